This design comes from an exercise in tuning for small area, a short achievable clock period and few clock cycles per item on the open sky130 flow, not from production work. Where RTL was checked, it was by simulation tests only, not by an equivalence proof against the original. The runs stand in the order in which they began. Some may have run side by side, so a run need not build on the results above it, and the first need not be the original design. Some runs may be left out. An edit can pass the tests and still lose a function that they never use. Only the layout flow was run in runs 2 to 4; the RTL was not checked for function there.

==> design.v <==
module converter (clk, rst, number_in, valid_in,conv_type, select, reverse, number_out, valid_out);
input clk, rst;   
input reverse;    
input valid_in;   
input [31:0] number_in;  
input [1:0]  conv_type;  
input [2:0]  select;  
output [31:0] number_out;   
output valid_out;   
reg [31:0] conv_factor;   
reg [31:0] conv_add;    
wire m_valid_in,m_valid_out;  
wire a_valid_in,a_valid_out;  
wire [31:0] m_number_in,m_number_out;  
wire [31:0] a_number_in,a_number_out;  
fp_mul fp_mult(clk,rst,m_number_in,conv_factor,m_valid_in,m_number_out,m_valid_out);  
fp_add_sub fp_add(clk,rst,a_number_in,conv_add,a_valid_in,a_number_out,a_valid_out);  
assign m_number_in = (conv_type != 2'b11)? number_in   : (!reverse) ? a_number_out : number_in;
assign m_valid_in  = (conv_type != 2'b11)? valid_in    : (!reverse) ? a_valid_out  : valid_in ;
assign a_number_in = (conv_type != 2'b11)? 32'h0       : (!reverse) ? number_in    : m_number_out;
assign a_valid_in  = (conv_type != 2'b11)? 1'b0        : (!reverse) ? valid_in     : m_valid_out;
assign number_out  = (conv_type != 2'b11)? m_number_out: (!reverse) ? m_number_out : a_number_out;
assign valid_out   = (conv_type != 2'b11)? m_valid_out : (!reverse) ? m_valid_out  : a_valid_out ;
always @(posedge clk)
  begin
      if (rst) begin   
         conv_factor <= 0;
         conv_add    <= 0;
      end else 
      begin
  if(conv_type == 2'b00)   
      begin
      case (select)   
         0: conv_factor <= (!reverse) ? 32'h41cb3333 : 32'h3d214270;  
         1: conv_factor <= (!reverse) ? 32'h40228f5c : 32'h3ec9930c;  
         2: conv_factor <= (!reverse) ? 32'h3cd013a9 : 32'h421d7afb;  
         3: conv_factor <= (!reverse) ? 32'h3e9c0ebf : 32'h4051f944;  
         4: conv_factor <= (!reverse) ? 32'h399fcd90 : 32'h454d0d70;  
         5: conv_factor <= (!reverse) ? 32'h3f6a161e : 32'h3f8bfb83;  
         6: conv_factor <= (!reverse) ? 32'h3a6fb458 : 32'h4488b3a0;  
         7: conv_factor <= (!reverse) ? 32'h3fcdfd8b : 32'h3f1f1349;  
      endcase
      end
   else if(conv_type == 2'b01)  
         begin
            case (select)   
               0: conv_factor <= (!reverse) ? 32'h46dd7c00 : 32'h3813f27b;  
               1: conv_factor <= (!reverse) ? 32'h41e2cccd : 32'h3d107acc;  
               2: conv_factor <= (!reverse) ? 32'h43e2cccd : 32'h3b107ab7;  
               3: conv_factor <= (!reverse) ? 32'h3ee83e42 : 32'h400d17ee;  
               4: conv_factor <= (!reverse) ? 32'h40cb35a8 : 32'h3e214091;  
               5: conv_factor <= (!reverse) ? 32'h424b353f : 32'h3ca140c2;  
               6: conv_factor <= (!reverse) ? 32'h4462cccd : 32'h3a907ab7;  
               7: conv_factor <= (!reverse) ? 32'h3f683e42 : 32'h3f8d17ee;  
            endcase
         end
   else if(conv_type == 2'b10)  
         begin
            case (select)   
               0: conv_factor <= (!reverse) ? 32'h41831893 : 32'h3d79f341;  
               1: conv_factor <= (!reverse) ? 32'h3ce7ff58 : 32'h420d3e31;  
               2: conv_factor <= (!reverse) ? 32'h41ec978d : 32'h3d0a7f80;  
               3: conv_factor <= (!reverse) ? 32'h3cf2452c : 32'h42074102;  
               4: conv_factor <= (!reverse) ? 32'h43ec999a : 32'h3b0a7eca;  
               5: conv_factor <= (!reverse) ? 32'h3ef24745 : 32'h40073fd5;  
               6: conv_factor <= (!reverse) ? 32'h407243fe : 32'h3e8741a8;  
               7: conv_factor <= (!reverse) ? 32'h3b781479 : 32'h43841621;  
            endcase
         end
   else if(conv_type == 2'b11)  
         begin
            conv_add    <= (!reverse) ? 32'hc2000000 : 32'h42000000;  
            conv_factor <= (!reverse) ? 32'h3f0e38e4 : 32'h3fe66666;  
         end
   end
   end
endmodule   
module fp_mul(clk,rst,num1,num2,start,num_out,done);
input clk;  
input rst;  
input [31:0] num1;   
input [31:0] num2;   
input start;          
output [31:0] num_out;   
output done;             
reg done;   
reg [31:0] num_out;  
reg [23:0] num1_m, num2_m, out_m;   
reg [9:0] num1_exp, num2_exp, out_exp;  
reg num1_s,num2_s,out_s;   
reg [49:0] temp_product;   
reg [25:0] junk;  
reg [2:0] compute_state;   
parameter init_var        = 3'd0,
          check_number    = 3'd1,
          multiply_start  = 3'd2,
          multiply_finish = 3'd3,
          normalize       = 3'd4,
          output_result   = 3'd5;
always @(posedge clk)
begin
   if (rst) begin   
	 compute_state <= init_var;
    done <= 0;
    num_out <= 0;
   end
	else begin
		case(compute_state)
         init_var:
			begin
         done <= 0;  
				if (start)   
				begin
					num1_s <= num1[31];
					num2_s <= num2[31];
					num1_exp <= num1[30:23]-127;
					num2_exp <= num2[30:23]-127;
               num1_m <= num1[22:0];
					num2_m <= num2[22:0];
					compute_state <= check_number;  
				 end
			 end
         check_number:
         begin
				if ($signed(num1_exp) == -127) begin
				num1_exp <= -126;
				end
				else begin
				num1_m[23] <= 1;   
				end
				if ($signed(num2_exp) == -127) begin
				num2_exp <= -126;
				end 
				else begin
				num2_m[23] <= 1;   
				end
				compute_state <= multiply_start;  
			 end
         multiply_start:
         begin
            out_s <= num1_s ^ num2_s;  
            out_exp <= num1_exp + num2_exp + 1;  
            temp_product <= num1_m * num2_m * 4;  
            compute_state <= multiply_finish;  
         end
         multiply_finish:
         begin
            out_m <= temp_product[49:26];   
		      junk <= temp_product[25:0];   
            compute_state <= normalize;  
         end
         normalize:
         begin
            if (out_m[23] == 0) begin 
            out_exp <= out_exp - 1;
			   out_m <= out_m << 1;
            out_m[0] <= 0;
            end
		      else begin
            compute_state <= output_result;  
            end
         end
         output_result:
         begin
            done <= 1;  
            num_out[31] <= out_s;
            num_out[30:23] <= out_exp[7:0]+127;  
            num_out[22:0] <= out_m[22:0];
            compute_state <= init_var;  
         end
      endcase
	 end
end
endmodule
module fp_add_sub(clk,rst,num1,num2,start,num_out,done);
input clk;   
input rst;   
input [31:0] num1;   
input [31:0] num2;   
input start;          
output [31:0] num_out;   
output done;             
reg done;   
reg [31:0] num_out;  
reg [23:0] num1_m, num2_m;   
reg [23:0] out_m;  
reg [9:0] num1_exp, num2_exp, out_exp;  
reg num1_s, num2_s, out_s;   
reg [24:0] temp_sum_m;   
reg [2:0] compute_state;   
parameter init_var      = 3'd0,  
          balance       = 3'd1,
          start_adding  = 3'd2,
          check_overflow= 3'd3,
          normalize     = 3'd4,
          output_result = 3'd5;
always @(posedge clk)
begin
   if (rst) begin   
    compute_state <= init_var;
    done <= 0;
    num_out <= 0;
   end 
   else begin 
      case(compute_state)
         init_var:
         begin
         done <= 0;  
            if(start)   
            begin
               num1_s <= num1[31];
               num2_s <= num2[31];
               num1_exp <= num1[30:23]-127;
               num2_exp <= num2[30:23]-127;
               num1_m <= {1'b1,num1[22:0]};
               num2_m <= {1'b1,num2[22:0]};
               compute_state <= balance;  
            end
         end
         balance:
         begin
            if ($signed(num1_exp) > $signed(num2_exp)) begin   
               num2_exp <= num2_exp + 1;  
               num2_m <= num2_m >> 1;     
               end else if ($signed(num1_exp) < $signed(num2_exp)) begin  
               num1_exp <= num1_exp + 1;
               num1_m <= num1_m >> 1;
               end else begin  
               compute_state <= start_adding;
               end
         end
         start_adding:
         begin
              out_exp <= num1_exp;  
              if (num1_s == num2_s) begin  
              temp_sum_m <= num1_m + num2_m;  
              out_s <= num1_s;  
              end else begin
              if (num1_m >= num2_m) begin 
              temp_sum_m <= num1_m - num2_m;
              out_s <= num1_s;
              end else begin
              temp_sum_m <= num2_m - num1_m;
              out_s <= num2_s;
                       end
                  end
              compute_state <= check_overflow;   
         end
         check_overflow:
         begin
              if (temp_sum_m[24]) begin
              out_m <= temp_sum_m[24:1];
              out_exp <= out_exp + 1;
              end else begin  
              out_m <= temp_sum_m[23:0];
              end
              compute_state <= normalize;   
         end
         normalize:
         begin
               if (out_m[23] == 0 && $signed(out_exp) > -126) begin
               out_exp <= out_exp - 1;
               out_m <= out_m << 1;
               end else begin 
               compute_state <= output_result;  
               end
         end
         output_result:
         begin
               done <= 1;   
               num_out[31] <= out_s;
               num_out[30:23] <= out_exp[7:0]+127;  
               num_out[22:0] <= out_m[22:0];
               compute_state <= init_var;  
         end
      endcase
   end
end
endmodule
==> run.sh <==
#!/bin/bash
# synth_recipe.tcl (not shown) runs the flow's synth.tcl, then flattens the netlist and writes it again
# the make line also repeats each setting of config.mk as NAME=value (left out here)
make -C /OpenROAD-flow-scripts/flow DESIGN_CONFIG=/design/flow/config.mk WORK_HOME=/design/flow/orfs CLKGATE_MAP_FILE= SYNTH_SCRIPT=/design/flow/synth_recipe.tcl finish
==> config.mk <==
export PLATFORM = sky130hd
export DESIGN_NAME = converter
export DESIGN_NICKNAME = converter
export VERILOG_FILES = /design/flow/design.v
export SDC_FILE = /design/flow/constraint.sdc
export NUM_CORES = 4
export LEC_CHECK = 0
export CAP_MARGIN = 20
export CORE_MARGIN = 2
export CORE_UTILIZATION = 40
export PLACE_DENSITY = 0.6
export SLEW_MARGIN = 20
==> constraint.sdc <==
create_clock -name core_clock -period 10.0 [get_ports {clk}]
set_input_delay 2.0000 -clock core_clock [delete_from_list [all_inputs] [get_ports {clk}]]
set_output_delay 2.0000 -clock core_clock [all_outputs]
set_load 0.01 [all_outputs]
==> flow_summary.ini, run 1 <==
[min_path]
hold_start = conv_factor[10]$_SDFFE_PP0P_
hp-class = register to register
whs_endpoint = fp_mult.num2_m[10]$_DFFE_PP_
min_path_cells = 0

[worst_setup_path]
slowest_stage = edfxtp_1
cp.arrival_ns = 8.36
endpoint_kind = register
crit_required_ns = 10.33
worst-r2r-setup-slack_ns = 1.97
cpMostUsedCell = fa_1
slowest_delay_ns = 1.08
worstSetupStartpointType = register
cpLargestDelayFamily = adder cells
worst-path-buf-inv = 5
worstPathCellList = nand2_1, fa_1, inv_1, fa_1, inv_1, fa_1, inv_1, fa_1, fa_1, fa_1, inv_1, fa_1, inv_1, ha_1, nand4_2, nor2_2, nand3_2, o41ai_4, o2111ai_2, o21ai_4, a31oi_4, o31ai_4, a21oi_1, xnor2_1
worst_r2r_endpoint = fp_mult.temp_product[45]$_DFFE_PP_
critPathMaxFanout = 24
crit_type = register to register
r2r_start = fp_mult.num1_m[7]$_DFFE_PP_
r2r_cells = 24

[detailed_routing]
drt-total-wl_um = 114000
drc = 0
antenna_left = 0
first_iter_violations = 2365
avgRoutedWirePerCell_um = 20.6
dr_total_vias = 30000
firstDrtPassIters = 6
via_per_inst = 5.42

[timing]
fmax_mhz = 125
skew_ns = 0.0282
rsz0062_at_grt = false
tightest_slew_ns = 1.18
fin_setup_tns_ns = 0
setup_violations = 0
finalCriticalPeriod_ns = 8.03
hold_slack_ns = 0.388
hold_viol_final = 0
drv_slew = 0
period_share = 0.803
slew-limit-headroom = 0.212

[global_routing]
grt_max_degree = 79
grt_pass1_vias = 30700
overflow = 0
grt.total_usage = 0.230
antenna_found_initial = 6
grt_pass1_wl_um = 179000

[placement]
dp_hpwl_um = 85000
port_buffers = 73
gp_congestion = 0.939

[yosys]
synthTopCellsByArea = fa_1 25%, edfxtp_1 19%, ha_1 8.8%
synthArstFlopShare = 0
synth_top_area_frac = 0.248
yosysSeqAreaShare = 0.247
syn_area_mm2 = 0.0393
synth-edff-count = 254
ys_types = 90
yosysMostFrequentCell = inv_1
ys_top_cells_by_count = 656 x inv_1, 537 x nand2_1, 486 x fa_1, 292 x and2_1, 288 x a21oi_1
synth_warnings = 3
yosysTopAreaCell = fa_1
syn_inst = 4296
synth_flop_cell = edfxtp_1
avgSynthCellArea_um2 = 9.14
ys_ff_latch = 357

[die]
die-area_mm2 = 0.101
core_area_mm2 = 0.0970
die_h_um = 317
die_w_um = 317
rows = 114
start_util = 0.405
io_pins = 74

[cts]
root_buffer = clkbuf_16
clkLatencyLatePin_ns = 0.59
hold_buffers = 0
cts_setup_buffers = 0
cts_tree = built
clk_path_buf_depth = 3
clk_pin_slew_ns = 0.07
cts.repair.resized = 0
numClockSinks = 357
numCtsBuffers = 42
htree_levels = 2

[status]
outcome = finished clean

[final_layout]
layout-area-overhead-vs-synth_pct = 8.39
nets = 5028
drive_above_1_share = 0.0622

[flow_run]
cap_violations = 0
-- per-layer routing --
metal,track usage,part of all wire,up-vias
met5,0,0.00014,-
li1,-,-,13700
met2,0.386,0.48,1066
met4,0.0584,0.025,2
met1,0.314,0.43,15000
met3,0.0316,0.067,202
-- worst max path at each step --
stage                                     start                            endpoint  slack [ns]  cells past startpoint
floorplan                               reverse         fp_mult.num1_m[0]$_DFFE_PP_        3.08                      6
global placement    fp_mult.num1_m[7]$_DFFE_PP_  fp_mult.temp_product[49]$_DFFE_PP_        2.06                     24
detailed placement  fp_mult.num1_m[7]$_DFFE_PP_  fp_mult.temp_product[49]$_DFFE_PP_        1.99                     24
CTS                 fp_mult.num1_m[7]$_DFFE_PP_  fp_mult.temp_product[49]$_DFFE_PP_        1.96                     24
global route        fp_mult.num2_m[3]$_DFFE_PP_  fp_mult.temp_product[49]$_DFFE_PP_        1.53                     24
finish              fp_mult.num1_m[7]$_DFFE_PP_  fp_mult.temp_product[45]$_DFFE_PP_        1.97                     24
-- through the flow --
| stage | worst slack [ns] | area, µm² | instances | util |
|---|---|---|---|---|
| 2_1_floorplan | 3.08 | 39300 | 4296 | - |
| 3_3_place_gp | 2.06 | 41200 | 5457 | 0.424 |
| 3_5_place_dp | 1.99 | 41200 | 5457 | 0.424 |
| 4_1_cts | 1.96 | 42600 | 5535 | 0.439 |
| 5_1_grt | 1.53 | 42600 | 5537 | 0.439 |
| 6_report | 1.97 | 42600 | 5537 | 0.439 |
-- cell families after synthesis --
group | Yosys count | share of synthesized area
AOI/OAI and AO/OA | 692 | 0.108
DFF | 357 | 0.247
and+or+nand+nor | 1328 | 0.159
muxes | 142 | 0.0391
adders and majority gates | 761 | 0.335
xor gates and xnor gates | 108 | 0.0241
buffers and inverters | 908 | 0.0879
-- registers in the layout (all words and copies together), names as in the netlist, 25 cells and up --
register           cells
conv_factor           29
fp_add.num_out        32
fp_add.temp_sum_m     25
fp_mult.num_out       32
-- layout by cell type (no fill, tap or decap), types with 21 or more instances in the layout --
cell,count
a21o_1,36
o21bai_1,21
ha_1,275
xor2_1,28
nor2b_1,21
inv_1,656
a211oi_1,33
a21oi_1,286
nand3_1,63
dfxtp_1,103
mux2_2,87
and2_1,292
nor2_1,251
xnor2_1,78
o21ai_0,151
buf_4,61
clkbuf_16,45
nand2b_1,44
clkdlybuf4s50_1,69
nand2_1,535
mux2i_1,52
fa_1,486
nor3_1,34
edfxtp_1,254
-- final cells by class --
type / count / area [µm²]
clock inverter: 15 / 145
sequential: 357 / 9690
multi-input combinational: 3031 / 26200
tap: 1276 / 1600
antenna: 1 / 2.50
timing repair buffer: 133 / 1170
inverter: 661 / 2480
clock buffer: 63 / 1260
fill: 9550 / 54400
Testbench counts, summed over its fixed seeds: cycles 22,573, items 2,503.
Power of run 1 is not shown: the default activity estimate is doubtful for this run.
==> run 2: changes to the inputs <==
==> design.v (replaced) <==
module converter (clk, rst, number_in, valid_in, conv_type, select, reverse, number_out, valid_out);
input clk, rst;
input reverse;
input valid_in;
input [31:0] number_in;
input [1:0]  conv_type;
input [2:0]  select;
output [31:0] number_out;
output valid_out;
reg [5:0] set_r;
always @(posedge clk) set_r <= {conv_type, select, reverse};
reg [31:0] factor;
always @* begin
  case (set_r)
    6'b00_000_0: factor = 32'h41cb3333; 6'b00_000_1: factor = 32'h3d214270;
    6'b00_001_0: factor = 32'h40228f5c; 6'b00_001_1: factor = 32'h3ec9930c;
    6'b00_010_0: factor = 32'h3cd013a9; 6'b00_010_1: factor = 32'h421d7afb;
    6'b00_011_0: factor = 32'h3e9c0ebf; 6'b00_011_1: factor = 32'h4051f944;
    6'b00_100_0: factor = 32'h399fcd90; 6'b00_100_1: factor = 32'h454d0d70;
    6'b00_101_0: factor = 32'h3f6a161e; 6'b00_101_1: factor = 32'h3f8bfb83;
    6'b00_110_0: factor = 32'h3a6fb458; 6'b00_110_1: factor = 32'h4488b3a0;
    6'b00_111_0: factor = 32'h3fcdfd8b; 6'b00_111_1: factor = 32'h3f1f1349;
    6'b01_000_0: factor = 32'h46dd7c00; 6'b01_000_1: factor = 32'h3813f27b;
    6'b01_001_0: factor = 32'h41e2cccd; 6'b01_001_1: factor = 32'h3d107acc;
    6'b01_010_0: factor = 32'h43e2cccd; 6'b01_010_1: factor = 32'h3b107ab7;
    6'b01_011_0: factor = 32'h3ee83e42; 6'b01_011_1: factor = 32'h400d17ee;
    6'b01_100_0: factor = 32'h40cb35a8; 6'b01_100_1: factor = 32'h3e214091;
    6'b01_101_0: factor = 32'h424b353f; 6'b01_101_1: factor = 32'h3ca140c2;
    6'b01_110_0: factor = 32'h4462cccd; 6'b01_110_1: factor = 32'h3a907ab7;
    6'b01_111_0: factor = 32'h3f683e42; 6'b01_111_1: factor = 32'h3f8d17ee;
    6'b10_000_0: factor = 32'h41831893; 6'b10_000_1: factor = 32'h3d79f341;
    6'b10_001_0: factor = 32'h3ce7ff58; 6'b10_001_1: factor = 32'h420d3e31;
    6'b10_010_0: factor = 32'h41ec978d; 6'b10_010_1: factor = 32'h3d0a7f80;
    6'b10_011_0: factor = 32'h3cf2452c; 6'b10_011_1: factor = 32'h42074102;
    6'b10_100_0: factor = 32'h43ec999a; 6'b10_100_1: factor = 32'h3b0a7eca;
    6'b10_101_0: factor = 32'h3ef24745; 6'b10_101_1: factor = 32'h40073fd5;
    6'b10_110_0: factor = 32'h407243fe; 6'b10_110_1: factor = 32'h3e8741a8;
    6'b10_111_0: factor = 32'h3b781479; 6'b10_111_1: factor = 32'h43841621;
    default: factor = set_r[0] ? 32'h3fe66666 : 32'h3f0e38e4;  
  endcase
end
wire temp = set_r[5:4] == 2'b11;
wire fc2  = temp & ~set_r[0];    
wire c2f  = temp &  set_r[0];    
reg  [31:0] t_r;
wire [31:0] a = fc2 ? t_r : number_in;        
wire [47:0] ra, rb;
sigmul u_mul (.x({1'b1, a[22:0]}), .c({1'b1, factor[22:0]}), .ra(ra), .rb(rb));
wire [24:0] lo = {1'b0, ra[23:0]} + {1'b0, rb[23:0]};
reg [23:0] m_ra, m_rb;
reg        m_c, m_s;
reg [7:0]  m_e;
reg        v1, v2;
always @(posedge clk) begin
  v1   <= valid_in & ~rst;
  v2   <= v1 & ~rst;
  m_ra <= ra[47:24];
  m_rb <= rb[47:24];
  m_c  <= lo[24];
  m_s  <= a[31];
  m_e  <= a[30:23] + factor[30:23] - 8'd127;
end
wire [23:0] P = m_ra + m_rb + {23'd0, m_c};
wire [31:0] mul_y = {m_s, m_e + {7'd0, P[23]}, P[23] ? P[22:0] : {P[21:0], 1'b0}};
wire [31:0] add_y;
fp_add_sub u_add (.a(c2f ? mul_y : number_in), .sb(~c2f), .y(add_y));
always @(posedge clk) t_r <= add_y;
assign number_out = c2f ? t_r : mul_y;
assign valid_out  = temp ? v2 : v1;
endmodule   
module sigmul(x, c, ra, rb);
input  [23:0] x;
input  [23:0] c;
output [47:0] ra, rb;
wire [26:0] cc = {2'b00, c, 1'b0};
wire [11:0] neg, one, two;
assign neg[0] = cc[2] & ~(cc[1] & cc[0]);
assign one[0] = cc[1] ^ cc[0];
assign two[0] = (cc[2] & ~cc[1] & ~cc[0]) | (~cc[2] & cc[1] & cc[0]);
wire [24:0] pp0 = ({25{one[0]}} & {1'b0, x}) ^ ({25{two[0]}} & {x, 1'b0}) ^ {25{neg[0]}};
assign neg[1] = cc[4] & ~(cc[3] & cc[2]);
assign one[1] = cc[3] ^ cc[2];
assign two[1] = (cc[4] & ~cc[3] & ~cc[2]) | (~cc[4] & cc[3] & cc[2]);
wire [24:0] pp1 = ({25{one[1]}} & {1'b0, x}) ^ ({25{two[1]}} & {x, 1'b0}) ^ {25{neg[1]}};
assign neg[2] = cc[6] & ~(cc[5] & cc[4]);
assign one[2] = cc[5] ^ cc[4];
assign two[2] = (cc[6] & ~cc[5] & ~cc[4]) | (~cc[6] & cc[5] & cc[4]);
wire [24:0] pp2 = ({25{one[2]}} & {1'b0, x}) ^ ({25{two[2]}} & {x, 1'b0}) ^ {25{neg[2]}};
assign neg[3] = cc[8] & ~(cc[7] & cc[6]);
assign one[3] = cc[7] ^ cc[6];
assign two[3] = (cc[8] & ~cc[7] & ~cc[6]) | (~cc[8] & cc[7] & cc[6]);
wire [24:0] pp3 = ({25{one[3]}} & {1'b0, x}) ^ ({25{two[3]}} & {x, 1'b0}) ^ {25{neg[3]}};
assign neg[4] = cc[10] & ~(cc[9] & cc[8]);
assign one[4] = cc[9] ^ cc[8];
assign two[4] = (cc[10] & ~cc[9] & ~cc[8]) | (~cc[10] & cc[9] & cc[8]);
wire [24:0] pp4 = ({25{one[4]}} & {1'b0, x}) ^ ({25{two[4]}} & {x, 1'b0}) ^ {25{neg[4]}};
assign neg[5] = cc[12] & ~(cc[11] & cc[10]);
assign one[5] = cc[11] ^ cc[10];
assign two[5] = (cc[12] & ~cc[11] & ~cc[10]) | (~cc[12] & cc[11] & cc[10]);
wire [24:0] pp5 = ({25{one[5]}} & {1'b0, x}) ^ ({25{two[5]}} & {x, 1'b0}) ^ {25{neg[5]}};
assign neg[6] = cc[14] & ~(cc[13] & cc[12]);
assign one[6] = cc[13] ^ cc[12];
assign two[6] = (cc[14] & ~cc[13] & ~cc[12]) | (~cc[14] & cc[13] & cc[12]);
wire [24:0] pp6 = ({25{one[6]}} & {1'b0, x}) ^ ({25{two[6]}} & {x, 1'b0}) ^ {25{neg[6]}};
assign neg[7] = cc[16] & ~(cc[15] & cc[14]);
assign one[7] = cc[15] ^ cc[14];
assign two[7] = (cc[16] & ~cc[15] & ~cc[14]) | (~cc[16] & cc[15] & cc[14]);
wire [24:0] pp7 = ({25{one[7]}} & {1'b0, x}) ^ ({25{two[7]}} & {x, 1'b0}) ^ {25{neg[7]}};
assign neg[8] = cc[18] & ~(cc[17] & cc[16]);
assign one[8] = cc[17] ^ cc[16];
assign two[8] = (cc[18] & ~cc[17] & ~cc[16]) | (~cc[18] & cc[17] & cc[16]);
wire [24:0] pp8 = ({25{one[8]}} & {1'b0, x}) ^ ({25{two[8]}} & {x, 1'b0}) ^ {25{neg[8]}};
assign neg[9] = cc[20] & ~(cc[19] & cc[18]);
assign one[9] = cc[19] ^ cc[18];
assign two[9] = (cc[20] & ~cc[19] & ~cc[18]) | (~cc[20] & cc[19] & cc[18]);
wire [24:0] pp9 = ({25{one[9]}} & {1'b0, x}) ^ ({25{two[9]}} & {x, 1'b0}) ^ {25{neg[9]}};
assign neg[10] = cc[22] & ~(cc[21] & cc[20]);
assign one[10] = cc[21] ^ cc[20];
assign two[10] = (cc[22] & ~cc[21] & ~cc[20]) | (~cc[22] & cc[21] & cc[20]);
wire [24:0] pp10 = ({25{one[10]}} & {1'b0, x}) ^ ({25{two[10]}} & {x, 1'b0}) ^ {25{neg[10]}};
assign neg[11] = cc[24] & ~(cc[23] & cc[22]);
assign one[11] = cc[23] ^ cc[22];
assign two[11] = (cc[24] & ~cc[23] & ~cc[22]) | (~cc[24] & cc[23] & cc[22]);
wire [24:0] pp11 = ({25{one[11]}} & {1'b0, x}) ^ ({25{two[11]}} & {x, 1'b0}) ^ {25{neg[11]}};
wire s1 = ~neg[0] ^ pp1[23];
wire c2 = ~neg[0] & pp1[23];
wire s3 = pp1[24] ^ pp2[22];
wire c4 = pp1[24] & pp2[22];
wire s5 = pp0[16] ^ pp1[14];
wire c6 = pp0[16] & pp1[14];
wire s7 = pp0[17] ^ pp1[15];
wire c8 = pp0[17] & pp1[15];
wire s9 = pp0[18] ^ pp1[16] ^ pp2[14];
wire c10 = (pp0[18] & pp1[16]) | (pp0[18] & pp2[14]) | (pp1[16] & pp2[14]);
wire s11 = pp3[12] ^ pp4[10];
wire c12 = pp3[12] & pp4[10];
wire s13 = pp0[19] ^ pp1[17] ^ pp2[15];
wire c14 = (pp0[19] & pp1[17]) | (pp0[19] & pp2[15]) | (pp1[17] & pp2[15]);
wire s15 = pp3[13] ^ pp4[11];
wire c16 = pp3[13] & pp4[11];
wire s17 = pp0[20] ^ pp1[18] ^ pp2[16];
wire c18 = (pp0[20] & pp1[18]) | (pp0[20] & pp2[16]) | (pp1[18] & pp2[16]);
wire s19 = pp3[14] ^ pp4[12] ^ pp5[10];
wire c20 = (pp3[14] & pp4[12]) | (pp3[14] & pp5[10]) | (pp4[12] & pp5[10]);
wire s21 = pp6[8] ^ pp7[6];
wire c22 = pp6[8] & pp7[6];
wire s23 = pp0[21] ^ pp1[19] ^ pp2[17];
wire c24 = (pp0[21] & pp1[19]) | (pp0[21] & pp2[17]) | (pp1[19] & pp2[17]);
wire s25 = pp3[15] ^ pp4[13] ^ pp5[11];
wire c26 = (pp3[15] & pp4[13]) | (pp3[15] & pp5[11]) | (pp4[13] & pp5[11]);
wire s27 = pp6[9] ^ pp7[7];
wire c28 = pp6[9] & pp7[7];
wire s29 = pp0[22] ^ pp1[20] ^ pp2[18];
wire c30 = (pp0[22] & pp1[20]) | (pp0[22] & pp2[18]) | (pp1[20] & pp2[18]);
wire s31 = pp3[16] ^ pp4[14] ^ pp5[12];
wire c32 = (pp3[16] & pp4[14]) | (pp3[16] & pp5[12]) | (pp4[14] & pp5[12]);
wire s33 = pp6[10] ^ pp7[8] ^ pp8[6];
wire c34 = (pp6[10] & pp7[8]) | (pp6[10] & pp8[6]) | (pp7[8] & pp8[6]);
wire s35 = pp9[4] ^ pp10[2];
wire c36 = pp9[4] & pp10[2];
wire s37 = pp0[23] ^ pp1[21] ^ pp2[19];
wire c38 = (pp0[23] & pp1[21]) | (pp0[23] & pp2[19]) | (pp1[21] & pp2[19]);
wire s39 = pp3[17] ^ pp4[15] ^ pp5[13];
wire c40 = (pp3[17] & pp4[15]) | (pp3[17] & pp5[13]) | (pp4[15] & pp5[13]);
wire s41 = pp6[11] ^ pp7[9] ^ pp8[7];
wire c42 = (pp6[11] & pp7[9]) | (pp6[11] & pp8[7]) | (pp7[9] & pp8[7]);
wire s43 = pp9[5] ^ pp10[3];
wire c44 = pp9[5] & pp10[3];
wire s45 = pp0[24] ^ pp1[22] ^ pp2[20];
wire c46 = (pp0[24] & pp1[22]) | (pp0[24] & pp2[20]) | (pp1[22] & pp2[20]);
wire s47 = pp3[18] ^ pp4[16] ^ pp5[14];
wire c48 = (pp3[18] & pp4[16]) | (pp3[18] & pp5[14]) | (pp4[16] & pp5[14]);
wire s49 = pp6[12] ^ pp7[10] ^ pp8[8];
wire c50 = (pp6[12] & pp7[10]) | (pp6[12] & pp8[8]) | (pp7[10] & pp8[8]);
wire s51 = pp9[6] ^ pp10[4] ^ pp11[2];
wire c52 = (pp9[6] & pp10[4]) | (pp9[6] & pp11[2]) | (pp10[4] & pp11[2]);
wire s53 = pp2[21] ^ pp3[19] ^ pp4[17];
wire c54 = (pp2[21] & pp3[19]) | (pp2[21] & pp4[17]) | (pp3[19] & pp4[17]);
wire s55 = pp5[15] ^ pp6[13] ^ pp7[11];
wire c56 = (pp5[15] & pp6[13]) | (pp5[15] & pp7[11]) | (pp6[13] & pp7[11]);
wire s57 = pp8[9] ^ pp9[7] ^ pp10[5];
wire c58 = (pp8[9] & pp9[7]) | (pp8[9] & pp10[5]) | (pp9[7] & pp10[5]);
wire s59 = pp11[3] ^ x[1] ^ 1'b1;
wire c60 = (pp11[3] & x[1]) | (pp11[3] & 1'b1) | (x[1] & 1'b1);
wire s61 = pp3[20] ^ pp4[18] ^ pp5[16];
wire c62 = (pp3[20] & pp4[18]) | (pp3[20] & pp5[16]) | (pp4[18] & pp5[16]);
wire s63 = pp6[14] ^ pp7[12] ^ pp8[10];
wire c64 = (pp6[14] & pp7[12]) | (pp6[14] & pp8[10]) | (pp7[12] & pp8[10]);
wire s65 = pp9[8] ^ pp10[6] ^ pp11[4];
wire c66 = (pp9[8] & pp10[6]) | (pp9[8] & pp11[4]) | (pp10[6] & pp11[4]);
wire s67 = x[2] ^ 1'b1 ^ c2;
wire c68 = (x[2] & 1'b1) | (x[2] & c2) | (1'b1 & c2);
wire s69 = ~neg[1] ^ pp2[23] ^ pp3[21];
wire c70 = (~neg[1] & pp2[23]) | (~neg[1] & pp3[21]) | (pp2[23] & pp3[21]);
wire s71 = pp4[19] ^ pp5[17] ^ pp6[15];
wire c72 = (pp4[19] & pp5[17]) | (pp4[19] & pp6[15]) | (pp5[17] & pp6[15]);
wire s73 = pp7[13] ^ pp8[11] ^ pp9[9];
wire c74 = (pp7[13] & pp8[11]) | (pp7[13] & pp9[9]) | (pp8[11] & pp9[9]);
wire s75 = pp10[7] ^ pp11[5] ^ x[3];
wire c76 = (pp10[7] & pp11[5]) | (pp10[7] & x[3]) | (pp11[5] & x[3]);
wire s77 = pp2[24] ^ pp3[22] ^ pp4[20];
wire c78 = (pp2[24] & pp3[22]) | (pp2[24] & pp4[20]) | (pp3[22] & pp4[20]);
wire s79 = pp5[18] ^ pp6[16] ^ pp7[14];
wire c80 = (pp5[18] & pp6[16]) | (pp5[18] & pp7[14]) | (pp6[16] & pp7[14]);
wire s81 = pp8[12] ^ pp9[10] ^ pp10[8];
wire c82 = (pp8[12] & pp9[10]) | (pp8[12] & pp10[8]) | (pp9[10] & pp10[8]);
wire s83 = pp11[6] ^ x[4];
wire c84 = pp11[6] & x[4];
wire s85 = ~neg[2] ^ pp3[23] ^ pp4[21];
wire c86 = (~neg[2] & pp3[23]) | (~neg[2] & pp4[21]) | (pp3[23] & pp4[21]);
wire s87 = pp5[19] ^ pp6[17] ^ pp7[15];
wire c88 = (pp5[19] & pp6[17]) | (pp5[19] & pp7[15]) | (pp6[17] & pp7[15]);
wire s89 = pp8[13] ^ pp9[11] ^ pp10[9];
wire c90 = (pp8[13] & pp9[11]) | (pp8[13] & pp10[9]) | (pp9[11] & pp10[9]);
wire s91 = pp3[24] ^ pp4[22] ^ pp5[20];
wire c92 = (pp3[24] & pp4[22]) | (pp3[24] & pp5[20]) | (pp4[22] & pp5[20]);
wire s93 = pp6[18] ^ pp7[16] ^ pp8[14];
wire c94 = (pp6[18] & pp7[16]) | (pp6[18] & pp8[14]) | (pp7[16] & pp8[14]);
wire s95 = pp9[12] ^ pp10[10];
wire c96 = pp9[12] & pp10[10];
wire s97 = ~neg[3] ^ pp4[23] ^ pp5[21];
wire c98 = (~neg[3] & pp4[23]) | (~neg[3] & pp5[21]) | (pp4[23] & pp5[21]);
wire s99 = pp6[19] ^ pp7[17] ^ pp8[15];
wire c100 = (pp6[19] & pp7[17]) | (pp6[19] & pp8[15]) | (pp7[17] & pp8[15]);
wire s101 = pp4[24] ^ pp5[22] ^ pp6[20];
wire c102 = (pp4[24] & pp5[22]) | (pp4[24] & pp6[20]) | (pp5[22] & pp6[20]);
wire s103 = pp7[18] ^ pp8[16];
wire c104 = pp7[18] & pp8[16];
wire s105 = ~neg[4] ^ pp5[23] ^ pp6[21];
wire c106 = (~neg[4] & pp5[23]) | (~neg[4] & pp6[21]) | (pp5[23] & pp6[21]);
wire s107 = pp5[24] ^ pp6[22];
wire c108 = pp5[24] & pp6[22];
wire s109 = pp0[10] ^ pp1[8];
wire c110 = pp0[10] & pp1[8];
wire s111 = pp0[11] ^ pp1[9];
wire c112 = pp0[11] & pp1[9];
wire s113 = pp0[12] ^ pp1[10] ^ pp2[8];
wire c114 = (pp0[12] & pp1[10]) | (pp0[12] & pp2[8]) | (pp1[10] & pp2[8]);
wire s115 = pp3[6] ^ pp4[4];
wire c116 = pp3[6] & pp4[4];
wire s117 = pp0[13] ^ pp1[11] ^ pp2[9];
wire c118 = (pp0[13] & pp1[11]) | (pp0[13] & pp2[9]) | (pp1[11] & pp2[9]);
wire s119 = pp3[7] ^ pp4[5];
wire c120 = pp3[7] & pp4[5];
wire s121 = pp0[14] ^ pp1[12] ^ pp2[10];
wire c122 = (pp0[14] & pp1[12]) | (pp0[14] & pp2[10]) | (pp1[12] & pp2[10]);
wire s123 = pp3[8] ^ pp4[6] ^ pp5[4];
wire c124 = (pp3[8] & pp4[6]) | (pp3[8] & pp5[4]) | (pp4[6] & pp5[4]);
wire s125 = pp6[2] ^ pp7[0];
wire c126 = pp6[2] & pp7[0];
wire s127 = pp0[15] ^ pp1[13] ^ pp2[11];
wire c128 = (pp0[15] & pp1[13]) | (pp0[15] & pp2[11]) | (pp1[13] & pp2[11]);
wire s129 = pp3[9] ^ pp4[7] ^ pp5[5];
wire c130 = (pp3[9] & pp4[7]) | (pp3[9] & pp5[5]) | (pp4[7] & pp5[5]);
wire s131 = pp6[3] ^ pp7[1];
wire c132 = pp6[3] & pp7[1];
wire s133 = pp2[12] ^ pp3[10] ^ pp4[8];
wire c134 = (pp2[12] & pp3[10]) | (pp2[12] & pp4[8]) | (pp3[10] & pp4[8]);
wire s135 = pp5[6] ^ pp6[4] ^ pp7[2];
wire c136 = (pp5[6] & pp6[4]) | (pp5[6] & pp7[2]) | (pp6[4] & pp7[2]);
wire s137 = pp8[0] ^ neg[8] ^ s5;
wire c138 = (pp8[0] & neg[8]) | (pp8[0] & s5) | (neg[8] & s5);
wire s139 = pp2[13] ^ pp3[11] ^ pp4[9];
wire c140 = (pp2[13] & pp3[11]) | (pp2[13] & pp4[9]) | (pp3[11] & pp4[9]);
wire s141 = pp5[7] ^ pp6[5] ^ pp7[3];
wire c142 = (pp5[7] & pp6[5]) | (pp5[7] & pp7[3]) | (pp6[5] & pp7[3]);
wire s143 = pp8[1] ^ c6 ^ s7;
wire c144 = (pp8[1] & c6) | (pp8[1] & s7) | (c6 & s7);
wire s145 = pp5[8] ^ pp6[6] ^ pp7[4];
wire c146 = (pp5[8] & pp6[6]) | (pp5[8] & pp7[4]) | (pp6[6] & pp7[4]);
wire s147 = pp8[2] ^ pp9[0] ^ neg[9];
wire c148 = (pp8[2] & pp9[0]) | (pp8[2] & neg[9]) | (pp9[0] & neg[9]);
wire s149 = c8 ^ s9 ^ s11;
wire c150 = (c8 & s9) | (c8 & s11) | (s9 & s11);
wire s151 = pp5[9] ^ pp6[7] ^ pp7[5];
wire c152 = (pp5[9] & pp6[7]) | (pp5[9] & pp7[5]) | (pp6[7] & pp7[5]);
wire s153 = pp8[3] ^ pp9[1] ^ c10;
wire c154 = (pp8[3] & pp9[1]) | (pp8[3] & c10) | (pp9[1] & c10);
wire s155 = c12 ^ s13 ^ s15;
wire c156 = (c12 & s13) | (c12 & s15) | (s13 & s15);
wire s157 = pp8[4] ^ pp9[2] ^ pp10[0];
wire c158 = (pp8[4] & pp9[2]) | (pp8[4] & pp10[0]) | (pp9[2] & pp10[0]);
wire s159 = neg[10] ^ c14 ^ c16;
wire c160 = (neg[10] & c14) | (neg[10] & c16) | (c14 & c16);
wire s161 = s17 ^ s19 ^ s21;
wire c162 = (s17 & s19) | (s17 & s21) | (s19 & s21);
wire s163 = pp8[5] ^ pp9[3] ^ pp10[1];
wire c164 = (pp8[5] & pp9[3]) | (pp8[5] & pp10[1]) | (pp9[3] & pp10[1]);
wire s165 = c18 ^ c20 ^ c22;
wire c166 = (c18 & c20) | (c18 & c22) | (c20 & c22);
wire s167 = s23 ^ s25 ^ s27;
wire c168 = (s23 & s25) | (s23 & s27) | (s25 & s27);
wire s169 = pp11[0] ^ neg[11] ^ c24;
wire c170 = (pp11[0] & neg[11]) | (pp11[0] & c24) | (neg[11] & c24);
wire s171 = c26 ^ c28 ^ s29;
wire c172 = (c26 & c28) | (c26 & s29) | (c28 & s29);
wire s173 = s31 ^ s33 ^ s35;
wire c174 = (s31 & s33) | (s31 & s35) | (s33 & s35);
wire s175 = pp11[1] ^ c30 ^ c32;
wire c176 = (pp11[1] & c30) | (pp11[1] & c32) | (c30 & c32);
wire s177 = c34 ^ c36 ^ s37;
wire c178 = (c34 & c36) | (c34 & s37) | (c36 & s37);
wire s179 = s39 ^ s41 ^ s43;
wire c180 = (s39 & s41) | (s39 & s43) | (s41 & s43);
wire s181 = x[0] ^ c38 ^ c40;
wire c182 = (x[0] & c38) | (x[0] & c40) | (c38 & c40);
wire s183 = c42 ^ c44 ^ s45;
wire c184 = (c42 & c44) | (c42 & s45) | (c44 & s45);
wire s185 = s47 ^ s49 ^ s51;
wire c186 = (s47 & s49) | (s47 & s51) | (s49 & s51);
wire s187 = s1 ^ c46 ^ c48;
wire c188 = (s1 & c46) | (s1 & c48) | (c46 & c48);
wire s189 = c50 ^ c52 ^ s53;
wire c190 = (c50 & c52) | (c50 & s53) | (c52 & s53);
wire s191 = s55 ^ s57 ^ s59;
wire c192 = (s55 & s57) | (s55 & s59) | (s57 & s59);
wire s193 = s3 ^ c54 ^ c56;
wire c194 = (s3 & c54) | (s3 & c56) | (c54 & c56);
wire s195 = c58 ^ c60 ^ s61;
wire c196 = (c58 & c60) | (c58 & s61) | (c60 & s61);
wire s197 = s63 ^ s65 ^ s67;
wire c198 = (s63 & s65) | (s63 & s67) | (s65 & s67);
wire s199 = c4 ^ c62 ^ c64;
wire c200 = (c4 & c62) | (c4 & c64) | (c62 & c64);
wire s201 = c66 ^ c68 ^ s69;
wire c202 = (c66 & c68) | (c66 & s69) | (c68 & s69);
wire s203 = s71 ^ s73 ^ s75;
wire c204 = (s71 & s73) | (s71 & s75) | (s73 & s75);
wire s205 = 1'b1 ^ c70 ^ c72;
wire c206 = (1'b1 & c70) | (1'b1 & c72) | (c70 & c72);
wire s207 = c74 ^ c76 ^ s77;
wire c208 = (c74 & c76) | (c74 & s77) | (c76 & s77);
wire s209 = s79 ^ s81 ^ s83;
wire c210 = (s79 & s81) | (s79 & s83) | (s81 & s83);
wire s211 = pp11[7] ^ x[5] ^ c78;
wire c212 = (pp11[7] & x[5]) | (pp11[7] & c78) | (x[5] & c78);
wire s213 = c80 ^ c82 ^ c84;
wire c214 = (c80 & c82) | (c80 & c84) | (c82 & c84);
wire s215 = s85 ^ s87 ^ s89;
wire c216 = (s85 & s87) | (s85 & s89) | (s87 & s89);
wire s217 = pp11[8] ^ x[6] ^ 1'b1;
wire c218 = (pp11[8] & x[6]) | (pp11[8] & 1'b1) | (x[6] & 1'b1);
wire s219 = c86 ^ c88 ^ c90;
wire c220 = (c86 & c88) | (c86 & c90) | (c88 & c90);
wire s221 = s91 ^ s93 ^ s95;
wire c222 = (s91 & s93) | (s91 & s95) | (s93 & s95);
wire s223 = pp9[13] ^ pp10[11] ^ pp11[9];
wire c224 = (pp9[13] & pp10[11]) | (pp9[13] & pp11[9]) | (pp10[11] & pp11[9]);
wire s225 = x[7] ^ c92 ^ c94;
wire c226 = (x[7] & c92) | (x[7] & c94) | (c92 & c94);
wire s227 = c96 ^ s97 ^ s99;
wire c228 = (c96 & s97) | (c96 & s99) | (s97 & s99);
wire s229 = pp9[14] ^ pp10[12] ^ pp11[10];
wire c230 = (pp9[14] & pp10[12]) | (pp9[14] & pp11[10]) | (pp10[12] & pp11[10]);
wire s231 = x[8] ^ 1'b1 ^ c98;
wire c232 = (x[8] & 1'b1) | (x[8] & c98) | (1'b1 & c98);
wire s233 = c100 ^ s101 ^ s103;
wire c234 = (c100 & s101) | (c100 & s103) | (s101 & s103);
wire s235 = pp7[19] ^ pp8[17] ^ pp9[15];
wire c236 = (pp7[19] & pp8[17]) | (pp7[19] & pp9[15]) | (pp8[17] & pp9[15]);
wire s237 = pp10[13] ^ pp11[11] ^ x[9];
wire c238 = (pp10[13] & pp11[11]) | (pp10[13] & x[9]) | (pp11[11] & x[9]);
wire s239 = c102 ^ c104 ^ s105;
wire c240 = (c102 & c104) | (c102 & s105) | (c104 & s105);
wire s241 = pp7[20] ^ pp8[18] ^ pp9[16];
wire c242 = (pp7[20] & pp8[18]) | (pp7[20] & pp9[16]) | (pp8[18] & pp9[16]);
wire s243 = pp10[14] ^ pp11[12] ^ x[10];
wire c244 = (pp10[14] & pp11[12]) | (pp10[14] & x[10]) | (pp11[12] & x[10]);
wire s245 = 1'b1 ^ c106 ^ s107;
wire c246 = (1'b1 & c106) | (1'b1 & s107) | (c106 & s107);
wire s247 = ~neg[5] ^ pp6[23] ^ pp7[21];
wire c248 = (~neg[5] & pp6[23]) | (~neg[5] & pp7[21]) | (pp6[23] & pp7[21]);
wire s249 = pp8[19] ^ pp9[17] ^ pp10[15];
wire c250 = (pp8[19] & pp9[17]) | (pp8[19] & pp10[15]) | (pp9[17] & pp10[15]);
wire s251 = pp11[13] ^ x[11] ^ c108;
wire c252 = (pp11[13] & x[11]) | (pp11[13] & c108) | (x[11] & c108);
wire s253 = pp6[24] ^ pp7[22] ^ pp8[20];
wire c254 = (pp6[24] & pp7[22]) | (pp6[24] & pp8[20]) | (pp7[22] & pp8[20]);
wire s255 = pp9[18] ^ pp10[16] ^ pp11[14];
wire c256 = (pp9[18] & pp10[16]) | (pp9[18] & pp11[14]) | (pp10[16] & pp11[14]);
wire s257 = x[12] ^ 1'b1;
wire c258 = x[12] & 1'b1;
wire s259 = ~neg[6] ^ pp7[23] ^ pp8[21];
wire c260 = (~neg[6] & pp7[23]) | (~neg[6] & pp8[21]) | (pp7[23] & pp8[21]);
wire s261 = pp9[19] ^ pp10[17] ^ pp11[15];
wire c262 = (pp9[19] & pp10[17]) | (pp9[19] & pp11[15]) | (pp10[17] & pp11[15]);
wire s263 = pp7[24] ^ pp8[22] ^ pp9[20];
wire c264 = (pp7[24] & pp8[22]) | (pp7[24] & pp9[20]) | (pp8[22] & pp9[20]);
wire s265 = pp10[18] ^ pp11[16];
wire c266 = pp10[18] & pp11[16];
wire s267 = ~neg[7] ^ pp8[23] ^ pp9[21];
wire c268 = (~neg[7] & pp8[23]) | (~neg[7] & pp9[21]) | (pp8[23] & pp9[21]);
wire s269 = pp8[24] ^ pp9[22];
wire c270 = pp8[24] & pp9[22];
wire s271 = pp0[6] ^ pp1[4];
wire c272 = pp0[6] & pp1[4];
wire s273 = pp0[7] ^ pp1[5];
wire c274 = pp0[7] & pp1[5];
wire s275 = pp0[8] ^ pp1[6] ^ pp2[4];
wire c276 = (pp0[8] & pp1[6]) | (pp0[8] & pp2[4]) | (pp1[6] & pp2[4]);
wire s277 = pp3[2] ^ pp4[0];
wire c278 = pp3[2] & pp4[0];
wire s279 = pp0[9] ^ pp1[7] ^ pp2[5];
wire c280 = (pp0[9] & pp1[7]) | (pp0[9] & pp2[5]) | (pp1[7] & pp2[5]);
wire s281 = pp3[3] ^ pp4[1];
wire c282 = pp3[3] & pp4[1];
wire s283 = pp2[6] ^ pp3[4] ^ pp4[2];
wire c284 = (pp2[6] & pp3[4]) | (pp2[6] & pp4[2]) | (pp3[4] & pp4[2]);
wire s285 = pp5[0] ^ neg[5] ^ s109;
wire c286 = (pp5[0] & neg[5]) | (pp5[0] & s109) | (neg[5] & s109);
wire s287 = pp2[7] ^ pp3[5] ^ pp4[3];
wire c288 = (pp2[7] & pp3[5]) | (pp2[7] & pp4[3]) | (pp3[5] & pp4[3]);
wire s289 = pp5[1] ^ c110 ^ s111;
wire c290 = (pp5[1] & c110) | (pp5[1] & s111) | (c110 & s111);
wire s291 = pp5[2] ^ pp6[0] ^ neg[6];
wire c292 = (pp5[2] & pp6[0]) | (pp5[2] & neg[6]) | (pp6[0] & neg[6]);
wire s293 = c112 ^ s113 ^ s115;
wire c294 = (c112 & s113) | (c112 & s115) | (s113 & s115);
wire s295 = pp5[3] ^ pp6[1] ^ c114;
wire c296 = (pp5[3] & pp6[1]) | (pp5[3] & c114) | (pp6[1] & c114);
wire s297 = c116 ^ s117 ^ s119;
wire c298 = (c116 & s117) | (c116 & s119) | (s117 & s119);
wire s299 = neg[7] ^ c118 ^ c120;
wire c300 = (neg[7] & c118) | (neg[7] & c120) | (c118 & c120);
wire s301 = s121 ^ s123 ^ s125;
wire c302 = (s121 & s123) | (s121 & s125) | (s123 & s125);
wire s303 = c122 ^ c124 ^ c126;
wire c304 = (c122 & c124) | (c122 & c126) | (c124 & c126);
wire s305 = s127 ^ s129 ^ s131;
wire c306 = (s127 & s129) | (s127 & s131) | (s129 & s131);
wire s307 = c128 ^ c130 ^ c132;
wire c308 = (c128 & c130) | (c128 & c132) | (c130 & c132);
wire s309 = s133 ^ s135 ^ s137;
wire c310 = (s133 & s135) | (s133 & s137) | (s135 & s137);
wire s311 = c134 ^ c136 ^ c138;
wire c312 = (c134 & c136) | (c134 & c138) | (c136 & c138);
wire s313 = s139 ^ s141 ^ s143;
wire c314 = (s139 & s141) | (s139 & s143) | (s141 & s143);
wire s315 = c140 ^ c142 ^ c144;
wire c316 = (c140 & c142) | (c140 & c144) | (c142 & c144);
wire s317 = s145 ^ s147 ^ s149;
wire c318 = (s145 & s147) | (s145 & s149) | (s147 & s149);
wire s319 = c146 ^ c148 ^ c150;
wire c320 = (c146 & c148) | (c146 & c150) | (c148 & c150);
wire s321 = s151 ^ s153 ^ s155;
wire c322 = (s151 & s153) | (s151 & s155) | (s153 & s155);
wire s323 = c152 ^ c154 ^ c156;
wire c324 = (c152 & c154) | (c152 & c156) | (c154 & c156);
wire s325 = s157 ^ s159 ^ s161;
wire c326 = (s157 & s159) | (s157 & s161) | (s159 & s161);
wire s327 = c158 ^ c160 ^ c162;
wire c328 = (c158 & c160) | (c158 & c162) | (c160 & c162);
wire s329 = s163 ^ s165 ^ s167;
wire c330 = (s163 & s165) | (s163 & s167) | (s165 & s167);
wire s331 = c164 ^ c166 ^ c168;
wire c332 = (c164 & c166) | (c164 & c168) | (c166 & c168);
wire s333 = s169 ^ s171 ^ s173;
wire c334 = (s169 & s171) | (s169 & s173) | (s171 & s173);
wire s335 = c170 ^ c172 ^ c174;
wire c336 = (c170 & c172) | (c170 & c174) | (c172 & c174);
wire s337 = s175 ^ s177 ^ s179;
wire c338 = (s175 & s177) | (s175 & s179) | (s177 & s179);
wire s339 = c176 ^ c178 ^ c180;
wire c340 = (c176 & c178) | (c176 & c180) | (c178 & c180);
wire s341 = s181 ^ s183 ^ s185;
wire c342 = (s181 & s183) | (s181 & s185) | (s183 & s185);
wire s343 = c182 ^ c184 ^ c186;
wire c344 = (c182 & c184) | (c182 & c186) | (c184 & c186);
wire s345 = s187 ^ s189 ^ s191;
wire c346 = (s187 & s189) | (s187 & s191) | (s189 & s191);
wire s347 = c188 ^ c190 ^ c192;
wire c348 = (c188 & c190) | (c188 & c192) | (c190 & c192);
wire s349 = s193 ^ s195 ^ s197;
wire c350 = (s193 & s195) | (s193 & s197) | (s195 & s197);
wire s351 = c194 ^ c196 ^ c198;
wire c352 = (c194 & c196) | (c194 & c198) | (c196 & c198);
wire s353 = s199 ^ s201 ^ s203;
wire c354 = (s199 & s201) | (s199 & s203) | (s201 & s203);
wire s355 = c200 ^ c202 ^ c204;
wire c356 = (c200 & c202) | (c200 & c204) | (c202 & c204);
wire s357 = s205 ^ s207 ^ s209;
wire c358 = (s205 & s207) | (s205 & s209) | (s207 & s209);
wire s359 = c206 ^ c208 ^ c210;
wire c360 = (c206 & c208) | (c206 & c210) | (c208 & c210);
wire s361 = s211 ^ s213 ^ s215;
wire c362 = (s211 & s213) | (s211 & s215) | (s213 & s215);
wire s363 = c212 ^ c214 ^ c216;
wire c364 = (c212 & c214) | (c212 & c216) | (c214 & c216);
wire s365 = s217 ^ s219 ^ s221;
wire c366 = (s217 & s219) | (s217 & s221) | (s219 & s221);
wire s367 = c218 ^ c220 ^ c222;
wire c368 = (c218 & c220) | (c218 & c222) | (c220 & c222);
wire s369 = s223 ^ s225 ^ s227;
wire c370 = (s223 & s225) | (s223 & s227) | (s225 & s227);
wire s371 = c224 ^ c226 ^ c228;
wire c372 = (c224 & c226) | (c224 & c228) | (c226 & c228);
wire s373 = s229 ^ s231 ^ s233;
wire c374 = (s229 & s231) | (s229 & s233) | (s231 & s233);
wire s375 = c230 ^ c232 ^ c234;
wire c376 = (c230 & c232) | (c230 & c234) | (c232 & c234);
wire s377 = s235 ^ s237 ^ s239;
wire c378 = (s235 & s237) | (s235 & s239) | (s237 & s239);
wire s379 = c236 ^ c238 ^ c240;
wire c380 = (c236 & c238) | (c236 & c240) | (c238 & c240);
wire s381 = s241 ^ s243 ^ s245;
wire c382 = (s241 & s243) | (s241 & s245) | (s243 & s245);
wire s383 = c242 ^ c244 ^ c246;
wire c384 = (c242 & c244) | (c242 & c246) | (c244 & c246);
wire s385 = s247 ^ s249 ^ s251;
wire c386 = (s247 & s249) | (s247 & s251) | (s249 & s251);
wire s387 = c248 ^ c250 ^ c252;
wire c388 = (c248 & c250) | (c248 & c252) | (c250 & c252);
wire s389 = s253 ^ s255 ^ s257;
wire c390 = (s253 & s255) | (s253 & s257) | (s255 & s257);
wire s391 = x[13] ^ c254 ^ c256;
wire c392 = (x[13] & c254) | (x[13] & c256) | (c254 & c256);
wire s393 = c258 ^ s259 ^ s261;
wire c394 = (c258 & s259) | (c258 & s261) | (s259 & s261);
wire s395 = x[14] ^ 1'b1 ^ c260;
wire c396 = (x[14] & 1'b1) | (x[14] & c260) | (1'b1 & c260);
wire s397 = c262 ^ s263 ^ s265;
wire c398 = (c262 & s263) | (c262 & s265) | (s263 & s265);
wire s399 = pp10[19] ^ pp11[17] ^ x[15];
wire c400 = (pp10[19] & pp11[17]) | (pp10[19] & x[15]) | (pp11[17] & x[15]);
wire s401 = c264 ^ c266 ^ s267;
wire c402 = (c264 & c266) | (c264 & s267) | (c266 & s267);
wire s403 = pp10[20] ^ pp11[18] ^ x[16];
wire c404 = (pp10[20] & pp11[18]) | (pp10[20] & x[16]) | (pp11[18] & x[16]);
wire s405 = 1'b1 ^ c268 ^ s269;
wire c406 = (1'b1 & c268) | (1'b1 & s269) | (c268 & s269);
wire s407 = ~neg[8] ^ pp9[23] ^ pp10[21];
wire c408 = (~neg[8] & pp9[23]) | (~neg[8] & pp10[21]) | (pp9[23] & pp10[21]);
wire s409 = pp11[19] ^ x[17] ^ c270;
wire c410 = (pp11[19] & x[17]) | (pp11[19] & c270) | (x[17] & c270);
wire s411 = pp9[24] ^ pp10[22] ^ pp11[20];
wire c412 = (pp9[24] & pp10[22]) | (pp9[24] & pp11[20]) | (pp10[22] & pp11[20]);
wire s413 = x[18] ^ 1'b1;
wire c414 = x[18] & 1'b1;
wire s415 = ~neg[9] ^ pp10[23] ^ pp11[21];
wire c416 = (~neg[9] & pp10[23]) | (~neg[9] & pp11[21]) | (pp10[23] & pp11[21]);
wire s417 = pp10[24] ^ pp11[22];
wire c418 = pp10[24] & pp11[22];
wire s419 = pp0[4] ^ pp1[2];
wire c420 = pp0[4] & pp1[2];
wire s421 = pp0[5] ^ pp1[3];
wire c422 = pp0[5] & pp1[3];
wire s423 = pp2[2] ^ pp3[0] ^ neg[3];
wire c424 = (pp2[2] & pp3[0]) | (pp2[2] & neg[3]) | (pp3[0] & neg[3]);
wire s425 = pp2[3] ^ pp3[1] ^ c272;
wire c426 = (pp2[3] & pp3[1]) | (pp2[3] & c272) | (pp3[1] & c272);
wire s427 = neg[4] ^ c274 ^ s275;
wire c428 = (neg[4] & c274) | (neg[4] & s275) | (c274 & s275);
wire s429 = c276 ^ c278 ^ s279;
wire c430 = (c276 & c278) | (c276 & s279) | (c278 & s279);
wire s431 = c280 ^ c282 ^ s283;
wire c432 = (c280 & c282) | (c280 & s283) | (c282 & s283);
wire s433 = c284 ^ c286 ^ s287;
wire c434 = (c284 & c286) | (c284 & s287) | (c286 & s287);
wire s435 = c288 ^ c290 ^ s291;
wire c436 = (c288 & c290) | (c288 & s291) | (c290 & s291);
wire s437 = c292 ^ c294 ^ s295;
wire c438 = (c292 & c294) | (c292 & s295) | (c294 & s295);
wire s439 = c296 ^ c298 ^ s299;
wire c440 = (c296 & c298) | (c296 & s299) | (c298 & s299);
wire s441 = c300 ^ c302 ^ s303;
wire c442 = (c300 & c302) | (c300 & s303) | (c302 & s303);
wire s443 = c304 ^ c306 ^ s307;
wire c444 = (c304 & c306) | (c304 & s307) | (c306 & s307);
wire s445 = c308 ^ c310 ^ s311;
wire c446 = (c308 & c310) | (c308 & s311) | (c310 & s311);
wire s447 = c312 ^ c314 ^ s315;
wire c448 = (c312 & c314) | (c312 & s315) | (c314 & s315);
wire s449 = c316 ^ c318 ^ s319;
wire c450 = (c316 & c318) | (c316 & s319) | (c318 & s319);
wire s451 = c320 ^ c322 ^ s323;
wire c452 = (c320 & c322) | (c320 & s323) | (c322 & s323);
wire s453 = c324 ^ c326 ^ s327;
wire c454 = (c324 & c326) | (c324 & s327) | (c326 & s327);
wire s455 = c328 ^ c330 ^ s331;
wire c456 = (c328 & c330) | (c328 & s331) | (c330 & s331);
wire s457 = c332 ^ c334 ^ s335;
wire c458 = (c332 & c334) | (c332 & s335) | (c334 & s335);
wire s459 = c336 ^ c338 ^ s339;
wire c460 = (c336 & c338) | (c336 & s339) | (c338 & s339);
wire s461 = c340 ^ c342 ^ s343;
wire c462 = (c340 & c342) | (c340 & s343) | (c342 & s343);
wire s463 = c344 ^ c346 ^ s347;
wire c464 = (c344 & c346) | (c344 & s347) | (c346 & s347);
wire s465 = c348 ^ c350 ^ s351;
wire c466 = (c348 & c350) | (c348 & s351) | (c350 & s351);
wire s467 = c352 ^ c354 ^ s355;
wire c468 = (c352 & c354) | (c352 & s355) | (c354 & s355);
wire s469 = c356 ^ c358 ^ s359;
wire c470 = (c356 & c358) | (c356 & s359) | (c358 & s359);
wire s471 = c360 ^ c362 ^ s363;
wire c472 = (c360 & c362) | (c360 & s363) | (c362 & s363);
wire s473 = c364 ^ c366 ^ s367;
wire c474 = (c364 & c366) | (c364 & s367) | (c366 & s367);
wire s475 = c368 ^ c370 ^ s371;
wire c476 = (c368 & c370) | (c368 & s371) | (c370 & s371);
wire s477 = c372 ^ c374 ^ s375;
wire c478 = (c372 & c374) | (c372 & s375) | (c374 & s375);
wire s479 = c376 ^ c378 ^ s379;
wire c480 = (c376 & c378) | (c376 & s379) | (c378 & s379);
wire s481 = c380 ^ c382 ^ s383;
wire c482 = (c380 & c382) | (c380 & s383) | (c382 & s383);
wire s483 = c384 ^ c386 ^ s387;
wire c484 = (c384 & c386) | (c384 & s387) | (c386 & s387);
wire s485 = c388 ^ c390 ^ s391;
wire c486 = (c388 & c390) | (c388 & s391) | (c390 & s391);
wire s487 = c392 ^ c394 ^ s395;
wire c488 = (c392 & c394) | (c392 & s395) | (c394 & s395);
wire s489 = c396 ^ c398 ^ s399;
wire c490 = (c396 & c398) | (c396 & s399) | (c398 & s399);
wire s491 = c400 ^ c402 ^ s403;
wire c492 = (c400 & c402) | (c400 & s403) | (c402 & s403);
wire s493 = c404 ^ c406 ^ s407;
wire c494 = (c404 & c406) | (c404 & s407) | (c406 & s407);
wire s495 = c408 ^ c410 ^ s411;
wire c496 = (c408 & c410) | (c408 & s411) | (c410 & s411);
wire s497 = x[19] ^ c412 ^ c414;
wire c498 = (x[19] & c412) | (x[19] & c414) | (c412 & c414);
wire s499 = x[20] ^ 1'b1 ^ c416;
wire c500 = (x[20] & 1'b1) | (x[20] & c416) | (1'b1 & c416);
wire s501 = ~neg[10] ^ pp11[23] ^ x[21];
wire c502 = (~neg[10] & pp11[23]) | (~neg[10] & x[21]) | (pp11[23] & x[21]);
wire s503 = pp11[24] ^ x[22];
wire c504 = pp11[24] & x[22];
wire s505 = pp0[2] ^ pp1[0];
wire c506 = pp0[2] & pp1[0];
wire s507 = pp0[3] ^ pp1[1];
wire c508 = pp0[3] & pp1[1];
wire s509 = pp2[0] ^ neg[2] ^ s419;
wire c510 = (pp2[0] & neg[2]) | (pp2[0] & s419) | (neg[2] & s419);
wire s511 = pp2[1] ^ c420 ^ s421;
wire c512 = (pp2[1] & c420) | (pp2[1] & s421) | (c420 & s421);
wire s513 = s271 ^ c422 ^ s423;
wire c514 = (s271 & c422) | (s271 & s423) | (c422 & s423);
wire s515 = s273 ^ c424 ^ s425;
wire c516 = (s273 & c424) | (s273 & s425) | (c424 & s425);
wire s517 = s277 ^ c426 ^ s427;
wire c518 = (s277 & c426) | (s277 & s427) | (c426 & s427);
wire s519 = s281 ^ c428 ^ s429;
wire c520 = (s281 & c428) | (s281 & s429) | (c428 & s429);
wire s521 = s285 ^ c430 ^ s431;
wire c522 = (s285 & c430) | (s285 & s431) | (c430 & s431);
wire s523 = s289 ^ c432 ^ s433;
wire c524 = (s289 & c432) | (s289 & s433) | (c432 & s433);
wire s525 = s293 ^ c434 ^ s435;
wire c526 = (s293 & c434) | (s293 & s435) | (c434 & s435);
wire s527 = s297 ^ c436 ^ s437;
wire c528 = (s297 & c436) | (s297 & s437) | (c436 & s437);
wire s529 = s301 ^ c438 ^ s439;
wire c530 = (s301 & c438) | (s301 & s439) | (c438 & s439);
wire s531 = s305 ^ c440 ^ s441;
wire c532 = (s305 & c440) | (s305 & s441) | (c440 & s441);
wire s533 = s309 ^ c442 ^ s443;
wire c534 = (s309 & c442) | (s309 & s443) | (c442 & s443);
wire s535 = s313 ^ c444 ^ s445;
wire c536 = (s313 & c444) | (s313 & s445) | (c444 & s445);
wire s537 = s317 ^ c446 ^ s447;
wire c538 = (s317 & c446) | (s317 & s447) | (c446 & s447);
wire s539 = s321 ^ c448 ^ s449;
wire c540 = (s321 & c448) | (s321 & s449) | (c448 & s449);
wire s541 = s325 ^ c450 ^ s451;
wire c542 = (s325 & c450) | (s325 & s451) | (c450 & s451);
wire s543 = s329 ^ c452 ^ s453;
wire c544 = (s329 & c452) | (s329 & s453) | (c452 & s453);
wire s545 = s333 ^ c454 ^ s455;
wire c546 = (s333 & c454) | (s333 & s455) | (c454 & s455);
wire s547 = s337 ^ c456 ^ s457;
wire c548 = (s337 & c456) | (s337 & s457) | (c456 & s457);
wire s549 = s341 ^ c458 ^ s459;
wire c550 = (s341 & c458) | (s341 & s459) | (c458 & s459);
wire s551 = s345 ^ c460 ^ s461;
wire c552 = (s345 & c460) | (s345 & s461) | (c460 & s461);
wire s553 = s349 ^ c462 ^ s463;
wire c554 = (s349 & c462) | (s349 & s463) | (c462 & s463);
wire s555 = s353 ^ c464 ^ s465;
wire c556 = (s353 & c464) | (s353 & s465) | (c464 & s465);
wire s557 = s357 ^ c466 ^ s467;
wire c558 = (s357 & c466) | (s357 & s467) | (c466 & s467);
wire s559 = s361 ^ c468 ^ s469;
wire c560 = (s361 & c468) | (s361 & s469) | (c468 & s469);
wire s561 = s365 ^ c470 ^ s471;
wire c562 = (s365 & c470) | (s365 & s471) | (c470 & s471);
wire s563 = s369 ^ c472 ^ s473;
wire c564 = (s369 & c472) | (s369 & s473) | (c472 & s473);
wire s565 = s373 ^ c474 ^ s475;
wire c566 = (s373 & c474) | (s373 & s475) | (c474 & s475);
wire s567 = s377 ^ c476 ^ s477;
wire c568 = (s377 & c476) | (s377 & s477) | (c476 & s477);
wire s569 = s381 ^ c478 ^ s479;
wire c570 = (s381 & c478) | (s381 & s479) | (c478 & s479);
wire s571 = s385 ^ c480 ^ s481;
wire c572 = (s385 & c480) | (s385 & s481) | (c480 & s481);
wire s573 = s389 ^ c482 ^ s483;
wire c574 = (s389 & c482) | (s389 & s483) | (c482 & s483);
wire s575 = s393 ^ c484 ^ s485;
wire c576 = (s393 & c484) | (s393 & s485) | (c484 & s485);
wire s577 = s397 ^ c486 ^ s487;
wire c578 = (s397 & c486) | (s397 & s487) | (c486 & s487);
wire s579 = s401 ^ c488 ^ s489;
wire c580 = (s401 & c488) | (s401 & s489) | (c488 & s489);
wire s581 = s405 ^ c490 ^ s491;
wire c582 = (s405 & c490) | (s405 & s491) | (c490 & s491);
wire s583 = s409 ^ c492 ^ s493;
wire c584 = (s409 & c492) | (s409 & s493) | (c492 & s493);
wire s585 = s413 ^ c494 ^ s495;
wire c586 = (s413 & c494) | (s413 & s495) | (c494 & s495);
wire s587 = s415 ^ c496 ^ s497;
wire c588 = (s415 & c496) | (s415 & s497) | (c496 & s497);
wire s589 = s417 ^ c498 ^ s499;
wire c590 = (s417 & c498) | (s417 & s499) | (c498 & s499);
wire s591 = c418 ^ c500 ^ s501;
wire c592 = (c418 & c500) | (c418 & s501) | (c500 & s501);
wire s593 = 1'b1 ^ c502 ^ s503;
wire c594 = (1'b1 & c502) | (1'b1 & s503) | (c502 & s503);
wire s595 = ~neg[11] ^ x[23] ^ c504;
wire c596 = (~neg[11] & x[23]) | (~neg[11] & c504) | (x[23] & c504);
assign ra = {c594, c592, c590, c588, c586, c584, c582, c580, c578, c576, c574, c572, c570, c568, c566, c564, c562, c560, c558, c556, c554, c552, c550, c548, c546, c544, c542, c540, c538, c536, c534, c532, c530, c528, c526, c524, c522, c520, c518, c516, c514, c512, c510, c508, c506, neg[1], pp0[1], pp0[0]};
assign rb = {s595, s593, s591, s589, s587, s585, s583, s581, s579, s577, s575, s573, s571, s569, s567, s565, s563, s561, s559, s557, s555, s553, s551, s549, s547, s545, s543, s541, s539, s537, s535, s533, s531, s529, s527, s525, s523, s521, s519, s517, s515, s513, s511, s509, s507, s505, 1'b0, neg[0]};
endmodule
module fp_add_sub(a, sb, y);
input  [31:0] a;
input         sb;
output [31:0] y;
wire        sa = a[31];
wire [7:0]  fe = a[30:23];
wire [22:0] fr = a[22:0];
wire [23:0] ma = {1'b1, fr};
wire        sub = sa ^ sb;
wire        big   = fe >= 8'd132;                
wire [7:0]  db    = fe - 8'd132;                 
wire [7:0]  ds    = 8'd132 - fe;                 
wire        ds1   = ds == 8'd1;
wire        eq    = fe == 8'd132;
wire [23:0] oh = (db > 8'd23) ? 24'd0 : (24'h800000 >> db[4:0]);     
wire [23:0] t  = (ds > 8'd23) ? 24'd0 : (ma >> ds[4:0]);             
wire [24:0] X  = big ? {1'b0, ma} : 25'd0;
wire [24:0] Z  = big ? (sub ? {1'b1, ~oh} : {1'b0, oh}) : (sub ? {1'b1, ~t} : {1'b0, t});
wire [24:0] T  = X + Z + {24'd0, sub};
reg  [7:0]  f_far;
reg  [22:0] m_far;
always @* begin
  if (big) begin
    if (T[24] & ~sub)       begin f_far = fe + 8'd1; m_far = T[23:1];          end
    else if (~T[23])        begin f_far = fe - 8'd1; m_far = {T[21:0], 1'b0}; end
    else                    begin f_far = fe;        m_far = T[22:0];          end
  end else begin
    if (~sub)               begin f_far = 8'd132;    m_far = T[22:0];          end
    else if (t == 24'd0)    begin f_far = 8'd132;    m_far = 23'd0;            end
    else                    begin f_far = 8'd131;    m_far = {T[21:0], 1'b0}; end
  end
end
wire [22:0] N = eq ? fr : (23'h400000 - {1'b0, fr[22:1]});
reg  [4:0]  lz;
integer i;
always @* begin
  lz = 5'd23;
  for (i = 0; i < 23; i = i + 1)
    if (N[i]) lz = 5'd22 - i[4:0];
end
wire        nzero = (N == 23'd0);
wire [22:0] m_near = (N << lz) << 1;             
wire [7:0]  f_near = nzero ? 8'd1 : (8'd131 - {3'd0, lz});
wire        near = sub & (eq | ds1);
wire        s = (sub & ~big) ? sb : sa;
assign y = near ? {s, f_near, m_near} : {s, f_far, m_far};
endmodule
--- a/config.mk
+++ b/config.mk
@@ -9,4 +9,5 @@
 export CORE_MARGIN = 2
 export CORE_UTILIZATION = 40
 export PLACE_DENSITY = 0.6
+export SETUP_SLACK_MARGIN = 3.5
 export SLEW_MARGIN = 20
==> run 2 against run 1 <==
Net effect: still clean on timing, DRC and antenna; first-iteration DRC count increased by 80%; synthesized cell count decreased by 4.7%; fmax decreased by 1.4%; wire length increased by 13%; flip-flop and latch count decreased by 259; setup slack got worse by 0.12 ns; hold slack improved by 0.083 ns; via count increased by 7.8%; largest cell class unchanged; highest routed layer is now met4.
==> flow_summary.ini, run 2 <==
[yosys]
ys_types = 122
syn_inst = 4094
synthTopCellsByArea = fa_1 17%, xnor2_1 14%, dfxtp_1 6.5%
yosysTopAreaCell = fa_1
ys_top_cells_by_count = 516 x nand2_1, 490 x nor2_1, 468 x xnor2_1, 366 x inv_1, 251 x fa_1
yosysMostFrequentCell = nand2_1
synthArstFlopShare = 0
avgSynthCellArea_um2 = 7.35
synth_top_area_frac = 0.167
synth_flop_cell = dfxtp_1
ys_ff_latch = 98
synth-edff-count = 0
synth_warnings = 2
yosysSeqAreaShare = 0.0652
syn_area_mm2 = 0.0301

[worst_setup_path]
worstSetupStartpointType = register
crit_cells = 42
crit_required_ns = 10.31
worst-path-buf-inv = 6
worst-r2r-setup-slack_ns = 1.85
endpoint_kind = register
cp.arrival_ns = 8.46
r2r_cells = 42
cpLargestDelayFamily = compound AO/OA/AOI/OAI gates
r2r_start = m_ra[0]$_DFF_P_
critPathCapture = t_r[5]$_DFF_P_
slowest_delay_ns = 0.41
slowest_stage = fa_2
critPathMaxFanout = 7
crit_type = register to register
worst_r2r_endpoint = t_r[5]$_DFF_P_
crit_start = m_ra[0]$_DFF_P_

[timing]
fmax_mhz = 123
period_share = 0.815
drv_slew = 0
fin_setup_tns_ns = 0
rsz0062_at_grt = true
skew_ns = 0.0198
hold_slack_ns = 0.471
setup_violations = 0
hold_viol_final = 0
tightest_slew_ns = 1.10
slew-limit-headroom = 0.263
finalCriticalPeriod_ns = 8.15

[cts]
clkLatencyLatePin_ns = 0.39
clk_path_buf_depth = 2
clk_pin_slew_ns = 0.09
root_buffer = clkbuf_16
cts_tree = built
htree_levels = 3
numClockSinks = 98
numCtsBuffers = 9

[status]
outcome = finished clean

[final_layout]
mostFrequentLayoutCells = 496 x nand2_1, 453 x nor2_1, 447 x xnor2_1, 345 x buf_4, 331 x inv_1
final_util = 0.505
largest_reg_flops = 32
final_common_cell = nand2_1
layout-area-overhead-vs-synth_pct = 25.0
nets = 4793
drive_above_1_share = 0.223
top_regs = t_r: 32 flops, m_ra: 24 flops, m_rb: 24 flops
final_cells = 5322
top_register = t_r

[detailed_routing]
avgRoutedWirePerCell_um = 24.3
dr_total_vias = 32400
via_per_inst = 6.08
drt-total-wl_um = 129000
first_iter_violations = 4258
firstDrtPassIters = 6
antenna_left = 0
drc = 0

[global_routing]
grt_max_degree = 82
antenna_found_initial = 5
grt_pass1_wl_um = 185000
grt_pass1_vias = 29100
grt.total_usage = 0.310
overflow = 0

[placement]
port_buffers = 73
dp_hpwl_um = 88400
gp_congestion = 0.986
dp_cells = 4978

[die]
core_area_mm2 = 0.0744
die_h_um = 278
die-area_mm2 = 0.0775
rows = 100
die_w_um = 278
start_util = 0.404
io_pins = 74

[flow_run]
cap_violations = 0

[min_path]
hp-class = register to register
[run 2: cell types whose count changed after synthesis, moves of 50 or more]
| cell | delta |
|---|---|
| xnor2_1 | +389 |
| inv_1 | -290 |
| and2_1 | -270 |
| edfxtp_1 | -254 |
| nor2_1 | +236 |
| fa_1 | -235 |
| xor2_1 | +124 |
| ha_1 | -120 |
| a21oi_1 | -79 |
| o21ai_0 | +71 |
| mux2_2 | -50 |
[run 2: repair_timing]
action,4_1_cts,5_1_grt
hold buffers,0,0
resized for setup,148,459
pin swaps,50,156
buffers inserted,117,189
endpoints found under the setup margin,52,49
cloned,3,17
[run 2: layout make-up]
type / instances / area (µm²)
clock inverters: 6 / 55.1
flip-flops and latches: 98 / 1980
inverters: 374 / 1510
repair buffers: 525 / 5010
clock buffers: 10 / 229
multi-input cells: 3337 / 27600
repair inverters: 1 / 5.00
diodes: 2 / 5.00
well taps: 969 / 1210
fillers: 6976 / 36800
[run 2: per-layer routing]
layer  vias to the layer above  routed length, µm  global-route usage
li1                      14200                  -                   -
met4                         0               6810               0.118
met5                         -                  0                   0
met3                       416              14800              0.0524
met1                     15500              52900               0.435
met2                      2215              54700               0.476
[run 2: worst min path at each step]
| stage | start | end | slack, ns | depth (start not counted) |
|---|---|---|---|---|
| after floorplan | v1$_DFF_P_ | v2$_DFF_P_ | 0.43 | 1 |
| after global placement | v1$_DFF_P_ | v2$_DFF_P_ | 0.46 | 1 |
| after detailed placement | v1$_DFF_P_ | v2$_DFF_P_ | 0.46 | 1 |
| after CTS | v1$_DFF_P_ | v2$_DFF_P_ | 0.47 | 1 |
| after global routing | v1$_DFF_P_ | v2$_DFF_P_ | 0.49 | 1 |
| final | v1$_DFF_P_ | v2$_DFF_P_ | 0.47 | 1 |
[run 2: worst reg2reg max path, delay by kind of cell (launching register included)]
family / cells / cell delay, ns
buffers and inverters: 6 / 1.00
flip-flops: 1 / 0.33
multiplexers: 1 / 0.24
AO/OA/AOI/OAI: 19 / 3.56
XOR/XNOR: 3 / 0.73
AND/OR/NAND/NOR: 9 / 1.04
adder cells (fa/ha/maj): 4 / 1.16
[run 2: cells by family (layout without fill, tap and decap cells)]
group / Yosys count / count (layout) / synth area share
adder cells (fa/ha/maj): 406 / 406 / 0.231
multiplexers: 109 / 109 / 0.0464
AO/OA/AOI/OAI: 880 / 880 / 0.198
buffers and inverters: 661 / 916 / 0.0857
flip-flops: 98 / 98 / 0.0652
AND/OR/NAND/NOR: 1319 / 1320 / 0.193
XOR/XNOR: 621 / 622 / 0.181
other: 0 / 2 / 0
[run 2: stage by stage]
stage / area [µm²] / worst slack [ns]
after floorplan: 30500 / 1.40
after global placement: 32200 / 0.853
after detailed placement: 32200 / 0.728
after CTS: 34000 / 2.08
after global routing: 37600 / 1.46
final: 37600 / 1.85
Power of run 2 is not shown: default switching activity piles up to over one toggle a cycle in this logic, so the estimate is an artifact.
==> run 3: changes to the inputs <==
--- a/design.v
+++ b/design.v
@@ -48,7 +48,7 @@
 sigmul u_mul (.x({1'b1, a[22:0]}), .c({1'b1, factor[22:0]}), .ra(ra), .rb(rb));
 wire [24:0] lo = {1'b0, ra[23:0]} + {1'b0, rb[23:0]};
 reg [23:0] m_ra, m_rb;
-reg        m_c, m_s;
+reg        m_c, m_s, m_p;
 reg [7:0]  m_e;
 reg        v1, v2;
 always @(posedge clk) begin
@@ -59,11 +59,13 @@
   m_c  <= lo[24];
   m_s  <= a[31];
   m_e  <= a[30:23] + factor[30:23] - 8'd127;
+  m_p  <= {1'b1, a[22:0]} >= 24'h8e38e4;
 end
 wire [23:0] P = m_ra + m_rb + {23'd0, m_c};
 wire [31:0] mul_y = {m_s, m_e + {7'd0, P[23]}, P[23] ? P[22:0] : {P[21:0], 1'b0}};
+wire [31:0] cf_y  = {m_s, m_e + {7'd0, m_p}, m_p ? P[22:0] : {P[21:0], 1'b0}};   
 wire [31:0] add_y;
-fp_add_sub u_add (.a(c2f ? mul_y : number_in), .sb(~c2f), .y(add_y));
+fp_add_sub u_add (.a(c2f ? cf_y : number_in), .sb(~c2f), .y(add_y));
 always @(posedge clk) t_r <= add_y;
 assign number_out = c2f ? t_r : mul_y;
 assign valid_out  = temp ? v2 : v1;
@@ -725,46 +727,91 @@
 input  [31:0] a;
 input         sb;
 output [31:0] y;
-wire        sa = a[31];
-wire [7:0]  fe = a[30:23];
-wire [22:0] fr = a[22:0];
-wire [23:0] ma = {1'b1, fr};
+wire        sa  = a[31];
+wire [7:0]  fe  = a[30:23];
+wire [22:0] fr  = a[22:0];
+wire [23:0] ma  = {1'b1, fr};
 wire        sub = sa ^ sb;
-wire        big   = fe >= 8'd132;                
-wire [7:0]  db    = fe - 8'd132;                 
-wire [7:0]  ds    = 8'd132 - fe;                 
-wire        ds1   = ds == 8'd1;
+wire        big   = fe >= 8'd132;
 wire        eq    = fe == 8'd132;
-wire [23:0] oh = (db > 8'd23) ? 24'd0 : (24'h800000 >> db[4:0]);     
-wire [23:0] t  = (ds > 8'd23) ? 24'd0 : (ma >> ds[4:0]);             
-wire [24:0] X  = big ? {1'b0, ma} : 25'd0;
-wire [24:0] Z  = big ? (sub ? {1'b1, ~oh} : {1'b0, oh}) : (sub ? {1'b1, ~t} : {1'b0, t});
-wire [24:0] T  = X + Z + {24'd0, sub};
-reg  [7:0]  f_far;
-reg  [22:0] m_far;
+wire        one_below = fe == 8'd131;
+wire        killb = fe >= 8'd156;             
+wire        killa = fe <= 8'd108;             
+wire [7:0]  ds    = 8'd132 - fe;
+reg  [23:0] mb, ms;
+integer i;
 always @* begin
-  if (big) begin
-    if (T[24] & ~sub)       begin f_far = fe + 8'd1; m_far = T[23:1];          end
-    else if (~T[23])        begin f_far = fe - 8'd1; m_far = {T[21:0], 1'b0}; end
-    else                    begin f_far = fe;        m_far = T[22:0];          end
-  end else begin
-    if (~sub)               begin f_far = 8'd132;    m_far = T[22:0];          end
-    else if (t == 24'd0)    begin f_far = 8'd132;    m_far = 23'd0;            end
-    else                    begin f_far = 8'd131;    m_far = {T[21:0], 1'b0}; end
+  for (i = 0; i < 24; i = i + 1) begin
+    mb[i] = (fe >= 8'd155 - i) & ~killb;
+    ms[i] = (fe >= 8'd132 - i);
   end
 end
-wire [22:0] N = eq ? fr : (23'h400000 - {1'b0, fr[22:1]});
+reg  [23:0] ca, cs, wo;
+reg  [21:0] wv;
+integer s;
+always @* begin
+  ca = {ma[22:0] | ~mb[22:0], 1'b1};         
+  cs = {~ma[22:0] | ~mb[22:0], 1'b1};        
+  wo = {ma[22:0] & ms[22:0], 1'b0};          
+  wv = {fr[21:1], 1'b0};                     
+  for (s = 1; s < 24; s = s * 2) begin
+    ca = ca & (ca << s | ((24'd1 << s) - 24'd1));
+    cs = cs & (cs << s | ((24'd1 << s) - 24'd1));
+    wo = wo | (wo << s);
+  end
+  for (s = 1; s < 22; s = s * 2)
+    wv = wv | (wv << s);
+end
+wire [23:0] tadd = ma ^ (mb & ca);
+wire        ov   = ca[23] & ma[23] & ~killb & (fe <= 8'd155);      
+wire [23:0] tsub = ma ^ (mb & cs);
+wire        n1   = ~tsub[23];
+wire [22:0] m_big = sub ? (n1 ? {tsub[21:0], 1'b0} : tsub[22:0])
+                        : (ov ? tadd[23:1] : tadd[22:0]);
+wire [7:0]  f_big = sub ? fe - {7'd0, n1} : fe + {7'd0, ov};
+wire [23:0] z  = sub ? (ma ^ wo) : ma;       
+wire [24:0] zs = $signed({sub, z}) >>> ds[4:0];
+wire [23:0] ts = killa ? 24'd0 : zs[23:0];
+wire [22:0] m_small = sub ? {ts[21:0], 1'b0} : ts[22:0];
+wire [7:0]  f_small = (sub & ~killa) ? 8'd131 : 8'd132;
+wire [21:0] negv = fr[22:1] ^ wv;            
+wire        vz   = ~|fr[22:1];
+wire [22:0] N    = eq ? fr : {vz, negv};
+wire [31:0] Np   = {N, 1'b1, 8'd0};
+reg  [15:0] v1, c1;
+reg  [7:0]  v2; reg [15:0] c2;
+reg  [3:0]  v3; reg [11:0] c3;
+reg  [1:0]  v4; reg [7:0]  c4;
 reg  [4:0]  lz;
-integer i;
+integer g;
 always @* begin
-  lz = 5'd23;
-  for (i = 0; i < 23; i = i + 1)
-    if (N[i]) lz = 5'd22 - i[4:0];
+  for (g = 0; g < 16; g = g + 1) begin
+    v1[g] = Np[2*g+1] | Np[2*g];
+    c1[g] = ~Np[2*g+1];
+  end
+  for (g = 0; g < 8; g = g + 1) begin
+    v2[g] = v1[2*g+1] | v1[2*g];
+    c2[2*g+:2] = v1[2*g+1] ? {1'b0, c1[2*g+1]} : {1'b1, c1[2*g]};
+  end
+  for (g = 0; g < 4; g = g + 1) begin
+    v3[g] = v2[2*g+1] | v2[2*g];
+    c3[3*g+:3] = v2[2*g+1] ? {1'b0, c2[2*(2*g+1)+:2]} : {1'b1, c2[2*(2*g)+:2]};
+  end
+  for (g = 0; g < 2; g = g + 1) begin
+    v4[g] = v3[2*g+1] | v3[2*g];
+    c4[4*g+:4] = v3[2*g+1] ? {1'b0, c3[3*(2*g+1)+:3]} : {1'b1, c3[3*(2*g)+:3]};
+  end
+  lz = v4[1] ? {1'b0, c4[7:4]} : {1'b1, c4[3:0]};
 end
-wire        nzero = (N == 23'd0);
-wire [22:0] m_near = (N << lz) << 1;             
-wire [7:0]  f_near = nzero ? 8'd1 : (8'd131 - {3'd0, lz});
-wire        near = sub & (eq | ds1);
-wire        s = (sub & ~big) ? sb : sa;
-assign y = near ? {s, f_near, m_near} : {s, f_far, m_far};
+wire [22:0] n4 = lz[4] ? {N[6:0], 16'd0} : N;
+wire [22:0] n3 = lz[3] ? {n4[14:0], 8'd0} : n4;
+wire [22:0] n2 = lz[2] ? {n3[18:0], 4'd0} : n3;
+wire [22:0] n1s = lz[1] ? {n2[20:0], 2'd0} : n2;
+wire [22:0] n0 = lz[0] ? {n1s[21:0], 1'b0} : n1s;
+wire        nzero  = lz == 5'd23;
+wire [22:0] m_near = {n0[21:0], 1'b0};
+wire [7:0]  f_near = nzero ? 8'd1 : 8'd131 - {3'd0, lz};
+wire        near = sub & (eq | one_below);
+wire        sgn  = (sub & ~big) ? sb : sa;
+assign y = near ? {sgn, f_near, m_near} : big ? {sgn, f_big, m_big} : {sgn, f_small, m_small};
 endmodule
==> run 3 against run 2 <==
Net effect: hold slack gained 0.0042 ns; wire length grew 15%; setup slack gained 1.5 ns; register-to-register slack gained 1.7 ns; flip-flop and latch count grew 1; still clean; synthesized cell count grew 9.5%; sequential share of layout area grew 0.094 points; critical path type is now input pin to register; clock-buffer cell count shrank 1; die area grew 6.2%; global-route usage grew 3.8 points; via count grew 8.4%.
==> flow_summary.ini, run 3 <==
[cts]
clkLatencyLatePin_ns = 0.43
root_buffer = clkbuf_16
clk_path_buf_depth = 2
cts_tree = built
clk_pin_slew_ns = 0.09
hold_buffers = 0
htree_levels = 3
numCtsBuffers = 9
numClockSinks = 99

[final_layout]
layout-area-overhead-vs-synth_pct = 16.7
fin_area_mm2 = 0.0373
drive_above_1_share = 0.146
nFillCells = 8065
mostFrequentLayoutCells = 640 x nand2_1, 454 x xnor2_1, 450 x nor2_1, 356 x inv_1, 247 x fa_1
top_register = t_r
final_common_cell = nand2_1
nets = 4962
top_regs = t_r: 32 flops, m_ra: 24 flops, m_rb: 24 flops
largest_reg_flops = 32
final_cells = 5597

[yosys]
synth_flop_cell = dfxtp_1
synthArstFlopShare = 0
syn_inst = 4482
synth-edff-count = 0
synth_warnings = 2
ys_ff_latch = 99
synthTopCellsByArea = fa_1 16%, xnor2_1 13%, nand2_1 7.7%
synth_top_area_frac = 0.156
ys_types = 117
yosysMostFrequentCell = nand2_1
avgSynthCellArea_um2 = 7.14
ys_top_cells_by_count = 655 x nand2_1, 471 x nor2_1, 460 x xnor2_1, 365 x inv_1, 250 x fa_1
yosysTopAreaCell = fa_1
syn_area_mm2 = 0.0320
yosysSeqAreaShare = 0.0620

[die]
die_h_um = 287
die_w_um = 287
core_area_mm2 = 0.0791
rows = 103
io_pins = 74
start_util = 0.404
die-area_mm2 = 0.0822

[placement]
dp_hpwl_um = 106000
dp_cells = 5411
place_area_mm2 = 0.0340
port_buffers = 73
gp_congestion = 1.06

[worst_setup_path]
endpoint_kind = register
r2r_start = m_c$_DFF_P_
worst-r2r-setup-slack_ns = 3.52
worstSetupStartpointType = input pin
crit_required_ns = 10.25
crit_type = input pin to register
crit_start = number_in[4]
cp.arrival_ns = 6.86
critPathMaxFanout = 16

[global_routing]
grt_max_degree = 54
overflow = 0
grt_pass1_vias = 32800
grt_pass1_wl_um = 216000
antenna_found_initial = 1
grt.total_usage = 0.349

[detailed_routing]
firstDrtPassIters = 8
first_iter_violations = 4979
antenna_left = 0
drc = 0
avgRoutedWirePerCell_um = 26.5
drt-total-wl_um = 148000
via_per_inst = 6.26
dr_total_vias = 35100

[timing]
tightest_slew_ns = 0.952
hold_slack_ns = 0.475
skew_ns = 0.0324
period_share = 0.661
slew-limit-headroom = 0.358
drv_slew = 0
fin_setup_tns_ns = 0
rsz0062_at_grt = true
finalCriticalPeriod_ns = 6.61
hold_viol_final = 0
fmax_mhz = 151
setup_violations = 0

[flow_run]
cap_violations = 0

[min_path]
hp-class = register to register
hold_start = v1$_DFF_P_

[status]
outcome = finished clean
==> run 3: cell count changes after synthesis, sizes merged, moves of 16 or more <==
cell,before,now
mux2i,50,93
clkbuf,195,229
nor2,494,473
nand2,518,655
a21oi,214,234
ha,155,130
nand4,19,37
nand3,81,97
nand2b,15,34
==> run 3: timing repair <==
action                                  in CTS  in global routing
endpoints found under the hold margin        0                  0
endpoints found under the setup margin      91                 51
gates resized for setup                    173                247
gates cloned                                 5                  7
pin swaps                                   18                 38
setup buffers                               67                 90
==> run 3: metrics by stage <==
step | util | setup slack, ns
5_1_grt | 0.472 | 3.37
2_1_floorplan | - | 3.41
3_5_place_dp | 0.429 | 1.81
4_1_cts | 0.449 | 3.41
6_report | 0.472 | 3.39
3_3_place_gp | 0.429 | 1.76
==> run 3: kinds of logic after synthesis <==
kind of cell	after synthesis	synth area share
simple gates	1520	0.209
compound gates	1017	0.218
buf+inv	708	0.0863
xor+xnor	623	0.171
fa+ha+maj	380	0.207
mux	135	0.0471
flops	99	0.0620
==> run 3: area by class of cell <==
type	count	area (µm²)	share of cell area
clock inverters	7	70.1	0.00188
inverters	393	1640	0.0438
repair inverters	1	7.51	0.000201
flip-flops and latches	99	2000	0.0536
repair buffers	359	3440	0.0922
clock buffers	9	225	0.00603
well taps	1050	1310	0.0352
multi-input cells	3678	28600	0.767
diodes	1	2.50	0.0000670
==> run 3: worst max-delay path, cell delays in order <==
cell,delay [ns]
clkdlybuf4s50_1,0.43
nand2b_1,0.29
and3_1,0.45
nor3_4,0.39
and4_1,0.38
nand3_1,0.26
nor4_4,0.51
a211oi_2,0.20
o211ai_1,0.34
buf_4,0.30
a21oi_1,0.06
a22oi_1,0.39
mux2i_1,0.28
a22oi_1,0.31
nand3_1,0.23
==> run 3: metal layers <==
metal | vias to the layer above | track usage | share of wire
met5 | - | 0 | 0
met4 | 0 | 0.189 | 0.066
met3 | 516 | 0.0844 | 0.12
met2 | 2385 | 0.510 | 0.41
met1 | 16800 | 0.471 | 0.40
li1 | 15400 | - | -
==> run 3: final timing paths <==
check	depth (start not counted)	to
max	15	t_r[16]$_DFF_P_
min	1	v2$_DFF_P_
max reg2reg	19	t_r[16]$_DFF_P_
min reg2reg	1	v2$_DFF_P_
Power of run 3 is not shown: the default activity estimate is doubtful for this run.
==> run 4: changes to the inputs <==
==> design.v (replaced) <==
module converter (clk, rst, number_in, valid_in, conv_type, select, reverse, number_out, valid_out);
input clk, rst;
input reverse;
input valid_in;
input [31:0] number_in;
input [1:0]  conv_type;
input [2:0]  select;
output [31:0] number_out;
output valid_out;
reg [5:0] set_r;
always @(posedge clk) set_r <= {conv_type, select, reverse};
reg [31:0] factor;
always @* begin
  case (set_r)
    6'b00_000_0: factor = 32'h41cb3333; 6'b00_000_1: factor = 32'h3d214270;
    6'b00_001_0: factor = 32'h40228f5c; 6'b00_001_1: factor = 32'h3ec9930c;
    6'b00_010_0: factor = 32'h3cd013a9; 6'b00_010_1: factor = 32'h421d7afb;
    6'b00_011_0: factor = 32'h3e9c0ebf; 6'b00_011_1: factor = 32'h4051f944;
    6'b00_100_0: factor = 32'h399fcd90; 6'b00_100_1: factor = 32'h454d0d70;
    6'b00_101_0: factor = 32'h3f6a161e; 6'b00_101_1: factor = 32'h3f8bfb83;
    6'b00_110_0: factor = 32'h3a6fb458; 6'b00_110_1: factor = 32'h4488b3a0;
    6'b00_111_0: factor = 32'h3fcdfd8b; 6'b00_111_1: factor = 32'h3f1f1349;
    6'b01_000_0: factor = 32'h46dd7c00; 6'b01_000_1: factor = 32'h3813f27b;
    6'b01_001_0: factor = 32'h41e2cccd; 6'b01_001_1: factor = 32'h3d107acc;
    6'b01_010_0: factor = 32'h43e2cccd; 6'b01_010_1: factor = 32'h3b107ab7;
    6'b01_011_0: factor = 32'h3ee83e42; 6'b01_011_1: factor = 32'h400d17ee;
    6'b01_100_0: factor = 32'h40cb35a8; 6'b01_100_1: factor = 32'h3e214091;
    6'b01_101_0: factor = 32'h424b353f; 6'b01_101_1: factor = 32'h3ca140c2;
    6'b01_110_0: factor = 32'h4462cccd; 6'b01_110_1: factor = 32'h3a907ab7;
    6'b01_111_0: factor = 32'h3f683e42; 6'b01_111_1: factor = 32'h3f8d17ee;
    6'b10_000_0: factor = 32'h41831893; 6'b10_000_1: factor = 32'h3d79f341;
    6'b10_001_0: factor = 32'h3ce7ff58; 6'b10_001_1: factor = 32'h420d3e31;
    6'b10_010_0: factor = 32'h41ec978d; 6'b10_010_1: factor = 32'h3d0a7f80;
    6'b10_011_0: factor = 32'h3cf2452c; 6'b10_011_1: factor = 32'h42074102;
    6'b10_100_0: factor = 32'h43ec999a; 6'b10_100_1: factor = 32'h3b0a7eca;
    6'b10_101_0: factor = 32'h3ef24745; 6'b10_101_1: factor = 32'h40073fd5;
    6'b10_110_0: factor = 32'h407243fe; 6'b10_110_1: factor = 32'h3e8741a8;
    6'b10_111_0: factor = 32'h3b781479; 6'b10_111_1: factor = 32'h43841621;
    default: factor = set_r[0] ? 32'h3fe66666 : 32'h3f0e38e4;  
  endcase
end
wire temp = set_r[5:4] == 2'b11;
wire fc2  = temp & ~set_r[0];    
wire c2f  = temp &  set_r[0];    
reg  [31:0] t_r;
wire [31:0] a = fc2 ? t_r : number_in;        
wire [47:0] ra, rb;
sigmul u_mul (.x({1'b1, a[22:0]}), .c({1'b1, factor[22:0]}), .ra(ra), .rb(rb));
wire [24:0] lo = {1'b0, ra[23:0]} + {1'b0, rb[23:0]};
reg [23:0] m_ra, m_rb;
reg        m_c, m_s, m_p;
reg [7:0]  m_e;
reg        v1, v2;
always @(posedge clk) begin
  v1   <= valid_in & ~rst;
  v2   <= v1 & ~rst;
  m_ra <= ra[47:24];
  m_rb <= rb[47:24];
  m_c  <= lo[24];
  m_s  <= a[31];
  m_e  <= a[30:23] + factor[30:23] - 8'd127;
  m_p  <= {1'b1, a[22:0]} >= 24'h8e38e4;
end
wire [23:0] P = m_ra + m_rb + {23'd0, m_c};
wire [31:0] mul_y = {m_s, m_e + {7'd0, P[23]}, P[23] ? P[22:0] : {P[21:0], 1'b0}};
wire [31:0] cf_y  = {m_s, m_e + {7'd0, m_p}, m_p ? P[22:0] : {P[21:0], 1'b0}};   
wire [31:0] add_y;
fp_add_sub u_add (.a(c2f ? cf_y : number_in), .sb(~c2f), .y(add_y));
always @(posedge clk) t_r <= add_y;
assign number_out = c2f ? t_r : mul_y;
assign valid_out  = temp ? v2 : v1;
endmodule   
module sigmul(x, c, ra, rb);
input  [23:0] x;
input  [23:0] c;
output [47:0] ra, rb;
wire [26:0] cc = {2'b00, c, 1'b0};
wire [11:0] neg, one, two;
assign neg[0] = cc[2] & ~(cc[1] & cc[0]);
assign one[0] = cc[1] ^ cc[0];
assign two[0] = (cc[2] & ~cc[1] & ~cc[0]) | (~cc[2] & cc[1] & cc[0]);
wire [24:0] xn0 = {1'b0, x} ^ {25{neg[0]}};
wire [24:0] pp0 = ({25{one[0]}} & xn0) | ({25{two[0]}} & {xn0[23:0], neg[0]});
assign neg[1] = cc[4] & ~(cc[3] & cc[2]);
assign one[1] = cc[3] ^ cc[2];
assign two[1] = (cc[4] & ~cc[3] & ~cc[2]) | (~cc[4] & cc[3] & cc[2]);
wire [24:0] xn1 = {1'b0, x} ^ {25{neg[1]}};
wire [24:0] pp1 = ({25{one[1]}} & xn1) | ({25{two[1]}} & {xn1[23:0], neg[1]});
assign neg[2] = cc[6] & ~(cc[5] & cc[4]);
assign one[2] = cc[5] ^ cc[4];
assign two[2] = (cc[6] & ~cc[5] & ~cc[4]) | (~cc[6] & cc[5] & cc[4]);
wire [24:0] xn2 = {1'b0, x} ^ {25{neg[2]}};
wire [24:0] pp2 = ({25{one[2]}} & xn2) | ({25{two[2]}} & {xn2[23:0], neg[2]});
assign neg[3] = cc[8] & ~(cc[7] & cc[6]);
assign one[3] = cc[7] ^ cc[6];
assign two[3] = (cc[8] & ~cc[7] & ~cc[6]) | (~cc[8] & cc[7] & cc[6]);
wire [24:0] xn3 = {1'b0, x} ^ {25{neg[3]}};
wire [24:0] pp3 = ({25{one[3]}} & xn3) | ({25{two[3]}} & {xn3[23:0], neg[3]});
assign neg[4] = cc[10] & ~(cc[9] & cc[8]);
assign one[4] = cc[9] ^ cc[8];
assign two[4] = (cc[10] & ~cc[9] & ~cc[8]) | (~cc[10] & cc[9] & cc[8]);
wire [24:0] xn4 = {1'b0, x} ^ {25{neg[4]}};
wire [24:0] pp4 = ({25{one[4]}} & xn4) | ({25{two[4]}} & {xn4[23:0], neg[4]});
assign neg[5] = cc[12] & ~(cc[11] & cc[10]);
assign one[5] = cc[11] ^ cc[10];
assign two[5] = (cc[12] & ~cc[11] & ~cc[10]) | (~cc[12] & cc[11] & cc[10]);
wire [24:0] xn5 = {1'b0, x} ^ {25{neg[5]}};
wire [24:0] pp5 = ({25{one[5]}} & xn5) | ({25{two[5]}} & {xn5[23:0], neg[5]});
assign neg[6] = cc[14] & ~(cc[13] & cc[12]);
assign one[6] = cc[13] ^ cc[12];
assign two[6] = (cc[14] & ~cc[13] & ~cc[12]) | (~cc[14] & cc[13] & cc[12]);
wire [24:0] xn6 = {1'b0, x} ^ {25{neg[6]}};
wire [24:0] pp6 = ({25{one[6]}} & xn6) | ({25{two[6]}} & {xn6[23:0], neg[6]});
assign neg[7] = cc[16] & ~(cc[15] & cc[14]);
assign one[7] = cc[15] ^ cc[14];
assign two[7] = (cc[16] & ~cc[15] & ~cc[14]) | (~cc[16] & cc[15] & cc[14]);
wire [24:0] xn7 = {1'b0, x} ^ {25{neg[7]}};
wire [24:0] pp7 = ({25{one[7]}} & xn7) | ({25{two[7]}} & {xn7[23:0], neg[7]});
assign neg[8] = cc[18] & ~(cc[17] & cc[16]);
assign one[8] = cc[17] ^ cc[16];
assign two[8] = (cc[18] & ~cc[17] & ~cc[16]) | (~cc[18] & cc[17] & cc[16]);
wire [24:0] xn8 = {1'b0, x} ^ {25{neg[8]}};
wire [24:0] pp8 = ({25{one[8]}} & xn8) | ({25{two[8]}} & {xn8[23:0], neg[8]});
assign neg[9] = cc[20] & ~(cc[19] & cc[18]);
assign one[9] = cc[19] ^ cc[18];
assign two[9] = (cc[20] & ~cc[19] & ~cc[18]) | (~cc[20] & cc[19] & cc[18]);
wire [24:0] xn9 = {1'b0, x} ^ {25{neg[9]}};
wire [24:0] pp9 = ({25{one[9]}} & xn9) | ({25{two[9]}} & {xn9[23:0], neg[9]});
assign neg[10] = cc[22] & ~(cc[21] & cc[20]);
assign one[10] = cc[21] ^ cc[20];
assign two[10] = (cc[22] & ~cc[21] & ~cc[20]) | (~cc[22] & cc[21] & cc[20]);
wire [24:0] xn10 = {1'b0, x} ^ {25{neg[10]}};
wire [24:0] pp10 = ({25{one[10]}} & xn10) | ({25{two[10]}} & {xn10[23:0], neg[10]});
assign neg[11] = cc[24] & ~(cc[23] & cc[22]);
assign one[11] = cc[23] ^ cc[22];
assign two[11] = (cc[24] & ~cc[23] & ~cc[22]) | (~cc[24] & cc[23] & cc[22]);
wire [24:0] xn11 = {1'b0, x} ^ {25{neg[11]}};
wire [24:0] pp11 = ({25{one[11]}} & xn11) | ({25{two[11]}} & {xn11[23:0], neg[11]});
wire s1, c2;
ha u_s1 (.a(~neg[0]), .b(pp1[23]), .s(s1), .co(c2));
wire s3, c4;
ha u_s3 (.a(pp1[24]), .b(pp2[22]), .s(s3), .co(c4));
wire s5, c6;
ha u_s5 (.a(pp0[16]), .b(pp1[14]), .s(s5), .co(c6));
wire s7, c8;
ha u_s7 (.a(pp0[17]), .b(pp1[15]), .s(s7), .co(c8));
wire s9, c10;
fa u_s9 (.a(pp0[18]), .b(pp1[16]), .c(pp2[14]), .s(s9), .co(c10));
wire s11, c12;
ha u_s11 (.a(pp3[12]), .b(pp4[10]), .s(s11), .co(c12));
wire s13, c14;
fa u_s13 (.a(pp0[19]), .b(pp1[17]), .c(pp2[15]), .s(s13), .co(c14));
wire s15, c16;
ha u_s15 (.a(pp3[13]), .b(pp4[11]), .s(s15), .co(c16));
wire s17, c18;
fa u_s17 (.a(pp0[20]), .b(pp1[18]), .c(pp2[16]), .s(s17), .co(c18));
wire s19, c20;
fa u_s19 (.a(pp3[14]), .b(pp4[12]), .c(pp5[10]), .s(s19), .co(c20));
wire s21, c22;
ha u_s21 (.a(pp6[8]), .b(pp7[6]), .s(s21), .co(c22));
wire s23, c24;
fa u_s23 (.a(pp0[21]), .b(pp1[19]), .c(pp2[17]), .s(s23), .co(c24));
wire s25, c26;
fa u_s25 (.a(pp3[15]), .b(pp4[13]), .c(pp5[11]), .s(s25), .co(c26));
wire s27, c28;
ha u_s27 (.a(pp6[9]), .b(pp7[7]), .s(s27), .co(c28));
wire s29, c30;
fa u_s29 (.a(pp0[22]), .b(pp1[20]), .c(pp2[18]), .s(s29), .co(c30));
wire s31, c32;
fa u_s31 (.a(pp3[16]), .b(pp4[14]), .c(pp5[12]), .s(s31), .co(c32));
wire s33, c34;
fa u_s33 (.a(pp6[10]), .b(pp7[8]), .c(pp8[6]), .s(s33), .co(c34));
wire s35, c36;
ha u_s35 (.a(pp9[4]), .b(pp10[2]), .s(s35), .co(c36));
wire s37, c38;
fa u_s37 (.a(pp0[23]), .b(pp1[21]), .c(pp2[19]), .s(s37), .co(c38));
wire s39, c40;
fa u_s39 (.a(pp3[17]), .b(pp4[15]), .c(pp5[13]), .s(s39), .co(c40));
wire s41, c42;
fa u_s41 (.a(pp6[11]), .b(pp7[9]), .c(pp8[7]), .s(s41), .co(c42));
wire s43, c44;
ha u_s43 (.a(pp9[5]), .b(pp10[3]), .s(s43), .co(c44));
wire s45, c46;
fa u_s45 (.a(pp0[24]), .b(pp1[22]), .c(pp2[20]), .s(s45), .co(c46));
wire s47, c48;
fa u_s47 (.a(pp3[18]), .b(pp4[16]), .c(pp5[14]), .s(s47), .co(c48));
wire s49, c50;
fa u_s49 (.a(pp6[12]), .b(pp7[10]), .c(pp8[8]), .s(s49), .co(c50));
wire s51, c52;
fa u_s51 (.a(pp9[6]), .b(pp10[4]), .c(pp11[2]), .s(s51), .co(c52));
wire s53, c54;
fa u_s53 (.a(pp2[21]), .b(pp3[19]), .c(pp4[17]), .s(s53), .co(c54));
wire s55, c56;
fa u_s55 (.a(pp5[15]), .b(pp6[13]), .c(pp7[11]), .s(s55), .co(c56));
wire s57, c58;
fa u_s57 (.a(pp8[9]), .b(pp9[7]), .c(pp10[5]), .s(s57), .co(c58));
wire s59 = ~(pp11[3] ^ x[1]);
wire c60 = pp11[3] | x[1];
wire s61, c62;
fa u_s61 (.a(pp3[20]), .b(pp4[18]), .c(pp5[16]), .s(s61), .co(c62));
wire s63, c64;
fa u_s63 (.a(pp6[14]), .b(pp7[12]), .c(pp8[10]), .s(s63), .co(c64));
wire s65, c66;
fa u_s65 (.a(pp9[8]), .b(pp10[6]), .c(pp11[4]), .s(s65), .co(c66));
wire s67 = ~(x[2] ^ c2);
wire c68 = x[2] | c2;
wire s69, c70;
fa u_s69 (.a(~neg[1]), .b(pp2[23]), .c(pp3[21]), .s(s69), .co(c70));
wire s71, c72;
fa u_s71 (.a(pp4[19]), .b(pp5[17]), .c(pp6[15]), .s(s71), .co(c72));
wire s73, c74;
fa u_s73 (.a(pp7[13]), .b(pp8[11]), .c(pp9[9]), .s(s73), .co(c74));
wire s75, c76;
fa u_s75 (.a(pp10[7]), .b(pp11[5]), .c(x[3]), .s(s75), .co(c76));
wire s77, c78;
fa u_s77 (.a(pp2[24]), .b(pp3[22]), .c(pp4[20]), .s(s77), .co(c78));
wire s79, c80;
fa u_s79 (.a(pp5[18]), .b(pp6[16]), .c(pp7[14]), .s(s79), .co(c80));
wire s81, c82;
fa u_s81 (.a(pp8[12]), .b(pp9[10]), .c(pp10[8]), .s(s81), .co(c82));
wire s83, c84;
ha u_s83 (.a(pp11[6]), .b(x[4]), .s(s83), .co(c84));
wire s85, c86;
fa u_s85 (.a(~neg[2]), .b(pp3[23]), .c(pp4[21]), .s(s85), .co(c86));
wire s87, c88;
fa u_s87 (.a(pp5[19]), .b(pp6[17]), .c(pp7[15]), .s(s87), .co(c88));
wire s89, c90;
fa u_s89 (.a(pp8[13]), .b(pp9[11]), .c(pp10[9]), .s(s89), .co(c90));
wire s91, c92;
fa u_s91 (.a(pp3[24]), .b(pp4[22]), .c(pp5[20]), .s(s91), .co(c92));
wire s93, c94;
fa u_s93 (.a(pp6[18]), .b(pp7[16]), .c(pp8[14]), .s(s93), .co(c94));
wire s95, c96;
ha u_s95 (.a(pp9[12]), .b(pp10[10]), .s(s95), .co(c96));
wire s97, c98;
fa u_s97 (.a(~neg[3]), .b(pp4[23]), .c(pp5[21]), .s(s97), .co(c98));
wire s99, c100;
fa u_s99 (.a(pp6[19]), .b(pp7[17]), .c(pp8[15]), .s(s99), .co(c100));
wire s101, c102;
fa u_s101 (.a(pp4[24]), .b(pp5[22]), .c(pp6[20]), .s(s101), .co(c102));
wire s103, c104;
ha u_s103 (.a(pp7[18]), .b(pp8[16]), .s(s103), .co(c104));
wire s105, c106;
fa u_s105 (.a(~neg[4]), .b(pp5[23]), .c(pp6[21]), .s(s105), .co(c106));
wire s107, c108;
ha u_s107 (.a(pp5[24]), .b(pp6[22]), .s(s107), .co(c108));
wire s109, c110;
ha u_s109 (.a(pp0[10]), .b(pp1[8]), .s(s109), .co(c110));
wire s111, c112;
ha u_s111 (.a(pp0[11]), .b(pp1[9]), .s(s111), .co(c112));
wire s113, c114;
fa u_s113 (.a(pp0[12]), .b(pp1[10]), .c(pp2[8]), .s(s113), .co(c114));
wire s115, c116;
ha u_s115 (.a(pp3[6]), .b(pp4[4]), .s(s115), .co(c116));
wire s117, c118;
fa u_s117 (.a(pp0[13]), .b(pp1[11]), .c(pp2[9]), .s(s117), .co(c118));
wire s119, c120;
ha u_s119 (.a(pp3[7]), .b(pp4[5]), .s(s119), .co(c120));
wire s121, c122;
fa u_s121 (.a(pp0[14]), .b(pp1[12]), .c(pp2[10]), .s(s121), .co(c122));
wire s123, c124;
fa u_s123 (.a(pp3[8]), .b(pp4[6]), .c(pp5[4]), .s(s123), .co(c124));
wire s125, c126;
ha u_s125 (.a(pp6[2]), .b(pp7[0]), .s(s125), .co(c126));
wire s127, c128;
fa u_s127 (.a(pp0[15]), .b(pp1[13]), .c(pp2[11]), .s(s127), .co(c128));
wire s129, c130;
fa u_s129 (.a(pp3[9]), .b(pp4[7]), .c(pp5[5]), .s(s129), .co(c130));
wire s131, c132;
ha u_s131 (.a(pp6[3]), .b(pp7[1]), .s(s131), .co(c132));
wire s133, c134;
fa u_s133 (.a(pp2[12]), .b(pp3[10]), .c(pp4[8]), .s(s133), .co(c134));
wire s135, c136;
fa u_s135 (.a(pp5[6]), .b(pp6[4]), .c(pp7[2]), .s(s135), .co(c136));
wire s137, c138;
fa u_s137 (.a(pp8[0]), .b(neg[8]), .c(s5), .s(s137), .co(c138));
wire s139, c140;
fa u_s139 (.a(pp2[13]), .b(pp3[11]), .c(pp4[9]), .s(s139), .co(c140));
wire s141, c142;
fa u_s141 (.a(pp5[7]), .b(pp6[5]), .c(pp7[3]), .s(s141), .co(c142));
wire s143, c144;
fa u_s143 (.a(pp8[1]), .b(c6), .c(s7), .s(s143), .co(c144));
wire s145, c146;
fa u_s145 (.a(pp5[8]), .b(pp6[6]), .c(pp7[4]), .s(s145), .co(c146));
wire s147, c148;
fa u_s147 (.a(pp8[2]), .b(pp9[0]), .c(neg[9]), .s(s147), .co(c148));
wire s149, c150;
fa u_s149 (.a(c8), .b(s9), .c(s11), .s(s149), .co(c150));
wire s151, c152;
fa u_s151 (.a(pp5[9]), .b(pp6[7]), .c(pp7[5]), .s(s151), .co(c152));
wire s153, c154;
fa u_s153 (.a(pp8[3]), .b(pp9[1]), .c(c10), .s(s153), .co(c154));
wire s155, c156;
fa u_s155 (.a(c12), .b(s13), .c(s15), .s(s155), .co(c156));
wire s157, c158;
fa u_s157 (.a(pp8[4]), .b(pp9[2]), .c(pp10[0]), .s(s157), .co(c158));
wire s159, c160;
fa u_s159 (.a(neg[10]), .b(c14), .c(c16), .s(s159), .co(c160));
wire s161, c162;
fa u_s161 (.a(s17), .b(s19), .c(s21), .s(s161), .co(c162));
wire s163, c164;
fa u_s163 (.a(pp8[5]), .b(pp9[3]), .c(pp10[1]), .s(s163), .co(c164));
wire s165, c166;
fa u_s165 (.a(c18), .b(c20), .c(c22), .s(s165), .co(c166));
wire s167, c168;
fa u_s167 (.a(s23), .b(s25), .c(s27), .s(s167), .co(c168));
wire s169, c170;
fa u_s169 (.a(pp11[0]), .b(neg[11]), .c(c24), .s(s169), .co(c170));
wire s171, c172;
fa u_s171 (.a(c26), .b(c28), .c(s29), .s(s171), .co(c172));
wire s173, c174;
fa u_s173 (.a(s31), .b(s33), .c(s35), .s(s173), .co(c174));
wire s175, c176;
fa u_s175 (.a(pp11[1]), .b(c30), .c(c32), .s(s175), .co(c176));
wire s177, c178;
fa u_s177 (.a(c34), .b(c36), .c(s37), .s(s177), .co(c178));
wire s179, c180;
fa u_s179 (.a(s39), .b(s41), .c(s43), .s(s179), .co(c180));
wire s181, c182;
fa u_s181 (.a(x[0]), .b(c38), .c(c40), .s(s181), .co(c182));
wire s183, c184;
fa u_s183 (.a(c42), .b(c44), .c(s45), .s(s183), .co(c184));
wire s185, c186;
fa u_s185 (.a(s47), .b(s49), .c(s51), .s(s185), .co(c186));
wire s187, c188;
fa u_s187 (.a(s1), .b(c46), .c(c48), .s(s187), .co(c188));
wire s189, c190;
fa u_s189 (.a(c50), .b(c52), .c(s53), .s(s189), .co(c190));
wire s191, c192;
fa u_s191 (.a(s55), .b(s57), .c(s59), .s(s191), .co(c192));
wire s193, c194;
fa u_s193 (.a(s3), .b(c54), .c(c56), .s(s193), .co(c194));
wire s195, c196;
fa u_s195 (.a(c58), .b(c60), .c(s61), .s(s195), .co(c196));
wire s197, c198;
fa u_s197 (.a(s63), .b(s65), .c(s67), .s(s197), .co(c198));
wire s199, c200;
fa u_s199 (.a(c4), .b(c62), .c(c64), .s(s199), .co(c200));
wire s201, c202;
fa u_s201 (.a(c66), .b(c68), .c(s69), .s(s201), .co(c202));
wire s203, c204;
fa u_s203 (.a(s71), .b(s73), .c(s75), .s(s203), .co(c204));
wire s205 = ~(c70 ^ c72);
wire c206 = c70 | c72;
wire s207, c208;
fa u_s207 (.a(c74), .b(c76), .c(s77), .s(s207), .co(c208));
wire s209, c210;
fa u_s209 (.a(s79), .b(s81), .c(s83), .s(s209), .co(c210));
wire s211, c212;
fa u_s211 (.a(pp11[7]), .b(x[5]), .c(c78), .s(s211), .co(c212));
wire s213, c214;
fa u_s213 (.a(c80), .b(c82), .c(c84), .s(s213), .co(c214));
wire s215, c216;
fa u_s215 (.a(s85), .b(s87), .c(s89), .s(s215), .co(c216));
wire s217 = ~(pp11[8] ^ x[6]);
wire c218 = pp11[8] | x[6];
wire s219, c220;
fa u_s219 (.a(c86), .b(c88), .c(c90), .s(s219), .co(c220));
wire s221, c222;
fa u_s221 (.a(s91), .b(s93), .c(s95), .s(s221), .co(c222));
wire s223, c224;
fa u_s223 (.a(pp9[13]), .b(pp10[11]), .c(pp11[9]), .s(s223), .co(c224));
wire s225, c226;
fa u_s225 (.a(x[7]), .b(c92), .c(c94), .s(s225), .co(c226));
wire s227, c228;
fa u_s227 (.a(c96), .b(s97), .c(s99), .s(s227), .co(c228));
wire s229, c230;
fa u_s229 (.a(pp9[14]), .b(pp10[12]), .c(pp11[10]), .s(s229), .co(c230));
wire s231 = ~(x[8] ^ c98);
wire c232 = x[8] | c98;
wire s233, c234;
fa u_s233 (.a(c100), .b(s101), .c(s103), .s(s233), .co(c234));
wire s235, c236;
fa u_s235 (.a(pp7[19]), .b(pp8[17]), .c(pp9[15]), .s(s235), .co(c236));
wire s237, c238;
fa u_s237 (.a(pp10[13]), .b(pp11[11]), .c(x[9]), .s(s237), .co(c238));
wire s239, c240;
fa u_s239 (.a(c102), .b(c104), .c(s105), .s(s239), .co(c240));
wire s241, c242;
fa u_s241 (.a(pp7[20]), .b(pp8[18]), .c(pp9[16]), .s(s241), .co(c242));
wire s243, c244;
fa u_s243 (.a(pp10[14]), .b(pp11[12]), .c(x[10]), .s(s243), .co(c244));
wire s245 = ~(c106 ^ s107);
wire c246 = c106 | s107;
wire s247, c248;
fa u_s247 (.a(~neg[5]), .b(pp6[23]), .c(pp7[21]), .s(s247), .co(c248));
wire s249, c250;
fa u_s249 (.a(pp8[19]), .b(pp9[17]), .c(pp10[15]), .s(s249), .co(c250));
wire s251, c252;
fa u_s251 (.a(pp11[13]), .b(x[11]), .c(c108), .s(s251), .co(c252));
wire s253, c254;
fa u_s253 (.a(pp6[24]), .b(pp7[22]), .c(pp8[20]), .s(s253), .co(c254));
wire s255, c256;
fa u_s255 (.a(pp9[18]), .b(pp10[16]), .c(pp11[14]), .s(s255), .co(c256));
wire s257 = ~x[12];
wire c258 = x[12];
wire s259, c260;
fa u_s259 (.a(~neg[6]), .b(pp7[23]), .c(pp8[21]), .s(s259), .co(c260));
wire s261, c262;
fa u_s261 (.a(pp9[19]), .b(pp10[17]), .c(pp11[15]), .s(s261), .co(c262));
wire s263, c264;
fa u_s263 (.a(pp7[24]), .b(pp8[22]), .c(pp9[20]), .s(s263), .co(c264));
wire s265, c266;
ha u_s265 (.a(pp10[18]), .b(pp11[16]), .s(s265), .co(c266));
wire s267, c268;
fa u_s267 (.a(~neg[7]), .b(pp8[23]), .c(pp9[21]), .s(s267), .co(c268));
wire s269, c270;
ha u_s269 (.a(pp8[24]), .b(pp9[22]), .s(s269), .co(c270));
wire s271, c272;
ha u_s271 (.a(pp0[6]), .b(pp1[4]), .s(s271), .co(c272));
wire s273, c274;
ha u_s273 (.a(pp0[7]), .b(pp1[5]), .s(s273), .co(c274));
wire s275, c276;
fa u_s275 (.a(pp0[8]), .b(pp1[6]), .c(pp2[4]), .s(s275), .co(c276));
wire s277, c278;
ha u_s277 (.a(pp3[2]), .b(pp4[0]), .s(s277), .co(c278));
wire s279, c280;
fa u_s279 (.a(pp0[9]), .b(pp1[7]), .c(pp2[5]), .s(s279), .co(c280));
wire s281, c282;
ha u_s281 (.a(pp3[3]), .b(pp4[1]), .s(s281), .co(c282));
wire s283, c284;
fa u_s283 (.a(pp2[6]), .b(pp3[4]), .c(pp4[2]), .s(s283), .co(c284));
wire s285, c286;
fa u_s285 (.a(pp5[0]), .b(neg[5]), .c(s109), .s(s285), .co(c286));
wire s287, c288;
fa u_s287 (.a(pp2[7]), .b(pp3[5]), .c(pp4[3]), .s(s287), .co(c288));
wire s289, c290;
fa u_s289 (.a(pp5[1]), .b(c110), .c(s111), .s(s289), .co(c290));
wire s291, c292;
fa u_s291 (.a(pp5[2]), .b(pp6[0]), .c(neg[6]), .s(s291), .co(c292));
wire s293, c294;
fa u_s293 (.a(c112), .b(s113), .c(s115), .s(s293), .co(c294));
wire s295, c296;
fa u_s295 (.a(pp5[3]), .b(pp6[1]), .c(c114), .s(s295), .co(c296));
wire s297, c298;
fa u_s297 (.a(c116), .b(s117), .c(s119), .s(s297), .co(c298));
wire s299, c300;
fa u_s299 (.a(neg[7]), .b(c118), .c(c120), .s(s299), .co(c300));
wire s301, c302;
fa u_s301 (.a(s121), .b(s123), .c(s125), .s(s301), .co(c302));
wire s303, c304;
fa u_s303 (.a(c122), .b(c124), .c(c126), .s(s303), .co(c304));
wire s305, c306;
fa u_s305 (.a(s127), .b(s129), .c(s131), .s(s305), .co(c306));
wire s307, c308;
fa u_s307 (.a(c128), .b(c130), .c(c132), .s(s307), .co(c308));
wire s309, c310;
fa u_s309 (.a(s133), .b(s135), .c(s137), .s(s309), .co(c310));
wire s311, c312;
fa u_s311 (.a(c134), .b(c136), .c(c138), .s(s311), .co(c312));
wire s313, c314;
fa u_s313 (.a(s139), .b(s141), .c(s143), .s(s313), .co(c314));
wire s315, c316;
fa u_s315 (.a(c140), .b(c142), .c(c144), .s(s315), .co(c316));
wire s317, c318;
fa u_s317 (.a(s145), .b(s147), .c(s149), .s(s317), .co(c318));
wire s319, c320;
fa u_s319 (.a(c146), .b(c148), .c(c150), .s(s319), .co(c320));
wire s321, c322;
fa u_s321 (.a(s151), .b(s153), .c(s155), .s(s321), .co(c322));
wire s323, c324;
fa u_s323 (.a(c152), .b(c154), .c(c156), .s(s323), .co(c324));
wire s325, c326;
fa u_s325 (.a(s157), .b(s159), .c(s161), .s(s325), .co(c326));
wire s327, c328;
fa u_s327 (.a(c158), .b(c160), .c(c162), .s(s327), .co(c328));
wire s329, c330;
fa u_s329 (.a(s163), .b(s165), .c(s167), .s(s329), .co(c330));
wire s331, c332;
fa u_s331 (.a(c164), .b(c166), .c(c168), .s(s331), .co(c332));
wire s333, c334;
fa u_s333 (.a(s169), .b(s171), .c(s173), .s(s333), .co(c334));
wire s335, c336;
fa u_s335 (.a(c170), .b(c172), .c(c174), .s(s335), .co(c336));
wire s337, c338;
fa u_s337 (.a(s175), .b(s177), .c(s179), .s(s337), .co(c338));
wire s339, c340;
fa u_s339 (.a(c176), .b(c178), .c(c180), .s(s339), .co(c340));
wire s341, c342;
fa u_s341 (.a(s181), .b(s183), .c(s185), .s(s341), .co(c342));
wire s343, c344;
fa u_s343 (.a(c182), .b(c184), .c(c186), .s(s343), .co(c344));
wire s345, c346;
fa u_s345 (.a(s187), .b(s189), .c(s191), .s(s345), .co(c346));
wire s347, c348;
fa u_s347 (.a(c188), .b(c190), .c(c192), .s(s347), .co(c348));
wire s349, c350;
fa u_s349 (.a(s193), .b(s195), .c(s197), .s(s349), .co(c350));
wire s351, c352;
fa u_s351 (.a(c194), .b(c196), .c(c198), .s(s351), .co(c352));
wire s353, c354;
fa u_s353 (.a(s199), .b(s201), .c(s203), .s(s353), .co(c354));
wire s355, c356;
fa u_s355 (.a(c200), .b(c202), .c(c204), .s(s355), .co(c356));
wire s357, c358;
fa u_s357 (.a(s205), .b(s207), .c(s209), .s(s357), .co(c358));
wire s359, c360;
fa u_s359 (.a(c206), .b(c208), .c(c210), .s(s359), .co(c360));
wire s361, c362;
fa u_s361 (.a(s211), .b(s213), .c(s215), .s(s361), .co(c362));
wire s363, c364;
fa u_s363 (.a(c212), .b(c214), .c(c216), .s(s363), .co(c364));
wire s365, c366;
fa u_s365 (.a(s217), .b(s219), .c(s221), .s(s365), .co(c366));
wire s367, c368;
fa u_s367 (.a(c218), .b(c220), .c(c222), .s(s367), .co(c368));
wire s369, c370;
fa u_s369 (.a(s223), .b(s225), .c(s227), .s(s369), .co(c370));
wire s371, c372;
fa u_s371 (.a(c224), .b(c226), .c(c228), .s(s371), .co(c372));
wire s373, c374;
fa u_s373 (.a(s229), .b(s231), .c(s233), .s(s373), .co(c374));
wire s375, c376;
fa u_s375 (.a(c230), .b(c232), .c(c234), .s(s375), .co(c376));
wire s377, c378;
fa u_s377 (.a(s235), .b(s237), .c(s239), .s(s377), .co(c378));
wire s379, c380;
fa u_s379 (.a(c236), .b(c238), .c(c240), .s(s379), .co(c380));
wire s381, c382;
fa u_s381 (.a(s241), .b(s243), .c(s245), .s(s381), .co(c382));
wire s383, c384;
fa u_s383 (.a(c242), .b(c244), .c(c246), .s(s383), .co(c384));
wire s385, c386;
fa u_s385 (.a(s247), .b(s249), .c(s251), .s(s385), .co(c386));
wire s387, c388;
fa u_s387 (.a(c248), .b(c250), .c(c252), .s(s387), .co(c388));
wire s389, c390;
fa u_s389 (.a(s253), .b(s255), .c(s257), .s(s389), .co(c390));
wire s391, c392;
fa u_s391 (.a(x[13]), .b(c254), .c(c256), .s(s391), .co(c392));
wire s393, c394;
fa u_s393 (.a(c258), .b(s259), .c(s261), .s(s393), .co(c394));
wire s395 = ~(x[14] ^ c260);
wire c396 = x[14] | c260;
wire s397, c398;
fa u_s397 (.a(c262), .b(s263), .c(s265), .s(s397), .co(c398));
wire s399, c400;
fa u_s399 (.a(pp10[19]), .b(pp11[17]), .c(x[15]), .s(s399), .co(c400));
wire s401, c402;
fa u_s401 (.a(c264), .b(c266), .c(s267), .s(s401), .co(c402));
wire s403, c404;
fa u_s403 (.a(pp10[20]), .b(pp11[18]), .c(x[16]), .s(s403), .co(c404));
wire s405 = ~(c268 ^ s269);
wire c406 = c268 | s269;
wire s407, c408;
fa u_s407 (.a(~neg[8]), .b(pp9[23]), .c(pp10[21]), .s(s407), .co(c408));
wire s409, c410;
fa u_s409 (.a(pp11[19]), .b(x[17]), .c(c270), .s(s409), .co(c410));
wire s411, c412;
fa u_s411 (.a(pp9[24]), .b(pp10[22]), .c(pp11[20]), .s(s411), .co(c412));
wire s413 = ~x[18];
wire c414 = x[18];
wire s415, c416;
fa u_s415 (.a(~neg[9]), .b(pp10[23]), .c(pp11[21]), .s(s415), .co(c416));
wire s417, c418;
ha u_s417 (.a(pp10[24]), .b(pp11[22]), .s(s417), .co(c418));
wire s419, c420;
ha u_s419 (.a(pp0[4]), .b(pp1[2]), .s(s419), .co(c420));
wire s421, c422;
ha u_s421 (.a(pp0[5]), .b(pp1[3]), .s(s421), .co(c422));
wire s423, c424;
fa u_s423 (.a(pp2[2]), .b(pp3[0]), .c(neg[3]), .s(s423), .co(c424));
wire s425, c426;
fa u_s425 (.a(pp2[3]), .b(pp3[1]), .c(c272), .s(s425), .co(c426));
wire s427, c428;
fa u_s427 (.a(neg[4]), .b(c274), .c(s275), .s(s427), .co(c428));
wire s429, c430;
fa u_s429 (.a(c276), .b(c278), .c(s279), .s(s429), .co(c430));
wire s431, c432;
fa u_s431 (.a(c280), .b(c282), .c(s283), .s(s431), .co(c432));
wire s433, c434;
fa u_s433 (.a(c284), .b(c286), .c(s287), .s(s433), .co(c434));
wire s435, c436;
fa u_s435 (.a(c288), .b(c290), .c(s291), .s(s435), .co(c436));
wire s437, c438;
fa u_s437 (.a(c292), .b(c294), .c(s295), .s(s437), .co(c438));
wire s439, c440;
fa u_s439 (.a(c296), .b(c298), .c(s299), .s(s439), .co(c440));
wire s441, c442;
fa u_s441 (.a(c300), .b(c302), .c(s303), .s(s441), .co(c442));
wire s443, c444;
fa u_s443 (.a(c304), .b(c306), .c(s307), .s(s443), .co(c444));
wire s445, c446;
fa u_s445 (.a(c308), .b(c310), .c(s311), .s(s445), .co(c446));
wire s447, c448;
fa u_s447 (.a(c312), .b(c314), .c(s315), .s(s447), .co(c448));
wire s449, c450;
fa u_s449 (.a(c316), .b(c318), .c(s319), .s(s449), .co(c450));
wire s451, c452;
fa u_s451 (.a(c320), .b(c322), .c(s323), .s(s451), .co(c452));
wire s453, c454;
fa u_s453 (.a(c324), .b(c326), .c(s327), .s(s453), .co(c454));
wire s455, c456;
fa u_s455 (.a(c328), .b(c330), .c(s331), .s(s455), .co(c456));
wire s457, c458;
fa u_s457 (.a(c332), .b(c334), .c(s335), .s(s457), .co(c458));
wire s459, c460;
fa u_s459 (.a(c336), .b(c338), .c(s339), .s(s459), .co(c460));
wire s461, c462;
fa u_s461 (.a(c340), .b(c342), .c(s343), .s(s461), .co(c462));
wire s463, c464;
fa u_s463 (.a(c344), .b(c346), .c(s347), .s(s463), .co(c464));
wire s465, c466;
fa u_s465 (.a(c348), .b(c350), .c(s351), .s(s465), .co(c466));
wire s467, c468;
fa u_s467 (.a(c352), .b(c354), .c(s355), .s(s467), .co(c468));
wire s469, c470;
fa u_s469 (.a(c356), .b(c358), .c(s359), .s(s469), .co(c470));
wire s471, c472;
fa u_s471 (.a(c360), .b(c362), .c(s363), .s(s471), .co(c472));
wire s473, c474;
fa u_s473 (.a(c364), .b(c366), .c(s367), .s(s473), .co(c474));
wire s475, c476;
fa u_s475 (.a(c368), .b(c370), .c(s371), .s(s475), .co(c476));
wire s477, c478;
fa u_s477 (.a(c372), .b(c374), .c(s375), .s(s477), .co(c478));
wire s479, c480;
fa u_s479 (.a(c376), .b(c378), .c(s379), .s(s479), .co(c480));
wire s481, c482;
fa u_s481 (.a(c380), .b(c382), .c(s383), .s(s481), .co(c482));
wire s483, c484;
fa u_s483 (.a(c384), .b(c386), .c(s387), .s(s483), .co(c484));
wire s485, c486;
fa u_s485 (.a(c388), .b(c390), .c(s391), .s(s485), .co(c486));
wire s487, c488;
fa u_s487 (.a(c392), .b(c394), .c(s395), .s(s487), .co(c488));
wire s489, c490;
fa u_s489 (.a(c396), .b(c398), .c(s399), .s(s489), .co(c490));
wire s491, c492;
fa u_s491 (.a(c400), .b(c402), .c(s403), .s(s491), .co(c492));
wire s493, c494;
fa u_s493 (.a(c404), .b(c406), .c(s407), .s(s493), .co(c494));
wire s495, c496;
fa u_s495 (.a(c408), .b(c410), .c(s411), .s(s495), .co(c496));
wire s497, c498;
fa u_s497 (.a(x[19]), .b(c412), .c(c414), .s(s497), .co(c498));
wire s499 = ~(x[20] ^ c416);
wire c500 = x[20] | c416;
wire s501, c502;
fa u_s501 (.a(~neg[10]), .b(pp11[23]), .c(x[21]), .s(s501), .co(c502));
wire s503, c504;
ha u_s503 (.a(pp11[24]), .b(x[22]), .s(s503), .co(c504));
wire s505, c506;
ha u_s505 (.a(pp0[2]), .b(pp1[0]), .s(s505), .co(c506));
wire s507, c508;
ha u_s507 (.a(pp0[3]), .b(pp1[1]), .s(s507), .co(c508));
wire s509, c510;
fa u_s509 (.a(pp2[0]), .b(neg[2]), .c(s419), .s(s509), .co(c510));
wire s511, c512;
fa u_s511 (.a(pp2[1]), .b(c420), .c(s421), .s(s511), .co(c512));
wire s513, c514;
fa u_s513 (.a(s271), .b(c422), .c(s423), .s(s513), .co(c514));
wire s515, c516;
fa u_s515 (.a(s273), .b(c424), .c(s425), .s(s515), .co(c516));
wire s517, c518;
fa u_s517 (.a(s277), .b(c426), .c(s427), .s(s517), .co(c518));
wire s519, c520;
fa u_s519 (.a(s281), .b(c428), .c(s429), .s(s519), .co(c520));
wire s521, c522;
fa u_s521 (.a(s285), .b(c430), .c(s431), .s(s521), .co(c522));
wire s523, c524;
fa u_s523 (.a(s289), .b(c432), .c(s433), .s(s523), .co(c524));
wire s525, c526;
fa u_s525 (.a(s293), .b(c434), .c(s435), .s(s525), .co(c526));
wire s527, c528;
fa u_s527 (.a(s297), .b(c436), .c(s437), .s(s527), .co(c528));
wire s529, c530;
fa u_s529 (.a(s301), .b(c438), .c(s439), .s(s529), .co(c530));
wire s531, c532;
fa u_s531 (.a(s305), .b(c440), .c(s441), .s(s531), .co(c532));
wire s533, c534;
fa u_s533 (.a(s309), .b(c442), .c(s443), .s(s533), .co(c534));
wire s535, c536;
fa u_s535 (.a(s313), .b(c444), .c(s445), .s(s535), .co(c536));
wire s537, c538;
fa u_s537 (.a(s317), .b(c446), .c(s447), .s(s537), .co(c538));
wire s539, c540;
fa u_s539 (.a(s321), .b(c448), .c(s449), .s(s539), .co(c540));
wire s541, c542;
fa u_s541 (.a(s325), .b(c450), .c(s451), .s(s541), .co(c542));
wire s543, c544;
fa u_s543 (.a(s329), .b(c452), .c(s453), .s(s543), .co(c544));
wire s545, c546;
fa u_s545 (.a(s333), .b(c454), .c(s455), .s(s545), .co(c546));
wire s547, c548;
fa u_s547 (.a(s337), .b(c456), .c(s457), .s(s547), .co(c548));
wire s549, c550;
fa u_s549 (.a(s341), .b(c458), .c(s459), .s(s549), .co(c550));
wire s551, c552;
fa u_s551 (.a(s345), .b(c460), .c(s461), .s(s551), .co(c552));
wire s553, c554;
fa u_s553 (.a(s349), .b(c462), .c(s463), .s(s553), .co(c554));
wire s555, c556;
fa u_s555 (.a(s353), .b(c464), .c(s465), .s(s555), .co(c556));
wire s557, c558;
fa u_s557 (.a(s357), .b(c466), .c(s467), .s(s557), .co(c558));
wire s559, c560;
fa u_s559 (.a(s361), .b(c468), .c(s469), .s(s559), .co(c560));
wire s561, c562;
fa u_s561 (.a(s365), .b(c470), .c(s471), .s(s561), .co(c562));
wire s563, c564;
fa u_s563 (.a(s369), .b(c472), .c(s473), .s(s563), .co(c564));
wire s565, c566;
fa u_s565 (.a(s373), .b(c474), .c(s475), .s(s565), .co(c566));
wire s567, c568;
fa u_s567 (.a(s377), .b(c476), .c(s477), .s(s567), .co(c568));
wire s569, c570;
fa u_s569 (.a(s381), .b(c478), .c(s479), .s(s569), .co(c570));
wire s571, c572;
fa u_s571 (.a(s385), .b(c480), .c(s481), .s(s571), .co(c572));
wire s573, c574;
fa u_s573 (.a(s389), .b(c482), .c(s483), .s(s573), .co(c574));
wire s575, c576;
fa u_s575 (.a(s393), .b(c484), .c(s485), .s(s575), .co(c576));
wire s577, c578;
fa u_s577 (.a(s397), .b(c486), .c(s487), .s(s577), .co(c578));
wire s579, c580;
fa u_s579 (.a(s401), .b(c488), .c(s489), .s(s579), .co(c580));
wire s581, c582;
fa u_s581 (.a(s405), .b(c490), .c(s491), .s(s581), .co(c582));
wire s583, c584;
fa u_s583 (.a(s409), .b(c492), .c(s493), .s(s583), .co(c584));
wire s585, c586;
fa u_s585 (.a(s413), .b(c494), .c(s495), .s(s585), .co(c586));
wire s587, c588;
fa u_s587 (.a(s415), .b(c496), .c(s497), .s(s587), .co(c588));
wire s589, c590;
fa u_s589 (.a(s417), .b(c498), .c(s499), .s(s589), .co(c590));
wire s591, c592;
fa u_s591 (.a(c418), .b(c500), .c(s501), .s(s591), .co(c592));
wire s593 = ~(c502 ^ s503);
wire c594 = c502 | s503;
wire s595, c596;
fa u_s595 (.a(~neg[11]), .b(x[23]), .c(c504), .s(s595), .co(c596));
assign ra = {c594, c592, c590, c588, c586, c584, c582, c580, c578, c576, c574, c572, c570, c568, c566, c564, c562, c560, c558, c556, c554, c552, c550, c548, c546, c544, c542, c540, c538, c536, c534, c532, c530, c528, c526, c524, c522, c520, c518, c516, c514, c512, c510, c508, c506, neg[1], pp0[1], pp0[0]};
assign rb = {s595, s593, s591, s589, s587, s585, s583, s581, s579, s577, s575, s573, s571, s569, s567, s565, s563, s561, s559, s557, s555, s553, s551, s549, s547, s545, s543, s541, s539, s537, s535, s533, s531, s529, s527, s525, s523, s521, s519, s517, s515, s513, s511, s509, s507, s505, 1'b0, neg[0]};
endmodule
module fa(a, b, c, s, co);
input a, b, c;
output s, co;
assign s = a ^ b ^ c;
assign co = (a & b) | (a & c) | (b & c);
endmodule
module ha(a, b, s, co);
input a, b;
output s, co;
assign s = a ^ b;
assign co = a & b;
endmodule
module fp_add_sub(a, sb, y);
input  [31:0] a;
input         sb;
output [31:0] y;
wire        sa  = a[31];
wire [7:0]  fe  = a[30:23];
wire [22:0] fr  = a[22:0];
wire [23:0] ma  = {1'b1, fr};
wire        sub = sa ^ sb;
wire        big   = fe >= 8'd132;
wire        eq    = fe == 8'd132;
wire        one_below = fe == 8'd131;
wire        killb = fe >= 8'd156;             
wire        killa = fe <= 8'd108;             
wire [7:0]  ds    = 8'd132 - fe;
reg  [23:0] mb, ms;
integer i;
always @* begin
  for (i = 0; i < 24; i = i + 1) begin
    mb[i] = (fe >= 8'd155 - i) & ~killb;
    ms[i] = (fe >= 8'd132 - i);
  end
end
reg  [23:0] ca, cs, wo;
reg  [21:0] wv;
integer s;
always @* begin
  ca = {ma[22:0] | ~mb[22:0], 1'b1};         
  cs = {~ma[22:0] | ~mb[22:0], 1'b1};        
  wo = {ma[22:0] & ms[22:0], 1'b0};          
  wv = {fr[21:1], 1'b0};                     
  for (s = 1; s < 24; s = s * 2) begin
    ca = ca & (ca << s | ((24'd1 << s) - 24'd1));
    cs = cs & (cs << s | ((24'd1 << s) - 24'd1));
    wo = wo | (wo << s);
  end
  for (s = 1; s < 22; s = s * 2)
    wv = wv | (wv << s);
end
wire [23:0] tadd = ma ^ (mb & ca);
wire        ov   = ca[23] & ma[23] & ~killb & (fe <= 8'd155);      
wire [23:0] tsub = ma ^ (mb & cs);
wire        n1   = ~tsub[23];
wire [22:0] m_big = sub ? (n1 ? {tsub[21:0], 1'b0} : tsub[22:0])
                        : (ov ? tadd[23:1] : tadd[22:0]);
wire [7:0]  f_big = sub ? fe - {7'd0, n1} : fe + {7'd0, ov};
wire [23:0] z  = sub ? (ma ^ wo) : ma;       
wire [24:0] zs = $signed({sub, z}) >>> ds[4:0];
wire [23:0] ts = killa ? 24'd0 : zs[23:0];
wire [22:0] m_small = sub ? {ts[21:0], 1'b0} : ts[22:0];
wire [7:0]  f_small = (sub & ~killa) ? 8'd131 : 8'd132;
wire [21:0] negv = fr[22:1] ^ wv;            
wire        vz   = ~|fr[22:1];
wire [22:0] N    = eq ? fr : {vz, negv};
wire [31:0] Np   = {N, 1'b1, 8'd0};
reg  [15:0] v1, c1;
reg  [7:0]  v2; reg [15:0] c2;
reg  [3:0]  v3; reg [11:0] c3;
reg  [1:0]  v4; reg [7:0]  c4;
reg  [4:0]  lz;
integer g;
always @* begin
  for (g = 0; g < 16; g = g + 1) begin
    v1[g] = Np[2*g+1] | Np[2*g];
    c1[g] = ~Np[2*g+1];
  end
  for (g = 0; g < 8; g = g + 1) begin
    v2[g] = v1[2*g+1] | v1[2*g];
    c2[2*g+:2] = v1[2*g+1] ? {1'b0, c1[2*g+1]} : {1'b1, c1[2*g]};
  end
  for (g = 0; g < 4; g = g + 1) begin
    v3[g] = v2[2*g+1] | v2[2*g];
    c3[3*g+:3] = v2[2*g+1] ? {1'b0, c2[2*(2*g+1)+:2]} : {1'b1, c2[2*(2*g)+:2]};
  end
  for (g = 0; g < 2; g = g + 1) begin
    v4[g] = v3[2*g+1] | v3[2*g];
    c4[4*g+:4] = v3[2*g+1] ? {1'b0, c3[3*(2*g+1)+:3]} : {1'b1, c3[3*(2*g)+:3]};
  end
  lz = v4[1] ? {1'b0, c4[7:4]} : {1'b1, c4[3:0]};
end
wire [22:0] n4 = lz[4] ? {N[6:0], 16'd0} : N;
wire [22:0] n3 = lz[3] ? {n4[14:0], 8'd0} : n4;
wire [22:0] n2 = lz[2] ? {n3[18:0], 4'd0} : n3;
wire [22:0] n1s = lz[1] ? {n2[20:0], 2'd0} : n2;
wire [22:0] n0 = lz[0] ? {n1s[21:0], 1'b0} : n1s;
wire        nzero  = lz == 5'd23;
wire [22:0] m_near = {n0[21:0], 1'b0};
wire [7:0]  f_near = nzero ? 8'd1 : 8'd131 - {3'd0, lz};
wire        near = sub & (eq | one_below);
wire        sgn  = (sub & ~big) ? sb : sa;
assign y = near ? {sgn, f_near, m_near} : big ? {sgn, f_big, m_big} : {sgn, f_small, m_small};
endmodule
--- a/config.mk
+++ b/config.mk
@@ -9,5 +9,5 @@
 export CORE_MARGIN = 2
 export CORE_UTILIZATION = 40
 export PLACE_DENSITY = 0.6
-export SETUP_SLACK_MARGIN = 3.5
 export SLEW_MARGIN = 20
+export SYNTH_HIERARCHICAL = 1
==> run 4 against run 3 <==
Net effect: clock-buffer cell count grew 1; largest cell class unchanged; die area shrank 7.5%; sequential share of layout area grew 1.2 points; wire length shrank 19%; flip-flop and latch count is the same; synthesized cell count shrank 15%; synthesized area shrank 7.6%; register-to-register slack lost 1.4 ns; fmax shrank 16%; still clean; non-clock buffer count shrank 175; highest routed layer is now met5.
==> flow_summary.ini, run 4 <==
[status]
outcome = finished clean

[flow_run]
cap_violations = 0

[timing]
finalCriticalPeriod_ns = 7.91
setup_violations = 0
period_share = 0.791
rsz0062_at_grt = false
drv_slew = 0
tightest_slew_ns = 1.24
slew-limit-headroom = 0.174
hold_viol_final = 0
fin_setup_tns_ns = 0
fmax_mhz = 126
skew_ns = 0.0256
setup_ws_ns = 2.09

[final_layout]
multiInputGateArea_mm2 = 0.0248
layout-area-overhead-vs-synth_pct = 2.61
top_register = t_r
final_cells = 4540
mostFrequentLayoutCells = 397 x nand2_1, 335 x xnor2_1, 297 x o22ai_1, 262 x nor2_1, 258 x fa_1
largest_reg_flops = 32
nets = 4007
drive_above_1_share = 0.0799
final_common_cell = nand2_1
top_regs = t_r: 32 flops, m_ra: 24 flops, m_rb: 24 flops
regArea_mm2 = 0.00198
n_antenna_cell = 0
nFillCells = 7576

[detailed_routing]
drc = 0
first_iter_violations = 4610
avgRoutedWirePerCell_um = 26.3
antenna_left = 0
drt-total-wl_um = 120000
via_per_inst = 6.65
firstDrtPassIters = 19
dr_total_vias = 30200

[yosys]
ys_top_cells_by_count = 398 x nand2_1, 338 x xnor2_1, 297 x o22ai_1, 263 x nor2_1, 258 x fa_1
synthTopCellsByArea = fa_1 17%, xnor2_1 10%, dfxtp_1 6.7%
synth_flop_cell = dfxtp_1
synthArstFlopShare = 0
syn_area_mm2 = 0.0295
ys_types = 130
ys_ff_latch = 99
syn_inst = 3810
synth_top_area_frac = 0.175
yosysMostFrequentCell = nand2_1
yosysTopAreaCell = fa_1
synth_warnings = 8
synth-edff-count = 0
yosysSeqAreaShare = 0.0671
avgSynthCellArea_um2 = 7.75

[placement]
dp_cells = 4524
port_buffers = 73
gp_congestion = 1.03
dp_hpwl_um = 91000
pre_cts_ws_ns = 1.92

[cts]
clkLatencyLatePin_ns = 0.39
htree_levels = 3
clk_path_buf_depth = 2
numClockSinks = 99
root_buffer = clkbuf_16
hold_buffers = 0
numCtsBuffers = 9
clk_pin_slew_ns = 0.09
cts.repair.resized = 0
cts_tree = built
cts_setup_buffers = 0

[global_routing]
grt.total_usage = 0.309
met2_usage = 0.433
grt.met3_usage = 0.0928
grt_max_degree = 76
grtUsageMet1 = 0.449
overflow = 0
grt-busiest-layer = met1
grt_pass1_vias = 27900
grt_pass1_wl_um = 179000
antenna_found_initial = 1

[die]
die_w_um = 276
die-area_mm2 = 0.0760
start_util = 0.404
rows = 99
io_pins = 74
core_area_mm2 = 0.0731
die_h_um = 276

[worst_setup_path]
r2r_cells = 25
crit_start = set_r[1]$_DFF_P_
r2r_start = set_r[1]$_DFF_P_
cp.arrival_ns = 8.18
worstSetupStartpointType = register
crit_required_ns = 10.27
crit_type = register to register
critPathMaxFanout = 75
endpoint_kind = register

[min_path]
min_path_cells = 2
hp-class = register to register
hold_start = t_r[31]$_DFF_P_
-- run 4: cell count changes after synthesis, sizes merged, moves of 24 or more --
cell / before / now
clkbuf: 229 / 188
xor2: 163 / 37
nand2: 655 / 402
a21oi: 234 / 180
buf: 86 / 246
inv: 375 / 101
o22ai: 46 / 297
xnor2: 460 / 339
mux2: 37 / 13
nor2: 473 / 264
-- run 4: stage by stage --
stage	hold slack (ns)	instance area (µm²)	utilization
2_1_floorplan	0.415	29600	-
3_3_place_gp	0.444	30000	0.411
3_5_place_dp	0.454	30000	0.411
4_1_cts	0.466	30300	0.415
5_1_grt	0.481	30300	0.415
6_report	0.466	30300	0.415
-- run 4: Yosys stat by module (local to each module, per instance) --
module      flops+latches  cells  copies in the design
converter              99   1087                     1
fa                      0      1                   254
fp_add_sub              0   1459                     1
ha                      0      1                    32
sigmul                  0    978                     1
-- run 4: cell families (layout without fill, tap and decap cells) --
kind of cell,Yosys count,after routing,synth area share
other,2,7,0.000254
DFF,99,99,0.0671
adders and majority gates,390,390,0.231
and+or+nand+nor,1073,1073,0.175
muxes,88,88,0.0312
AOI/OAI and AO/OA,1235,1235,0.284
xor gates and xnor gates,376,376,0.112
buffers and inverters,547,313,0.0997
-- run 4: worst max-delay path, stage by stage, from the launching register on --
cell	delay [ns]
dfxtp_2	0.32
buf_4	0.56
inv_1	0.57
nand2_1	0.30
nor2_1	0.09
nor2_1	0.11
nor2_1	0.05
a21oi_1	0.13
nor2_1	0.05
a221oi_1	0.79
ha_1	0.29
nand2b_2	0.28
inv_4	0.24
xnor2_1	0.31
o22ai_1	0.15
fa_1	0.59
fa_1	0.45
fa_1	0.41
fa_1	0.55
fa_1	0.43
ha_1	0.31
a21oi_1	0.15
nor2b_1	0.05
o21ai_0	0.17
o211ai_1	0.11
a31o_2	0.27
-- run 4: final cells by class --
type	instances	share of cell area
well taps	959	0.0396
clock inverters	6	0.00277
clock buffers	10	0.00755
flip-flops and latches	99	0.0655
multi-input cells	3169	0.818
inverters	113	0.0151
repair buffers	184	0.0516
-- run 4: per-layer routing --
layer / part of all wire / wire, µm / vias to the layer above
li1: - / - / 13400
met1: 0.43 / 51600 / 14500
met2: 0.40 / 47900 / 1962
met3: 0.13 / 15800 / 271
met4: 0.035 / 4190 / 2
met5: 0.00017 / 20 / -
-- run 4: worst paths after layout --
check | end | slack [ns]
worst min register to register | m_s$_DFF_P_ | 0.47
worst max register to register | m_c$_DFF_P_ | 2.09
worst max-delay path | m_c$_DFF_P_ | 2.09
worst min-delay path | m_s$_DFF_P_ | 0.47
Power of run 4 is not shown: the default activity estimate is doubtful for this run.
==> run 5: changes to the inputs <==
--- a/design.v
+++ b/design.v
@@ -770,35 +770,28 @@
     ms[i] = (fe >= 8'd132 - i);
   end
 end
-reg  [23:0] ca, cs, wo;
-reg  [21:0] wv;
+reg  [23:0] cb, wo;
 integer s;
 always @* begin
-  ca = {ma[22:0] | ~mb[22:0], 1'b1};         
-  cs = {~ma[22:0] | ~mb[22:0], 1'b1};        
-  wo = {ma[22:0] & ms[22:0], 1'b0};          
-  wv = {fr[21:1], 1'b0};                     
+  cb = {(ma[22:0] ^ {23{sub}}) | ~mb[22:0], 1'b1};
+  wo = {ma[22:0] & ms[22:0], 1'b0};
   for (s = 1; s < 24; s = s * 2) begin
-    ca = ca & (ca << s | ((24'd1 << s) - 24'd1));
-    cs = cs & (cs << s | ((24'd1 << s) - 24'd1));
+    cb = cb & (cb << s | ((24'd1 << s) - 24'd1));
     wo = wo | (wo << s);
   end
-  for (s = 1; s < 22; s = s * 2)
-    wv = wv | (wv << s);
 end
-wire [23:0] tadd = ma ^ (mb & ca);
-wire        ov   = ca[23] & ma[23] & ~killb & (fe <= 8'd155);      
-wire [23:0] tsub = ma ^ (mb & cs);
-wire        n1   = ~tsub[23];
-wire [22:0] m_big = sub ? (n1 ? {tsub[21:0], 1'b0} : tsub[22:0])
-                        : (ov ? tadd[23:1] : tadd[22:0]);
-wire [7:0]  f_big = sub ? fe - {7'd0, n1} : fe + {7'd0, ov};
-wire [23:0] z  = sub ? (ma ^ wo) : ma;       
+wire [23:0] tb   = ma ^ (mb & cb);
+wire        ovn  = cb[23] & ~killb;          
+wire [22:0] m_big = sub ? (ovn ? {tb[21:0], 1'b0} : tb[22:0])
+                        : (ovn ? tb[23:1] : tb[22:0]);
+wire [7:0]  f_big = sub ? fe - {7'd0, ovn} : fe + {7'd0, ovn};
+wire [23:0] zn = ma ^ wo;                    
+wire [23:0] z  = sub ? zn : ma;
 wire [24:0] zs = $signed({sub, z}) >>> ds[4:0];
 wire [23:0] ts = killa ? 24'd0 : zs[23:0];
 wire [22:0] m_small = sub ? {ts[21:0], 1'b0} : ts[22:0];
 wire [7:0]  f_small = (sub & ~killa) ? 8'd131 : 8'd132;
-wire [21:0] negv = fr[22:1] ^ wv;            
+wire [21:0] negv = zn[22:1];
 wire        vz   = ~|fr[22:1];
 wire [22:0] N    = eq ? fr : {vz, negv};
 wire [31:0] Np   = {N, 1'b1, 8'd0};
--- a/config.mk
+++ b/config.mk
@@ -6,8 +6,9 @@
 export NUM_CORES = 4
 export LEC_CHECK = 0
 export CAP_MARGIN = 20
-export CORE_MARGIN = 2
+export CORE_MARGIN = 4
 export CORE_UTILIZATION = 40
 export PLACE_DENSITY = 0.6
+export SETUP_SLACK_MARGIN = 3.5
 export SLEW_MARGIN = 20
 export SYNTH_HIERARCHICAL = 1
==> run 5 against run 4 <==
Net effect: clock skew shrank 0.0031 ns; cell area up 4.3%; critical path type is now input pin to register; final cell count is 1.9% lower; non-clock buffer count rose by 153; synthesized cell count fell by 6.9%; synthesized area shrank 5.1%; clock-buffer cell count is the same; register-to-register slack better by 1.5 ns; still clean; global-route usage down 2.3 points.
==> flow_summary.ini, run 5 <==
[final_layout]
mostFrequentLayoutCells = 345 x xnor2_1, 340 x nand2_1, 281 x o22ai_1, 247 x fa_1, 230 x buf_4
nFillCells = 6842
drive_above_1_share = 0.169
final_util = 0.458
nets = 3944
regArea_mm2 = 0.00200
final_cells = 4453
final_common_cell = xnor2_1
layout-area-overhead-vs-synth_pct = 12.7
top_regs = t_r: 32 flops, m_ra: 24 flops, m_rb: 24 flops
top_register = t_r
largest_reg_flops = 32
multiInputGateArea_mm2 = 0.0245

[yosys]
syn_inst = 3549
ys_ff_latch = 99
synthArstFlopShare = 0
synthTopCellsByArea = fa_1 18%, xnor2_1 11%, dfxtp_1 7.1%
synth-edff-count = 0
yosysMostFrequentCell = nand2_1
synth_warnings = 8
yosysTopAreaCell = fa_1
ys_top_cells_by_count = 358 x nand2_1, 357 x xnor2_1, 290 x o22ai_1, 258 x fa_1, 231 x nor2_1
avgSynthCellArea_um2 = 7.90
synth_top_area_frac = 0.184
yosysSeqAreaShare = 0.0707
syn_area_mm2 = 0.0280
ys_types = 122
synth_flop_cell = dfxtp_1

[timing]
hold_slack_ns = 0.451
period_share = 0.646
drv_slew = 0
finalCriticalPeriod_ns = 6.46
tightest_slew_ns = 0.941
skew_ns = 0.0226
fin_setup_tns_ns = 0
hold_viol_final = 0
setup_violations = 0
rsz0062_at_grt = true
slew-limit-headroom = 0.371
fmax_mhz = 155

[global_routing]
antenna_found_initial = 3
grt_max_degree = 62
grt.total_usage = 0.286
grt_pass1_vias = 26200
grt_pass1_wl_um = 166000
overflow = 0

[cts]
cts_tree = built
hold_buffers = 0
clk_pin_slew_ns = 0.09
clkLatencyLatePin_ns = 0.39
numClockSinks = 99
htree_levels = 3
root_buffer = clkbuf_16
clk_path_buf_depth = 2
numCtsBuffers = 9

[min_path]
min_path_cells = 2
whs_endpoint = m_s$_DFF_P_
hold_start = t_r[31]$_DFF_P_
hp-class = register to register

[worst_setup_path]
worstPathCellList = clkdlybuf4s50_1, nand2_1, nand2_1, buf_6, xnor2_1, o22ai_1, fa_1, fa_1, fa_1, ha_1, a21o_1, a21o_1, a21oi_1, nor2b_1, o21ai_1, nand2b_1, a221o_1, a31o_2
worst-path-buf-inv = 2
critPathMaxFanout = 15
worst-r2r-setup-slack_ns = 3.58
endpoint_kind = register
r2r_start = m_ra[0]$_DFF_P_
worstSetupStartpointType = input pin
crit_required_ns = 10.26
crit_type = input pin to register
worst_r2r_endpoint = t_r[21]$_DFF_P_
r2r_cells = 26
slowest_stage = clkdlybuf4s50_1
crit_cells = 18
cpMostUsedCell = fa_1
slowest_delay_ns = 0.66
cpLargestDelayFamily = adder cells
cp.arrival_ns = 6.72

[status]
outcome = finished clean

[die]
die_h_um = 273
io_pins = 74
rows = 96
die-area_mm2 = 0.0744
die_w_um = 273
core_area_mm2 = 0.0691
start_util = 0.406

[detailed_routing]
firstDrtPassIters = 6
first_iter_violations = 3719
via_per_inst = 6.44
antenna_left = 0
dr_total_vias = 28700
avgRoutedWirePerCell_um = 25.7
drt-total-wl_um = 115000
drc = 0

[placement]
dp_hpwl_um = 84700
dp_cells = 4257
port_buffers = 73
gp_congestion = 1.07

[flow_run]
cap_violations = 0
run 5: cell types whose count changed in the layout (fill, tap and decap cells not counted), sizes merged, moves of 20 or more:
| cell | delta |
|---|---|
| a21oi | +36 |
| clkinvlp | +20 |
| mux2i | +27 |
| a31oi | -24 |
| nor2 | -30 |
| nand3 | -24 |
| buf | +152 |
| nand2 | -44 |
run 5: worst reg2reg max path, stage by stage (launching register included):
cell	delay, ns
dfxtp_1	0.33
fa_2	0.44
fa_1	0.43
a21oi_2	0.17
o21ai_1	0.13
a21oi_2	0.30
buf_4	0.16
o211ai_1	0.08
nand2_1	0.09
xnor2_1	0.34
mux2i_1	0.15
o21ai_1	0.25
buf_4	0.27
inv_1	0.20
a22oi_2	0.34
o31a_1	0.24
a211oi_2	0.07
and3_2	0.29
a311o_1	0.36
o211ai_2	0.09
buf_8	0.23
or2_4	0.26
o211ai_1	0.15
buf_4	0.16
a211oi_1	0.41
nor4_1	0.10
a221o_1	0.27
run 5: area by class of cell:
| type | instances | area share |
|---|---|---|
| multi-input cells | 2948 | 0.774 |
| repair buffers | 337 | 0.0952 |
| flip-flops and latches | 99 | 0.0631 |
| well taps | 931 | 0.0368 |
| inverters | 105 | 0.0182 |
| clock buffers | 10 | 0.00756 |
| repair inverters | 16 | 0.00360 |
| clock inverters | 6 | 0.00178 |
| diodes | 1 | 0.0000791 |
run 5: kinds of logic after synthesis:
family                   count (synthesis)  synth area share
other                                    2          0.000268
adder cells (fa/ha/maj)                387             0.242
flip-flops                              99            0.0707
buffers and inverters                  512            0.0999
multiplexers                           125            0.0483
XOR/XNOR                               404             0.129
AND/OR/NAND/NOR                        919             0.153
AO/OA/AOI/OAI                         1101             0.257
run 5: metrics by stage:
step                      area [µm²]  setup slack [ns]
after floorplan                28100              3.52
after global placement         28500              2.14
after detailed placement       28500              2.04
after CTS                      29700              3.46
after global routing           31600              3.39
final                          31600              3.54
run 5: routing by layer:
metal	GRT usage	part of all wire	vias up
met5	0	0.00022	-
met4	0.0874	0.044	4
met3	0.0867	0.13	319
met2	0.431	0.42	1886
met1	0.395	0.40	13800
li1	-	-	12600
run 5: worst max-delay path by stage:
stage	startpoint	slack (ns)	to
after floorplan	set_r[5]$_DFF_P_	3.52	m_c$_DFF_P_
after global placement	number_in[30]	2.14	t_r[30]$_DFF_P_
after detailed placement	number_in[24]	2.04	t_r[30]$_DFF_P_
after CTS	number_in[31]	3.46	t_r[30]$_DFF_P_
after global routing	number_in[30]	3.39	t_r[20]$_DFF_P_
final	number_in[4]	3.54	m_c$_DFF_P_
run 5: Yosys stat by module (local to each module, per instance):
module	cell area (µm²)	cells inside	flops+latches
fp_add_sub	7720	1215	0
converter	7690	1070	99
sigmul	7150	978	0
fa	20.0	1	0
ha	12.5	1	0
run 5: what timing repair did:
action,4_1_cts,5_1_grt
setup endpoints to repair,68,34
setup buffers,32,125
resized for setup,154,199
hold endpoints to repair,0,0
pin swaps,12,36
gates cloned,6,16
Testbench counts for the RTL of run 5, summed over its fixed seeds: cycles 3,804, items 2,503.
Power of run 5 is not shown: the default activity estimate is doubtful for this run.
==> run 6: changes to the inputs <==
--- a/design.v
+++ b/design.v
@@ -7,43 +7,50 @@
 input [2:0]  select;
 output [31:0] number_out;
 output valid_out;
-reg [5:0] set_r;
-always @(posedge clk) set_r <= {conv_type, select, reverse};
-reg [31:0] factor;
+wire [5:0] set_in = {conv_type, select, reverse};
+reg [31:0] factor_in;
 always @* begin
-  case (set_r)
-    6'b00_000_0: factor = 32'h41cb3333; 6'b00_000_1: factor = 32'h3d214270;
-    6'b00_001_0: factor = 32'h40228f5c; 6'b00_001_1: factor = 32'h3ec9930c;
-    6'b00_010_0: factor = 32'h3cd013a9; 6'b00_010_1: factor = 32'h421d7afb;
-    6'b00_011_0: factor = 32'h3e9c0ebf; 6'b00_011_1: factor = 32'h4051f944;
-    6'b00_100_0: factor = 32'h399fcd90; 6'b00_100_1: factor = 32'h454d0d70;
-    6'b00_101_0: factor = 32'h3f6a161e; 6'b00_101_1: factor = 32'h3f8bfb83;
-    6'b00_110_0: factor = 32'h3a6fb458; 6'b00_110_1: factor = 32'h4488b3a0;
-    6'b00_111_0: factor = 32'h3fcdfd8b; 6'b00_111_1: factor = 32'h3f1f1349;
-    6'b01_000_0: factor = 32'h46dd7c00; 6'b01_000_1: factor = 32'h3813f27b;
-    6'b01_001_0: factor = 32'h41e2cccd; 6'b01_001_1: factor = 32'h3d107acc;
-    6'b01_010_0: factor = 32'h43e2cccd; 6'b01_010_1: factor = 32'h3b107ab7;
-    6'b01_011_0: factor = 32'h3ee83e42; 6'b01_011_1: factor = 32'h400d17ee;
-    6'b01_100_0: factor = 32'h40cb35a8; 6'b01_100_1: factor = 32'h3e214091;
-    6'b01_101_0: factor = 32'h424b353f; 6'b01_101_1: factor = 32'h3ca140c2;
-    6'b01_110_0: factor = 32'h4462cccd; 6'b01_110_1: factor = 32'h3a907ab7;
-    6'b01_111_0: factor = 32'h3f683e42; 6'b01_111_1: factor = 32'h3f8d17ee;
-    6'b10_000_0: factor = 32'h41831893; 6'b10_000_1: factor = 32'h3d79f341;
-    6'b10_001_0: factor = 32'h3ce7ff58; 6'b10_001_1: factor = 32'h420d3e31;
-    6'b10_010_0: factor = 32'h41ec978d; 6'b10_010_1: factor = 32'h3d0a7f80;
-    6'b10_011_0: factor = 32'h3cf2452c; 6'b10_011_1: factor = 32'h42074102;
-    6'b10_100_0: factor = 32'h43ec999a; 6'b10_100_1: factor = 32'h3b0a7eca;
-    6'b10_101_0: factor = 32'h3ef24745; 6'b10_101_1: factor = 32'h40073fd5;
-    6'b10_110_0: factor = 32'h407243fe; 6'b10_110_1: factor = 32'h3e8741a8;
-    6'b10_111_0: factor = 32'h3b781479; 6'b10_111_1: factor = 32'h43841621;
-    default: factor = set_r[0] ? 32'h3fe66666 : 32'h3f0e38e4;  
+  case (set_in)
+    6'b00_000_0: factor_in = 32'h41cb3333; 6'b00_000_1: factor_in = 32'h3d214270;
+    6'b00_001_0: factor_in = 32'h40228f5c; 6'b00_001_1: factor_in = 32'h3ec9930c;
+    6'b00_010_0: factor_in = 32'h3cd013a9; 6'b00_010_1: factor_in = 32'h421d7afb;
+    6'b00_011_0: factor_in = 32'h3e9c0ebf; 6'b00_011_1: factor_in = 32'h4051f944;
+    6'b00_100_0: factor_in = 32'h399fcd90; 6'b00_100_1: factor_in = 32'h454d0d70;
+    6'b00_101_0: factor_in = 32'h3f6a161e; 6'b00_101_1: factor_in = 32'h3f8bfb83;
+    6'b00_110_0: factor_in = 32'h3a6fb458; 6'b00_110_1: factor_in = 32'h4488b3a0;
+    6'b00_111_0: factor_in = 32'h3fcdfd8b; 6'b00_111_1: factor_in = 32'h3f1f1349;
+    6'b01_000_0: factor_in = 32'h46dd7c00; 6'b01_000_1: factor_in = 32'h3813f27b;
+    6'b01_001_0: factor_in = 32'h41e2cccd; 6'b01_001_1: factor_in = 32'h3d107acc;
+    6'b01_010_0: factor_in = 32'h43e2cccd; 6'b01_010_1: factor_in = 32'h3b107ab7;
+    6'b01_011_0: factor_in = 32'h3ee83e42; 6'b01_011_1: factor_in = 32'h400d17ee;
+    6'b01_100_0: factor_in = 32'h40cb35a8; 6'b01_100_1: factor_in = 32'h3e214091;
+    6'b01_101_0: factor_in = 32'h424b353f; 6'b01_101_1: factor_in = 32'h3ca140c2;
+    6'b01_110_0: factor_in = 32'h4462cccd; 6'b01_110_1: factor_in = 32'h3a907ab7;
+    6'b01_111_0: factor_in = 32'h3f683e42; 6'b01_111_1: factor_in = 32'h3f8d17ee;
+    6'b10_000_0: factor_in = 32'h41831893; 6'b10_000_1: factor_in = 32'h3d79f341;
+    6'b10_001_0: factor_in = 32'h3ce7ff58; 6'b10_001_1: factor_in = 32'h420d3e31;
+    6'b10_010_0: factor_in = 32'h41ec978d; 6'b10_010_1: factor_in = 32'h3d0a7f80;
+    6'b10_011_0: factor_in = 32'h3cf2452c; 6'b10_011_1: factor_in = 32'h42074102;
+    6'b10_100_0: factor_in = 32'h43ec999a; 6'b10_100_1: factor_in = 32'h3b0a7eca;
+    6'b10_101_0: factor_in = 32'h3ef24745; 6'b10_101_1: factor_in = 32'h40073fd5;
+    6'b10_110_0: factor_in = 32'h407243fe; 6'b10_110_1: factor_in = 32'h3e8741a8;
+    6'b10_111_0: factor_in = 32'h3b781479; 6'b10_111_1: factor_in = 32'h43841621;
+    default: factor_in = set_in[0] ? 32'h3fe66666 : 32'h3f0e38e4;  
   endcase
 end
-wire temp = set_r[5:4] == 2'b11;
-wire fc2  = temp & ~set_r[0];    
-wire c2f  = temp &  set_r[0];    
-reg  [31:0] t_r;
-wire [31:0] a = fc2 ? t_r : number_in;        
+reg [30:0] factor;
+reg [1:0]  mode_r;
+always @(posedge clk) begin
+  factor <= factor_in[30:0];
+  mode_r <= {conv_type == 2'b11, reverse};
+end
+wire temp = mode_r[1];
+wire fc2  = temp & ~mode_r[0];   
+wire c2f  = temp &  mode_r[0];   
+reg  [35:0] t_r;                               
+wire [31:0] add_y;
+fp_add_post u_post (.st(t_r), .y(add_y));
+wire [31:0] a = fc2 ? add_y : number_in;      
 wire [47:0] ra, rb;
 sigmul u_mul (.x({1'b1, a[22:0]}), .c({1'b1, factor[22:0]}), .ra(ra), .rb(rb));
 wire [24:0] lo = {1'b0, ra[23:0]} + {1'b0, rb[23:0]};
@@ -64,10 +71,10 @@
 wire [23:0] P = m_ra + m_rb + {23'd0, m_c};
 wire [31:0] mul_y = {m_s, m_e + {7'd0, P[23]}, P[23] ? P[22:0] : {P[21:0], 1'b0}};
 wire [31:0] cf_y  = {m_s, m_e + {7'd0, m_p}, m_p ? P[22:0] : {P[21:0], 1'b0}};   
-wire [31:0] add_y;
-fp_add_sub u_add (.a(c2f ? cf_y : number_in), .sb(~c2f), .y(add_y));
-always @(posedge clk) t_r <= add_y;
-assign number_out = c2f ? t_r : mul_y;
+wire [35:0] add_st;
+fp_add_pre u_add (.a(c2f ? cf_y : number_in), .sb(~c2f), .st(add_st));
+always @(posedge clk) t_r <= add_st;
+assign number_out = c2f ? add_y : mul_y;
 assign valid_out  = temp ? v2 : v1;
 endmodule   
 module sigmul(x, c, ra, rb);
@@ -747,10 +754,10 @@
 assign s = a ^ b;
 assign co = a & b;
 endmodule
-module fp_add_sub(a, sb, y);
+module fp_add_pre(a, sb, st);
 input  [31:0] a;
 input         sb;
-output [31:0] y;
+output [35:0] st;
 wire        sa  = a[31];
 wire [7:0]  fe  = a[30:23];
 wire [22:0] fr  = a[22:0];
@@ -782,14 +789,13 @@
 end
 wire [23:0] tb   = ma ^ (mb & cb);
 wire        ovn  = cb[23] & ~killb;          
-wire [22:0] m_big = sub ? (ovn ? {tb[21:0], 1'b0} : tb[22:0])
-                        : (ovn ? tb[23:1] : tb[22:0]);
-wire [7:0]  f_big = sub ? fe - {7'd0, ovn} : fe + {7'd0, ovn};
+wire [1:0]  c_big = ovn ? (sub ? 2'd1 : 2'd2) : 2'd0;
+wire [7:0]  f_big = ovn ? (sub ? fe - 8'd1 : fe + 8'd1) : fe;
 wire [23:0] zn = ma ^ wo;                    
 wire [23:0] z  = sub ? zn : ma;
 wire [24:0] zs = $signed({sub, z}) >>> ds[4:0];
 wire [23:0] ts = killa ? 24'd0 : zs[23:0];
-wire [22:0] m_small = sub ? {ts[21:0], 1'b0} : ts[22:0];
+wire [1:0]  c_small = sub ? 2'd1 : 2'd0;
 wire [7:0]  f_small = (sub & ~killa) ? 8'd131 : 8'd132;
 wire [21:0] negv = zn[22:1];
 wire        vz   = ~|fr[22:1];
@@ -820,6 +826,22 @@
   end
   lz = v4[1] ? {1'b0, c4[7:4]} : {1'b1, c4[3:0]};
 end
+wire        near = sub & (eq | one_below);
+wire        sgn  = (sub & ~big) ? sb : sa;
+assign st = near ? {sgn, 1'b1, 1'b0, N, 2'd0, 3'd0, lz}
+          : big  ? {sgn, 1'b0, tb, c_big, f_big}
+          :        {sgn, 1'b0, ts, c_small, f_small};
+endmodule
+module fp_add_post(st, y);
+input  [35:0] st;
+output [31:0] y;
+wire        sgn  = st[35];
+wire        near = st[34];
+wire [23:0] v    = st[33:10];
+wire [1:0]  code = st[9:8];
+wire [7:0]  f    = st[7:0];
+wire [4:0]  lz   = f[4:0];
+wire [22:0] N    = v[22:0];
 wire [22:0] n4 = lz[4] ? {N[6:0], 16'd0} : N;
 wire [22:0] n3 = lz[3] ? {n4[14:0], 8'd0} : n4;
 wire [22:0] n2 = lz[2] ? {n3[18:0], 4'd0} : n3;
@@ -828,7 +850,6 @@
 wire        nzero  = lz == 5'd23;
 wire [22:0] m_near = {n0[21:0], 1'b0};
 wire [7:0]  f_near = nzero ? 8'd1 : 8'd131 - {3'd0, lz};
-wire        near = sub & (eq | one_below);
-wire        sgn  = (sub & ~big) ? sb : sa;
-assign y = near ? {sgn, f_near, m_near} : big ? {sgn, f_big, m_big} : {sgn, f_small, m_small};
+wire [22:0] m_far = code[0] ? {v[21:0], 1'b0} : code[1] ? v[23:1] : v[22:0];
+assign y = near ? {sgn, f_near, m_near} : {sgn, f, m_far};
 endmodule
==> run 6 against run 5 <==
Net effect: largest cell class unchanged; highest routed layer unchanged; final cell count is 0.20% higher; core utilization fell by 3.4 points; flip-flop and latch count is 29 higher; die area up 5.2%; fmax increased by 0.55%; critical path type unchanged; synthesized area is 5.4% higher; wire length fell by 1.6%; cell area is 2.0% lower; clock skew is 0.0017 ns lower; non-clock buffer count down 129; via count up 0.66%; sequential share of layout area grew 2.0 points.
==> flow_summary.ini, run 6 <==
[yosys]
ys_top_cells_by_count = 349 x nand2_1, 343 x xnor2_1, 290 x o22ai_1, 260 x nor2_1, 258 x fa_1
synth_flop_cell = dfxtp_1
yosysTopAreaCell = fa_1
ys_ff_latch = 128
syn_area_mm2 = 0.0296
syn_inst = 3690
avgSynthCellArea_um2 = 8.01
synth_warnings = 8
synthTopCellsByArea = fa_1 17%, xnor2_1 10%, dfxtp_1 8.7%
ys_types = 126
synth-edff-count = 0
synthArstFlopShare = 0
synth_top_area_frac = 0.175
yosysMostFrequentCell = nand2_1
yosysSeqAreaShare = 0.0867

[worst_setup_path]
worstSetupStartpointType = input pin
cp.arrival_ns = 6.80
crit_type = input pin to register
crit_start = number_in[23]
endpoint_kind = register
critPathMaxFanout = 27
worst-r2r-setup-slack_ns = 3.75
r2r_start = mode_r[1]$_DFF_P_
crit_required_ns = 10.38

[global_routing]
antenna_found_initial = 3
grt.total_usage = 0.280
overflow = 0
grt_pass1_wl_um = 171000
grt_max_degree = 69
grt_pass1_vias = 27300

[final_layout]
final_util = 0.424
top_register = t_r
mostFrequentLayoutCells = 344 x nand2_1, 340 x xnor2_1, 288 x o22ai_1, 258 x nor2_1, 256 x fa_1
top_regs = t_r: 36 flops, factor: 29 flops
layout-area-overhead-vs-synth_pct = 4.87
final_common_cell = nand2_1
final_cells = 4462
largest_reg_flops = 36
nets = 3916
drive_above_1_share = 0.102
multiInputGateArea_mm2 = 0.0243
nFillCells = 7423
regArea_mm2 = 0.00257

[timing]
rsz0062_at_grt = true
hold_viol_final = 0
slew-limit-headroom = 0.275
finalCriticalPeriod_ns = 6.42
fmax_mhz = 156
tightest_slew_ns = 1.06
period_share = 0.642
hold_slack_ns = 0.470
skew_ns = 0.0208
setup_violations = 0
fin_setup_tns_ns = 0
drv_slew = 0

[placement]
dp_cells = 4399
gp_congestion = 1.00
dp_hpwl_um = 84500
port_buffers = 73

[detailed_routing]
firstDrtPassIters = 6
drt-total-wl_um = 113000
avgRoutedWirePerCell_um = 25.3
drc = 0
dr_total_vias = 28900
first_iter_violations = 4050
antenna_left = 0
via_per_inst = 6.47

[die]
start_util = 0.405
die-area_mm2 = 0.0783
die_w_um = 280
die_h_um = 280
core_area_mm2 = 0.0731
rows = 99
io_pins = 74

[cts]
cts_tree = built
clk_pin_slew_ns = 0.08
numClockSinks = 128
clk_path_buf_depth = 2
numCtsBuffers = 17
hold_buffers = 0
root_buffer = clkbuf_16
htree_levels = 4
clkLatencyLatePin_ns = 0.47

[min_path]
hold_start = v1$_DFF_P_
hp-class = register to register

[flow_run]
cap_violations = 0

[status]
outcome = finished clean
[run 6: cell count changes after synthesis, moves of 14 or more]
| cell | previous run | this run |
|---|---|---|
| dfxtp_1 | 99 | 128 |
| nor2_1 | 231 | 260 |
| o21ai_0 | 200 | 176 |
| a21oi_1 | 200 | 180 |
| nor3_1 | 77 | 59 |
| nand2b_1 | 15 | 31 |
| o21a_1 | 9 | 25 |
| clkbuf_1 | 165 | 179 |
| xnor2_1 | 357 | 343 |
[run 6: logic make-up (layout without fill, tap and decap cells)]
| kind of cell | count (synthesis) | after routing | share of synthesized area |
|---|---|---|---|
| AO/OA/AOI/OAI | 1145 | 1145 | 0.263 |
| XOR/XNOR | 382 | 382 | 0.115 |
| buffers and inverters | 548 | 354 | 0.101 |
| multiplexers | 137 | 138 | 0.0510 |
| flip-flops | 128 | 128 | 0.0867 |
| adder cells (fa/ha/maj) | 385 | 385 | 0.228 |
| AND/OR/NAND/NOR | 963 | 963 | 0.154 |
| other | 2 | 8 | 0.000254 |
[run 6: per-module statistics from Yosys (local to each module, per instance)]
module	flip-flops and latches	cell area, µm²	copies in the design
ha	0	12.5	32
converter	128	8400	1
fp_add_post	0	1940	1
fp_add_pre	0	6590	1
sigmul	0	7150	1
fa	0	20.0	254
[run 6: cell type report]
class,count,area share
Clock inverter,14,0.00472
Multi-Input combinational cell,3020,0.784
Sequential cell,128,0.0830
Timing Repair Buffer,208,0.0603
Inverter,115,0.0151
Clock buffer,17,0.0137
Tap cell,959,0.0387
Antenna cell,1,0.0000807
[run 6: final timing paths]
| path | endpoint | depth (start not counted) |
|---|---|---|
| worst min-delay path | v2$_DFF_P_ | 1 |
| worst max register to register | t_r[10]$_DFF_P_ | 19 |
| worst min register to register | v2$_DFF_P_ | 1 |
| worst max-delay path | t_r[10]$_DFF_P_ | 16 |
[run 6: stage by stage]
step                cell area, µm²  setup slack, ns
finish                       31000             3.58
global route                 31000             3.47
CTS                          30600             3.48
detailed placement           29800             2.53
global placement             29800             2.57
floorplan                    29600             3.72
[run 6: worst max-delay path, stage by stage]
cell,delay [ns]
clkdlybuf4s50_1,0.46
nand2_1,0.10
nand2_2,0.23
inv_1,0.11
buf_4,0.37
ha_1,0.33
or4b_4,0.53
and3_1,0.23
nor3_2,0.49
a211oi_1,0.17
a2111oi_0,0.59
a221o_1,0.33
a2bb2oi_1,0.38
nand2_1,0.13
o2bb2ai_1,0.22
o31ai_2,0.09
[run 6: repair_timing]
item                                    4_1_cts  5_1_grt
resized for setup                            25       76
buffers inserted                              8       22
pin swaps                                     3       12
gates cloned                                  1        0
endpoints found under the setup margin       39       41
[run 6: routing by layer]
metal / wire, µm / global-route usage / part of all wire / up-vias
li1: - / - / - / 12900
met1: 48400 / 0.394 / 0.43 / 14000
met2: 47700 / 0.422 / 0.42 / 1690
met3: 11700 / 0.0592 / 0.10 / 294
met4: 4860 / 0.109 / 0.043 / 4
met5: 26 / 0 / 0.00023 / -
Testbench counts for the RTL of run 6, summed over its fixed seeds: cycles 3,804, items 2,503.
Power of run 6 is not shown: the default activity estimate is doubtful for this run.
==> run 7: changes to the inputs <==
==> design.v (replaced) <==
module converter (clk, rst, number_in, valid_in, conv_type, select, reverse, number_out, valid_out);
input clk, rst;
input reverse;
input valid_in;
input [31:0] number_in;
input [1:0]  conv_type;
input [2:0]  select;
output [31:0] number_out;
output valid_out;
wire [5:0] set_in = {conv_type, select, reverse};
reg [31:0] factor_in;
always @* begin
  case (set_in)
    6'b00_000_0: factor_in = 32'h41cb3333; 6'b00_000_1: factor_in = 32'h3d214270;
    6'b00_001_0: factor_in = 32'h40228f5c; 6'b00_001_1: factor_in = 32'h3ec9930c;
    6'b00_010_0: factor_in = 32'h3cd013a9; 6'b00_010_1: factor_in = 32'h421d7afb;
    6'b00_011_0: factor_in = 32'h3e9c0ebf; 6'b00_011_1: factor_in = 32'h4051f944;
    6'b00_100_0: factor_in = 32'h399fcd90; 6'b00_100_1: factor_in = 32'h454d0d70;
    6'b00_101_0: factor_in = 32'h3f6a161e; 6'b00_101_1: factor_in = 32'h3f8bfb83;
    6'b00_110_0: factor_in = 32'h3a6fb458; 6'b00_110_1: factor_in = 32'h4488b3a0;
    6'b00_111_0: factor_in = 32'h3fcdfd8b; 6'b00_111_1: factor_in = 32'h3f1f1349;
    6'b01_000_0: factor_in = 32'h46dd7c00; 6'b01_000_1: factor_in = 32'h3813f27b;
    6'b01_001_0: factor_in = 32'h41e2cccd; 6'b01_001_1: factor_in = 32'h3d107acc;
    6'b01_010_0: factor_in = 32'h43e2cccd; 6'b01_010_1: factor_in = 32'h3b107ab7;
    6'b01_011_0: factor_in = 32'h3ee83e42; 6'b01_011_1: factor_in = 32'h400d17ee;
    6'b01_100_0: factor_in = 32'h40cb35a8; 6'b01_100_1: factor_in = 32'h3e214091;
    6'b01_101_0: factor_in = 32'h424b353f; 6'b01_101_1: factor_in = 32'h3ca140c2;
    6'b01_110_0: factor_in = 32'h4462cccd; 6'b01_110_1: factor_in = 32'h3a907ab7;
    6'b01_111_0: factor_in = 32'h3f683e42; 6'b01_111_1: factor_in = 32'h3f8d17ee;
    6'b10_000_0: factor_in = 32'h41831893; 6'b10_000_1: factor_in = 32'h3d79f341;
    6'b10_001_0: factor_in = 32'h3ce7ff58; 6'b10_001_1: factor_in = 32'h420d3e31;
    6'b10_010_0: factor_in = 32'h41ec978d; 6'b10_010_1: factor_in = 32'h3d0a7f80;
    6'b10_011_0: factor_in = 32'h3cf2452c; 6'b10_011_1: factor_in = 32'h42074102;
    6'b10_100_0: factor_in = 32'h43ec999a; 6'b10_100_1: factor_in = 32'h3b0a7eca;
    6'b10_101_0: factor_in = 32'h3ef24745; 6'b10_101_1: factor_in = 32'h40073fd5;
    6'b10_110_0: factor_in = 32'h407243fe; 6'b10_110_1: factor_in = 32'h3e8741a8;
    6'b10_111_0: factor_in = 32'h3b781479; 6'b10_111_1: factor_in = 32'h43841621;
    default: factor_in = set_in[0] ? 32'h3fe66666 : 32'h3f0e38e4;  
  endcase
end
reg [30:0] factor;
reg [1:0]  mode_r;
always @(posedge clk) begin
  factor <= factor_in[30:0];
  mode_r <= {conv_type == 2'b11, reverse};
end
wire temp = mode_r[1];
wire fc2  = temp & ~mode_r[0];   
wire c2f  = temp &  mode_r[0];   
reg  [35:0] t_r;                               
wire [31:0] add_y;
fp_add_post u_post (.st(t_r), .y(add_y));
wire [31:0] a = fc2 ? add_y : number_in;      
wire [47:0] ra, rb;
sigmul u_mul (.x({1'b1, a[22:0]}), .c({1'b1, factor[22:0]}), .ra(ra), .rb(rb));
wire [24:0] lo = {1'b0, ra[23:0]} + {1'b0, rb[23:0]};
reg [23:0] m_ra, m_rb;
reg        m_c, m_s, m_p;
reg [7:0]  m_e;
reg        v1, v2;
always @(posedge clk) begin
  v1   <= valid_in & ~rst;
  v2   <= v1 & ~rst;
  m_ra <= ra[47:24];
  m_rb <= rb[47:24];
  m_c  <= lo[24];
  m_s  <= a[31];
  m_e  <= a[30:23] + factor[30:23] - 8'd127;
  m_p  <= {1'b1, a[22:0]} >= 24'h8e38e4;
end
wire [23:0] P = m_ra + m_rb + {23'd0, m_c};
wire [31:0] mul_y = {m_s, m_e + {7'd0, P[23]}, P[23] ? P[22:0] : {P[21:0], 1'b0}};
wire [31:0] cf_y  = {m_s, m_e + {7'd0, m_p}, m_p ? P[22:0] : {P[21:0], 1'b0}};   
wire [35:0] add_st;
fp_add_pre u_add (.a(c2f ? cf_y : number_in), .sb(~c2f), .st(add_st));
always @(posedge clk) t_r <= add_st;
assign number_out = c2f ? add_y : mul_y;
assign valid_out  = temp ? v2 : v1;
endmodule   
module sigmul(x, c, ra, rb);
input  [23:0] x;
input  [23:0] c;
output [47:0] ra, rb;
wire [26:0] cc = {2'b00, c, 1'b0};
wire [11:0] neg, one, two;
assign neg[0] = cc[2] & ~(cc[1] & cc[0]);
assign one[0] = cc[1] ^ cc[0];
assign two[0] = (cc[2] & ~cc[1] & ~cc[0]) | (~cc[2] & cc[1] & cc[0]);
wire [24:0] xn0 = {1'b0, x} ^ {25{neg[0]}};
wire [24:0] pp0 = ({25{one[0]}} & xn0) | ({25{two[0]}} & {xn0[23:0], neg[0]});
assign neg[1] = cc[4] & ~(cc[3] & cc[2]);
assign one[1] = cc[3] ^ cc[2];
assign two[1] = (cc[4] & ~cc[3] & ~cc[2]) | (~cc[4] & cc[3] & cc[2]);
wire [24:0] xn1 = {1'b0, x} ^ {25{neg[1]}};
wire [24:0] pp1 = ({25{one[1]}} & xn1) | ({25{two[1]}} & {xn1[23:0], neg[1]});
assign neg[2] = cc[6] & ~(cc[5] & cc[4]);
assign one[2] = cc[5] ^ cc[4];
assign two[2] = (cc[6] & ~cc[5] & ~cc[4]) | (~cc[6] & cc[5] & cc[4]);
wire [24:0] xn2 = {1'b0, x} ^ {25{neg[2]}};
wire [24:0] pp2 = ({25{one[2]}} & xn2) | ({25{two[2]}} & {xn2[23:0], neg[2]});
assign neg[3] = cc[8] & ~(cc[7] & cc[6]);
assign one[3] = cc[7] ^ cc[6];
assign two[3] = (cc[8] & ~cc[7] & ~cc[6]) | (~cc[8] & cc[7] & cc[6]);
wire [24:0] xn3 = {1'b0, x} ^ {25{neg[3]}};
wire [24:0] pp3 = ({25{one[3]}} & xn3) | ({25{two[3]}} & {xn3[23:0], neg[3]});
assign neg[4] = cc[10] & ~(cc[9] & cc[8]);
assign one[4] = cc[9] ^ cc[8];
assign two[4] = (cc[10] & ~cc[9] & ~cc[8]) | (~cc[10] & cc[9] & cc[8]);
wire [24:0] xn4 = {1'b0, x} ^ {25{neg[4]}};
wire [24:0] pp4 = ({25{one[4]}} & xn4) | ({25{two[4]}} & {xn4[23:0], neg[4]});
assign neg[5] = cc[12] & ~(cc[11] & cc[10]);
assign one[5] = cc[11] ^ cc[10];
assign two[5] = (cc[12] & ~cc[11] & ~cc[10]) | (~cc[12] & cc[11] & cc[10]);
wire [24:0] xn5 = {1'b0, x} ^ {25{neg[5]}};
wire [24:0] pp5 = ({25{one[5]}} & xn5) | ({25{two[5]}} & {xn5[23:0], neg[5]});
assign neg[6] = cc[14] & ~(cc[13] & cc[12]);
assign one[6] = cc[13] ^ cc[12];
assign two[6] = (cc[14] & ~cc[13] & ~cc[12]) | (~cc[14] & cc[13] & cc[12]);
wire [24:0] xn6 = {1'b0, x} ^ {25{neg[6]}};
wire [24:0] pp6 = ({25{one[6]}} & xn6) | ({25{two[6]}} & {xn6[23:0], neg[6]});
assign neg[7] = cc[16] & ~(cc[15] & cc[14]);
assign one[7] = cc[15] ^ cc[14];
assign two[7] = (cc[16] & ~cc[15] & ~cc[14]) | (~cc[16] & cc[15] & cc[14]);
wire [24:0] xn7 = {1'b0, x} ^ {25{neg[7]}};
wire [24:0] pp7 = ({25{one[7]}} & xn7) | ({25{two[7]}} & {xn7[23:0], neg[7]});
assign neg[8] = cc[18] & ~(cc[17] & cc[16]);
assign one[8] = cc[17] ^ cc[16];
assign two[8] = (cc[18] & ~cc[17] & ~cc[16]) | (~cc[18] & cc[17] & cc[16]);
wire [24:0] xn8 = {1'b0, x} ^ {25{neg[8]}};
wire [24:0] pp8 = ({25{one[8]}} & xn8) | ({25{two[8]}} & {xn8[23:0], neg[8]});
assign neg[9] = cc[20] & ~(cc[19] & cc[18]);
assign one[9] = cc[19] ^ cc[18];
assign two[9] = (cc[20] & ~cc[19] & ~cc[18]) | (~cc[20] & cc[19] & cc[18]);
wire [24:0] xn9 = {1'b0, x} ^ {25{neg[9]}};
wire [24:0] pp9 = ({25{one[9]}} & xn9) | ({25{two[9]}} & {xn9[23:0], neg[9]});
assign neg[10] = cc[22] & ~(cc[21] & cc[20]);
assign one[10] = cc[21] ^ cc[20];
assign two[10] = (cc[22] & ~cc[21] & ~cc[20]) | (~cc[22] & cc[21] & cc[20]);
wire [24:0] xn10 = {1'b0, x} ^ {25{neg[10]}};
wire [24:0] pp10 = ({25{one[10]}} & xn10) | ({25{two[10]}} & {xn10[23:0], neg[10]});
assign neg[11] = cc[24] & ~(cc[23] & cc[22]);
assign one[11] = cc[23] ^ cc[22];
assign two[11] = (cc[24] & ~cc[23] & ~cc[22]) | (~cc[24] & cc[23] & cc[22]);
wire [24:0] xn11 = {1'b0, x} ^ {25{neg[11]}};
wire [24:0] pp11 = ({25{one[11]}} & xn11) | ({25{two[11]}} & {xn11[23:0], neg[11]});
wire [47:0] hneg = {neg[11], 1'b0, neg[10], 1'b0, neg[9], 1'b0, neg[8], 1'b0, neg[7], 1'b0, neg[6], 1'b0, neg[5], 1'b0, neg[4], 1'b0, neg[3], 1'b0, neg[2], 1'b0, neg[1], 1'b0, neg[0], 25'd0};
wire [47:0] kc = -hneg;
wire s1, c2;
ha u_s1 (.a(pp0[16]), .b(pp1[14]), .s(s1), .co(c2));
wire s3, c4;
ha u_s3 (.a(pp0[17]), .b(pp1[15]), .s(s3), .co(c4));
wire s5, c6;
fa u_s5 (.a(pp0[18]), .b(pp1[16]), .c(pp2[14]), .s(s5), .co(c6));
wire s7, c8;
ha u_s7 (.a(pp3[12]), .b(pp4[10]), .s(s7), .co(c8));
wire s9, c10;
fa u_s9 (.a(pp0[19]), .b(pp1[17]), .c(pp2[15]), .s(s9), .co(c10));
wire s11, c12;
ha u_s11 (.a(pp3[13]), .b(pp4[11]), .s(s11), .co(c12));
wire s13, c14;
fa u_s13 (.a(pp0[20]), .b(pp1[18]), .c(pp2[16]), .s(s13), .co(c14));
wire s15, c16;
fa u_s15 (.a(pp3[14]), .b(pp4[12]), .c(pp5[10]), .s(s15), .co(c16));
wire s17, c18;
ha u_s17 (.a(pp6[8]), .b(pp7[6]), .s(s17), .co(c18));
wire s19, c20;
fa u_s19 (.a(pp0[21]), .b(pp1[19]), .c(pp2[17]), .s(s19), .co(c20));
wire s21, c22;
fa u_s21 (.a(pp3[15]), .b(pp4[13]), .c(pp5[11]), .s(s21), .co(c22));
wire s23, c24;
ha u_s23 (.a(pp6[9]), .b(pp7[7]), .s(s23), .co(c24));
wire s25, c26;
fa u_s25 (.a(pp0[22]), .b(pp1[20]), .c(pp2[18]), .s(s25), .co(c26));
wire s27, c28;
fa u_s27 (.a(pp3[16]), .b(pp4[14]), .c(pp5[12]), .s(s27), .co(c28));
wire s29, c30;
fa u_s29 (.a(pp6[10]), .b(pp7[8]), .c(pp8[6]), .s(s29), .co(c30));
wire s31, c32;
ha u_s31 (.a(pp9[4]), .b(pp10[2]), .s(s31), .co(c32));
wire s33, c34;
fa u_s33 (.a(pp0[23]), .b(pp1[21]), .c(pp2[19]), .s(s33), .co(c34));
wire s35, c36;
fa u_s35 (.a(pp3[17]), .b(pp4[15]), .c(pp5[13]), .s(s35), .co(c36));
wire s37, c38;
fa u_s37 (.a(pp6[11]), .b(pp7[9]), .c(pp8[7]), .s(s37), .co(c38));
wire s39, c40;
ha u_s39 (.a(pp9[5]), .b(pp10[3]), .s(s39), .co(c40));
wire s41, c42;
fa u_s41 (.a(pp0[24]), .b(pp1[22]), .c(pp2[20]), .s(s41), .co(c42));
wire s43, c44;
fa u_s43 (.a(pp3[18]), .b(pp4[16]), .c(pp5[14]), .s(s43), .co(c44));
wire s45, c46;
fa u_s45 (.a(pp6[12]), .b(pp7[10]), .c(pp8[8]), .s(s45), .co(c46));
wire s47, c48;
fa u_s47 (.a(pp9[6]), .b(pp10[4]), .c(pp11[2]), .s(s47), .co(c48));
wire s49, c50;
fa u_s49 (.a(pp1[23]), .b(pp2[21]), .c(pp3[19]), .s(s49), .co(c50));
wire s51, c52;
fa u_s51 (.a(pp4[17]), .b(pp5[15]), .c(pp6[13]), .s(s51), .co(c52));
wire s53, c54;
fa u_s53 (.a(pp7[11]), .b(pp8[9]), .c(pp9[7]), .s(s53), .co(c54));
wire s55, c56;
fa u_s55 (.a(pp10[5]), .b(pp11[3]), .c(x[1]), .s(s55), .co(c56));
wire s57, c58;
fa u_s57 (.a(pp1[24]), .b(pp2[22]), .c(pp3[20]), .s(s57), .co(c58));
wire s59, c60;
fa u_s59 (.a(pp4[18]), .b(pp5[16]), .c(pp6[14]), .s(s59), .co(c60));
wire s61, c62;
fa u_s61 (.a(pp7[12]), .b(pp8[10]), .c(pp9[8]), .s(s61), .co(c62));
wire s63, c64;
fa u_s63 (.a(pp10[6]), .b(pp11[4]), .c(x[2]), .s(s63), .co(c64));
wire s65, c66;
fa u_s65 (.a(pp2[23]), .b(pp3[21]), .c(pp4[19]), .s(s65), .co(c66));
wire s67, c68;
fa u_s67 (.a(pp5[17]), .b(pp6[15]), .c(pp7[13]), .s(s67), .co(c68));
wire s69, c70;
fa u_s69 (.a(pp8[11]), .b(pp9[9]), .c(pp10[7]), .s(s69), .co(c70));
wire s71, c72;
ha u_s71 (.a(pp11[5]), .b(x[3]), .s(s71), .co(c72));
wire s73, c74;
fa u_s73 (.a(pp2[24]), .b(pp3[22]), .c(pp4[20]), .s(s73), .co(c74));
wire s75, c76;
fa u_s75 (.a(pp5[18]), .b(pp6[16]), .c(pp7[14]), .s(s75), .co(c76));
wire s77, c78;
fa u_s77 (.a(pp8[12]), .b(pp9[10]), .c(pp10[8]), .s(s77), .co(c78));
wire s79, c80;
ha u_s79 (.a(pp11[6]), .b(x[4]), .s(s79), .co(c80));
wire s81, c82;
fa u_s81 (.a(pp3[23]), .b(pp4[21]), .c(pp5[19]), .s(s81), .co(c82));
wire s83, c84;
fa u_s83 (.a(pp6[17]), .b(pp7[15]), .c(pp8[13]), .s(s83), .co(c84));
wire s85, c86;
fa u_s85 (.a(pp9[11]), .b(pp10[9]), .c(pp11[7]), .s(s85), .co(c86));
wire s87, c88;
fa u_s87 (.a(pp3[24]), .b(pp4[22]), .c(pp5[20]), .s(s87), .co(c88));
wire s89, c90;
fa u_s89 (.a(pp6[18]), .b(pp7[16]), .c(pp8[14]), .s(s89), .co(c90));
wire s91, c92;
ha u_s91 (.a(pp9[12]), .b(pp10[10]), .s(s91), .co(c92));
wire s93, c94;
fa u_s93 (.a(pp4[23]), .b(pp5[21]), .c(pp6[19]), .s(s93), .co(c94));
wire s95, c96;
fa u_s95 (.a(pp7[17]), .b(pp8[15]), .c(pp9[13]), .s(s95), .co(c96));
wire s97, c98;
fa u_s97 (.a(pp4[24]), .b(pp5[22]), .c(pp6[20]), .s(s97), .co(c98));
wire s99, c100;
ha u_s99 (.a(pp7[18]), .b(pp8[16]), .s(s99), .co(c100));
wire s101, c102;
fa u_s101 (.a(pp5[23]), .b(pp6[21]), .c(pp7[19]), .s(s101), .co(c102));
wire s103, c104;
ha u_s103 (.a(pp5[24]), .b(pp6[22]), .s(s103), .co(c104));
wire s105, c106;
ha u_s105 (.a(pp0[10]), .b(pp1[8]), .s(s105), .co(c106));
wire s107, c108;
ha u_s107 (.a(pp0[11]), .b(pp1[9]), .s(s107), .co(c108));
wire s109, c110;
fa u_s109 (.a(pp0[12]), .b(pp1[10]), .c(pp2[8]), .s(s109), .co(c110));
wire s111, c112;
ha u_s111 (.a(pp3[6]), .b(pp4[4]), .s(s111), .co(c112));
wire s113, c114;
fa u_s113 (.a(pp0[13]), .b(pp1[11]), .c(pp2[9]), .s(s113), .co(c114));
wire s115, c116;
ha u_s115 (.a(pp3[7]), .b(pp4[5]), .s(s115), .co(c116));
wire s117, c118;
fa u_s117 (.a(pp0[14]), .b(pp1[12]), .c(pp2[10]), .s(s117), .co(c118));
wire s119, c120;
fa u_s119 (.a(pp3[8]), .b(pp4[6]), .c(pp5[4]), .s(s119), .co(c120));
wire s121, c122;
ha u_s121 (.a(pp6[2]), .b(pp7[0]), .s(s121), .co(c122));
wire s123, c124;
fa u_s123 (.a(pp0[15]), .b(pp1[13]), .c(pp2[11]), .s(s123), .co(c124));
wire s125, c126;
fa u_s125 (.a(pp3[9]), .b(pp4[7]), .c(pp5[5]), .s(s125), .co(c126));
wire s127, c128;
ha u_s127 (.a(pp6[3]), .b(pp7[1]), .s(s127), .co(c128));
wire s129, c130;
fa u_s129 (.a(pp2[12]), .b(pp3[10]), .c(pp4[8]), .s(s129), .co(c130));
wire s131, c132;
fa u_s131 (.a(pp5[6]), .b(pp6[4]), .c(pp7[2]), .s(s131), .co(c132));
wire s133, c134;
fa u_s133 (.a(pp8[0]), .b(neg[8]), .c(s1), .s(s133), .co(c134));
wire s135, c136;
fa u_s135 (.a(pp2[13]), .b(pp3[11]), .c(pp4[9]), .s(s135), .co(c136));
wire s137, c138;
fa u_s137 (.a(pp5[7]), .b(pp6[5]), .c(pp7[3]), .s(s137), .co(c138));
wire s139, c140;
fa u_s139 (.a(pp8[1]), .b(c2), .c(s3), .s(s139), .co(c140));
wire s141, c142;
fa u_s141 (.a(pp5[8]), .b(pp6[6]), .c(pp7[4]), .s(s141), .co(c142));
wire s143, c144;
fa u_s143 (.a(pp8[2]), .b(pp9[0]), .c(neg[9]), .s(s143), .co(c144));
wire s145, c146;
fa u_s145 (.a(c4), .b(s5), .c(s7), .s(s145), .co(c146));
wire s147, c148;
fa u_s147 (.a(pp5[9]), .b(pp6[7]), .c(pp7[5]), .s(s147), .co(c148));
wire s149, c150;
fa u_s149 (.a(pp8[3]), .b(pp9[1]), .c(c6), .s(s149), .co(c150));
wire s151, c152;
fa u_s151 (.a(c8), .b(s9), .c(s11), .s(s151), .co(c152));
wire s153, c154;
fa u_s153 (.a(pp8[4]), .b(pp9[2]), .c(pp10[0]), .s(s153), .co(c154));
wire s155, c156;
fa u_s155 (.a(neg[10]), .b(c10), .c(c12), .s(s155), .co(c156));
wire s157, c158;
fa u_s157 (.a(s13), .b(s15), .c(s17), .s(s157), .co(c158));
wire s159, c160;
fa u_s159 (.a(pp8[5]), .b(pp9[3]), .c(pp10[1]), .s(s159), .co(c160));
wire s161, c162;
fa u_s161 (.a(c14), .b(c16), .c(c18), .s(s161), .co(c162));
wire s163, c164;
fa u_s163 (.a(s19), .b(s21), .c(s23), .s(s163), .co(c164));
wire s165, c166;
fa u_s165 (.a(pp11[0]), .b(neg[11]), .c(c20), .s(s165), .co(c166));
wire s167, c168;
fa u_s167 (.a(c22), .b(c24), .c(s25), .s(s167), .co(c168));
wire s169, c170;
fa u_s169 (.a(s27), .b(s29), .c(s31), .s(s169), .co(c170));
wire s171, c172;
fa u_s171 (.a(pp11[1]), .b(c26), .c(c28), .s(s171), .co(c172));
wire s173, c174;
fa u_s173 (.a(c30), .b(c32), .c(s33), .s(s173), .co(c174));
wire s175, c176;
fa u_s175 (.a(s35), .b(s37), .c(s39), .s(s175), .co(c176));
wire s177, c178;
fa u_s177 (.a(x[0]), .b(c34), .c(c36), .s(s177), .co(c178));
wire s179, c180;
fa u_s179 (.a(c38), .b(c40), .c(s41), .s(s179), .co(c180));
wire s181, c182;
fa u_s181 (.a(s43), .b(s45), .c(s47), .s(s181), .co(c182));
wire s183, c184;
fa u_s183 (.a(kc[25]), .b(c42), .c(c44), .s(s183), .co(c184));
wire s185, c186;
fa u_s185 (.a(c46), .b(c48), .c(s49), .s(s185), .co(c186));
wire s187, c188;
fa u_s187 (.a(s51), .b(s53), .c(s55), .s(s187), .co(c188));
wire s189, c190;
fa u_s189 (.a(kc[26]), .b(c50), .c(c52), .s(s189), .co(c190));
wire s191, c192;
fa u_s191 (.a(c54), .b(c56), .c(s57), .s(s191), .co(c192));
wire s193, c194;
fa u_s193 (.a(s59), .b(s61), .c(s63), .s(s193), .co(c194));
wire s195, c196;
fa u_s195 (.a(kc[27]), .b(c58), .c(c60), .s(s195), .co(c196));
wire s197, c198;
fa u_s197 (.a(c62), .b(c64), .c(s65), .s(s197), .co(c198));
wire s199, c200;
fa u_s199 (.a(s67), .b(s69), .c(s71), .s(s199), .co(c200));
wire s201, c202;
fa u_s201 (.a(kc[28]), .b(c66), .c(c68), .s(s201), .co(c202));
wire s203, c204;
fa u_s203 (.a(c70), .b(c72), .c(s73), .s(s203), .co(c204));
wire s205, c206;
fa u_s205 (.a(s75), .b(s77), .c(s79), .s(s205), .co(c206));
wire s207, c208;
fa u_s207 (.a(x[5]), .b(kc[29]), .c(c74), .s(s207), .co(c208));
wire s209, c210;
fa u_s209 (.a(c76), .b(c78), .c(c80), .s(s209), .co(c210));
wire s211, c212;
fa u_s211 (.a(s81), .b(s83), .c(s85), .s(s211), .co(c212));
wire s213, c214;
fa u_s213 (.a(pp11[8]), .b(x[6]), .c(kc[30]), .s(s213), .co(c214));
wire s215, c216;
fa u_s215 (.a(c82), .b(c84), .c(c86), .s(s215), .co(c216));
wire s217, c218;
fa u_s217 (.a(s87), .b(s89), .c(s91), .s(s217), .co(c218));
wire s219, c220;
fa u_s219 (.a(pp10[11]), .b(pp11[9]), .c(x[7]), .s(s219), .co(c220));
wire s221, c222;
fa u_s221 (.a(kc[31]), .b(c88), .c(c90), .s(s221), .co(c222));
wire s223, c224;
fa u_s223 (.a(c92), .b(s93), .c(s95), .s(s223), .co(c224));
wire s225, c226;
fa u_s225 (.a(pp9[14]), .b(pp10[12]), .c(pp11[10]), .s(s225), .co(c226));
wire s227, c228;
fa u_s227 (.a(x[8]), .b(kc[32]), .c(c94), .s(s227), .co(c228));
wire s229, c230;
fa u_s229 (.a(c96), .b(s97), .c(s99), .s(s229), .co(c230));
wire s231, c232;
fa u_s231 (.a(pp8[17]), .b(pp9[15]), .c(pp10[13]), .s(s231), .co(c232));
wire s233, c234;
fa u_s233 (.a(pp11[11]), .b(x[9]), .c(kc[33]), .s(s233), .co(c234));
wire s235, c236;
fa u_s235 (.a(c98), .b(c100), .c(s101), .s(s235), .co(c236));
wire s237, c238;
fa u_s237 (.a(pp7[20]), .b(pp8[18]), .c(pp9[16]), .s(s237), .co(c238));
wire s239, c240;
fa u_s239 (.a(pp10[14]), .b(pp11[12]), .c(x[10]), .s(s239), .co(c240));
wire s241, c242;
fa u_s241 (.a(kc[34]), .b(c102), .c(s103), .s(s241), .co(c242));
wire s243, c244;
fa u_s243 (.a(pp6[23]), .b(pp7[21]), .c(pp8[19]), .s(s243), .co(c244));
wire s245, c246;
fa u_s245 (.a(pp9[17]), .b(pp10[15]), .c(pp11[13]), .s(s245), .co(c246));
wire s247, c248;
fa u_s247 (.a(x[11]), .b(kc[35]), .c(c104), .s(s247), .co(c248));
wire s249, c250;
fa u_s249 (.a(pp6[24]), .b(pp7[22]), .c(pp8[20]), .s(s249), .co(c250));
wire s251, c252;
fa u_s251 (.a(pp9[18]), .b(pp10[16]), .c(pp11[14]), .s(s251), .co(c252));
wire s253, c254;
ha u_s253 (.a(x[12]), .b(kc[36]), .s(s253), .co(c254));
wire s255, c256;
fa u_s255 (.a(pp7[23]), .b(pp8[21]), .c(pp9[19]), .s(s255), .co(c256));
wire s257, c258;
fa u_s257 (.a(pp10[17]), .b(pp11[15]), .c(x[13]), .s(s257), .co(c258));
wire s259, c260;
fa u_s259 (.a(pp7[24]), .b(pp8[22]), .c(pp9[20]), .s(s259), .co(c260));
wire s261, c262;
ha u_s261 (.a(pp10[18]), .b(pp11[16]), .s(s261), .co(c262));
wire s263, c264;
fa u_s263 (.a(pp8[23]), .b(pp9[21]), .c(pp10[19]), .s(s263), .co(c264));
wire s265, c266;
ha u_s265 (.a(pp8[24]), .b(pp9[22]), .s(s265), .co(c266));
wire s267, c268;
ha u_s267 (.a(pp0[6]), .b(pp1[4]), .s(s267), .co(c268));
wire s269, c270;
ha u_s269 (.a(pp0[7]), .b(pp1[5]), .s(s269), .co(c270));
wire s271, c272;
fa u_s271 (.a(pp0[8]), .b(pp1[6]), .c(pp2[4]), .s(s271), .co(c272));
wire s273, c274;
ha u_s273 (.a(pp3[2]), .b(pp4[0]), .s(s273), .co(c274));
wire s275, c276;
fa u_s275 (.a(pp0[9]), .b(pp1[7]), .c(pp2[5]), .s(s275), .co(c276));
wire s277, c278;
ha u_s277 (.a(pp3[3]), .b(pp4[1]), .s(s277), .co(c278));
wire s279, c280;
fa u_s279 (.a(pp2[6]), .b(pp3[4]), .c(pp4[2]), .s(s279), .co(c280));
wire s281, c282;
fa u_s281 (.a(pp5[0]), .b(neg[5]), .c(s105), .s(s281), .co(c282));
wire s283, c284;
fa u_s283 (.a(pp2[7]), .b(pp3[5]), .c(pp4[3]), .s(s283), .co(c284));
wire s285, c286;
fa u_s285 (.a(pp5[1]), .b(c106), .c(s107), .s(s285), .co(c286));
wire s287, c288;
fa u_s287 (.a(pp5[2]), .b(pp6[0]), .c(neg[6]), .s(s287), .co(c288));
wire s289, c290;
fa u_s289 (.a(c108), .b(s109), .c(s111), .s(s289), .co(c290));
wire s291, c292;
fa u_s291 (.a(pp5[3]), .b(pp6[1]), .c(c110), .s(s291), .co(c292));
wire s293, c294;
fa u_s293 (.a(c112), .b(s113), .c(s115), .s(s293), .co(c294));
wire s295, c296;
fa u_s295 (.a(neg[7]), .b(c114), .c(c116), .s(s295), .co(c296));
wire s297, c298;
fa u_s297 (.a(s117), .b(s119), .c(s121), .s(s297), .co(c298));
wire s299, c300;
fa u_s299 (.a(c118), .b(c120), .c(c122), .s(s299), .co(c300));
wire s301, c302;
fa u_s301 (.a(s123), .b(s125), .c(s127), .s(s301), .co(c302));
wire s303, c304;
fa u_s303 (.a(c124), .b(c126), .c(c128), .s(s303), .co(c304));
wire s305, c306;
fa u_s305 (.a(s129), .b(s131), .c(s133), .s(s305), .co(c306));
wire s307, c308;
fa u_s307 (.a(c130), .b(c132), .c(c134), .s(s307), .co(c308));
wire s309, c310;
fa u_s309 (.a(s135), .b(s137), .c(s139), .s(s309), .co(c310));
wire s311, c312;
fa u_s311 (.a(c136), .b(c138), .c(c140), .s(s311), .co(c312));
wire s313, c314;
fa u_s313 (.a(s141), .b(s143), .c(s145), .s(s313), .co(c314));
wire s315, c316;
fa u_s315 (.a(c142), .b(c144), .c(c146), .s(s315), .co(c316));
wire s317, c318;
fa u_s317 (.a(s147), .b(s149), .c(s151), .s(s317), .co(c318));
wire s319, c320;
fa u_s319 (.a(c148), .b(c150), .c(c152), .s(s319), .co(c320));
wire s321, c322;
fa u_s321 (.a(s153), .b(s155), .c(s157), .s(s321), .co(c322));
wire s323, c324;
fa u_s323 (.a(c154), .b(c156), .c(c158), .s(s323), .co(c324));
wire s325, c326;
fa u_s325 (.a(s159), .b(s161), .c(s163), .s(s325), .co(c326));
wire s327, c328;
fa u_s327 (.a(c160), .b(c162), .c(c164), .s(s327), .co(c328));
wire s329, c330;
fa u_s329 (.a(s165), .b(s167), .c(s169), .s(s329), .co(c330));
wire s331, c332;
fa u_s331 (.a(c166), .b(c168), .c(c170), .s(s331), .co(c332));
wire s333, c334;
fa u_s333 (.a(s171), .b(s173), .c(s175), .s(s333), .co(c334));
wire s335, c336;
fa u_s335 (.a(c172), .b(c174), .c(c176), .s(s335), .co(c336));
wire s337, c338;
fa u_s337 (.a(s177), .b(s179), .c(s181), .s(s337), .co(c338));
wire s339, c340;
fa u_s339 (.a(c178), .b(c180), .c(c182), .s(s339), .co(c340));
wire s341, c342;
fa u_s341 (.a(s183), .b(s185), .c(s187), .s(s341), .co(c342));
wire s343, c344;
fa u_s343 (.a(c184), .b(c186), .c(c188), .s(s343), .co(c344));
wire s345, c346;
fa u_s345 (.a(s189), .b(s191), .c(s193), .s(s345), .co(c346));
wire s347, c348;
fa u_s347 (.a(c190), .b(c192), .c(c194), .s(s347), .co(c348));
wire s349, c350;
fa u_s349 (.a(s195), .b(s197), .c(s199), .s(s349), .co(c350));
wire s351, c352;
fa u_s351 (.a(c196), .b(c198), .c(c200), .s(s351), .co(c352));
wire s353, c354;
fa u_s353 (.a(s201), .b(s203), .c(s205), .s(s353), .co(c354));
wire s355, c356;
fa u_s355 (.a(c202), .b(c204), .c(c206), .s(s355), .co(c356));
wire s357, c358;
fa u_s357 (.a(s207), .b(s209), .c(s211), .s(s357), .co(c358));
wire s359, c360;
fa u_s359 (.a(c208), .b(c210), .c(c212), .s(s359), .co(c360));
wire s361, c362;
fa u_s361 (.a(s213), .b(s215), .c(s217), .s(s361), .co(c362));
wire s363, c364;
fa u_s363 (.a(c214), .b(c216), .c(c218), .s(s363), .co(c364));
wire s365, c366;
fa u_s365 (.a(s219), .b(s221), .c(s223), .s(s365), .co(c366));
wire s367, c368;
fa u_s367 (.a(c220), .b(c222), .c(c224), .s(s367), .co(c368));
wire s369, c370;
fa u_s369 (.a(s225), .b(s227), .c(s229), .s(s369), .co(c370));
wire s371, c372;
fa u_s371 (.a(c226), .b(c228), .c(c230), .s(s371), .co(c372));
wire s373, c374;
fa u_s373 (.a(s231), .b(s233), .c(s235), .s(s373), .co(c374));
wire s375, c376;
fa u_s375 (.a(c232), .b(c234), .c(c236), .s(s375), .co(c376));
wire s377, c378;
fa u_s377 (.a(s237), .b(s239), .c(s241), .s(s377), .co(c378));
wire s379, c380;
fa u_s379 (.a(c238), .b(c240), .c(c242), .s(s379), .co(c380));
wire s381, c382;
fa u_s381 (.a(s243), .b(s245), .c(s247), .s(s381), .co(c382));
wire s383, c384;
fa u_s383 (.a(c244), .b(c246), .c(c248), .s(s383), .co(c384));
wire s385, c386;
fa u_s385 (.a(s249), .b(s251), .c(s253), .s(s385), .co(c386));
wire s387, c388;
fa u_s387 (.a(kc[37]), .b(c250), .c(c252), .s(s387), .co(c388));
wire s389, c390;
fa u_s389 (.a(c254), .b(s255), .c(s257), .s(s389), .co(c390));
wire s391, c392;
fa u_s391 (.a(x[14]), .b(kc[38]), .c(c256), .s(s391), .co(c392));
wire s393, c394;
fa u_s393 (.a(c258), .b(s259), .c(s261), .s(s393), .co(c394));
wire s395, c396;
fa u_s395 (.a(pp11[17]), .b(x[15]), .c(kc[39]), .s(s395), .co(c396));
wire s397, c398;
fa u_s397 (.a(c260), .b(c262), .c(s263), .s(s397), .co(c398));
wire s399, c400;
fa u_s399 (.a(pp10[20]), .b(pp11[18]), .c(x[16]), .s(s399), .co(c400));
wire s401, c402;
fa u_s401 (.a(kc[40]), .b(c264), .c(s265), .s(s401), .co(c402));
wire s403, c404;
fa u_s403 (.a(pp9[23]), .b(pp10[21]), .c(pp11[19]), .s(s403), .co(c404));
wire s405, c406;
fa u_s405 (.a(x[17]), .b(kc[41]), .c(c266), .s(s405), .co(c406));
wire s407, c408;
fa u_s407 (.a(pp9[24]), .b(pp10[22]), .c(pp11[20]), .s(s407), .co(c408));
wire s409, c410;
ha u_s409 (.a(x[18]), .b(kc[42]), .s(s409), .co(c410));
wire s411, c412;
fa u_s411 (.a(pp10[23]), .b(pp11[21]), .c(x[19]), .s(s411), .co(c412));
wire s413, c414;
ha u_s413 (.a(pp10[24]), .b(pp11[22]), .s(s413), .co(c414));
wire s415, c416;
ha u_s415 (.a(pp0[4]), .b(pp1[2]), .s(s415), .co(c416));
wire s417, c418;
ha u_s417 (.a(pp0[5]), .b(pp1[3]), .s(s417), .co(c418));
wire s419, c420;
fa u_s419 (.a(pp2[2]), .b(pp3[0]), .c(neg[3]), .s(s419), .co(c420));
wire s421, c422;
fa u_s421 (.a(pp2[3]), .b(pp3[1]), .c(c268), .s(s421), .co(c422));
wire s423, c424;
fa u_s423 (.a(neg[4]), .b(c270), .c(s271), .s(s423), .co(c424));
wire s425, c426;
fa u_s425 (.a(c272), .b(c274), .c(s275), .s(s425), .co(c426));
wire s427, c428;
fa u_s427 (.a(c276), .b(c278), .c(s279), .s(s427), .co(c428));
wire s429, c430;
fa u_s429 (.a(c280), .b(c282), .c(s283), .s(s429), .co(c430));
wire s431, c432;
fa u_s431 (.a(c284), .b(c286), .c(s287), .s(s431), .co(c432));
wire s433, c434;
fa u_s433 (.a(c288), .b(c290), .c(s291), .s(s433), .co(c434));
wire s435, c436;
fa u_s435 (.a(c292), .b(c294), .c(s295), .s(s435), .co(c436));
wire s437, c438;
fa u_s437 (.a(c296), .b(c298), .c(s299), .s(s437), .co(c438));
wire s439, c440;
fa u_s439 (.a(c300), .b(c302), .c(s303), .s(s439), .co(c440));
wire s441, c442;
fa u_s441 (.a(c304), .b(c306), .c(s307), .s(s441), .co(c442));
wire s443, c444;
fa u_s443 (.a(c308), .b(c310), .c(s311), .s(s443), .co(c444));
wire s445, c446;
fa u_s445 (.a(c312), .b(c314), .c(s315), .s(s445), .co(c446));
wire s447, c448;
fa u_s447 (.a(c316), .b(c318), .c(s319), .s(s447), .co(c448));
wire s449, c450;
fa u_s449 (.a(c320), .b(c322), .c(s323), .s(s449), .co(c450));
wire s451, c452;
fa u_s451 (.a(c324), .b(c326), .c(s327), .s(s451), .co(c452));
wire s453, c454;
fa u_s453 (.a(c328), .b(c330), .c(s331), .s(s453), .co(c454));
wire s455, c456;
fa u_s455 (.a(c332), .b(c334), .c(s335), .s(s455), .co(c456));
wire s457, c458;
fa u_s457 (.a(c336), .b(c338), .c(s339), .s(s457), .co(c458));
wire s459, c460;
fa u_s459 (.a(c340), .b(c342), .c(s343), .s(s459), .co(c460));
wire s461, c462;
fa u_s461 (.a(c344), .b(c346), .c(s347), .s(s461), .co(c462));
wire s463, c464;
fa u_s463 (.a(c348), .b(c350), .c(s351), .s(s463), .co(c464));
wire s465, c466;
fa u_s465 (.a(c352), .b(c354), .c(s355), .s(s465), .co(c466));
wire s467, c468;
fa u_s467 (.a(c356), .b(c358), .c(s359), .s(s467), .co(c468));
wire s469, c470;
fa u_s469 (.a(c360), .b(c362), .c(s363), .s(s469), .co(c470));
wire s471, c472;
fa u_s471 (.a(c364), .b(c366), .c(s367), .s(s471), .co(c472));
wire s473, c474;
fa u_s473 (.a(c368), .b(c370), .c(s371), .s(s473), .co(c474));
wire s475, c476;
fa u_s475 (.a(c372), .b(c374), .c(s375), .s(s475), .co(c476));
wire s477, c478;
fa u_s477 (.a(c376), .b(c378), .c(s379), .s(s477), .co(c478));
wire s479, c480;
fa u_s479 (.a(c380), .b(c382), .c(s383), .s(s479), .co(c480));
wire s481, c482;
fa u_s481 (.a(c384), .b(c386), .c(s387), .s(s481), .co(c482));
wire s483, c484;
fa u_s483 (.a(c388), .b(c390), .c(s391), .s(s483), .co(c484));
wire s485, c486;
fa u_s485 (.a(c392), .b(c394), .c(s395), .s(s485), .co(c486));
wire s487, c488;
fa u_s487 (.a(c396), .b(c398), .c(s399), .s(s487), .co(c488));
wire s489, c490;
fa u_s489 (.a(c400), .b(c402), .c(s403), .s(s489), .co(c490));
wire s491, c492;
fa u_s491 (.a(c404), .b(c406), .c(s407), .s(s491), .co(c492));
wire s493, c494;
fa u_s493 (.a(kc[43]), .b(c408), .c(c410), .s(s493), .co(c494));
wire s495, c496;
fa u_s495 (.a(x[20]), .b(kc[44]), .c(c412), .s(s495), .co(c496));
wire s497, c498;
fa u_s497 (.a(pp11[23]), .b(x[21]), .c(kc[45]), .s(s497), .co(c498));
wire s499, c500;
ha u_s499 (.a(pp11[24]), .b(x[22]), .s(s499), .co(c500));
wire s501, c502;
ha u_s501 (.a(pp0[2]), .b(pp1[0]), .s(s501), .co(c502));
wire s503, c504;
ha u_s503 (.a(pp0[3]), .b(pp1[1]), .s(s503), .co(c504));
wire s505, c506;
fa u_s505 (.a(pp2[0]), .b(neg[2]), .c(s415), .s(s505), .co(c506));
wire s507, c508;
fa u_s507 (.a(pp2[1]), .b(c416), .c(s417), .s(s507), .co(c508));
wire s509, c510;
fa u_s509 (.a(s267), .b(c418), .c(s419), .s(s509), .co(c510));
wire s511, c512;
fa u_s511 (.a(s269), .b(c420), .c(s421), .s(s511), .co(c512));
wire s513, c514;
fa u_s513 (.a(s273), .b(c422), .c(s423), .s(s513), .co(c514));
wire s515, c516;
fa u_s515 (.a(s277), .b(c424), .c(s425), .s(s515), .co(c516));
wire s517, c518;
fa u_s517 (.a(s281), .b(c426), .c(s427), .s(s517), .co(c518));
wire s519, c520;
fa u_s519 (.a(s285), .b(c428), .c(s429), .s(s519), .co(c520));
wire s521, c522;
fa u_s521 (.a(s289), .b(c430), .c(s431), .s(s521), .co(c522));
wire s523, c524;
fa u_s523 (.a(s293), .b(c432), .c(s433), .s(s523), .co(c524));
wire s525, c526;
fa u_s525 (.a(s297), .b(c434), .c(s435), .s(s525), .co(c526));
wire s527, c528;
fa u_s527 (.a(s301), .b(c436), .c(s437), .s(s527), .co(c528));
wire s529, c530;
fa u_s529 (.a(s305), .b(c438), .c(s439), .s(s529), .co(c530));
wire s531, c532;
fa u_s531 (.a(s309), .b(c440), .c(s441), .s(s531), .co(c532));
wire s533, c534;
fa u_s533 (.a(s313), .b(c442), .c(s443), .s(s533), .co(c534));
wire s535, c536;
fa u_s535 (.a(s317), .b(c444), .c(s445), .s(s535), .co(c536));
wire s537, c538;
fa u_s537 (.a(s321), .b(c446), .c(s447), .s(s537), .co(c538));
wire s539, c540;
fa u_s539 (.a(s325), .b(c448), .c(s449), .s(s539), .co(c540));
wire s541, c542;
fa u_s541 (.a(s329), .b(c450), .c(s451), .s(s541), .co(c542));
wire s543, c544;
fa u_s543 (.a(s333), .b(c452), .c(s453), .s(s543), .co(c544));
wire s545, c546;
fa u_s545 (.a(s337), .b(c454), .c(s455), .s(s545), .co(c546));
wire s547, c548;
fa u_s547 (.a(s341), .b(c456), .c(s457), .s(s547), .co(c548));
wire s549, c550;
fa u_s549 (.a(s345), .b(c458), .c(s459), .s(s549), .co(c550));
wire s551, c552;
fa u_s551 (.a(s349), .b(c460), .c(s461), .s(s551), .co(c552));
wire s553, c554;
fa u_s553 (.a(s353), .b(c462), .c(s463), .s(s553), .co(c554));
wire s555, c556;
fa u_s555 (.a(s357), .b(c464), .c(s465), .s(s555), .co(c556));
wire s557, c558;
fa u_s557 (.a(s361), .b(c466), .c(s467), .s(s557), .co(c558));
wire s559, c560;
fa u_s559 (.a(s365), .b(c468), .c(s469), .s(s559), .co(c560));
wire s561, c562;
fa u_s561 (.a(s369), .b(c470), .c(s471), .s(s561), .co(c562));
wire s563, c564;
fa u_s563 (.a(s373), .b(c472), .c(s473), .s(s563), .co(c564));
wire s565, c566;
fa u_s565 (.a(s377), .b(c474), .c(s475), .s(s565), .co(c566));
wire s567, c568;
fa u_s567 (.a(s381), .b(c476), .c(s477), .s(s567), .co(c568));
wire s569, c570;
fa u_s569 (.a(s385), .b(c478), .c(s479), .s(s569), .co(c570));
wire s571, c572;
fa u_s571 (.a(s389), .b(c480), .c(s481), .s(s571), .co(c572));
wire s573, c574;
fa u_s573 (.a(s393), .b(c482), .c(s483), .s(s573), .co(c574));
wire s575, c576;
fa u_s575 (.a(s397), .b(c484), .c(s485), .s(s575), .co(c576));
wire s577, c578;
fa u_s577 (.a(s401), .b(c486), .c(s487), .s(s577), .co(c578));
wire s579, c580;
fa u_s579 (.a(s405), .b(c488), .c(s489), .s(s579), .co(c580));
wire s581, c582;
fa u_s581 (.a(s409), .b(c490), .c(s491), .s(s581), .co(c582));
wire s583, c584;
fa u_s583 (.a(s411), .b(c492), .c(s493), .s(s583), .co(c584));
wire s585, c586;
fa u_s585 (.a(s413), .b(c494), .c(s495), .s(s585), .co(c586));
wire s587, c588;
fa u_s587 (.a(c414), .b(c496), .c(s497), .s(s587), .co(c588));
wire s589, c590;
fa u_s589 (.a(kc[46]), .b(c498), .c(s499), .s(s589), .co(c590));
wire s591, c592;
fa u_s591 (.a(x[23]), .b(kc[47]), .c(c500), .s(s591), .co(c592));
assign ra = {c590, c588, c586, c584, c582, c580, c578, c576, c574, c572, c570, c568, c566, c564, c562, c560, c558, c556, c554, c552, c550, c548, c546, c544, c542, c540, c538, c536, c534, c532, c530, c528, c526, c524, c522, c520, c518, c516, c514, c512, c510, c508, c506, c504, c502, neg[1], pp0[1], pp0[0]};
assign rb = {s591, s589, s587, s585, s583, s581, s579, s577, s575, s573, s571, s569, s567, s565, s563, s561, s559, s557, s555, s553, s551, s549, s547, s545, s543, s541, s539, s537, s535, s533, s531, s529, s527, s525, s523, s521, s519, s517, s515, s513, s511, s509, s507, s505, s503, s501, 1'b0, neg[0]};
endmodule
module fa(a, b, c, s, co);
input a, b, c;
output s, co;
assign s = a ^ b ^ c;
assign co = (a & b) | (a & c) | (b & c);
endmodule
module ha(a, b, s, co);
input a, b;
output s, co;
assign s = a ^ b;
assign co = a & b;
endmodule
module fp_add_pre(a, sb, st);
input  [31:0] a;
input         sb;
output [35:0] st;
wire        sa  = a[31];
wire [7:0]  fe  = a[30:23];
wire [22:0] fr  = a[22:0];
wire [23:0] ma  = {1'b1, fr};
wire        sub = sa ^ sb;
wire        big   = fe >= 8'd132;
wire        eq    = fe == 8'd132;
wire        one_below = fe == 8'd131;
wire        killb = fe >= 8'd156;             
wire        killa = fe <= 8'd108;             
wire [7:0]  ds    = 8'd132 - fe;
reg  [23:0] mb, ms;
integer i;
always @* begin
  for (i = 0; i < 24; i = i + 1) begin
    mb[i] = (fe >= 8'd155 - i) & ~killb;
    ms[i] = (fe >= 8'd132 - i);
  end
end
reg  [23:0] cb, wo;
integer s;
always @* begin
  cb = {(ma[22:0] ^ {23{sub}}) | ~mb[22:0], 1'b1};
  wo = {ma[22:0] & ms[22:0], 1'b0};
  for (s = 1; s < 24; s = s * 2) begin
    cb = cb & (cb << s | ((24'd1 << s) - 24'd1));
    wo = wo | (wo << s);
  end
end
wire [23:0] tb   = ma ^ (mb & cb);
wire        ovn  = cb[23] & ~killb;          
wire [1:0]  c_big = ovn ? (sub ? 2'd1 : 2'd2) : 2'd0;
wire [7:0]  f_big = ovn ? (sub ? fe - 8'd1 : fe + 8'd1) : fe;
wire [23:0] zn = ma ^ wo;                    
wire [23:0] z  = sub ? zn : ma;
wire [24:0] zs = $signed({sub, z}) >>> ds[4:0];
wire [23:0] ts = killa ? 24'd0 : zs[23:0];
wire [1:0]  c_small = sub ? 2'd1 : 2'd0;
wire [7:0]  f_small = (sub & ~killa) ? 8'd131 : 8'd132;
wire [21:0] negv = zn[22:1];
wire        vz   = ~|fr[22:1];
wire [22:0] N    = eq ? fr : {vz, negv};
wire [31:0] Np   = {N, 1'b1, 8'd0};
reg  [15:0] v1, c1;
reg  [7:0]  v2; reg [15:0] c2;
reg  [3:0]  v3; reg [11:0] c3;
reg  [1:0]  v4; reg [7:0]  c4;
reg  [4:0]  lz;
integer g;
always @* begin
  for (g = 0; g < 16; g = g + 1) begin
    v1[g] = Np[2*g+1] | Np[2*g];
    c1[g] = ~Np[2*g+1];
  end
  for (g = 0; g < 8; g = g + 1) begin
    v2[g] = v1[2*g+1] | v1[2*g];
    c2[2*g+:2] = v1[2*g+1] ? {1'b0, c1[2*g+1]} : {1'b1, c1[2*g]};
  end
  for (g = 0; g < 4; g = g + 1) begin
    v3[g] = v2[2*g+1] | v2[2*g];
    c3[3*g+:3] = v2[2*g+1] ? {1'b0, c2[2*(2*g+1)+:2]} : {1'b1, c2[2*(2*g)+:2]};
  end
  for (g = 0; g < 2; g = g + 1) begin
    v4[g] = v3[2*g+1] | v3[2*g];
    c4[4*g+:4] = v3[2*g+1] ? {1'b0, c3[3*(2*g+1)+:3]} : {1'b1, c3[3*(2*g)+:3]};
  end
  lz = v4[1] ? {1'b0, c4[7:4]} : {1'b1, c4[3:0]};
end
wire        near = sub & (eq | one_below);
wire        sgn  = (sub & ~big) ? sb : sa;
assign st = near ? {sgn, 1'b1, 1'b0, N, 2'd0, 3'd0, lz}
          : big  ? {sgn, 1'b0, tb, c_big, f_big}
          :        {sgn, 1'b0, ts, c_small, f_small};
endmodule
module fp_add_post(st, y);
input  [35:0] st;
output [31:0] y;
wire        sgn  = st[35];
wire        near = st[34];
wire [23:0] v    = st[33:10];
wire [1:0]  code = st[9:8];
wire [7:0]  f    = st[7:0];
wire [4:0]  lz   = f[4:0];
wire [22:0] N    = v[22:0];
wire [22:0] n4 = lz[4] ? {N[6:0], 16'd0} : N;
wire [22:0] n3 = lz[3] ? {n4[14:0], 8'd0} : n4;
wire [22:0] n2 = lz[2] ? {n3[18:0], 4'd0} : n3;
wire [22:0] n1s = lz[1] ? {n2[20:0], 2'd0} : n2;
wire [22:0] n0 = lz[0] ? {n1s[21:0], 1'b0} : n1s;
wire        nzero  = lz == 5'd23;
wire [22:0] m_near = {n0[21:0], 1'b0};
wire [7:0]  f_near = nzero ? 8'd1 : 8'd131 - {3'd0, lz};
wire [22:0] m_far = code[0] ? {v[21:0], 1'b0} : code[1] ? v[23:1] : v[22:0];
assign y = near ? {sgn, f_near, m_near} : {sgn, f, m_far};
endmodule
==> run 7 against run 6 <==
Net effect: core utilization rose by 0.66 points; sequential share of layout area barely moved; synthesized area fell by 2.1%; wire length fell by 2.7%; die area fell by 2.0%; critical path depth did not move; cell area fell by 0.49%; hold slack got worse by 0.028 ns; clock-buffer cell count rose by 2; final cell count fell by 0.20%.
==> flow_summary.ini, run 7 <==
[status]
outcome = finished clean

[worst_setup_path]
cpMostUsedCell = nand2_1
crit_type = input pin to register
critPathMaxFanout = 16
endpoint_kind = register
worstSetupStartpointType = input pin
worst-r2r-setup-slack_ns = 3.81
slowest_delay_ns = 0.65
cp.arrival_ns = 6.67
crit_required_ns = 10.31
worstPathCellList = clkdlybuf4s50_1, nand2_1, nand2_1, buf_4, inv_1, ha_1, nand2b_1, a21oi_1, o22ai_1, o211a_1, or4_1, a211oi_2, o2111ai_4, or3_1, o311ai_0, o311ai_1
r2r_cells = 24
slowest_stage = or4_1
worst_r2r_endpoint = t_r[27]$_DFF_P_
r2r_start = m_c$_DFF_P_

[final_layout]
top_regs = t_r: 36 flops, factor: 29 flops
final_common_cell = nand2_1
drive_above_1_share = 0.102
top_register = t_r
multiInputGateArea_mm2 = 0.0242
nets = 3917
regArea_mm2 = 0.00256
final_util = 0.431
largest_reg_flops = 36
mostFrequentLayoutCells = 392 x nand2_1, 366 x xnor2_1, 287 x o22ai_1, 266 x fa_1, 241 x nor2_1
nFillCells = 7247
layout-area-overhead-vs-synth_pct = 6.55

[yosys]
synthTopCellsByArea = fa_1 18%, xnor2_1 11%, dfxtp_1 8.9%
synthArstFlopShare = 0
syn_area_mm2 = 0.0290
yosys.area_share.simple = 0.158
ys_ff_latch = 128
ys_types = 114
synth-compound-area-share = 0.244
synth_flop_cell = dfxtp_1
synth-xor-area-share = 0.124
synth-edff-count = 0
synth_mux_area_frac = 0.0597
synth_top_family_by_area = compound AO/OA/AOI/OAI gates
yosysTopAreaCell = fa_1
synth_warnings = 8
yosysSeqAreaShare = 0.0885
yosysMostFrequentCell = nand2_1
synth-adder-area-share = 0.236
synth_top_area_frac = 0.185
syn_inst = 3667
ys_top_cells_by_count = 398 x nand2_1, 372 x xnor2_1, 287 x o22ai_1, 267 x fa_1, 241 x nor2_1
avgSynthCellArea_um2 = 7.90

[detailed_routing]
avgRoutedWirePerCell_um = 24.6
firstDrtPassIters = 8
drt-total-wl_um = 110000
drc = 0
antenna_left = 0
dr_total_vias = 28300
first_iter_violations = 3789
via_per_inst = 6.35

[die]
die_w_um = 277
core_area_mm2 = 0.0716
die-area_mm2 = 0.0768
rows = 98
die_h_um = 277
io_pins = 74
start_util = 0.404

[cts]
clk_pin_slew_ns = 0.06
cts_tree = built
root_buffer = clkbuf_16
numCtsBuffers = 17
numClockSinks = 128
clkLatencyLatePin_ns = 0.47
htree_levels = 4
clk_path_buf_depth = 2

[placement]
gp_congestion = 0.973
dp_hpwl_um = 83500
port_buffers = 73

[global_routing]
grt.total_usage = 0.273
grt_pass1_vias = 26100
grt_pass1_wl_um = 164000
antenna_found_initial = 0
overflow = 0
grt_max_degree = 71

[min_path]
hp-class = register to register
whs_endpoint = m_s$_DFF_P_
min_path_cells = 2
hold_start = t_r[35]$_DFF_P_

[timing]
hold_viol_final = 0
skew_ns = 0.0174
slew-limit-headroom = 0.321
finalCriticalPeriod_ns = 6.36
rsz0062_at_grt = false
period_share = 0.636
hold_slack_ns = 0.441
setup_violations = 0
fin_setup_tns_ns = 0
fmax_mhz = 157
tightest_slew_ns = 1.02
drv_slew = 0

[flow_run]
cap_violations = 0
-- run 7: cells by family (layout without fill, tap and decap cells) --
group	after synthesis	in the layout
multiplexers	153	153
buffers and inverters	520	348
adder cells (fa/ha/maj)	386	386
other	2	9
flip-flops	128	128
XOR/XNOR	405	405
AND/OR/NAND/NOR	997	998
AO/OA/AOI/OAI	1076	1076
-- run 7: worst max-delay path: cells and delay by family --
kind | cells | cell delay (ns)
compound gates | 7 | 1.95
buf+inv | 3 | 0.99
fa+ha+maj | 1 | 0.28
simple gates | 5 | 1.44
-- run 7: timing repair --
item,4_1_cts,5_1_grt
setup endpoints to repair,36,35
gates resized for setup,34,64
gates cloned,0,1
pin swaps,8,13
buffers inserted,6,29
hold buffers,0,0
-- run 7: worst max path at each step --
| stage | from | endpoint | slack, ns | cells after the start |
|---|---|---|---|---|
| detailed placement | number_in[19] | m_c$_DFF_P_ | 2.81 | 16 |
| finish | number_in[24] | t_r[0]$_DFF_P_ | 3.64 | 16 |
| CTS | m_c$_DFF_P_ | number_out[27] | 3.38 | 14 |
| global placement | number_in[19] | m_c$_DFF_P_ | 2.85 | 16 |
| floorplan | number_in[17] | m_c$_DFF_P_ | 3.66 | 20 |
| global route | m_c$_DFF_P_ | t_r[27]$_DFF_P_ | 3.47 | 24 |
-- run 7: per-layer routing --
metal / part of all wire / GRT usage
met3: 0.12 / 0.0819
met5: 0 / 0
met4: 0.036 / 0.0913
met1: 0.43 / 0.389
met2: 0.41 / 0.392
-- run 7: Yosys stat by module, one instance, submodules excluded --
module       times used  cell area (µm²)
converter             1             8230
sigmul                1             6740
fp_add_pre            1             6360
fp_add_post           1             1940
fa                  263             20.0
ha                   33             12.5
-- run 7: metrics by stage --
stage               cells  area, µm²  setup slack, ns
floorplan            3673      29000             3.66
global placement     4385      29600             2.85
detailed placement   4385      29600             2.81
CTS                  4422      30400             3.38
global route         4452      30800             3.47
finish               4453      30800             3.64
-- run 7: layout make-up --
type	instances	area share
Multi-Input combinational cell	3026	0.784
Sequential cell	128	0.0831
Timing Repair Buffer	229	0.0661
Tap cell	950	0.0385
Clock buffer	19	0.0140
Inverter	88	0.0108
Clock inverter	12	0.00389
Antenna cell	1	0.0000811
Testbench counts for the RTL of run 7, summed over its fixed seeds: cycles 3,804, items 2,503.
Power of run 7 is not shown: the default activity estimate is doubtful for this run.
==> run 8: changes to the inputs <==
--- a/design.v
+++ b/design.v
@@ -39,14 +39,13 @@
   endcase
 end
 reg [30:0] factor;
-reg [1:0]  mode_r;
+reg        temp, fc2, c2f;
 always @(posedge clk) begin
   factor <= factor_in[30:0];
-  mode_r <= {conv_type == 2'b11, reverse};
+  temp   <= conv_type == 2'b11;
+  fc2    <= (conv_type == 2'b11) & ~reverse;   
+  c2f    <= (conv_type == 2'b11) &  reverse;   
 end
-wire temp = mode_r[1];
-wire fc2  = temp & ~mode_r[0];   
-wire c2f  = temp &  mode_r[0];   
 reg  [35:0] t_r;                               
 wire [31:0] add_y;
 fp_add_post u_post (.st(t_r), .y(add_y));
@@ -56,7 +55,8 @@
 wire [24:0] lo = {1'b0, ra[23:0]} + {1'b0, rb[23:0]};
 reg [23:0] m_ra, m_rb;
 reg        m_c, m_s, m_p;
-reg [7:0]  m_e;
+reg [7:0]  m_e, m_ecf;
+wire       p47_cf = {1'b1, a[22:0]} >= 24'h8e38e4;
 reg        v1, v2;
 always @(posedge clk) begin
   v1   <= valid_in & ~rst;
@@ -66,11 +66,12 @@
   m_c  <= lo[24];
   m_s  <= a[31];
   m_e  <= a[30:23] + factor[30:23] - 8'd127;
-  m_p  <= {1'b1, a[22:0]} >= 24'h8e38e4;
+  m_p  <= p47_cf;
+  m_ecf <= a[30:23] + factor[30:23] - 8'd127 + {7'd0, p47_cf};
 end
 wire [23:0] P = m_ra + m_rb + {23'd0, m_c};
 wire [31:0] mul_y = {m_s, m_e + {7'd0, P[23]}, P[23] ? P[22:0] : {P[21:0], 1'b0}};
-wire [31:0] cf_y  = {m_s, m_e + {7'd0, m_p}, m_p ? P[22:0] : {P[21:0], 1'b0}};   
+wire [31:0] cf_y  = {m_s, m_ecf, m_p ? P[22:0] : {P[21:0], 1'b0}};   
 wire [35:0] add_st;
 fp_add_pre u_add (.a(c2f ? cf_y : number_in), .sb(~c2f), .st(add_st));
 always @(posedge clk) t_r <= add_st;
@@ -761,18 +762,69 @@
 wire [22:0] fr  = a[22:0];
 wire [23:0] ma  = {1'b1, fr};
 wire        sub = sa ^ sb;
-wire        big   = fe >= 8'd132;
+function ge8;                                
+input [7:0] v;
+input [7:0] k;
+integer j;
+reg eqp, r;
+begin
+  eqp = 1'b1;
+  r   = 1'b0;
+  for (j = 7; j >= 0; j = j - 1) begin
+    r   = r | (eqp & v[j] & ~k[j]);
+    eqp = eqp & ~(v[j] ^ k[j]);
+  end
+  ge8 = r | eqp;
+end
+endfunction
+wire        big   = ge8(fe, 8'd132);
 wire        eq    = fe == 8'd132;
 wire        one_below = fe == 8'd131;
-wire        killb = fe >= 8'd156;             
-wire        killa = fe <= 8'd108;             
-wire [7:0]  ds    = 8'd132 - fe;
+wire        killb = ge8(fe, 8'd156);         
+wire        killa = ~ge8(fe, 8'd109);        
+reg  [4:0]  ds;                              
+always @* begin
+  case (fe[4:0])
+    5'd0: ds = 5'd4;
+    5'd1: ds = 5'd3;
+    5'd2: ds = 5'd2;
+    5'd3: ds = 5'd1;
+    5'd4: ds = 5'd0;
+    5'd5: ds = 5'd31;
+    5'd6: ds = 5'd30;
+    5'd7: ds = 5'd29;
+    5'd8: ds = 5'd28;
+    5'd9: ds = 5'd27;
+    5'd10: ds = 5'd26;
+    5'd11: ds = 5'd25;
+    5'd12: ds = 5'd24;
+    5'd13: ds = 5'd23;
+    5'd14: ds = 5'd22;
+    5'd15: ds = 5'd21;
+    5'd16: ds = 5'd20;
+    5'd17: ds = 5'd19;
+    5'd18: ds = 5'd18;
+    5'd19: ds = 5'd17;
+    5'd20: ds = 5'd16;
+    5'd21: ds = 5'd15;
+    5'd22: ds = 5'd14;
+    5'd23: ds = 5'd13;
+    5'd24: ds = 5'd12;
+    5'd25: ds = 5'd11;
+    5'd26: ds = 5'd10;
+    5'd27: ds = 5'd9;
+    5'd28: ds = 5'd8;
+    5'd29: ds = 5'd7;
+    5'd30: ds = 5'd6;
+    5'd31: ds = 5'd5;
+  endcase
+end
 reg  [23:0] mb, ms;
 integer i;
 always @* begin
   for (i = 0; i < 24; i = i + 1) begin
-    mb[i] = (fe >= 8'd155 - i) & ~killb;
-    ms[i] = (fe >= 8'd132 - i);
+    mb[i] = ge8(fe, 8'd155 - i[7:0]) & ~killb;
+    ms[i] = ge8(fe, 8'd132 - i[7:0]);
   end
 end
 reg  [23:0] cb, wo;
@@ -791,7 +843,7 @@
 wire [7:0]  f_big = ovn ? (sub ? fe - 8'd1 : fe + 8'd1) : fe;
 wire [23:0] zn = ma ^ wo;                    
 wire [23:0] z  = sub ? zn : ma;
-wire [24:0] zs = $signed({sub, z}) >>> ds[4:0];
+wire [24:0] zs = $signed({sub, z}) >>> ds;
 wire [23:0] ts = killa ? 24'd0 : zs[23:0];
 wire [1:0]  c_small = sub ? 2'd1 : 2'd0;
 wire [7:0]  f_small = (sub & ~killa) ? 8'd131 : 8'd132;
--- a/config.mk
+++ b/config.mk
@@ -9,6 +9,6 @@
 export CORE_MARGIN = 4
 export CORE_UTILIZATION = 40
 export PLACE_DENSITY = 0.6
-export SETUP_SLACK_MARGIN = 3.5
+export SETUP_SLACK_MARGIN = 4.0
 export SLEW_MARGIN = 20
 export SYNTH_HIERARCHICAL = 1
==> run 8 against run 7 <==
Net effect: setup slack improved by 0.41 ns; synthesized cell count fell by 1.7%; non-clock buffer count grew 72; critical endpoint is now m_c$_DFF_P_; clock skew grew 0.0067 ns; wire length rose by 5.8%; core utilization up 2.9 points; critical path depth decreased by 1; fmax up 6.8%; flip-flop and latch count rose by 9; register-to-register slack improved by 0.31 ns; global-route usage grew 1.1 points.
==> flow_summary.ini, run 8 <==
[detailed_routing]
wl_met3_um = 14100
drc = 0
drt-total-wl_um = 116000
wl_met2_um = 49600
dr_total_vias = 29300
antenna_left = 0
firstDrtPassIters = 9
via_per_inst = 6.58
first_iter_violations = 4199
routedLengthMet1_um = 47800
top_layer = met5
avgRoutedWirePerCell_um = 26.0

[placement]
gp_congestion = 0.993
pre_cts_ws_ns = 2.99
port_buffers = 73
dp_hpwl_um = 82600
dp_cells = 4277

[cts]
root_buffer = clkbuf_16
numClockSinks = 137
cts_tree = built
clkLatencyLatePin_ns = 0.48
htree_levels = 4
hold_buffers = 0
numCtsBuffers = 17
clk_pin_slew_ns = 0.08
clk_path_buf_depth = 2

[timing]
rsz0062_at_grt = true
finalCriticalPeriod_ns = 5.95
slew-limit-headroom = 0.269
setup_violations = 0
fin_setup_tns_ns = 0
setup_ws_ns = 4.05
hold_viol_final = 0
period_share = 0.595
skew_ns = 0.0241
tightest_slew_ns = 1.09
fmax_mhz = 168
drv_slew = 0

[yosys]
ys_ff_latch = 137
yosysMostFrequentCell = xnor2_1
synth_warnings = 8
synth_flop_cell = dfxtp_1
yosysSeqAreaShare = 0.0945
avgSynthCellArea_um2 = 8.05
ys_types = 115
synth_top_area_frac = 0.184
syn_area_mm2 = 0.0290
synthTopCellsByArea = fa_1 18%, xnor2_1 11%, dfxtp_1 9.5%
syn_inst = 3604
synthArstFlopShare = 0
ys_top_cells_by_count = 357 x xnor2_1, 291 x o22ai_1, 267 x fa_1, 264 x nand2_1, 246 x nor2_1
synth-edff-count = 0
yosysTopAreaCell = fa_1

[final_layout]
mostFrequentLayoutCells = 299 x xnor2_1, 267 x o22ai_1, 263 x nand2_1, 244 x nor2_1, 233 x fa_1
layout-area-overhead-vs-synth_pct = 13.6
nets = 3923
drive_above_1_share = 0.179
final_common_cell = xnor2_1
nFillCells = 6959
top_regs = t_r: 36 flops, factor: 29 flops
largest_reg_flops = 36
top_register = t_r
final_cells = 4462

[min_path]
whs_endpoint = v2$_DFF_P_
hp-class = register to register
min_path_cells = 1
hold_start = v1$_DFF_P_

[die]
die_w_um = 277
die_h_um = 277
rows = 98
io_pins = 74
die-area_mm2 = 0.0769
core_area_mm2 = 0.0717
start_util = 0.404

[global_routing]
grt.total_usage = 0.284
grt_pass1_wl_um = 172000
grt_max_degree = 82
overflow = 0
grt_pass1_vias = 27000
antenna_found_initial = 4

[worst_setup_path]
worst_r2r_endpoint = m_c$_DFF_P_
worst-r2r-setup-slack_ns = 4.12
worstSetupStartpointType = input pin
r2r_start = t_r[3]$_DFF_P_
r2r_cells = 20
critPathMaxFanout = 10
cp.arrival_ns = 6.37
crit_required_ns = 10.41
endpoint_kind = register
crit_type = input pin to register

[flow_run]
cap_violations = 0

[status]
outcome = finished clean
## run 8: cell count changes after synthesis, moves of 13 or more
cell / delta
a21o_1: +30
mux2i_1: -33
nand2b_1: -13
nand3_1: +28
mux2_2: +39
xnor2_1: -15
a21oi_1: +18
nand2_1: -134
o21ai_1: -13
or3_1: -17
a31oi_1: +38
## run 8: repair_timing
item | in CTS | in global routing
endpoints found under the setup margin | 58 | 52
gates resized for setup | 100 | 246
pin swaps | 23 | 74
cloned | 4 | 3
endpoints found under the hold margin | 0 | 0
buffers inserted | 64 | 81
## run 8: layout make-up
| cell class | count | area, µm² | area share |
|---|---|---|---|
| timing repair inverter | 1 | 5.00 | 0.000152 |
| tap | 950 | 1190 | 0.0361 |
| antenna | 1 | 2.50 | 0.0000759 |
| timing repair buffer | 301 | 2720 | 0.0824 |
| clock buffer | 19 | 443 | 0.0134 |
| multi-input combinational | 2961 | 25400 | 0.770 |
| clock inverter | 13 | 158 | 0.00478 |
| sequential | 137 | 2760 | 0.0838 |
| inverter | 79 | 308 | 0.00934 |
## run 8: metal layers
| metal | vias up | track usage |
|---|---|---|
| met3 | 293 | 0.0791 |
| met4 | 2 | 0.0999 |
| li1 | 12900 | - |
| met1 | 14200 | 0.395 |
| met5 | - | 0 |
| met2 | 1965 | 0.423 |
## run 8: per-module statistics from Yosys, one instance, submodules excluded
module,copies in the design,flops+latches,cells
converter,1,137,1040
fp_add_pre,1,0,984
sigmul,1,0,1019
ha,33,0,1
fa,263,0,1
fp_add_post,1,0,265
## run 8: how the worst max path moves through the flow
stage	start	slack, ns	end	cells after the start
after global routing	number_in[5]	3.95	m_c$_DFF_P_	14
after CTS	m_c$_DFF_P_	3.82	number_out[25]	13
after floorplan	number_in[9]	4.00	m_c$_DFF_P_	15
after detailed placement	number_in[17]	2.99	m_c$_DFF_P_	17
after global placement	number_in[5]	3.00	m_c$_DFF_P_	15
final	number_in[2]	4.05	m_c$_DFF_P_	15
## run 8: kinds of logic (layout without fill, tap and decap cells)
family | count (synthesis) | count (layout) | share of synthesized area
AOI/OAI and AO/OA | 1146 | 1148 | 0.258
and+or+nand+nor | 874 | 876 | 0.144
buffers and inverters | 516 | 413 | 0.0893
xor gates and xnor gates | 388 | 388 | 0.117
adders and majority gates | 384 | 384 | 0.235
muxes | 157 | 158 | 0.0618
DFF | 137 | 137 | 0.0945
other | 2 | 8 | 0.000259
## run 8: critical path, cell delays in order
cell and delay, ns:
clkdlybuf4s50_1 0.44, mux2_4 0.42, xnor2_2 0.30, o22ai_1 0.13, ha_1 0.24, fa_1 0.50, fa_1 0.53, fa_1 0.55
ha_4 0.30, nand4_1 0.09, nor2_2 0.19, o21ai_2 0.08, a21oi_2 0.23, o2111ai_2 0.16, a31oi_1 0.17
## run 8: stage by stage
stage                     cell area (µm²)  utilization  hold slack (ns)
after CTS                           30900        0.431            0.467
after floorplan                     29100            -            0.434
after global placement              29400        0.410            0.445
after global routing                33000        0.460            0.479
after detailed placement            29400        0.410            0.452
final                               33000        0.460            0.462
Testbench counts for the RTL of run 8, summed over its fixed seeds: cycles 3,804, items 2,503.
Power of run 8 is not shown: the default activity estimate is doubtful for this run.
==> run 9: changes to the inputs <==
==> design.v: back to that of run 7 <==
==> flow/run.sh (new file) <==
#!/bin/bash
# The standard layout (standard.sh: ORFS synthesis through finish, unchanged),
# except that the input and output ports are buffered with buf_2 cells, which the
# timing repair can size, rather than the delay buffers buffer_ports picks by default.
set -euo pipefail
export BUFFER_PORTS_ARGS="-buffer_cell sky130_fd_sc_hd__buf_2"
bash standard.sh > standard.log 2>&1
==> standard.sh (new file) <==
#!/bin/bash
# synth_recipe.tcl (not shown) runs the flow's synth.tcl, then flattens the netlist and writes it again
# the make line also repeats each setting of config.mk as NAME=value (left out here)
make -C /OpenROAD-flow-scripts/flow DESIGN_CONFIG=/design/flow/config.mk WORK_HOME=/design/flow/orfs CLKGATE_MAP_FILE= SYNTH_SCRIPT=/design/flow/synth_recipe.tcl "${@:-finish}"
--- a/config.mk
+++ b/config.mk
@@ -9,6 +9,6 @@
 export CORE_MARGIN = 4
 export CORE_UTILIZATION = 40
 export PLACE_DENSITY = 0.6
-export SETUP_SLACK_MARGIN = 4.0
+export SETUP_SLACK_MARGIN = 3.5
 export SLEW_MARGIN = 20
 export SYNTH_HIERARCHICAL = 1
removed: run.sh
==> run 9 against run 8 <==
Net effect: register-to-register slack worse by 0.46 ns; synthesized cell count up 1.7%; still clean on timing, DRC and antenna; via count down 4.1%; setup slack worse by 0.43 ns; synthesized area down 0.20%; global-route usage down 0.80 points; clock skew down 0.011 ns; sequential share of layout area up 0.18 points.
==> flow_summary.ini, run 9 <==
[status]
outcome = finished clean

[final_layout]
fin_area_mm2 = 0.0301
top_register = t_r
nFillCells = 7357
drive_above_1_share = 0.111
final_common_cell = nand2_1
nets = 3886
top_regs = t_r: 36 flops, factor: 29 flops
n_antenna_cell = 0
largest_reg_flops = 36
regArea_mm2 = 0.00257
multiInputGateArea_mm2 = 0.0240
layout-area-overhead-vs-synth_pct = 3.81
mostFrequentLayoutCells = 395 x nand2_1, 371 x xnor2_1, 286 x o22ai_1, 267 x fa_1, 240 x nor2_1

[die]
core_area_mm2 = 0.0716
io_pins = 74
rows = 98
die-area_mm2 = 0.0768
die_h_um = 277
start_util = 0.404
die_w_um = 277

[worst_setup_path]
worstSetupStartpointType = register
crit_required_ns = 8.00
worst-r2r-setup-slack_ns = 3.66
crit_type = register to output port
critPathMaxFanout = 26
endpoint_kind = output port
cp.arrival_ns = 4.38

[placement]
gp_congestion = 1.03
place_area_mm2 = 0.0293
port_buffers = 73
dp_hpwl_um = 84400

[timing]
hold_slack_ns = 0.447
finalCriticalPeriod_ns = 6.38
drv_slew = 0
fmax_mhz = 157
skew_ns = 0.0135
period_share = 0.638
setup_violations = 0
rsz0062_at_grt = true
tightest_slew_ns = 1.10
slew-limit-headroom = 0.268
fin_setup_tns_ns = 0
hold_viol_final = 0

[detailed_routing]
top_layer = met5
wl_met3_um = 13500
drt-total-wl_um = 110000
routedLengthMet1_um = 47500
avgRoutedWirePerCell_um = 24.9
antenna_left = 0
drc = 0
wl_met2_um = 44500
first_iter_violations = 3635
via_per_inst = 6.36
dr_total_vias = 28100
firstDrtPassIters = 6

[yosys]
ys_ff_latch = 128
synth-edff-count = 0
ys_types = 114
synthArstFlopShare = 0
synth_top_area_frac = 0.185
avgSynthCellArea_um2 = 7.90
synth_warnings = 8
yosysSeqAreaShare = 0.0885
yosysTopAreaCell = fa_1
yosysMostFrequentCell = nand2_1
synthTopCellsByArea = fa_1 18%, xnor2_1 11%, dfxtp_1 8.9%
syn_inst = 3667
synth_flop_cell = dfxtp_1
syn_area_mm2 = 0.0290
ys_top_cells_by_count = 398 x nand2_1, 372 x xnor2_1, 287 x o22ai_1, 267 x fa_1, 241 x nor2_1

[global_routing]
grt_pass1_wl_um = 166000
antenna_found_initial = 4
grt_max_degree = 71
grt_pass1_vias = 26500
overflow = 0
grt.total_usage = 0.276

[cts]
hold_buffers = 0
htree_levels = 4
clk_pin_slew_ns = 0.07
root_buffer = clkbuf_16
cts_tree = built
numCtsBuffers = 17
clkLatencyLatePin_ns = 0.47
numClockSinks = 128
clk_path_buf_depth = 2

[min_path]
hp-class = register to register

[flow_run]
cap_violations = 0
## run 9: cell type report
type / instances / share of cell area
inverter: 88 / 0.0113
sequential: 128 / 0.0855
tap: 950 / 0.0395
multi-input combinational: 3025 / 0.800
clock buffer: 20 / 0.0155
clock inverter: 11 / 0.00458
timing repair buffer: 199 / 0.0440
## run 9: logic make-up after synthesis
kind of cell	share of synthesized area
DFF	0.0885
other	0.000259
AOI/OAI and AO/OA	0.244
xor gates and xnor gates	0.124
adders and majority gates	0.236
buffers and inverters	0.0900
and+or+nand+nor	0.158
muxes	0.0597
## run 9: through the flow
step	utilization	worst slack, ns	std cells
after global placement	0.409	3.13	4381
after detailed placement	0.409	3.17	4381
final	0.420	3.62	4421
after floorplan	-	3.66	3673
after global routing	0.420	3.46	4421
after CTS	0.417	3.45	4412
## run 9: routing by layer
| layer | vias up | track usage |
|---|---|---|
| met4 | 2 | 0.104 |
| li1 | 12600 | - |
| met5 | - | 0 |
| met2 | 1734 | 0.391 |
| met1 | 13500 | 0.390 |
| met3 | 247 | 0.0899 |
## run 9: timing repair
action | CTS | global route
setup endpoints to repair | 15 | 35
resized for setup | 9 | 28
buffers inserted | 0 | 9
pin swaps | 0 | 5
hold endpoints to repair | 0 | 0
## run 9: modules after synthesis (local to each module, per instance)
module,cell area (µm²),flops+latches,copies in the design
fp_add_post,1940,0,1
sigmul,6740,0,1
ha,12.5,0,33
fp_add_pre,6360,0,1
fa,20.0,0,263
converter,8230,128,1
## run 9: path summary, 6_finish.rpt
kind,startpoint,endpoint,cells after the start
worst min register to register,t_r[35]$_DFF_P_,m_s$_DFF_P_,2
worst max-delay path,m_c$_DFF_P_,number_out[27],14
worst max register to register,m_c$_DFF_P_,t_r[27]$_DFF_P_,23
worst min-delay path,t_r[35]$_DFF_P_,m_s$_DFF_P_,2
## run 9: worst max-delay path: stages (launching register included)
cell and delay [ns]:
dfxtp_1 0.38, fa_1 0.45, a21oi_2 0.20, o211ai_1 0.23, and4_4 0.29, o31a_1 0.33
or2_1 0.29, a211o_1 0.28, clkbuf_8 0.25, ha_2 0.26, ha_1 0.23, nand3_1 0.09
xor2_1 0.07, o21ai_1 0.33, buf_2 0.21
Testbench counts for the RTL of run 9, summed over its fixed seeds: cycles 3,804, items 2,503.
Power of run 9 is not shown: the default activity estimate is doubtful for this run.
==> run 10: changes to the inputs <==
==> design.v: back to that of run 8 <==
--- a/config.mk
+++ b/config.mk
@@ -7,8 +7,8 @@
 export LEC_CHECK = 0
 export CAP_MARGIN = 20
 export CORE_MARGIN = 4
-export CORE_UTILIZATION = 40
-export PLACE_DENSITY = 0.6
-export SETUP_SLACK_MARGIN = 3.5
+export CORE_UTILIZATION = 70
+export PLACE_DENSITY = 0.8
+export SETUP_SLACK_MARGIN = 3.75
 export SLEW_MARGIN = 20
 export SYNTH_HIERARCHICAL = 1
==> run 10 against run 9 <==
Net effect: first-iteration DRC count increased by 64%; non-clock buffer count decreased by 48; global-route usage increased by 22 points; register-to-register slack improved by 0.15 ns; synthesized area increased by 0.20%; fmax increased by 2.3%; via count increased by 10%; synthesized cell count decreased by 1.7%; clock skew increased by 0.011 ns; core utilization increased by 30 points; wire length increased by 5.7%.
==> flow_summary.ini, run 10 <==
[status]
outcome = finished clean

[detailed_routing]
drc = 0
via_per_inst = 7.96
antenna_left = 0
avgRoutedWirePerCell_um = 29.9
dr_total_vias = 31000
firstDrtPassIters = 14
drt-total-wl_um = 116000
first_iter_violations = 5964

[global_routing]
overflow = 0
antenna_found_initial = 6
grt.total_usage = 0.492
grt_pass1_wl_um = 171000
grt_pass1_vias = 28900
grt_max_degree = 82

[timing]
slew-limit-headroom = 0.210
rsz0062_at_grt = true
fmax_mhz = 160
setup_violations = 0
period_share = 0.624
hold_slack_ns = 0.476
fin_setup_tns_ns = 0
finalCriticalPeriod_ns = 6.24
skew_ns = 0.0247
drv_slew = 0
tightest_slew_ns = 1.18
hold_viol_final = 0

[worst_setup_path]
cp.arrival_ns = 4.24
crit_required_ns = 8.00
critPathMaxFanout = 12
crit_type = register to output port
endpoint_kind = output port
worstSetupStartpointType = register

[yosys]
yosysMostFrequentCell = xnor2_1
avgSynthCellArea_um2 = 8.05
yosysTopAreaCell = fa_1
synth-edff-count = 0
synth_flop_cell = dfxtp_1
ys_top_cells_by_count = 357 x xnor2_1, 291 x o22ai_1, 267 x fa_1, 264 x nand2_1, 246 x nor2_1
synth_warnings = 8
ys_ff_latch = 137
synthArstFlopShare = 0
syn_inst = 3604
syn_area_mm2 = 0.0290
synthTopCellsByArea = fa_1 18%, xnor2_1 11%, dfxtp_1 9.5%
ys_types = 115
synth_top_area_frac = 0.184
yosysSeqAreaShare = 0.0945

[cts]
clk_pin_slew_ns = 0.09
clk_path_buf_depth = 2
hold_buffers = 0
root_buffer = clkbuf_16
cts_tree = built
clkLatencyLatePin_ns = 0.48
numClockSinks = 137
numCtsBuffers = 17
htree_levels = 4

[final_layout]
top_register = t_r
final_common_cell = xnor2_1
layout-area-overhead-vs-synth_pct = 1.07
drive_above_1_share = 0.112
mostFrequentLayoutCells = 354 x xnor2_1, 291 x o22ai_1, 266 x fa_1, 264 x nand2_1, 245 x nor2_1
largest_reg_flops = 36
top_regs = t_r: 36 flops, factor: 29 flops
nets = 3768

[die]
die_h_um = 212
start_util = 0.709
io_pins = 74
rows = 74
die-area_mm2 = 0.0448
die_w_um = 212
core_area_mm2 = 0.0409

[flow_run]
cap_violations = 0

[placement]
gp_congestion = 1.06
dp_hpwl_um = 83600
port_buffers = 73

[min_path]
hp-class = register to register
run 10: path summary, 6_finish.rpt:
kind | startpoint | to | slack, ns | cells after the start
max reg2reg | m_c$_DFF_P_ | t_r[15]$_DFF_P_ | 3.81 | 20
max | m_c$_DFF_P_ | number_out[29] | 3.76 | 14
min reg2reg | v1$_DFF_P_ | v2$_DFF_P_ | 0.48 | 1
min | v1$_DFF_P_ | v2$_DFF_P_ | 0.48 | 1
run 10: timing repair:
| item | 4_1_cts | 5_1_grt |
|---|---|---|
| endpoints found under the setup margin | 9 | 30 |
| setup buffers | 0 | 6 |
| endpoints found under the hold margin | 0 | 0 |
| gates resized for setup | 11 | 45 |
| gates cloned | 0 | 1 |
| pin swaps | 0 | 1 |
run 10: stage by stage:
step           instances  setup WS (ns)   util  cell area, µm²
2_1_floorplan       3609           3.77      -           29000
3_3_place_gp        3848           3.23  0.695           28400
3_5_place_dp        3848           3.23  0.695           28400
4_1_cts             3880           3.77  0.709           29000
5_1_grt             3892           3.64  0.716           29300
6_report            3894           3.76  0.716           29300
run 10: per-module statistics from Yosys, one instance, submodules excluded:
module       cell area, µm²  flops+latches  copies in the design
fp_add_pre             6140              0                     1
ha                     12.5              0                    33
converter              8490            137                     1
sigmul                 6770              0                     1
fp_add_post            1940              0                     1
fa                     20.0              0                   263
run 10: layout make-up:
class,instances,area [µm²]
multi-input combinational,2957,24000
clock inverter,15,134
clock buffer,17,425
inverter,79,298
fill,3102,11600
sequential,137,2750
antenna,6,15.0
tap,532,666
timing repair buffer,151,988
run 10: cell families after synthesis:
kind of cell | after synthesis | share of synthesized area
multiplexers | 157 | 0.0618
adder cells (fa/ha/maj) | 384 | 0.235
XOR/XNOR | 388 | 0.117
other | 2 | 0.000259
AO/OA/AOI/OAI | 1146 | 0.258
AND/OR/NAND/NOR | 874 | 0.144
flip-flops | 137 | 0.0945
buffers and inverters | 516 | 0.0893
run 10: worst max-delay path, cell delays in order, from the launching register on:
cell,delay (ns)
dfxtp_1,0.39
fa_2,0.43
a211oi_2,0.30
o211ai_2,0.16
a41oi_4,0.34
a211o_2,0.24
nand4_4,0.18
a21o_4,0.33
nand2_1,0.15
ha_1,0.19
ha_1,0.22
nand3_1,0.13
xor2_1,0.18
o21ai_2,0.30
buf_2,0.20
run 10: layer usage:
layer	up-vias	wire length [µm]	global-route usage
met5	-	16	0.0129
met3	917	20700	0.227
met1	14300	40000	0.623
met4	2	9830	0.283
met2	3216	45900	0.690
li1	12500	-	-
Testbench counts for the RTL of run 10, summed over its fixed seeds: cycles 3,804, items 2,503.
Power of run 10 is not shown: the default activity estimate is doubtful for this run.
==> run 11: changes to the inputs <==
--- a/config.mk
+++ b/config.mk
@@ -7,8 +7,8 @@
 export LEC_CHECK = 0
 export CAP_MARGIN = 20
 export CORE_MARGIN = 4
-export CORE_UTILIZATION = 70
-export PLACE_DENSITY = 0.8
+export CORE_UTILIZATION = 60
+export PLACE_DENSITY = 0.7
 export SETUP_SLACK_MARGIN = 3.75
 export SLEW_MARGIN = 20
 export SYNTH_HIERARCHICAL = 1
==> run 11 against run 10 <==
Net effect: clock-buffer cell count up 1; global-route usage down 7.8 points; clock skew down 0.0014 ns; still clean; fmax down 0.56%; critical path type is now register to register; via count down 5.1%.
==> flow_summary.ini, run 11 <==
[worst_setup_path]
crit_type = register to register
worst-r2r-setup-slack_ns = 3.73
worstSetupStartpointType = register
endpoint_kind = register
worstPathCellList = buf_4, clkinv_1, or3_1, a31oi_1, mux2_4, xnor2_1, o22ai_1, fa_1, fa_1, fa_1, fa_1, ha_1, nand4_1, nor2_1, o21ai_0, a21oi_1, o2111ai_1, a31oi_1
r2r_start = t_r[0]$_DFF_P_
r2r_cells = 18
cpMostUsedCell = fa_1
crit_required_ns = 10.38
cpLargestDelayFamily = adder cells
critPathMaxFanout = 28
worst-path-buf-inv = 2
worst_r2r_endpoint = m_c$_DFF_P_
slowest_delay_ns = 0.53
slowest_stage = fa_1
cp.arrival_ns = 6.66

[min_path]
hp-class = register to register
hold_start = v1$_DFF_P_
whs_endpoint = v2$_DFF_P_
min_path_cells = 1

[timing]
tightest_slew_ns = 0.980
hold_viol_final = 0
finalCriticalPeriod_ns = 6.27
drv_slew = 0
setup_violations = 0
skew_ns = 0.0233
rsz0062_at_grt = true
fin_setup_tns_ns = 0
period_share = 0.627
fmax_mhz = 159
slew-limit-headroom = 0.346

[yosys]
synth_warnings = 8
ys_top_cells_by_count = 357 x xnor2_1, 291 x o22ai_1, 267 x fa_1, 264 x nand2_1, 246 x nor2_1
syn_inst = 3604
synth-edff-count = 0
yosysMostFrequentCell = xnor2_1
synthTopCellsByArea = fa_1 18%, xnor2_1 11%, dfxtp_1 9.5%
syn_area_mm2 = 0.0290
synthArstFlopShare = 0
ys_types = 115
yosysSeqAreaShare = 0.0945
avgSynthCellArea_um2 = 8.05
synth_flop_cell = dfxtp_1
ys_ff_latch = 137
synth_top_area_frac = 0.184
yosysTopAreaCell = fa_1

[die]
die_h_um = 228
die_w_um = 228
core_area_mm2 = 0.0477
rows = 80
io_pins = 74
start_util = 0.608
die-area_mm2 = 0.0519

[cts]
htree_levels = 4
hold_buffers = 0
clk_path_buf_depth = 2
root_buffer = clkbuf_16
numClockSinks = 137
cts_tree = built
numCtsBuffers = 17
clk_pin_slew_ns = 0.08
clkLatencyLatePin_ns = 0.46

[detailed_routing]
drt-total-wl_um = 112000
avgRoutedWirePerCell_um = 28.3
antenna_left = 0
dr_total_vias = 29400
firstDrtPassIters = 8
via_per_inst = 7.42
drc = 0
first_iter_violations = 4702

[flow_run]
cap_violations = 0

[final_layout]
top_regs = t_r: 36 flops, factor: 29 flops
largest_reg_flops = 36
final_common_cell = xnor2_1
mostFrequentLayoutCells = 353 x xnor2_1, 291 x o22ai_1, 267 x fa_1, 264 x nand2_1, 246 x nor2_1
n_antenna_cell = 0
nets = 3764
drive_above_1_share = 0.109
top_register = t_r
nFillCells = 4323
layout-area-overhead-vs-synth_pct = 1.09

[placement]
gp_congestion = 1.04
dp_hpwl_um = 84500
port_buffers = 73

[global_routing]
overflow = 0
grt_max_degree = 82
grt_pass1_wl_um = 170000
grt.total_usage = 0.414
antenna_found_initial = 8
grt_pass1_vias = 27800

[status]
outcome = finished clean
## run 11: changes by cell type in the layout (fill, tap and decap cells not counted), moves of 4 or more
cell     before  now
mux2_2       48   57
diode_2       6    0
mux2_4       19   10
o21ai_2       6    2
o21ai_0     189  195
## run 11: stage by stage
step,cells,area (µm²),hold WS (ns),setup WS (ns),utilization
3_3_place_gp,3935,28600,0.443,3.33,0.598
5_1_grt,3967,29300,0.500,3.63,0.614
6_report,3967,29300,0.478,3.73,0.614
4_1_cts,3967,29200,0.478,3.70,0.611
2_1_floorplan,3609,29000,0.434,3.77,-
3_5_place_dp,3935,28600,0.466,3.31,0.598
## run 11: cell type report
cell class	instances	area (µm²)	share of cell area
multi-input combinational	2956	24000	0.818
sequential	137	2750	0.0938
timing repair buffer	148	928	0.0317
tap	615	769	0.0262
clock buffer	18	439	0.0150
inverter	79	302	0.0103
clock inverter	14	151	0.00516
## run 11: timing repair
action                                  4_1_cts  5_1_grt
endpoints found under the setup margin        2       23
pin swaps                                     0        1
resized for setup                             4       28
buffers inserted                              0        0
## run 11: worst max-delay path by stage
stage | cells after the start | startpoint | end
2_1_floorplan | 18 | number_in[17] | m_c$_DFF_P_
3_3_place_gp | 20 | t_r[3]$_DFF_P_ | m_c$_DFF_P_
3_5_place_dp | 20 | t_r[3]$_DFF_P_ | m_c$_DFF_P_
4_1_cts | 20 | t_r[3]$_DFF_P_ | m_c$_DFF_P_
5_1_grt | 22 | t_r[4]$_DFF_P_ | m_c$_DFF_P_
6_report | 18 | t_r[0]$_DFF_P_ | m_c$_DFF_P_
## run 11: cells by family after synthesis
logic type      after synthesis  synth area share
buf+inv                     516            0.0893
other cells                   2          0.000259
compound gates             1146             0.258
xor+xnor                    388             0.117
mux                         157            0.0618
flops                       137            0.0945
fa+ha+maj                   384             0.235
simple gates                874             0.144
## run 11: layer usage
layer  vias up  global-route usage  routed length (µm)
met1     14100               0.580               45100
li1      12500                   -                   -
met2      2361               0.596               45700
met3       438               0.136               16100
met5         -                   0                  46
met4         8               0.156                5440
## run 11: modules after synthesis (local to each module, per instance)
| module | copies in the design | flip-flops and latches | area, µm² |
|---|---|---|---|
| converter | 1 | 137 | 8490 |
| sigmul | 1 | 0 | 6770 |
| fp_add_pre | 1 | 0 | 6140 |
| fp_add_post | 1 | 0 | 1940 |
| fa | 263 | 0 | 20.0 |
| ha | 33 | 0 | 12.5 |
Power of run 11 is not shown: the default activity estimate is doubtful for this run.
==> run 12: changes to the inputs <==
--- a/config.mk
+++ b/config.mk
@@ -9,6 +9,6 @@
 export CORE_MARGIN = 4
 export CORE_UTILIZATION = 60
 export PLACE_DENSITY = 0.7
-export SETUP_SLACK_MARGIN = 3.75
+export SETUP_SLACK_MARGIN = 4.0
 export SLEW_MARGIN = 20
 export SYNTH_HIERARCHICAL = 1
==> run 12 against run 11 <==
Net effect: still clean; critical path depth fell by 4; cell area rose by 2.5%; hold slack got worse by 0.014 ns; flip-flop and latch count did not move; final cell count rose by 1.4%; core utilization rose by 1.5 points; global-route usage rose by 0.72 points; synthesized area did not move; first-iteration DRC count fell by 3.7%.
==> flow_summary.ini, run 12 <==
[min_path]
whs_endpoint = v2$_DFF_P_
hp-class = register to register
min_path_cells = 1
hold_start = v1$_DFF_P_

[yosys]
synth_top_area_frac = 0.184
ys_ff_latch = 137
ys_types = 115
avgSynthCellArea_um2 = 8.05
syn_inst = 3604
synth_warnings = 8
syn_area_mm2 = 0.0290
synth_flop_cell = dfxtp_1
yosysSeqAreaShare = 0.0945
synth-edff-count = 0
synthTopCellsByArea = fa_1 18%, xnor2_1 11%, dfxtp_1 9.5%
yosysTopAreaCell = fa_1
ys_top_cells_by_count = 357 x xnor2_1, 291 x o22ai_1, 267 x fa_1, 264 x nand2_1, 246 x nor2_1
yosysMostFrequentCell = xnor2_1
synthArstFlopShare = 0

[global_routing]
grt.total_usage = 0.422
antenna_found_initial = 4
overflow = 0
grt_pass1_vias = 28200
grt_pass1_wl_um = 172000
grt_max_degree = 82

[die]
die-area_mm2 = 0.0519
core_area_mm2 = 0.0477
io_pins = 74
rows = 80
die_w_um = 228
start_util = 0.608
die_h_um = 228

[timing]
drv_slew = 0
slew-limit-headroom = 0.239
finalCriticalPeriod_ns = 6.02
hold_viol_final = 0
setup_violations = 0
setup_ws_ns = 3.98
fmax_mhz = 166
skew_ns = 0.0334
rsz0062_at_grt = true
period_share = 0.602
tightest_slew_ns = 1.14
fin_setup_tns_ns = 0

[final_layout]
n_antenna_cell = 0
nets = 3821
fin_area_mm2 = 0.0301
drive_above_1_share = 0.136
mostFrequentLayoutCells = 350 x xnor2_1, 288 x o22ai_1, 263 x nand2_1, 263 x fa_1, 245 x nor2_1
top_regs = t_r: 36 flops, factor: 29 flops
final_common_cell = xnor2_1
nFillCells = 4211
layout-area-overhead-vs-synth_pct = 3.63
largest_reg_flops = 36
top_register = t_r

[worst_setup_path]
r2r_cells = 21
worst-r2r-setup-slack_ns = 4.01
crit_required_ns = 10.33
endpoint_kind = register
worst_r2r_endpoint = t_r[23]$_DFF_P_
cp.arrival_ns = 6.35
critPathMaxFanout = 40
crit_type = input pin to register
r2r_start = m_c$_DFF_P_
worstSetupStartpointType = input pin

[cts]
clk_pin_slew_ns = 0.06
clk_path_buf_depth = 2
numCtsBuffers = 17
clkLatencyLatePin_ns = 0.48
numClockSinks = 137
hold_buffers = 0
htree_levels = 4
cts_tree = built
root_buffer = clkbuf_16

[detailed_routing]
via_per_inst = 7.38
drt-total-wl_um = 115000
avgRoutedWirePerCell_um = 28.6
firstDrtPassIters = 7
first_iter_violations = 4526
drc = 0
dr_total_vias = 29700
antenna_left = 0

[placement]
dp_hpwl_um = 84900
place_area_mm2 = 0.0286
gp_congestion = 1.02
port_buffers = 73
pre_cts_ws_ns = 3.26

[status]
outcome = finished clean

[flow_run]
cap_violations = 0
## run 12: cell count changes in the layout (fill, tap and decap cells not counted), moves of 5 or more
cell,before,now
buf_4,75,119
buf_6,0,7
dfxtp_1,133,127
dfxtp_2,3,8
mux2_2,57,51
mux2_4,10,17
mux2i_1,79,72
mux2i_2,0,6
## run 12: worst max-delay path by stage
stage | startpoint | endpoint | slack [ns] | cells after the start
2_1_floorplan | number_in[9] | m_c$_DFF_P_ | 4.00 | 15
3_3_place_gp | number_in[23] | t_r[13]$_DFF_P_ | 3.29 | 15
3_5_place_dp | number_in[23] | t_r[13]$_DFF_P_ | 3.26 | 15
4_1_cts | m_c$_DFF_P_ | number_out[29] | 3.94 | 14
5_1_grt | m_ra[0]$_DFF_P_ | t_r[23]$_DFF_P_ | 3.79 | 21
6_report | number_in[23] | t_r[23]$_DFF_P_ | 3.98 | 14
## run 12: cells by family after synthesis
kind of cell | share of synthesized area
AOI/OAI and AO/OA | 0.258
other | 0.000259
muxes | 0.0618
adders and majority gates | 0.235
and+or+nand+nor | 0.144
xor gates and xnor gates | 0.117
buffers and inverters | 0.0893
DFF | 0.0945
## run 12: cell type report
| type | count | area [µm²] | area share |
|---|---|---|---|
| sequential | 137 | 2760 | 0.0918 |
| timing repair buffer | 201 | 1390 | 0.0463 |
| tap | 615 | 769 | 0.0256 |
| timing repair inverter | 1 | 5.00 | 0.000166 |
| inverter | 79 | 305 | 0.0102 |
| multi-input combinational | 2959 | 24300 | 0.807 |
| clock buffer | 19 | 443 | 0.0147 |
| clock inverter | 13 | 134 | 0.00445 |
## run 12: metrics by stage
stage	instances	util	hold WS, ns
global placement	3933	0.599	0.450
finish	4024	0.630	0.464
floorplan	3609	-	0.434
global route	4024	0.630	0.475
CTS	3977	0.615	0.465
detailed placement	3933	0.599	0.457
## run 12: Yosys stat by module, one instance, submodules excluded
module	copies in the design	area (µm²)	cells inside
converter	1	8490	1040
fa	263	20.0	1
fp_add_post	1	1940	265
fp_add_pre	1	6140	984
ha	33	12.5	1
sigmul	1	6770	1019
## run 12: critical path, stage by stage
cell	delay, ns
buf_2	0.13
mux2_2	0.38
buf_4	0.36
inv_1	0.07
buf_4	0.28
ha_1	0.34
buf_4	0.42
inv_1	0.57
nand2_1	0.31
o22ai_1	0.13
a311oi_2	0.42
o221ai_1	0.20
o31a_1	0.40
a211o_1	0.28
## run 12: routing by layer
metal	track usage	wire [µm]
met5	0	49
met4	0.222	7310
met3	0.140	16300
met2	0.630	48800
met1	0.545	42800
## run 12: timing repair
action / CTS / global route
setup buffers: 11 / 44
pin swaps: 6 / 11
cloned: 1 / 3
resized for setup: 27 / 73
setup endpoints to repair: 17 / 59
Power of run 12 is not shown: the default activity estimate is doubtful for this run.

## port drivers added, routing unchanged
In the flow no input, the clock included, has a driving cell. The finished layouts below were timed again as built, in two steps. Step 1 assumes that a clkbuf_16 drives the clock port and a buf_2 every other input. Step 2 moves the port delays by t, midway between the first and last clock arrival at a register: inputs arrive t later, outputs are due t later. That takes back most of the time a late clock gives input paths. a / b / c = no drivers / after step 1 / after step 2; a / b = the first two.
run	t (ns)	setup WS [ns]	latest minus earliest clock arrival (ns)	worst data-port slew with drivers (ns)
run 1	0.643	1.970 / 1.970 / 1.970	0.029 / 0.029	0.11
run 2	0.441	1.853 / 1.853 / 1.644	0.020 / 0.020	0.05
run 3	0.486	3.388 / 3.430 / 2.946	0.034 / 0.033	0.06
run 4	0.440	2.090 / 2.090 / 1.724	0.026 / 0.026	0.05
run 5	0.435	3.540 / 3.528 / 3.092	0.023 / 0.023	0.16
run 6	0.534	3.575 / 3.572 / 3.086	0.023 / 0.023	0.07
run 7	0.526	3.640 / 3.605 / 3.150	0.019 / 0.019	0.06
run 8	0.527	4.047 / 4.032 / 3.541	0.024 / 0.024	0.05
run 9	0.528	3.617 / 3.552 / 3.258	0.013 / 0.013	0.08
run 10	0.526	3.760 / 3.701 / 3.359	0.025 / 0.025	0.16
run 11	0.516	3.725 / 3.725 / 3.338	0.023 / 0.024	0.16
run 12	0.528	3.983 / 4.007 / 3.491	0.034 / 0.033	0.08
After both steps every run listed still meets setup and hold. For run 8, which loses most, drivers alone change the setup slack by -0.015 ns; drivers and shift together by -0.506 ns.
